Context: an optimization exercise on an open-source flow, tuned for a short achievable clock period and few clock cycles. The choices shown serve that exercise and are no tape-out recipe.
Where RTL was checked, it was by simulation tests only, not by an equivalence proof against the original.
The runs stand in the order in which they began. Some may have run side by side, so a run need not build on the results above it, and the first need not be the original design.
The series may have gaps, and a smaller design here may also do less where the tests do not look.
The RTL of runs 2, 3, 6 and 7 was laid out without a check of its function.
No activity file was given, so power comes from the tool's default toggle rates.

$ cat flow/run.sh
#!/bin/bash
# synth_recipe.tcl (not shown) runs the flow's synth.tcl, then flattens the netlist and writes it again
# the make line also repeats each setting of config.mk as NAME=value (left out here)
make -C /OpenROAD-flow-scripts/flow DESIGN_CONFIG=/design/flow/config.mk WORK_HOME=/design/flow/orfs CLKGATE_MAP_FILE= SYNTH_SCRIPT=/design/flow/synth_recipe.tcl finish
$ cat flow/config.mk
export PLATFORM = sky130hd
export DESIGN_NAME = manta_style
export DESIGN_NICKNAME = manta_style
export VERILOG_FILES = /design/flow/design.v
export SDC_FILE = /design/flow/constraint.sdc
export NUM_CORES = 4
export LEC_CHECK = 0
export CAP_MARGIN = 20
export CORE_MARGIN = 2
export CORE_UTILIZATION = 40
export PLACE_DENSITY = 0.6
export SLEW_MARGIN = 20
$ cat flow/constraint.sdc
create_clock -name core_clock -period 8.5 [get_ports {clk}]
set_input_delay 1.7000 -clock core_clock [delete_from_list [all_inputs] [get_ports {clk}]]
set_output_delay 1.7000 -clock core_clock [all_outputs]
set_load 0.01 [all_outputs]
$ cat flow/design.v
module multiplier3 (
    input           clk,
    input           rst,
    input [15:0]    instr,
    input [15:0]    A,
    input [15:0]    B,
    output [15:0]   product,
    output [1:0]    mul_status,
    output [15:0]   ex_instr_out
);
    reg [15:0]      m2_instr;
    reg [20:0]      m2_pp [3:0];
    reg [15:0]      ex_instr;
    reg [31:0]      ex_sum;
    assign mul_status[1] = (m2_instr != 16'd0);
    assign mul_status[0] = (ex_instr != 16'd0);
    assign ex_instr_out = ex_instr;
    assign product = (ex_sum > 16'hffff ? 16'hffff : ex_sum[15:0]);
    always @(posedge clk) begin
        if (rst == 1'b1) begin
            m2_instr <= 16'd0;
            ex_instr <= 16'd0;
        end else begin
            m2_instr <= instr;
            ex_instr <= m2_instr;
        end
        m2_pp[3] <= (((A & {16{B[15]}}) << 3) 
                    + ((A & {16{B[14]}}) << 2)
                    + ((A & {16{B[13]}}) << 1)
                    + ((A & {16{B[12]}})));
        m2_pp[2] <= (((A & {16{B[11]}}) << 3) 
                    + ((A & {16{B[10]}}) << 2)
                    + ((A & {16{B[9]}}) << 1)
                    + ((A & {16{B[8]}})));
        m2_pp[1] <= (((A & {16{B[7]}}) << 3) 
                    + ((A & {16{B[6]}}) << 2)
                    + ((A & {16{B[5]}}) << 1)
                    + ((A & {16{B[4]}})));
        m2_pp[0] <= (((A & {16{B[3]}}) << 3) 
                    + ((A & {16{B[2]}}) << 2)
                    + ((A & {16{B[1]}}) << 1)
                    + ((A & {16{B[0]}})));
        ex_sum <= (m2_pp[3] << 12) + (m2_pp[2] << 8)
                   + (m2_pp[1] << 4) + m2_pp[0];
    end
endmodule
module alu (
    input           clk,
    input           rst,
    input [15:0]    rs1_data,
    input [15:0]    rs2_data,
    input [15:0]    instr,
    input [15:0]    pc,
    output reg [15:0]   out,
    output [1:0]    alu_status,
    output [15:0]   ex_instr_out,
    output reg      br_taken,
    output reg [15:0]   br_target
);
    reg [15:0] alu_instr;
    wire [15:0] mul_instr;
    reg [15:0] A;
    reg [15:0] B;
    reg [3:0] opcode;
    reg sel;
    wire [15:0] mul_out;
    wire [1:0] mul_status;
    multiplier3 mul(
        .clk (clk),
        .rst (rst),
        .instr (mul_instr),
        .A (rs1_data),
        .B (rs2_data),
        .product (mul_out),
        .mul_status (mul_status),
        .ex_instr_out (ex_instr_out)
    );
    assign alu_status = mul_status;
    assign mul_instr = (instr[15:12] == 4'h5 ? instr : 4'd0);
    always @(*) begin
        sel = (alu_status != 2'b00 || instr[15:12] == 4'h5);
        alu_instr = instr;
        A = rs1_data;
        B = rs2_data;
        if (sel == 1'b1)  begin
            alu_instr = ex_instr_out;
        end
        opcode = alu_instr[15:12];
        if (opcode > 4'h5) begin
            B = alu_instr[7:4];
        end
        br_taken = 1'b0;
        br_target = 16'd0;
        out = 16'd0;
        if (opcode == 4'h0 || opcode == 4'h6 || opcode == 4'hb || opcode == 4'hc) begin
            out = A + B;
        end else if (opcode == 4'h1) begin
            out = A - B;
        end else if (opcode == 4'h2 || opcode == 4'h7) begin
            out = A & B;
        end else if (opcode == 4'h3 || opcode == 4'h8) begin
            out = A | B;
        end else if (opcode == 4'h4) begin
            out = A ^ B;
        end else if (opcode == 4'h9) begin
            out = A << B;
        end else if (opcode == 4'ha) begin
            out = A >> B;
        end else if (opcode == 4'h5) begin
            out = mul_out;
        end else if (opcode == 4'hd) begin
            out = 16'd0;
            if (rs1_data != rs2_data)
                br_taken = 1'b1;
            br_target = pc + {{12{instr[7]}}, instr[7:4]};
        end else if (opcode == 4'he) begin
            out = pc + 16'd1;
            br_taken = 1'b1;
            br_target = pc + {{8{instr[11]}}, instr[11:4]};
        end else if (opcode == 4'hf) begin
            out = pc + 16'd1;
            br_taken = 1'b1;
            br_target = A + {{12{instr[7]}}, instr[7:4]};
        end
    end
endmodule
module register_file(
    input clk,
    input rst,
    input [3:0]    rd_1,
    input [3:0]    rd_2,
    input [3:0]    wr,
    input [15:0]    wr_data,
    input           wr_en,
    output reg [15:0] rd_1_data,
    output reg [15:0] rd_2_data
);
    reg [15:0] gpr [15:0];
    integer i;
    always @(posedge clk) begin
        if (rst == 1'b1) begin
            rd_1_data <= 16'd0;
            rd_2_data <= 16'd0;
            for (i = 0; i < 16; i = i + 1) begin
                gpr[i] <= 16'd0;
            end
        end else begin
            rd_1_data <= gpr[rd_1];
            rd_2_data <= gpr[rd_2];
            if (wr_en == 1'b1 && wr != 4'd0) begin
                gpr[wr] <= wr_data;
            end
            gpr[4'd0] <= 16'd0;
        end
    end
endmodule
module hazard_control(
    input [15:0]   id_instr,
    input [3:0]    ex_rd,
    input [3:0]    mem_rd,
    input [3:0]    wb_rd,
    input [1:0]    alu_status,
    input [3:0]    m1_opcode,    
    input          fwd_r1_en,
    input          fwd_r2_en,
    output reg if_id_stall,
    output reg id_ex_stall
);
    wire [3:0] id_rs1;
    wire [3:0] id_rs2;
    assign id_rs1 = (id_instr[15:12] != 4'he ? id_instr[11:8] : 4'd0);
    assign id_rs2 = (id_instr[15:12] < 4'h6 ? id_instr[7:4] : (id_instr[15:13] == 3'b110 ? id_instr[3:0] : 4'd0));
    assign rs1_hazard = (id_rs1 != 4'd0 && (id_rs1 == ex_rd || id_rs1 == mem_rd || id_rs1 == wb_rd));
    assign rs2_hazard = (id_rs2 != 4'd0 && (id_rs2 == ex_rd || id_rs2 == mem_rd || id_rs2 == wb_rd));
    always @(*) begin
        if_id_stall = 1'b0;
        id_ex_stall = 1'b0;
        if (alu_status > 2'b01 || m1_opcode == 4'h5) begin
            if_id_stall = 1'b1;
            id_ex_stall = 1'b1;
        end else if ((rs1_hazard && fwd_r1_en == 1'b0) || (rs2_hazard && fwd_r2_en == 1'b0)) begin
            if_id_stall = 1'b1;
            id_ex_stall = 1'b1;
        end
        if (id_instr[15:12] == 4'hd || id_instr[15:12] == 4'he ||id_instr[15:12] == 4'hf) begin
            if_id_stall = 1'b1;
        end
    end
endmodule
module forward_control(
    input [15:0]   id_instr,
    input [15:0]   ex_instr,
    input [15:0]   mem_instr,
    input [3:0]   wb_dest,
    input          wb_en,
    input [15:0]   ex_data,
    input [15:0]   mem_data,
    input [15:0]   wb_data,
    output reg [15:0]   fwd_r1_data,
    output reg          fwd_r1_en,
    output reg [15:0]   fwd_r2_data,
    output reg          fwd_r2_en
);
    wire [3:0] id_rs1;
    wire [3:0] id_rs2;
    assign id_rs1 = (id_instr[15:12] != 4'he ? id_instr[11:8] : 4'd0);
    assign id_rs2 = (id_instr[15:12] < 4'h6 ? id_instr[7:4] : (id_instr[15:13] == 3'b110 ? id_instr[3:0] : 4'd0));
    wire [3:0] ex_dest;
    wire       ex_rdy;
    wire [3:0] mem_dest;
    wire       mem_rdy;
    assign ex_dest = (ex_instr[15:13] != 3'b110 ? ex_instr[3:0] : 4'd0);
    assign ex_rdy = (ex_instr[15:12] != 4'hb);
    assign mem_dest = (mem_instr[15:13] != 3'b110 ? mem_instr[3:0] : 4'd0);
    assign mem_rdy = (mem_instr[15:12] != 4'hb);
    always @(*) begin
        fwd_r1_en = 1'b0;
        fwd_r1_data = 4'd0;
        if (id_rs1 != 4'd0) begin
            if (id_rs1 == wb_dest && wb_en == 1'b1 && id_rs1 != mem_dest && id_rs1 != ex_dest) begin
                fwd_r1_data = wb_data;
                fwd_r1_en = 1'b1;
            end else if (id_rs1 == mem_dest && mem_rdy == 1'b1 && id_rs1 != ex_dest) begin
                fwd_r1_data = mem_data;
                fwd_r1_en = 1'b1;
            end else if (id_rs1 == ex_dest && ex_rdy == 1'b1) begin
                fwd_r1_data = ex_data;
                fwd_r1_en = 1'b1;
            end
        end
        fwd_r2_en = 1'b0;
        fwd_r2_data = 4'd0;
        if (id_rs2 != 4'd0) begin
            if (id_rs2 == wb_dest && wb_en == 1'b1 && id_rs2 != mem_dest && id_rs2 != ex_dest) begin
                fwd_r2_data = wb_data;
                fwd_r2_en = 1'b1;
            end else if (id_rs2 == mem_dest && mem_rdy == 1'b1 && id_rs2 != ex_dest) begin
                fwd_r2_data = mem_data;
                fwd_r2_en = 1'b1;
            end else if (id_rs2 == ex_dest && ex_rdy == 1'b1) begin
                fwd_r2_data = ex_data;
                fwd_r2_en = 1'b1;
            end
        end
    end
endmodule
module i_cache (
    input clk,
    input rst,
    input [15:0] rd_dest,
    input rd_en,
    input nop,
    input [15:0] imem_rdata,
    output reg [15:0] rd_out,
    output reg [15:0] pc_out
);
    always @(posedge clk) begin
        if (rst == 1'b1) begin
            rd_out <= 16'd0;
            pc_out <= 16'hffff;
        end else begin
            if (rd_en == 1'b1) begin
                rd_out <= imem_rdata;
                pc_out <= rd_dest;
            end
            if (nop == 1'b1) begin
                rd_out <= 16'd0;
            end
        end
    end
endmodule
module d_cache (
    input clk,
    input rst,
    input           rd_en,
    input [15:0]    dmem_rdata,
    output reg [15:0] rd_out
);
    always @(posedge clk) begin
        if (rst == 1'b1) begin
            rd_out <= 16'd0;
        end else if (rd_en == 1'b1) begin
            rd_out <= dmem_rdata;
        end
    end
endmodule
module manta_style (
    input clk,
    input rst,
    output [15:0] imem_addr,
    input  [15:0] imem_rdata,
    output [15:0] dmem_addr,
    output        dmem_we,
    output [15:0] dmem_wdata,
    input  [15:0] dmem_rdata
);
    reg [15:0] pc;
    reg [15:0] id_instr;
    reg [15:0] id_pc;
    reg [3:0] id_rs1;
    reg [3:0] id_rs2;
    reg [3:0] id_wr;
    reg [15:0] id_wr_data;
    reg        id_wr_en;
    reg [15:0] ex_instr;
    reg [15:0] ex_pc;
    reg [15:0] ex_fwd_r1_data;
    reg        ex_fwd_r1_en;
    reg [15:0] ex_fwd_r2_data;
    reg        ex_fwd_r2_en;
    reg [15:0] ex_rs1_data;
    reg [15:0] ex_rs2_data;
    reg [15:0] ex_alu_out;
    reg [1:0]  alu_status;
    reg [15:0] alu_ex_instr;
    reg        br_taken;
    reg [15:0] br_target;
    reg [15:0] mem_instr;
    reg [15:0] mem_pc;
    reg [15:0] mem_rd_dest;
    reg        mem_rd_en;
    reg [15:0] mem_wr_dest;
    reg [15:0] mem_wr_data;
    reg        mem_wr_en;
    reg  [15:0] mem_alu_out;
    reg [15:0] mem_r2_data;
    reg [15:0] wb_instr;
    reg [15:0] wb_pc;
    reg [15:0] wb_mem_out;
    reg [15:0] wb_alu_out;
    reg [3:0]    hc_ex_rd;
    reg [3:0]    hc_mem_rd;
    reg [3:0]    hc_wb_rd;
    reg [3:0]    hc_m1_opcode;
    reg        if_id_stall;
    reg        id_ex_stall;
    wire        if_id_stall_wire;
    wire        id_ex_stall_wire;
    wire [15:0] id_instr_wire;
    wire [15:0] id_pc_wire;
    wire [15:0] ex_rs1_data_wire;
    wire [15:0] ex_rs2_data_wire;
    wire [15:0] ex_alu_out_wire;
    wire [1:0] alu_status_wire;
    wire [15:0] alu_ex_instr_wire;
    wire        br_taken_wire;
    wire [15:0] br_target_wire;
    wire [15:0] wb_mem_out_wire;
    wire [15:0] fwd_r1_data_wire;
    wire        fwd_r1_en_wire;
    wire [15:0] fwd_r2_data_wire;
    wire        fwd_r2_en_wire;
    hazard_control hc(
        .id_instr (id_instr),
        .ex_rd (hc_ex_rd),
        .mem_rd (hc_mem_rd),
        .wb_rd (hc_wb_rd),
        .alu_status (alu_status),
        .m1_opcode (ex_instr[15:12]),        
        .fwd_r1_en (fwd_r1_en_wire),
        .fwd_r2_en (fwd_r2_en_wire),
        .if_id_stall (if_id_stall_wire),
        .id_ex_stall (id_ex_stall_wire)
    );
    forward_control fc(
        .id_instr (id_instr),
        .ex_instr ((alu_status == 2'b00 && ex_instr[15:12] != 4'h5) ? ex_instr : alu_ex_instr),
        .mem_instr (mem_instr),
        .wb_dest (id_wr),
        .wb_en (id_wr_en),
        .ex_data (ex_alu_out_wire),
        .mem_data (mem_alu_out),
        .wb_data (id_wr_data),
        .fwd_r1_data (fwd_r1_data_wire),
        .fwd_r1_en (fwd_r1_en_wire),
        .fwd_r2_data (fwd_r2_data_wire),
        .fwd_r2_en (fwd_r2_en_wire)
    );
    i_cache icache(
        .clk (clk),
        .rst (rst),
        .rd_dest (pc),
        .rd_en (~if_id_stall),
        .nop (if_id_stall == 1'b1 && id_ex_stall == 1'b0),
        .imem_rdata (imem_rdata),
        .rd_out (id_instr_wire),
        .pc_out (id_pc_wire)
    );
    register_file rf(
        .clk (clk),
        .rst (rst),
        .rd_1 (id_rs1),
        .rd_2 (id_rs2),
        .wr (id_wr),
        .wr_data (id_wr_data),
        .wr_en (id_wr_en),
        .rd_1_data (ex_rs1_data_wire),
        .rd_2_data (ex_rs2_data_wire)
    );
    alu alu(
        .clk (clk),
        .rst (rst),
        .rs1_data (ex_rs1_data),
        .rs2_data (ex_rs2_data),
        .instr (ex_instr),
        .pc (ex_pc),
        .out (ex_alu_out_wire),
        .alu_status (alu_status_wire),
        .ex_instr_out (alu_ex_instr_wire),
        .br_taken (br_taken_wire),
        .br_target (br_target_wire)
    );
    d_cache dcache(
        .clk (clk),
        .rst (rst),
        .rd_en (mem_rd_en),
        .dmem_rdata (dmem_rdata),
        .rd_out (wb_mem_out_wire)
    );
    assign imem_addr = pc;
    assign dmem_addr = mem_rd_dest;
    assign dmem_we = mem_wr_en;
    assign dmem_wdata = mem_wr_data;
    always @(*) begin
        if_id_stall = if_id_stall_wire;
        id_ex_stall = id_ex_stall_wire;
        id_instr = id_instr_wire;
        id_pc = id_pc_wire;
        ex_rs1_data = ex_rs1_data_wire;
        ex_rs2_data = ex_rs2_data_wire;
        ex_alu_out = ex_alu_out_wire;
        alu_status = alu_status_wire;
        alu_ex_instr = alu_ex_instr_wire;
        br_taken = br_taken_wire;
        br_target = br_target_wire;
        if (if_id_stall != 1'b1) begin
            pc = id_pc + 1;
            if (br_taken == 1'b1) begin
                pc = br_target;
            end
        end else begin
            pc = id_pc;
        end
        id_rs1 = id_instr[11:8];
        id_rs2 = (id_instr[15:12] < 4'h6 ? id_instr[7:4] : (id_instr[15:13] == 3'b110 ? id_instr[3:0] : 4'd0));
        id_wr = wb_instr[3:0];
        id_wr_data = (wb_instr[15:12] != 4'hb ? wb_alu_out : wb_mem_out_wire);
        id_wr_en = (wb_instr[15:12] != 4'hc && wb_instr[15:12] != 4'hd ? 1'b1 : 1'b0);
        if (ex_fwd_r1_en == 1'b1) begin
            ex_rs1_data = ex_fwd_r1_data;
        end
        if (ex_fwd_r2_en == 1'b1) begin
            ex_rs2_data = ex_fwd_r2_data;
        end
        mem_rd_dest = mem_alu_out;
        mem_wr_dest = mem_alu_out;
        mem_wr_data = mem_r2_data;
        mem_rd_en = 1'b0;
        mem_wr_en = 1'b0;
        if (mem_instr[15:12] == 4'hb) begin
            mem_rd_en = 1'b1;
        end else if (mem_instr[15:12] == 4'hc) begin
            mem_wr_en = 1'b1;
        end
        hc_mem_rd = (mem_instr[15:13] != 3'b110 ? mem_instr[3:0] : 4'd0);
        hc_wb_rd = (wb_instr[15:13] != 3'b110 ? wb_instr[3:0] : 4'd0);
        hc_ex_rd = (alu_ex_instr[15:13] != 3'b110 ? alu_ex_instr[3:0] : 4'd0);
        if (alu_status == 2'b00 && ex_instr[15:12] != 4'h5) begin
            hc_ex_rd = (ex_instr[15:13] != 3'b110 ? ex_instr[3:0] : 4'd0);
        end
    end
    always @(posedge clk) begin
        if (rst == 1'b1) begin
            ex_pc <= 16'd0;
            ex_instr <= 16'd0;
            ex_fwd_r1_data <= 16'd0;
            ex_fwd_r1_en <= 1'b0;
            ex_fwd_r2_data <= 16'd0;
            ex_fwd_r2_en <= 1'b0;
            mem_instr <= 16'd0;
            mem_alu_out <= 16'd0;
            mem_r2_data <= 16'd0;
            wb_instr <= 16'd0;
            wb_alu_out <= 16'd0;
        end else begin
            ex_pc <= id_pc_wire;
            if (id_ex_stall != 1'b1) begin
                ex_instr <= id_instr;
            end else begin
                ex_instr <= 4'h0;
            end
            ex_fwd_r1_data <= fwd_r1_data_wire;
            ex_fwd_r1_en <= fwd_r1_en_wire;
            ex_fwd_r2_data <= fwd_r2_data_wire;
            ex_fwd_r2_en <= fwd_r2_en_wire;
            if (alu_status == 2'b00 && ex_instr[15:12] != 4'h5) begin
                mem_instr <= ex_instr;
            end else begin
                mem_instr <= alu_ex_instr;
            end
            mem_alu_out <= ex_alu_out;
            mem_r2_data <= ex_rs2_data;
            wb_instr <= mem_instr;
            wb_alu_out <= mem_alu_out;
        end
    end
endmodule
==> run notes, run 1 <==
status no timing/DRC/antenna violations; CTS Buf Count 70; Synth cell types 94; Post-Syn Area per Cell approximately 9 um^2; biggest regs rf.gpr (256), alu.mul.m2_pp (83), alu.mul.ex_sum (32); Crit. End Element output port; Max IR drop VDD about 160 uV; flop2flop setup slack approximately 2 ns; site row count around 120; n_diodes 0; async set-reset flop share out of synthesis 0; Tcrit/Tclk final 0.912; Synth Flop Type dfxtp_1; Commonest cells post-synth nand2_1, nor2_1, dfxtp_1; Final Routed Wirelength 142 mm; Worst-Skew Late Latency around 0.68 ns; pwr dens 199 nW/um^2; Die ar. approximately 100,000 um^2; setup ws final 0.745 ns; maxcap violations 0; Fmax 129 MHz; Synth area leader dfxtp_1; CTS tree yes; initial antenna violation count 4; CTS root buffer clkbuf_16; # nets final about 4,900; Storage cell area approximately 15,000 um^2; pin count of the biggest net entering global routing 80; Vias/cell between 5 and 6; Final setup viols 0; GRT Util Overall 0.274; first-iteration detailed-routing DRC count approximately 3,900; Post-Layout Cell Count just under 6,000; Slowest-stage cell, CP and4_1; Reg clk slew, reported paths 0.06 ns; unrepaired setup endpoints after global routing no; pins over their slew limit 0; DPL Wire Length roughly 100 mm; share of cells above drive strength 1 0.0854; Arrival @ worst endpoint 6.06 ns; HP Class reg -> reg; DRC viols 0; Routability Congestion a little under 1; aggregate negative setup slack 0 ns; Syn Std Cell Area roughly 40,000 um^2; final hold vios 0; Leak Pwr around 18 nW; post-cts sizing count 0; Final Cell Area between 40,000 and 50,000 um^2; worst-path maximum fanout 27; Post-DP Area around 42,000 um^2; first-pass GRT wire length approximately 210 mm; Die H roughly 320 um; Starting Density 0.405; hold_buf cts 0; Chip Width approximately 320 um; sequential-to-total area share from yosys stat 0.367; gr ovfl total 0; minimum hold slack between 0.3 and 0.4 ns; H-tree Lvls 3; Post-synth EDFFs 240; CTS max path bufs 3; average wire per standard cell roughly 24 um; antenna viol nets, final 0; number of fill cells between 9,000 and 10,000; Placed Cells between 5,000 and 6,000; Slew @ Worst Pin ~1.2 ns; Vias approximately 35,000; startpoint types flip-flop; most frequent cell after synthesis nand2_1; setup bufs post-CTS 0; Pre-antenna DRT Iters 6; area of the multi-input gates between 20,000 and 25,000 um^2; Layout area overhead 12.3%; top-area cell type share of the netlist area 0.187; largest cells by area after synthesis dfxtp_1, edfxtp_1, ha_1; Synth Register Bits approximately 600; Port-buffer cells slightly above 80; Clock Skew 0.0568 ns; vias in the first global route about 34,000; clock sink count around 610; Ports between 80 and 90; Post-Synthesis Cells between 4,000 and 5,000; post-route minimum period around 7.8 ns; Slew headroom 0.205; Core ar. ~100,000 um^2; worst setup path class reg -> out; Worst EP required around 6.8 ns; max reg flops about 260; pre-CTS WS between 1.5 and 2 ns; Slowest Stage Delay on Critical Path a little over 0.7 ns; Most flops, register rf.gpr; synth warn 11; crit-path cells nor4_1 -> and4_1 -> a41o_1 -> nand3_1 -> o31ai_1 -> mux2_2 -> o21ai_0 -> nand4_2 -> a2111oi_0 -> or2_2 -> clkdlybuf4s50_1
## stage by stage
| step | util | total power (W) |
|---|---|---|
| after floorplan | - | 0.00493 |
| after detailed placement | 0.430 | 0.00577 |
| final | 0.455 | 0.00894 |
| after global placement | 0.430 | 0.00576 |
| after global routing | 0.455 | 0.00935 |
| after CTS | 0.455 | 0.00897 |
## final timing paths
check,start,endpoint,cells after the start
setup / recovery,alu.mul.ex_instr[1],imem_addr[13],11
hold / removal,alu.mul.m2_pp[0][0],alu.mul.ex_sum[0],0
setup reg to reg,ex_fwd_r2_en,alu.mul.m2_pp[1][19],21
hold reg to reg,alu.mul.m2_pp[0][0],alu.mul.ex_sum[0],0
## layer usage
metal	up-vias	GRT usage	part of all wire
met3	374	0.0488	0.084
met4	4	0.121	0.046
met5	-	0	0.00016
li1	15800	-	-
met1	16900	0.362	0.42
met2	1586	0.438	0.45
## where the power goes
group          total, W  switching [W]  internal [W]
sequential      0.00348       0.000179       0.00330
clock           0.00320        0.00133       0.00187
combinational   0.00227        0.00143      0.000832
total           0.00894        0.00294       0.00600
## cells in the final DEF (no fill, tap or decap), types with 82 or more instances in the layout
master    instances
fa_1            147
edfxtp_1        240
o21ai_0         146
xnor2_1         104
nor3_1           82
nand3_1         175
a21oi_1         213
nand2_1         651
inv_1           244
dfxtp_1         370
nor2_1          584
buf_4           124
ha_1            243
## worst max-delay path: cells and delay by family, from the launching register on
family,cells,cell delay [ns]
DFF,1,0.33
muxes,1,0.40
AOI/OAI and AO/OA,4,1.77
buffers and inverters,1,0.53
and+or+nand+nor,5,2.34
## cell type report
type                    instances  share of cell area
clock inverters                33             0.00897
multi-input cells            3341               0.523
repair buffers                206              0.0390
clock buffers                  95              0.0451
well taps                    1287              0.0359
flip-flops and latches        613               0.327
inverters                     253              0.0212
## kinds of logic after synthesis
logic type / count (synthesis) / synth area share
simple gates: 1823 / 0.203
compound gates: 838 / 0.141
flops: 613 / 0.367
buf+inv: 514 / 0.0496
fa+ha+maj: 390 / 0.150
xor+xnor: 137 / 0.0300
mux: 135 / 0.0589
other cells: 1 / 0.0000938
Testbench counts, summed over its fixed seeds: cycles 699,543.
==> run 2: changes to the inputs <==
==> flow/design.v (replaced) <==
module multiplier3 (
    input             clk,
    input      [15:0] A,
    input      [15:0] B,
    output     [15:0] product
);
    reg [19:0] p0, p1, p2, p3;
    always @(posedge clk) begin
        p0 <= A * B[3:0];
        p1 <= A * B[7:4];
        p2 <= A * B[11:8];
        p3 <= A * B[15:12];
    end
    wire [31:0] full = {12'd0, p0} + {8'd0, p1, 4'd0} + {4'd0, p2, 8'd0} + {p3, 12'd0};
    assign product = (|full[31:16]) ? 16'hffff : full[15:0];
endmodule
module alu (
    input      [15:0] A,
    input      [15:0] B,
    input      [3:0]  shamt,
    input      [15:0] pc1,
    input             op_add,     
    input             op_sub,
    input             op_and,
    input             op_or,
    input             op_xor,
    input             op_shl,
    input             op_shr,
    input             op_link,
    output     [15:0] sum,
    output     [15:0] out
);
    assign sum = A + (op_sub ? ~B : B) + {15'd0, op_sub};
    wire [15:0] shl = A << shamt;
    wire [15:0] shr = A >> shamt;
    assign out = ({16{op_add | op_sub}} & sum)
               | ({16{op_and}}  & (A & B))
               | ({16{op_or}}   & (A | B))
               | ({16{op_xor}}  & (A ^ B))
               | ({16{op_shl}}  & shl)
               | ({16{op_shr}}  & shr)
               | ({16{op_link}} & pc1);
endmodule
module register_file (
    input             clk,
    input             rst,
    input      [3:0]  rd_1,
    input      [3:0]  rd_2,
    input      [3:0]  wr,
    input      [15:0] wr_data,
    input             wr_en,
    output     [15:0] rd_1_data,
    output     [15:0] rd_2_data
);
    reg [15:0] gpr [1:15];
    integer i;
    always @(posedge clk) begin
        if (rst) begin
            for (i = 1; i < 16; i = i + 1) gpr[i] <= 16'd0;
        end else if (wr_en && wr != 4'd0) begin
            gpr[wr] <= wr_data;
        end
    end
    assign rd_1_data = (rd_1 == 4'd0) ? 16'd0 : gpr[rd_1];
    assign rd_2_data = (rd_2 == 4'd0) ? 16'd0 : gpr[rd_2];
endmodule
module manta_style (
    input clk,
    input rst,
    output [15:0] imem_addr,
    input  [15:0] imem_rdata,
    output [15:0] dmem_addr,
    output        dmem_we,
    output [15:0] dmem_wdata,
    input  [15:0] dmem_rdata
);
    reg [15:0] fa;               
    reg        lr_v;             
    reg [3:0]  lr_rd;            
    reg [15:0] lr_q;
    assign imem_addr = fa;
    wire [3:0]  f_op     = imem_rdata[15:12];
    wire        f_bne_t  = (f_op == 4'hd) && (imem_rdata[11:8] != imem_rdata[3:0]);
    wire        f_jalr_p = (f_op == 4'hf) && lr_v && (imem_rdata[11:8] == lr_rd);
    wire        f_jmp    = f_bne_t || (f_op == 4'he) || f_jalr_p;
    wire [15:0] f_off4   = {{12{imem_rdata[7]}}, imem_rdata[7:4]};
    wire [15:0] f_off    = f_op[1] ? {{8{imem_rdata[11]}}, imem_rdata[11:4]} : f_off4;
    wire [15:0] f_seq    = fa + 16'd1;
    wire [15:0] f_tgt    = f_jalr_p ? lr_q + f_off4 : fa + f_off;
    reg        d_valid;
    reg [15:0] d_ir;
    reg [15:0] d_pc1;
    reg        d_jp;             
    reg [15:0] d_pbase;
    wire [3:0] d_op = d_ir[15:12];
    wire [3:0] d_ra = d_ir[11:8];
    wire [3:0] d_rb = d_ir[7:4];
    wire [3:0] d_rc = d_ir[3:0];
    wire       d_uses_a = (d_op != 4'he);
    wire       d_rr     = (d_op < 4'h6);                     
    wire       d_cd     = (d_op == 4'hc) || (d_op == 4'hd);   
    wire [3:0] d_r1 = d_uses_a ? d_ra : 4'd0;
    wire [3:0] d_r2 = d_rr ? d_rb : (d_cd ? d_rc : 4'd0);
    wire       d_wr = !d_cd && (d_rc != 4'd0);
    wire       d_imm = !d_rr;                                
    wire [15:0] d_immv = (d_op == 4'hf) ? {{12{d_ir[7]}}, d_ir[7:4]} : {12'd0, d_ir[7:4]};
    reg        e_valid;
    reg        e_wr;
    reg [3:0]  e_rd;
    reg        e_late;           
    reg        e_load, e_store, e_mul, e_bne, e_jalr;
    reg        e_add, e_sub, e_and, e_or, e_xor, e_shl, e_shr, e_link;
    reg [15:0] e_a, e_b, e_s, e_pc1;
    reg        e_fam, e_faw, e_fbm, e_fbw, e_fsm, e_fsw;
    reg        e_bt;             
    reg        e_jp;             
    reg [15:0] e_pbase;
    reg        m_wr;
    reg [3:0]  m_rd;
    reg        m_load, m_mul;
    reg        m_we;
    reg [15:0] m_res;
    reg [15:0] m_s;
    reg        w_wr;
    reg [3:0]  w_rd;
    reg [15:0] w_res;
    wire [15:0] rf1, rf2;
    register_file rf (
        .clk(clk), .rst(rst),
        .rd_1(d_r1), .rd_2(d_r2),
        .wr(w_rd), .wr_data(w_res), .wr_en(w_wr),
        .rd_1_data(rf1), .rd_2_data(rf2)
    );
    wire [15:0] d_v1 = (w_wr && w_rd == d_r1) ? w_res : rf1;
    wire [15:0] d_v2 = (w_wr && w_rd == d_r2) ? w_res : rf2;
    wire d_he1 = e_wr && (e_rd == d_r1) && (d_r1 != 4'd0);
    wire d_he2 = e_wr && (e_rd == d_r2) && (d_r2 != 4'd0);
    wire d_hm1 = m_wr && (m_rd == d_r1) && (d_r1 != 4'd0);
    wire d_hm2 = m_wr && (m_rd == d_r2) && (d_r2 != 4'd0);
    wire d_stall = d_valid && e_late && (d_he1 || d_he2);
    wire [15:0] x_a = e_fam ? m_res : (e_faw ? w_res : e_a);
    wire [15:0] x_b = e_fbm ? m_res : (e_fbw ? w_res : e_b);
    wire [15:0] x_s = e_fsm ? m_res : (e_fsw ? w_res : e_s);
    wire [15:0] x_sum, x_out;
    alu alu (
        .A(x_a), .B(x_b), .shamt(e_b[3:0]), .pc1(e_pc1),
        .op_add(e_add), .op_sub(e_sub), .op_and(e_and), .op_or(e_or),
        .op_xor(e_xor), .op_shl(e_shl), .op_shr(e_shr), .op_link(e_link),
        .sum(x_sum), .out(x_out)
    );
    wire [15:0] mul_out;
    multiplier3 mul (.clk(clk), .A(x_a), .B(x_b), .product(mul_out));
    wire x_redir = e_valid && ((e_bne && e_bt && (x_a == x_s)) ||
                               (e_jalr && !(e_jp && (x_a == e_pbase))));
    wire [15:0] x_tgt = e_bne ? e_pc1 : x_sum;
    assign dmem_addr  = m_res;
    assign dmem_we    = m_we;
    assign dmem_wdata = m_s;
    always @(posedge clk) begin
        if (rst) begin
            fa <= 16'd0;
        end else if (x_redir) begin
            fa <= x_tgt;
        end else if (!d_stall) begin
            fa <= f_jmp ? f_tgt : f_seq;
        end
        if (rst) begin
            lr_v <= 1'b0;
        end else if (f_op == 4'he && imem_rdata[3:0] != 4'd0) begin
            lr_v  <= 1'b1;
            lr_rd <= imem_rdata[3:0];
            lr_q  <= f_seq;
        end
        if (rst || x_redir) begin
            d_valid <= 1'b0;
        end else if (!d_stall) begin
            d_valid <= 1'b1;
            d_ir    <= imem_rdata;
            d_pc1   <= f_seq;
            d_jp    <= f_jalr_p;
            d_pbase <= lr_q;
        end
        e_rd   <= d_rc;
        e_late <= (d_op == 4'hb) || (d_op == 4'h5);
        e_load <= (d_op == 4'hb);
        e_store <= (d_op == 4'hc);
        e_mul  <= (d_op == 4'h5);
        e_bne  <= (d_op == 4'hd);
        e_jalr <= (d_op == 4'hf);
        e_add  <= (d_op == 4'h0) || (d_op == 4'h6) || (d_op == 4'hb) || (d_op == 4'hc);
        e_sub  <= (d_op == 4'h1);
        e_and  <= (d_op == 4'h2) || (d_op == 4'h7);
        e_or   <= (d_op == 4'h3) || (d_op == 4'h8);
        e_xor  <= (d_op == 4'h4);
        e_shl  <= (d_op == 4'h9);
        e_shr  <= (d_op == 4'ha);
        e_link <= (d_op == 4'he) || (d_op == 4'hf);
        e_a    <= d_v1;
        e_b    <= d_imm ? d_immv : d_v2;
        e_s    <= d_v2;
        e_pc1  <= d_pc1;
        e_fam  <= d_he1;
        e_faw  <= d_hm1;
        e_fbm  <= d_he2 && !d_imm;
        e_fbw  <= d_hm2 && !d_imm;
        e_fsm  <= d_he2;
        e_fsw  <= d_hm2;
        e_bt   <= (d_ra != d_rc);
        e_jp   <= d_jp;
        e_pbase <= d_pbase;
        if (rst || x_redir || d_stall || !d_valid) begin
            e_valid <= 1'b0;
            e_wr    <= 1'b0;
        end else begin
            e_valid <= 1'b1;
            e_wr    <= d_wr;
        end
        m_rd    <= e_rd;
        m_load  <= e_load;
        m_mul   <= e_mul;
        m_res   <= x_out;
        m_s     <= x_s;
        if (rst) begin
            m_wr <= 1'b0;
            m_we <= 1'b0;
        end else begin
            m_wr <= e_wr;
            m_we <= e_valid && e_store;
        end
        w_rd  <= m_rd;
        w_res <= m_load ? dmem_rdata : (m_mul ? mul_out : m_res);
        if (rst) begin
            w_wr <= 1'b0;
        end else begin
            w_wr <= m_wr;
        end
    end
endmodule
--- a/flow/config.mk
+++ b/flow/config.mk
@@ -6,7 +6,9 @@
 export NUM_CORES = 4
 export LEC_CHECK = 0
+export ABC_CLOCK_PERIOD_IN_PS = 3000
 export CAP_MARGIN = 20
 export CORE_MARGIN = 2
 export CORE_UTILIZATION = 40
 export PLACE_DENSITY = 0.6
+export SETUP_SLACK_MARGIN = 5
 export SLEW_MARGIN = 20
==> run notes, run 2 <==
HP Class reg -> reg; Tcrit/Tclk final 0.667 (-0.245); Final Cell Area 48,000 um^2 (+6.9%); Slew @ Worst Pin 1.10 ns (-0.0857 ns); Arrival @ worst endpoint 6.18 ns (+0.12 ns); maxcap violations 0 (unchanged); largest family of logic cells by synthesized area simple AND/OR/NAND/NOR gates; CTS max path bufs 3 (unchanged); Slowest-stage cell, CP fa_2; pre-CTS WS 2.33 ns (+0.816 ns); vias in the first global route 32,500 (-3.2%); H-tree Lvls 3 (unchanged); Chip Width 316 um (-1.3%); mux contribution to synthesized area 0.0385 (-0.0205); Clock Skew 0.0456 ns (-0.0112 ns); DPL Wire Length 90.4 mm (-9.3%); CTS Buf Count 70 (unchanged); minimum hold slack 0.328 ns (-0.000563 ns); worst setup path class reg -> reg; Routability Congestion 0.958 (-3.1%); Post-Synthesis Cells 4,292 (-3.6%); share of cells above drive strength 1 0.186 (+0.101); Port-buffer cells 82 (unchanged); Slew headroom 0.261 (+0.0555); Synth Area in Adders 0.136 (-0.0135); most frequent cells in the layout nand2_1, edfxtp_1, nor2_1, and2_1, dfxtp_1; Vias/cell 5.79 (-2.4%); startpoint types flip-flop; top-area cell type share of the netlist area 0.251 (+0.0638); number of fill cells 8,721 (-8.8%); Die ar. 99,900 um^2 (-2.5%); gr ovfl total 0 (unchanged); Synth Flop Type edfxtp_1; pins over their slew limit 0 (unchanged); Starting Density 0.403 (-0.00169); # nets final 4,871 (-0.77%); CTS root buffer clkbuf_16; area of the multi-input gates 23,800 um^2 (+1.4%); Synth area leader edfxtp_1; Core ar. 96,600 um^2 (-2.2%); xor/xnor share of the synthesized area 0.0490 (+0.0190); clock sink count 592 (-3.4%); Crit. End Element flip-flop; Post-Syn Area per Cell 9.07 um^2 (+1.0%); Leak Pwr 19.7 nW (+7.8%); CTS tree yes; Layout area overhead 23.2%; post-layout util 0.497 (+0.0420); synth warn 3 (-8); simple-gate share of the synthesized area 0.189 (-0.0141); first-pass GRT wire length 202 mm (-5.2%); aggregate negative setup slack 0 ns (unchanged); Synth Area in Compound Gates 0.146 (+0.00493); antenna viol nets, final 0 (unchanged); Synth cell types 78 (-17%); Synth Register Bits 592 (-3.4%); Slowest Stage Delay on Critical Path 0.45 ns (-0.26 ns); initial antenna violation count 3 (-1); max reg flops 256 (unchanged); CP most frequent cell buf_6; Commonest cells post-synth nand2_1, edfxtp_1, nor2_1; Die H 316 um (-1.3%); post-route minimum period 5.67 ns (-2.08 ns); pwr dens 243 nW/um^2 (+22%); status no timing/DRC/antenna violations; Worst EP required 9.01 ns (+2.21 ns); average wire per standard cell 23.8 um (-2.2%); Fmax 176 MHz (+37%); commonest non-fill, non-tap cell in the layout nand2_1; reg-to-reg startpoint mul.p0[5]; Post-synth EDFFs 325 (+35%); unrepaired setup endpoints after global routing yes; final hold vios 0 (unchanged); HP Start e_load; Max IR drop VDD 190 uV (+22%); worst-path maximum fanout 8 (-70%); Final Routed Wirelength 139 mm (-2.2%); GRT Util Overall 0.268 (-0.00564); most frequent cell after synthesis nand2_1; Storage cell area 15,200 um^2 (+3.5%); Most flops, register rf.gpr; Syn Std Cell Area 38,900 um^2 (-2.6%); Post-DP Area 41,600 um^2 (-2.1%); setup ws final 2.83 ns (+2.08 ns); Ports 83 (unchanged); Pre-antenna DRT Iters 5 (-1); Final setup viols 0 (unchanged); sequential-to-total area share from yosys stat 0.388 (+0.0208); pin count of the biggest net entering global routing 73 (-8.8%); first-iteration detailed-routing DRC count 3,439 (-11%); Worst-Skew Late Latency 0.66 ns (-0.02 ns); Worst Setup SP mul.p0[5]; largest cells by area after synthesis edfxtp_1, dfxtp_1, ha_1; Vias 33,700 (-2.5%); DRC viols 0 (unchanged); Reg clk slew, reported paths 0.06 ns (about the same); site row count 114 (-0.87%); async set-reset flop share out of synthesis 0 (unchanged)
==> run 2: changes by cell type after synthesis, moves of 58 or more <==
cell,delta
dfxtp_1,-106
mux4_2,-77
nor2_1,-281
xnor2_1,+58
nand3_1,-62
and2_1,+219
edfxtp_1,+85
==> run 2: metrics by stage <==
stage	cells	power, W
after global placement	5468	0.00770
after global routing	5823	0.0123
final	5824	0.0117
after CTS	5715	0.0112
after detailed placement	5468	0.00771
after floorplan	4307	0.00640
==> run 2: path summary, 6_finish.rpt <==
| kind | endpoint | slack [ns] | cells past startpoint |
|---|---|---|---|
| worst max-delay path | w_res[3] | 2.83 | 33 |
| worst min-delay path | m_load | 0.33 | 0 |
| worst max register to register | w_res[3] | 2.83 | 33 |
| worst min register to register | m_load | 0.33 | 0 |
==> run 2: cell type report <==
type / count / area share
diodes: 1 / 0.0000522
clock buffers: 84 / 0.0391
clock inverters: 44 / 0.0103
inverters: 266 / 0.0240
multi-input cells: 3173 / 0.496
flip-flops and latches: 592 / 0.317
well taps: 1276 / 0.0333
repair buffers: 386 / 0.0802
repair inverters: 2 / 0.000235
==> run 2: logic make-up after synthesis <==
logic type,Yosys count
adder cells (fa/ha/maj),346
AO/OA/AOI/OAI,843
buffers and inverters,544
XOR/XNOR,218
other,1
multiplexers,142
AND/OR/NAND/NOR,1606
flip-flops,592
==> run 2: critical path: cells and delay by family, from the launching register on <==
family	cells	cell delay, ns
buffers and inverters	12	1.22
DFF	1	0.34
AOI/OAI and AO/OA	12	2.29
and+or+nand+nor	5	0.66
adders and majority gates	3	0.88
xor gates and xnor gates	1	0.17
==> run 2: repair_timing <==
| item | 4_1_cts | 5_1_grt |
|---|---|---|
| setup endpoints to repair | 425 | 269 |
| hold buffers | 0 | 0 |
| pin swaps | 76 | 114 |
| gates resized for setup | 296 | 224 |
| setup buffers | 112 | 97 |
| gates cloned | 7 | 11 |
==> run 2: per-layer routing <==
layer  vias to the layer above  share of wire  wire length, um  GRT usage
li1                      15300              -                -          -
met1                     16500           0.42            58100      0.373
met2                      1678           0.44            61100      0.412
met3                       288           0.10            14200     0.0566
met4                         2          0.037             5080     0.0953
met5                         -       0.000094               13          0
==> run 2: report_power, final <==
group	total [W]	internal, W	switching [W]	leakage [nW]
clock	0.00310	0.00178	0.00132	1.13
combinational	0.00487	0.00201	0.00286	13.0
sequential	0.00371	0.00336	0.000352	5.54
total	0.0117	0.00715	0.00453	19.7
==> run 3: changes to the inputs <==
--- a/flow/design.v
+++ b/flow/design.v
@@ -5,13 +5,487 @@
     output     [15:0] product
 );
-    reg [19:0] p0, p1, p2, p3;
+    wire pp_0_0 = A[0] & B[0];
+    wire pp_1_0 = A[1] & B[0];
+    wire pp_2_0 = A[2] & B[0];
+    wire pp_3_0 = A[3] & B[0];
+    wire pp_4_0 = A[4] & B[0];
+    wire pp_5_0 = A[5] & B[0];
+    wire pp_6_0 = A[6] & B[0];
+    wire pp_7_0 = A[7] & B[0];
+    wire pp_8_0 = A[8] & B[0];
+    wire pp_9_0 = A[9] & B[0];
+    wire pp_10_0 = A[10] & B[0];
+    wire pp_11_0 = A[11] & B[0];
+    wire pp_12_0 = A[12] & B[0];
+    wire pp_13_0 = A[13] & B[0];
+    wire pp_14_0 = A[14] & B[0];
+    wire pp_15_0 = A[15] & B[0];
+    wire pp_0_1 = A[0] & B[1];
+    wire pp_1_1 = A[1] & B[1];
+    wire pp_2_1 = A[2] & B[1];
+    wire pp_3_1 = A[3] & B[1];
+    wire pp_4_1 = A[4] & B[1];
+    wire pp_5_1 = A[5] & B[1];
+    wire pp_6_1 = A[6] & B[1];
+    wire pp_7_1 = A[7] & B[1];
+    wire pp_8_1 = A[8] & B[1];
+    wire pp_9_1 = A[9] & B[1];
+    wire pp_10_1 = A[10] & B[1];
+    wire pp_11_1 = A[11] & B[1];
+    wire pp_12_1 = A[12] & B[1];
+    wire pp_13_1 = A[13] & B[1];
+    wire pp_14_1 = A[14] & B[1];
+    wire pp_0_2 = A[0] & B[2];
+    wire pp_1_2 = A[1] & B[2];
+    wire pp_2_2 = A[2] & B[2];
+    wire pp_3_2 = A[3] & B[2];
+    wire pp_4_2 = A[4] & B[2];
+    wire pp_5_2 = A[5] & B[2];
+    wire pp_6_2 = A[6] & B[2];
+    wire pp_7_2 = A[7] & B[2];
+    wire pp_8_2 = A[8] & B[2];
+    wire pp_9_2 = A[9] & B[2];
+    wire pp_10_2 = A[10] & B[2];
+    wire pp_11_2 = A[11] & B[2];
+    wire pp_12_2 = A[12] & B[2];
+    wire pp_13_2 = A[13] & B[2];
+    wire pp_0_3 = A[0] & B[3];
+    wire pp_1_3 = A[1] & B[3];
+    wire pp_2_3 = A[2] & B[3];
+    wire pp_3_3 = A[3] & B[3];
+    wire pp_4_3 = A[4] & B[3];
+    wire pp_5_3 = A[5] & B[3];
+    wire pp_6_3 = A[6] & B[3];
+    wire pp_7_3 = A[7] & B[3];
+    wire pp_8_3 = A[8] & B[3];
+    wire pp_9_3 = A[9] & B[3];
+    wire pp_10_3 = A[10] & B[3];
+    wire pp_11_3 = A[11] & B[3];
+    wire pp_12_3 = A[12] & B[3];
+    wire pp_0_4 = A[0] & B[4];
+    wire pp_1_4 = A[1] & B[4];
+    wire pp_2_4 = A[2] & B[4];
+    wire pp_3_4 = A[3] & B[4];
+    wire pp_4_4 = A[4] & B[4];
+    wire pp_5_4 = A[5] & B[4];
+    wire pp_6_4 = A[6] & B[4];
+    wire pp_7_4 = A[7] & B[4];
+    wire pp_8_4 = A[8] & B[4];
+    wire pp_9_4 = A[9] & B[4];
+    wire pp_10_4 = A[10] & B[4];
+    wire pp_11_4 = A[11] & B[4];
+    wire pp_0_5 = A[0] & B[5];
+    wire pp_1_5 = A[1] & B[5];
+    wire pp_2_5 = A[2] & B[5];
+    wire pp_3_5 = A[3] & B[5];
+    wire pp_4_5 = A[4] & B[5];
+    wire pp_5_5 = A[5] & B[5];
+    wire pp_6_5 = A[6] & B[5];
+    wire pp_7_5 = A[7] & B[5];
+    wire pp_8_5 = A[8] & B[5];
+    wire pp_9_5 = A[9] & B[5];
+    wire pp_10_5 = A[10] & B[5];
+    wire pp_0_6 = A[0] & B[6];
+    wire pp_1_6 = A[1] & B[6];
+    wire pp_2_6 = A[2] & B[6];
+    wire pp_3_6 = A[3] & B[6];
+    wire pp_4_6 = A[4] & B[6];
+    wire pp_5_6 = A[5] & B[6];
+    wire pp_6_6 = A[6] & B[6];
+    wire pp_7_6 = A[7] & B[6];
+    wire pp_8_6 = A[8] & B[6];
+    wire pp_9_6 = A[9] & B[6];
+    wire pp_0_7 = A[0] & B[7];
+    wire pp_1_7 = A[1] & B[7];
+    wire pp_2_7 = A[2] & B[7];
+    wire pp_3_7 = A[3] & B[7];
+    wire pp_4_7 = A[4] & B[7];
+    wire pp_5_7 = A[5] & B[7];
+    wire pp_6_7 = A[6] & B[7];
+    wire pp_7_7 = A[7] & B[7];
+    wire pp_8_7 = A[8] & B[7];
+    wire pp_0_8 = A[0] & B[8];
+    wire pp_1_8 = A[1] & B[8];
+    wire pp_2_8 = A[2] & B[8];
+    wire pp_3_8 = A[3] & B[8];
+    wire pp_4_8 = A[4] & B[8];
+    wire pp_5_8 = A[5] & B[8];
+    wire pp_6_8 = A[6] & B[8];
+    wire pp_7_8 = A[7] & B[8];
+    wire pp_0_9 = A[0] & B[9];
+    wire pp_1_9 = A[1] & B[9];
+    wire pp_2_9 = A[2] & B[9];
+    wire pp_3_9 = A[3] & B[9];
+    wire pp_4_9 = A[4] & B[9];
+    wire pp_5_9 = A[5] & B[9];
+    wire pp_6_9 = A[6] & B[9];
+    wire pp_0_10 = A[0] & B[10];
+    wire pp_1_10 = A[1] & B[10];
+    wire pp_2_10 = A[2] & B[10];
+    wire pp_3_10 = A[3] & B[10];
+    wire pp_4_10 = A[4] & B[10];
+    wire pp_5_10 = A[5] & B[10];
+    wire pp_0_11 = A[0] & B[11];
+    wire pp_1_11 = A[1] & B[11];
+    wire pp_2_11 = A[2] & B[11];
+    wire pp_3_11 = A[3] & B[11];
+    wire pp_4_11 = A[4] & B[11];
+    wire pp_0_12 = A[0] & B[12];
+    wire pp_1_12 = A[1] & B[12];
+    wire pp_2_12 = A[2] & B[12];
+    wire pp_3_12 = A[3] & B[12];
+    wire pp_0_13 = A[0] & B[13];
+    wire pp_1_13 = A[1] & B[13];
+    wire pp_2_13 = A[2] & B[13];
+    wire pp_0_14 = A[0] & B[14];
+    wire pp_1_14 = A[1] & B[14];
+    wire pp_0_15 = A[0] & B[15];
+    wire [15:0] aor;
+    assign aor[15] = A[15];
+    genvar g;
+    generate for (g = 0; g < 15; g = g + 1) begin : aor_g
+        assign aor[g] = aor[g + 1] | A[g];
+    end endgenerate
+    wire hi_any = (B[1] & aor[15]) | (B[2] & aor[14]) | (B[3] & aor[13]) | (B[4] & aor[12]) | (B[5] & aor[11]) | (B[6] & aor[10]) | (B[7] & aor[9]) | (B[8] & aor[8]) | (B[9] & aor[7]) | (B[10] & aor[6]) | (B[11] & aor[5]) | (B[12] & aor[4]) | (B[13] & aor[3]) | (B[14] & aor[2]) | (B[15] & aor[1]);
+    wire s1 = pp_13_0 ^ pp_12_1;
+    wire c2 = pp_13_0 & pp_12_1;
+    wire s3 = pp_14_0 ^ pp_13_1 ^ pp_12_2;
+    wire c4 = (pp_14_0 & pp_13_1) | (pp_14_0 & pp_12_2) | (pp_13_1 & pp_12_2);
+    wire s5 = pp_11_3 ^ pp_10_4;
+    wire c6 = pp_11_3 & pp_10_4;
+    wire s7 = pp_15_0 ^ pp_14_1 ^ pp_13_2;
+    wire c8 = (pp_15_0 & pp_14_1) | (pp_15_0 & pp_13_2) | (pp_14_1 & pp_13_2);
+    wire s9 = pp_12_3 ^ pp_11_4 ^ pp_10_5;
+    wire c10 = (pp_12_3 & pp_11_4) | (pp_12_3 & pp_10_5) | (pp_11_4 & pp_10_5);
+    wire s11 = pp_9_6 ^ pp_8_7;
+    wire c12 = pp_9_6 & pp_8_7;
+    wire s13 = pp_9_0 ^ pp_8_1;
+    wire c14 = pp_9_0 & pp_8_1;
+    wire s15 = pp_10_0 ^ pp_9_1 ^ pp_8_2;
+    wire c16 = (pp_10_0 & pp_9_1) | (pp_10_0 & pp_8_2) | (pp_9_1 & pp_8_2);
+    wire s17 = pp_7_3 ^ pp_6_4;
+    wire c18 = pp_7_3 & pp_6_4;
+    wire s19 = pp_11_0 ^ pp_10_1 ^ pp_9_2;
+    wire c20 = (pp_11_0 & pp_10_1) | (pp_11_0 & pp_9_2) | (pp_10_1 & pp_9_2);
+    wire s21 = pp_8_3 ^ pp_7_4 ^ pp_6_5;
+    wire c22 = (pp_8_3 & pp_7_4) | (pp_8_3 & pp_6_5) | (pp_7_4 & pp_6_5);
+    wire s23 = pp_5_6 ^ pp_4_7;
+    wire c24 = pp_5_6 & pp_4_7;
+    wire s25 = pp_12_0 ^ pp_11_1 ^ pp_10_2;
+    wire c26 = (pp_12_0 & pp_11_1) | (pp_12_0 & pp_10_2) | (pp_11_1 & pp_10_2);
+    wire s27 = pp_9_3 ^ pp_8_4 ^ pp_7_5;
+    wire c28 = (pp_9_3 & pp_8_4) | (pp_9_3 & pp_7_5) | (pp_8_4 & pp_7_5);
+    wire s29 = pp_6_6 ^ pp_5_7 ^ pp_4_8;
+    wire c30 = (pp_6_6 & pp_5_7) | (pp_6_6 & pp_4_8) | (pp_5_7 & pp_4_8);
+    wire s31 = pp_3_9 ^ pp_2_10;
+    wire c32 = pp_3_9 & pp_2_10;
+    wire s33 = s1 ^ pp_11_2 ^ pp_10_3;
+    wire c34 = (s1 & pp_11_2) | (s1 & pp_10_3) | (pp_11_2 & pp_10_3);
+    wire s35 = pp_9_4 ^ pp_8_5 ^ pp_7_6;
+    wire c36 = (pp_9_4 & pp_8_5) | (pp_9_4 & pp_7_6) | (pp_8_5 & pp_7_6);
+    wire s37 = pp_6_7 ^ pp_5_8 ^ pp_4_9;
+    wire c38 = (pp_6_7 & pp_5_8) | (pp_6_7 & pp_4_9) | (pp_5_8 & pp_4_9);
+    wire s39 = pp_3_10 ^ pp_2_11 ^ pp_1_12;
+    wire c40 = (pp_3_10 & pp_2_11) | (pp_3_10 & pp_1_12) | (pp_2_11 & pp_1_12);
+    wire s41 = s3 ^ s5 ^ pp_9_5;
+    wire c42 = (s3 & s5) | (s3 & pp_9_5) | (s5 & pp_9_5);
+    wire s43 = pp_8_6 ^ pp_7_7 ^ pp_6_8;
+    wire c44 = (pp_8_6 & pp_7_7) | (pp_8_6 & pp_6_8) | (pp_7_7 & pp_6_8);
+    wire s45 = pp_5_9 ^ pp_4_10 ^ pp_3_11;
+    wire c46 = (pp_5_9 & pp_4_10) | (pp_5_9 & pp_3_11) | (pp_4_10 & pp_3_11);
+    wire s47 = pp_2_12 ^ pp_1_13 ^ pp_0_14;
+    wire c48 = (pp_2_12 & pp_1_13) | (pp_2_12 & pp_0_14) | (pp_1_13 & pp_0_14);
+    wire s49 = s7 ^ s9 ^ s11;
+    wire c50 = (s7 & s9) | (s7 & s11) | (s9 & s11);
+    wire s51 = pp_7_8 ^ pp_6_9 ^ pp_5_10;
+    wire c52 = (pp_7_8 & pp_6_9) | (pp_7_8 & pp_5_10) | (pp_6_9 & pp_5_10);
+    wire s53 = pp_4_11 ^ pp_3_12 ^ pp_2_13;
+    wire c54 = (pp_4_11 & pp_3_12) | (pp_4_11 & pp_2_13) | (pp_3_12 & pp_2_13);
+    wire s55 = pp_1_14 ^ pp_0_15 ^ c4;
+    wire c56 = (pp_1_14 & pp_0_15) | (pp_1_14 & c4) | (pp_0_15 & c4);
+    wire s57 = pp_6_0 ^ pp_5_1;
+    wire c58 = pp_6_0 & pp_5_1;
+    wire s59 = pp_7_0 ^ pp_6_1 ^ pp_5_2;
+    wire c60 = (pp_7_0 & pp_6_1) | (pp_7_0 & pp_5_2) | (pp_6_1 & pp_5_2);
+    wire s61 = pp_4_3 ^ pp_3_4;
+    wire c62 = pp_4_3 & pp_3_4;
+    wire s63 = pp_8_0 ^ pp_7_1 ^ pp_6_2;
+    wire c64 = (pp_8_0 & pp_7_1) | (pp_8_0 & pp_6_2) | (pp_7_1 & pp_6_2);
+    wire s65 = pp_5_3 ^ pp_4_4 ^ pp_3_5;
+    wire c66 = (pp_5_3 & pp_4_4) | (pp_5_3 & pp_3_5) | (pp_4_4 & pp_3_5);
+    wire s67 = pp_2_6 ^ pp_1_7;
+    wire c68 = pp_2_6 & pp_1_7;
+    wire s69 = s13 ^ pp_7_2 ^ pp_6_3;
+    wire c70 = (s13 & pp_7_2) | (s13 & pp_6_3) | (pp_7_2 & pp_6_3);
+    wire s71 = pp_5_4 ^ pp_4_5 ^ pp_3_6;
+    wire c72 = (pp_5_4 & pp_4_5) | (pp_5_4 & pp_3_6) | (pp_4_5 & pp_3_6);
+    wire s73 = pp_2_7 ^ pp_1_8 ^ pp_0_9;
+    wire c74 = (pp_2_7 & pp_1_8) | (pp_2_7 & pp_0_9) | (pp_1_8 & pp_0_9);
+    wire s75 = s15 ^ s17 ^ pp_5_5;
+    wire c76 = (s15 & s17) | (s15 & pp_5_5) | (s17 & pp_5_5);
+    wire s77 = pp_4_6 ^ pp_3_7 ^ pp_2_8;
+    wire c78 = (pp_4_6 & pp_3_7) | (pp_4_6 & pp_2_8) | (pp_3_7 & pp_2_8);
+    wire s79 = pp_1_9 ^ pp_0_10 ^ c14;
+    wire c80 = (pp_1_9 & pp_0_10) | (pp_1_9 & c14) | (pp_0_10 & c14);
+    wire s81 = s19 ^ s21 ^ s23;
+    wire c82 = (s19 & s21) | (s19 & s23) | (s21 & s23);
+    wire s83 = pp_3_8 ^ pp_2_9 ^ pp_1_10;
+    wire c84 = (pp_3_8 & pp_2_9) | (pp_3_8 & pp_1_10) | (pp_2_9 & pp_1_10);
+    wire s85 = pp_0_11 ^ c16 ^ c18;
+    wire c86 = (pp_0_11 & c16) | (pp_0_11 & c18) | (c16 & c18);
+    wire s87 = s25 ^ s27 ^ s29;
+    wire c88 = (s25 & s27) | (s25 & s29) | (s27 & s29);
+    wire s89 = s31 ^ pp_1_11 ^ pp_0_12;
+    wire c90 = (s31 & pp_1_11) | (s31 & pp_0_12) | (pp_1_11 & pp_0_12);
+    wire s91 = c20 ^ c22 ^ c24;
+    wire c92 = (c20 & c22) | (c20 & c24) | (c22 & c24);
+    wire s93 = s33 ^ s35 ^ s37;
+    wire c94 = (s33 & s35) | (s33 & s37) | (s35 & s37);
+    wire s95 = s39 ^ pp_0_13 ^ c26;
+    wire c96 = (s39 & pp_0_13) | (s39 & c26) | (pp_0_13 & c26);
+    wire s97 = c28 ^ c30 ^ c32;
+    wire c98 = (c28 & c30) | (c28 & c32) | (c30 & c32);
+    wire s99 = s41 ^ s43 ^ s45;
+    wire c100 = (s41 & s43) | (s41 & s45) | (s43 & s45);
+    wire s101 = s47 ^ c2 ^ c34;
+    wire c102 = (s47 & c2) | (s47 & c34) | (c2 & c34);
+    wire s103 = c36 ^ c38 ^ c40;
+    wire c104 = (c36 & c38) | (c36 & c40) | (c38 & c40);
+    wire s105 = s49 ^ s51 ^ s53;
+    wire c106 = (s49 & s51) | (s49 & s53) | (s51 & s53);
+    wire s107 = s55 ^ c6 ^ c42;
+    wire c108 = (s55 & c6) | (s55 & c42) | (c6 & c42);
+    wire s109 = c44 ^ c46 ^ c48;
+    wire c110 = (c44 & c46) | (c44 & c48) | (c46 & c48);
+    wire s111 = pp_4_0 ^ pp_3_1;
+    wire c112 = pp_4_0 & pp_3_1;
+    wire s113 = pp_5_0 ^ pp_4_1 ^ pp_3_2;
+    wire c114 = (pp_5_0 & pp_4_1) | (pp_5_0 & pp_3_2) | (pp_4_1 & pp_3_2);
+    wire s115 = pp_2_3 ^ pp_1_4;
+    wire c116 = pp_2_3 & pp_1_4;
+    wire s117 = s57 ^ pp_4_2 ^ pp_3_3;
+    wire c118 = (s57 & pp_4_2) | (s57 & pp_3_3) | (pp_4_2 & pp_3_3);
+    wire s119 = pp_2_4 ^ pp_1_5 ^ pp_0_6;
+    wire c120 = (pp_2_4 & pp_1_5) | (pp_2_4 & pp_0_6) | (pp_1_5 & pp_0_6);
+    wire s121 = s59 ^ s61 ^ pp_2_5;
+    wire c122 = (s59 & s61) | (s59 & pp_2_5) | (s61 & pp_2_5);
+    wire s123 = pp_1_6 ^ pp_0_7 ^ c58;
+    wire c124 = (pp_1_6 & pp_0_7) | (pp_1_6 & c58) | (pp_0_7 & c58);
+    wire s125 = s63 ^ s65 ^ s67;
+    wire c126 = (s63 & s65) | (s63 & s67) | (s65 & s67);
+    wire s127 = pp_0_8 ^ c60 ^ c62;
+    wire c128 = (pp_0_8 & c60) | (pp_0_8 & c62) | (c60 & c62);
+    wire s129 = s69 ^ s71 ^ s73;
+    wire c130 = (s69 & s71) | (s69 & s73) | (s71 & s73);
+    wire s131 = c64 ^ c66 ^ c68;
+    wire c132 = (c64 & c66) | (c64 & c68) | (c66 & c68);
+    wire s133 = s75 ^ s77 ^ s79;
+    wire c134 = (s75 & s77) | (s75 & s79) | (s77 & s79);
+    wire s135 = c70 ^ c72 ^ c74;
+    wire c136 = (c70 & c72) | (c70 & c74) | (c72 & c74);
+    wire s137 = s81 ^ s83 ^ s85;
+    wire c138 = (s81 & s83) | (s81 & s85) | (s83 & s85);
+    wire s139 = c76 ^ c78 ^ c80;
+    wire c140 = (c76 & c78) | (c76 & c80) | (c78 & c80);
+    wire s141 = s87 ^ s89 ^ s91;
+    wire c142 = (s87 & s89) | (s87 & s91) | (s89 & s91);
+    wire s143 = c82 ^ c84 ^ c86;
+    wire c144 = (c82 & c84) | (c82 & c86) | (c84 & c86);
+    wire s145 = s93 ^ s95 ^ s97;
+    wire c146 = (s93 & s95) | (s93 & s97) | (s95 & s97);
+    wire s147 = c88 ^ c90 ^ c92;
+    wire c148 = (c88 & c90) | (c88 & c92) | (c90 & c92);
+    wire s149 = s99 ^ s101 ^ s103;
+    wire c150 = (s99 & s101) | (s99 & s103) | (s101 & s103);
+    wire s151 = c94 ^ c96 ^ c98;
+    wire c152 = (c94 & c96) | (c94 & c98) | (c96 & c98);
+    wire s153 = s105 ^ s107 ^ s109;
+    wire c154 = (s105 & s107) | (s105 & s109) | (s107 & s109);
+    wire s155 = c100 ^ c102 ^ c104;
+    wire c156 = (c100 & c102) | (c100 & c104) | (c102 & c104);
+    wire ovf1 = hi_any | c8 | c10 | c12 | c50 | c52 | c54 | c56 | c106 | c108 | c110;
+    reg ovf1_q;
+    reg c154_q;
+    reg c156_q;
+    reg q0_0;
+    reg q0_1;
+    reg q1_1;
+    reg q0_2;
+    reg q1_2;
+    reg q2_2;
+    reg q0_3;
+    reg q1_3;
+    reg q2_3;
+    reg q3_3;
+    reg q0_4;
+    reg q1_4;
+    reg q2_4;
+    reg q3_4;
+    reg q0_5;
+    reg q1_5;
+    reg q2_5;
+    reg q3_5;
+    reg q0_6;
+    reg q1_6;
+    reg q2_6;
+    reg q3_6;
+    reg q0_7;
+    reg q1_7;
+    reg q2_7;
+    reg q3_7;
+    reg q0_8;
+    reg q1_8;
+    reg q2_8;
+    reg q3_8;
+    reg q0_9;
+    reg q1_9;
+    reg q2_9;
+    reg q3_9;
+    reg q0_10;
+    reg q1_10;
+    reg q2_10;
+    reg q3_10;
+    reg q0_11;
+    reg q1_11;
+    reg q2_11;
+    reg q3_11;
+    reg q0_12;
+    reg q1_12;
+    reg q2_12;
+    reg q3_12;
+    reg q0_13;
+    reg q1_13;
+    reg q2_13;
+    reg q3_13;
+    reg q0_14;
+    reg q1_14;
+    reg q2_14;
+    reg q3_14;
+    reg q0_15;
+    reg q1_15;
+    reg q2_15;
+    reg q3_15;
     always @(posedge clk) begin
-        p0 <= A * B[3:0];
-        p1 <= A * B[7:4];
-        p2 <= A * B[11:8];
-        p3 <= A * B[15:12];
+        ovf1_q <= ovf1;
+        q0_0 <= pp_0_0;
+        q0_1 <= pp_1_0;
+        q1_1 <= pp_0_1;
+        q0_2 <= pp_2_0;
+        q1_2 <= pp_1_1;
+        q2_2 <= pp_0_2;
+        q0_3 <= pp_3_0;
+        q1_3 <= pp_2_1;
+        q2_3 <= pp_1_2;
+        q3_3 <= pp_0_3;
+        q0_4 <= s111;
+        q1_4 <= pp_2_2;
+        q2_4 <= pp_1_3;
+        q3_4 <= pp_0_4;
+        q0_5 <= s113;
+        q1_5 <= s115;
+        q2_5 <= pp_0_5;
+        q3_5 <= c112;
+        q0_6 <= s117;
+        q1_6 <= s119;
+        q2_6 <= c114;
+        q3_6 <= c116;
+        q0_7 <= s121;
+        q1_7 <= s123;
+        q2_7 <= c118;
+        q3_7 <= c120;
+        q0_8 <= s125;
+        q1_8 <= s127;
+        q2_8 <= c122;
+        q3_8 <= c124;
+        q0_9 <= s129;
+        q1_9 <= s131;
+        q2_9 <= c126;
+        q3_9 <= c128;
+        q0_10 <= s133;
+        q1_10 <= s135;
+        q2_10 <= c130;
+        q3_10 <= c132;
+        q0_11 <= s137;
+        q1_11 <= s139;
+        q2_11 <= c134;
+        q3_11 <= c136;
+        q0_12 <= s141;
+        q1_12 <= s143;
+        q2_12 <= c138;
+        q3_12 <= c140;
+        q0_13 <= s145;
+        q1_13 <= s147;
+        q2_13 <= c142;
+        q3_13 <= c144;
+        q0_14 <= s149;
+        q1_14 <= s151;
+        q2_14 <= c146;
+        q3_14 <= c148;
+        q0_15 <= s153;
+        q1_15 <= s155;
+        q2_15 <= c150;
+        q3_15 <= c152;
+        c154_q <= c154;
+        c156_q <= c156;
     end
-    wire [31:0] full = {12'd0, p0} + {8'd0, p1, 4'd0} + {4'd0, p2, 8'd0} + {p3, 12'd0};
-    assign product = (|full[31:16]) ? 16'hffff : full[15:0];
+    wire s157 = q0_3 ^ q1_3;
+    wire c158 = q0_3 & q1_3;
+    wire s159 = q0_4 ^ q1_4 ^ q2_4;
+    wire c160 = (q0_4 & q1_4) | (q0_4 & q2_4) | (q1_4 & q2_4);
+    wire s161 = q0_5 ^ q1_5 ^ q2_5;
+    wire c162 = (q0_5 & q1_5) | (q0_5 & q2_5) | (q1_5 & q2_5);
+    wire s163 = q0_6 ^ q1_6 ^ q2_6;
+    wire c164 = (q0_6 & q1_6) | (q0_6 & q2_6) | (q1_6 & q2_6);
+    wire s165 = q0_7 ^ q1_7 ^ q2_7;
+    wire c166 = (q0_7 & q1_7) | (q0_7 & q2_7) | (q1_7 & q2_7);
+    wire s167 = q0_8 ^ q1_8 ^ q2_8;
+    wire c168 = (q0_8 & q1_8) | (q0_8 & q2_8) | (q1_8 & q2_8);
+    wire s169 = q0_9 ^ q1_9 ^ q2_9;
+    wire c170 = (q0_9 & q1_9) | (q0_9 & q2_9) | (q1_9 & q2_9);
+    wire s171 = q0_10 ^ q1_10 ^ q2_10;
+    wire c172 = (q0_10 & q1_10) | (q0_10 & q2_10) | (q1_10 & q2_10);
+    wire s173 = q0_11 ^ q1_11 ^ q2_11;
+    wire c174 = (q0_11 & q1_11) | (q0_11 & q2_11) | (q1_11 & q2_11);
+    wire s175 = q0_12 ^ q1_12 ^ q2_12;
+    wire c176 = (q0_12 & q1_12) | (q0_12 & q2_12) | (q1_12 & q2_12);
+    wire s177 = q0_13 ^ q1_13 ^ q2_13;
+    wire c178 = (q0_13 & q1_13) | (q0_13 & q2_13) | (q1_13 & q2_13);
+    wire s179 = q0_14 ^ q1_14 ^ q2_14;
+    wire c180 = (q0_14 & q1_14) | (q0_14 & q2_14) | (q1_14 & q2_14);
+    wire s181 = q0_15 ^ q1_15 ^ q2_15;
+    wire c182 = (q0_15 & q1_15) | (q0_15 & q2_15) | (q1_15 & q2_15);
+    wire s183 = q0_2 ^ q1_2;
+    wire c184 = q0_2 & q1_2;
+    wire s185 = s157 ^ q2_3 ^ q3_3;
+    wire c186 = (s157 & q2_3) | (s157 & q3_3) | (q2_3 & q3_3);
+    wire s187 = s159 ^ q3_4 ^ c158;
+    wire c188 = (s159 & q3_4) | (s159 & c158) | (q3_4 & c158);
+    wire s189 = s161 ^ q3_5 ^ c160;
+    wire c190 = (s161 & q3_5) | (s161 & c160) | (q3_5 & c160);
+    wire s191 = s163 ^ q3_6 ^ c162;
+    wire c192 = (s163 & q3_6) | (s163 & c162) | (q3_6 & c162);
+    wire s193 = s165 ^ q3_7 ^ c164;
+    wire c194 = (s165 & q3_7) | (s165 & c164) | (q3_7 & c164);
+    wire s195 = s167 ^ q3_8 ^ c166;
+    wire c196 = (s167 & q3_8) | (s167 & c166) | (q3_8 & c166);
+    wire s197 = s169 ^ q3_9 ^ c168;
+    wire c198 = (s169 & q3_9) | (s169 & c168) | (q3_9 & c168);
+    wire s199 = s171 ^ q3_10 ^ c170;
+    wire c200 = (s171 & q3_10) | (s171 & c170) | (q3_10 & c170);
+    wire s201 = s173 ^ q3_11 ^ c172;
+    wire c202 = (s173 & q3_11) | (s173 & c172) | (q3_11 & c172);
+    wire s203 = s175 ^ q3_12 ^ c174;
+    wire c204 = (s175 & q3_12) | (s175 & c174) | (q3_12 & c174);
+    wire s205 = s177 ^ q3_13 ^ c176;
+    wire c206 = (s177 & q3_13) | (s177 & c176) | (q3_13 & c176);
+    wire s207 = s179 ^ q3_14 ^ c178;
+    wire c208 = (s179 & q3_14) | (s179 & c178) | (q3_14 & c178);
+    wire s209 = s181 ^ q3_15 ^ c180;
+    wire c210 = (s181 & q3_15) | (s181 & c180) | (q3_15 & c180);
+    wire [15:0] ra = {s209, s207, s205, s203, s201, s199, s197, s195, s193, s191, s189, s187, s185, s183, q0_1, q0_0};
+    wire [15:0] rb = {c208, c206, c204, c202, c200, c198, c196, c194, c192, c190, c188, c186, c184, q2_2, q1_1, 1'b0};
+    wire [16:0] sum = {1'b0, ra} + {1'b0, rb};
+    wire ovf = ovf1_q | sum[16] | c182 | c210 | c154_q | c156_q;
+    assign product = ovf ? 16'hffff : sum[15:0];
 endmodule
 module alu (
@@ -113,4 +587,5 @@
     reg [15:0] e_a, e_b, e_s, e_pc1;
     reg        e_fam, e_faw, e_fbm, e_fbw, e_fsm, e_fsw;
+    reg        e_mfam, e_mfaw, e_mfbm, e_mfbw;
     reg        e_bt;             
     reg        e_jp;             
@@ -150,5 +625,7 @@
     );
     wire [15:0] mul_out;
-    multiplier3 mul (.clk(clk), .A(x_a), .B(x_b), .product(mul_out));
+    wire [15:0] x_ma = e_mfam ? m_res : (e_mfaw ? w_res : e_a);
+    wire [15:0] x_mb = e_mfbm ? m_res : (e_mfbw ? w_res : e_b);
+    multiplier3 mul (.clk(clk), .A(x_ma), .B(x_mb), .product(mul_out));
     wire x_redir = e_valid && ((e_bne && e_bt && (x_a == x_s)) ||
                                (e_jalr && !(e_jp && (x_a == e_pbase))));
@@ -176,4 +653,6 @@
         end else if (!d_stall) begin
             d_valid <= 1'b1;
+        end
+        if (!d_stall) begin
             d_ir    <= imem_rdata;
             d_pc1   <= f_seq;
@@ -206,4 +685,8 @@
         e_fsm  <= d_he2;
         e_fsw  <= d_hm2;
+        e_mfam <= d_he1 && (d_op == 4'h5);
+        e_mfaw <= d_hm1 && (d_op == 4'h5);
+        e_mfbm <= d_he2 && (d_op == 4'h5);
+        e_mfbw <= d_hm2 && (d_op == 4'h5);
         e_bt   <= (d_ra != d_rc);
         e_jp   <= d_jp;
--- a/flow/config.mk
+++ b/flow/config.mk
@@ -7,8 +7,8 @@
 export LEC_CHECK = 0
 export ABC_CLOCK_PERIOD_IN_PS = 3000
-export CAP_MARGIN = 20
+export CAP_MARGIN = 40
 export CORE_MARGIN = 2
 export CORE_UTILIZATION = 40
 export PLACE_DENSITY = 0.6
 export SETUP_SLACK_MARGIN = 5
-export SLEW_MARGIN = 20
+export SLEW_MARGIN = 40
==> run notes, run 3 <==
Synth area leader edfxtp_1; Die H 295 um (-6.5%); share of cells above drive strength 1 0.143 (-0.0438); Post-Syn Area per Cell 9.37 um^2 (+3.2%); Ports 83 (unchanged); Die ar. 87,300 um^2 (-13%); Synth Register Bits 577 (-2.5%); top-area cell type share of the netlist area 0.287 (+0.0368); Slowest Stage Delay on Critical Path 0.50 ns (+0.05 ns); hold_buf cts 0 (unchanged); antenna viol nets, final 0 (unchanged); worst setup path class reg -> reg; CTS tree yes; max reg flops 256 (unchanged); CTS Buf Count 67 (-4.3%); sequential-to-total area share from yosys stat 0.436 (+0.0481); CTS root buffer clkbuf_16; Routability Congestion 0.927 (-3.3%); met2 WL 51.9 mm (-15%); Placed Cells 4,679 (-14%); Slew @ Worst Pin 0.918 ns (-0.179 ns); Slowest-stage cell, CP fa_1; HP Class reg -> reg; Final Power 0.00879 W (-25%); Core ar. 83,800 um^2 (-13%); Port-buffer cells 82 (unchanged); H-tree Lvls 3 (unchanged); Layout area overhead 18.2%; first-iteration detailed-routing DRC count 3,263 (-5.1%); Post-Synthesis Cells 3,626 (-16%); pins over their slew limit 0 (unchanged); average wire per standard cell 23.9 um (+0.61%); crit-path leading delay family adder cells; synth warn 3 (unchanged); Leak Pwr 15.6 nW (-21%); CTS max path bufs 3 (unchanged); largest cells by area after synthesis edfxtp_1, dfxtp_1, nand2_1; clock sink count 577 (-2.5%); first-pass GRT wire length 171 mm (-15%); Crit. End Element flip-flop; Pre-antenna DRT Iters 9 (+4); Syn Std Cell Area 34,000 um^2 (-13%); Post-synth EDFFs 325 (unchanged); final hold vios 0 (unchanged); highest metal used met4; Reg clk slew, reported paths 0.06 ns (about the same); Clock Skew 0.0252 ns (-0.0203 ns); Worst EP required 8.98 ns (-0.03 ns); most frequent cell after synthesis nand2_1; Vias 28,500 (-16%); unrepaired setup endpoints after global routing yes; async set-reset flop share out of synthesis 0 (unchanged); pwr dens 219 nW/um^2 (-10%); startpoint types flip-flop; post-route minimum period 3.61 ns (-2.06 ns); crit-path cells buf_6 -> buf_4 -> mux2i_1 -> o21ai_2 -> nand2b_1 -> fa_1 -> inv_2 -> fa_1 -> fa_2 -> nor4_2 -> nand3b_1 -> nor3_2 -> o21ai_1 -> a2111oi_2 -> o2111ai_1; site row count 106 (-7.0%); aggregate negative setup slack 0 ns (unchanged); maxcap violations 0 (unchanged); Synth cell types 88 (+13%); M1 WL 49.9 mm (-14%); n_diodes 0 (-1); Buf/Inv on CP 3 (-9); Chip Width 295 um (-6.5%); gr ovfl total 0 (unchanged); Arrival @ worst endpoint 4.08 ns (-2.10 ns); Final Routed Wirelength 117 mm (-15%); Post-Layout Cell Count 4,898 (-16%); DRC viols 0 (unchanged); GRT Util Overall 0.259 (-0.00912); Max IR drop VDD 154 uV (-19%); DPL Wire Length 74.0 mm (-18%); most frequent cells in the layout nand2_1, edfxtp_1, nor2_1, and2_1, dfxtp_1; Final setup viols 0 (unchanged); Tcrit/Tclk final 0.424 (-0.243); # nets final 3,950 (-19%); Vias/cell 5.81 (+0.37%); Worst-Skew Late Latency 0.63 ns (-0.03 ns); vias in the first global route 26,700 (-18%); met3 wire length 9.93 mm (-30%); pin count of the biggest net entering global routing 71 (-2.7%); initial antenna violation count 1 (-2); Slew headroom 0.381 (+0.121); Synth Flop Type edfxtp_1; worst-path maximum fanout 6 (-2); Fmax 277 MHz (+57%); Commonest cells post-synth nand2_1, edfxtp_1, nor2_1; CP most frequent cell fa_1; commonest non-fill, non-tap cell in the layout nand2_1; Most flops, register rf.gpr; status no timing/DRC/antenna violations; Starting Density 0.405 (+0.00187)
-- run 3: cell types whose count changed in the layout (fill, tap and decap cells not counted), sizes merged, moves of 33 or more --
cell   before  now
fa        130   95
nor2      303  270
xnor2     162  109
inv       252  122
ha        216  106
nand2     701  607
buf       296  170
o21ai     194  116
-- run 3: logic make-up (layout without fill, tap and decap cells) --
group                    Yosys count  after routing  share of synthesized area
AO/OA/AOI/OAI                    706            709                      0.142
multiplexers                     120            120                     0.0390
XOR/XNOR                         143            143                     0.0369
adder cells (fa/ha/maj)          201            201                     0.0950
buffers and inverters            381            500                     0.0440
flip-flops                       577            577                      0.436
other                              1             16                   0.000110
AND/OR/NAND/NOR                 1497           1498                      0.207
-- run 3: power by group --
part	switching (W)	internal [W]
logic	0.00156	0.000989
registers	0.000267	0.00320
clock network	0.00121	0.00156
-- run 3: worst paths after layout --
path,from,end,slack (ns),depth (start not counted)
worst max-delay path,e_mfaw,mul.ovf1_q,4.89,15
worst min-delay path,e_mul,m_mul,0.33,0
worst max register to register,e_mfaw,mul.ovf1_q,4.89,15
worst min register to register,e_mul,m_mul,0.33,0
-- run 3: routing by layer --
layer	GRT usage	vias to the layer above
met2	0.399	1442
met1	0.364	13900
met4	0.106	0
met5	0	-
li1	-	12900
met3	0.0377	281
-- run 3: what timing repair did --
action	4_1_cts	5_1_grt
gates resized for setup	148	125
pin swaps	15	42
endpoints found under the setup margin	301	201
gates cloned	5	8
setup buffers	34	54
-- run 3: final cells by class --
type / count / area [um^2]
timing repair buffer: 259 / 2610
clock inverter: 23 / 224
inverter: 123 / 475
sequential: 577 / 14900
multi-input combinational: 2687 / 18700
tap: 1134 / 1420
fill: 7908 / 43700
clock buffer: 95 / 1850
-- run 3: through the flow --
step                      setup slack, ns  instance area, um^2  hold slack, ns  utilization
after floorplan                      4.62                34300           0.310            -
after global placement               3.50                36100           0.312        0.431
after detailed placement             3.50                36200           0.313        0.432
after CTS                            4.83                39100           0.326        0.467
after global routing                 4.71                40100           0.338        0.479
final                                4.89                40100           0.327        0.479
==> run 4: changes to the inputs <==
--- a/flow/design.v
+++ b/flow/design.v
@@ -304,8 +304,6 @@
     wire s155 = c100 ^ c102 ^ c104;
     wire c156 = (c100 & c102) | (c100 & c104) | (c102 & c104);
-    wire ovf1 = hi_any | c8 | c10 | c12 | c50 | c52 | c54 | c56 | c106 | c108 | c110;
+    wire ovf1 = hi_any | c8 | c10 | c12 | c50 | c52 | c54 | c56 | c106 | c108 | c110 | c154 | c156;
     reg ovf1_q;
-    reg c154_q;
-    reg c156_q;
     reg q0_0;
     reg q0_1;
@@ -426,6 +424,4 @@
         q2_15 <= c150;
         q3_15 <= c152;
-        c154_q <= c154;
-        c156_q <= c156;
     end
     wire s157 = q0_3 ^ q1_3;
@@ -486,5 +482,5 @@
     wire [15:0] rb = {c208, c206, c204, c202, c200, c198, c196, c194, c192, c190, c188, c186, c184, q2_2, q1_1, 1'b0};
     wire [16:0] sum = {1'b0, ra} + {1'b0, rb};
-    wire ovf = ovf1_q | sum[16] | c182 | c210 | c154_q | c156_q;
+    wire ovf = ovf1_q | sum[16] | c182 | c210;
     assign product = ovf ? 16'hffff : sum[15:0];
 endmodule
@@ -587,5 +583,4 @@
     reg [15:0] e_a, e_b, e_s, e_pc1;
     reg        e_fam, e_faw, e_fbm, e_fbw, e_fsm, e_fsw;
-    reg        e_mfam, e_mfaw, e_mfbm, e_mfbw;
     reg        e_bt;             
     reg        e_jp;             
@@ -625,7 +620,5 @@
     );
     wire [15:0] mul_out;
-    wire [15:0] x_ma = e_mfam ? m_res : (e_mfaw ? w_res : e_a);
-    wire [15:0] x_mb = e_mfbm ? m_res : (e_mfbw ? w_res : e_b);
-    multiplier3 mul (.clk(clk), .A(x_ma), .B(x_mb), .product(mul_out));
+    multiplier3 mul (.clk(clk), .A(x_a), .B(x_b), .product(mul_out));
     wire x_redir = e_valid && ((e_bne && e_bt && (x_a == x_s)) ||
                                (e_jalr && !(e_jp && (x_a == e_pbase))));
@@ -685,8 +678,4 @@
         e_fsm  <= d_he2;
         e_fsw  <= d_hm2;
-        e_mfam <= d_he1 && (d_op == 4'h5);
-        e_mfaw <= d_hm1 && (d_op == 4'h5);
-        e_mfbm <= d_he2 && (d_op == 4'h5);
-        e_mfbw <= d_hm2 && (d_op == 4'h5);
         e_bt   <= (d_ra != d_rc);
         e_jp   <= d_jp;
==> run notes, run 4 <==
Tcrit/Tclk final 0.517 (+0.0922); number of fill cells 7,686 (-2.8%); Final Routed Wirelength 124 mm (+5.7%); max reg flops 256 (unchanged); Slew headroom 0.374 (-0.00767); DRC viols 0 (unchanged); Clock Power Share 0.327 (+0.011); Synth Register Bits 571 (-1.0%); Clock Skew 0.0236 ns (-0.00158 ns); vias in the first global route 27,200 (+1.5%); CTS max path bufs 3 (unchanged); startpoint types flip-flop; commonest non-fill, non-tap cell in the layout nand2_1; Layout area overhead 19.3%; post-layout util 0.481 (+0.00269); CTS root buffer clkbuf_16; Reg clk slew, reported paths 0.06 ns (about the same); sw frac 0.344 (-0.00108); Slowest Stage Delay on Critical Path 0.49 ns (about the same); Most flops, register rf.gpr; Synth area leader edfxtp_1; site row count 106 (unchanged); most frequent cell after synthesis nand2_1; Buf/Inv on CP 4 (+1); top-area cell type share of the netlist area 0.289 (+0.00149); Max IR drop VDD 135 uV (-12%); gr ovfl total 0 (unchanged); synth warn 3 (unchanged); largest cells by area after synthesis edfxtp_1, dfxtp_1, fa_1; Pre-antenna DRT Iters 9 (unchanged); async set-reset flop share out of synthesis 0 (unchanged); worst-path maximum fanout 15 (+9); CTS Buf Count 68 (+1.5%); Synth cell types 89 (+1.1%); Routability Congestion 0.961 (+3.7%); Chip Width 295 um (-0.25%); Fmax 228 MHz (-18%); Core ar. 83,700 um^2 (-0.16%); crit-path cells buf_12 -> mux2i_1 -> nor2_1 -> a21oi_1 -> buf_6 -> inv_1 -> nand2_1 -> fa_1 -> inv_1 -> fa_1 -> fa_1 -> fa_2 -> nand4b_1 -> nor4_2 -> nand2_1 -> or4_1 -> nor4_1 -> nand3_1; Int Pwr 0.00592 W (+2.8%); H-tree Lvls 3 (unchanged); Commonest cells post-synth nand2_1, edfxtp_1, nor2_1; share of cells above drive strength 1 0.163 (+0.0198); GRT Util Overall 0.282 (+0.0231); Post-Syn Area per Cell 9.76 um^2 (+4.2%); pins over their slew limit 0 (unchanged); initial antenna violation count 3 (+2); clock sink count 571 (-1.0%); Worst-Skew Late Latency 0.62 ns (about the same); first-iteration detailed-routing DRC count 3,071 (-5.9%); sequential-to-total area share from yosys stat 0.435 (-0.00130); post-route minimum period 4.39 ns (+0.783 ns); Leak Pwr 15.8 nW (+0.91%); Slew @ Worst Pin 0.939 ns (+0.0202 ns); DPL Wire Length 80.2 mm (+8.4%); Final setup viols 0 (unchanged); Vias 28,000 (-1.6%); HP Class reg -> reg; most frequent cells in the layout nand2_1, edfxtp_1, nor2_1, and2_1, dfxtp_1; Ports 83 (unchanged); # nets final 3,785 (-4.2%); Post-synth EDFFs 325 (unchanged); Vias/cell 5.92 (+1.8%); switching power 0.00311 W (+2.4%); pin count of the biggest net entering global routing 119 (+68%); crit-path leading delay family adder cells; unrepaired setup endpoints after global routing yes; Storage cell area 14,800 um^2 (-0.79%); average wire per standard cell 26.2 um (+9.4%); CP most frequent cell fa_1; Comb pwr share 0.286 (-0.004); CTS tree yes; antenna viol nets, final 0 (unchanged); Crit. End Element flip-flop; Arrival @ worst endpoint 4.88 ns (+0.80 ns); final hold vios 0 (unchanged); Synth Flop Type edfxtp_1; hold_buf cts 0 (unchanged); status no timing/DRC/antenna violations; Starting Density 0.404 (-0.00145); aggregate negative setup slack 0 ns (unchanged); sequential power share 0.387 (-0.008); Die H 295 um (-0.25%); Port-buffer cells 82 (unchanged); Slowest-stage cell, CP fa_1; Die ar. 86,800 um^2 (-0.51%); area of the multi-input gates 18,500 um^2 (-0.66%); pwr dens 224 nW/um^2 (+2.3%); Post-Synthesis Cells 3,462 (-4.5%); worst setup path class reg -> reg; first-pass GRT wire length 181 mm (+6.0%); Syn Std Cell Area 33,800 um^2 (-0.52%); n_diodes 0 (unchanged); maxcap violations 0 (unchanged); Worst EP required 8.99 ns (about the same)
[run 4: cells by family (layout without fill, tap and decap cells)]
family	Yosys count	in the layout	synth area share
compound gates	730	731	0.153
xor+xnor	141	141	0.0370
fa+ha+maj	201	201	0.0955
buf+inv	435	557	0.0510
flops	571	571	0.435
mux	180	180	0.0600
other cells	1	16	0.000111
simple gates	1203	1203	0.169
[run 4: worst paths after layout]
path,start,to,slack [ns],cells past startpoint
min,e_mul,m_mul,0.33,0
max reg2reg,e_fbw,mul.ovf1_q,4.11,18
max,e_fbw,mul.ovf1_q,4.11,18
min reg2reg,e_mul,m_mul,0.33,0
[run 4: power groups by stage]
stage / Sequential, W / Clock (W) / Combinational [W]
finish: 0.00349 / 0.00295 / 0.00258
global route: 0.00352 / 0.00310 / 0.00277
CTS: 0.00348 / 0.00299 / 0.00239
detailed placement: 0.00354 / 0 / 0.00218
global placement: 0.00353 / 0 / 0.00217
floorplan: 0.00334 / 0 / 0.00148
[run 4: per-layer routing]
metal | share of wire | GRT usage
met1 | 0.42 | 0.394
met2 | 0.44 | 0.424
met3 | 0.096 | 0.0541
met4 | 0.047 | 0.124
met5 | 0.000089 | 0
[run 4: timing repair]
| action | CTS | global route |
|---|---|---|
| setup endpoints to repair | 382 | 102 |
| gates cloned | 4 | 1 |
| buffers inserted | 57 | 42 |
| pin swaps | 28 | 37 |
| resized for setup | 215 | 111 |
[run 4: worst register-to-register path, cell delays in order, from the launching register on]
cell,delay (ns)
dfxtp_4,0.43
buf_12,0.15
mux2i_1,0.19
nor2_1,0.05
a21oi_1,0.15
buf_6,0.23
inv_1,0.09
nand2_1,0.09
fa_1,0.41
inv_1,0.08
fa_1,0.43
fa_1,0.49
fa_2,0.34
nand4b_1,0.20
nor4_2,0.15
nand2_1,0.06
or4_1,0.43
nor4_1,0.19
nand3_1,0.11
[run 4: final cells by class]
cell class | count | area share
clock buffer | 93 | 0.0476
sequential | 571 | 0.367
inverter | 169 | 0.0172
clock inverter | 27 | 0.00761
timing repair buffer | 268 | 0.0656
tap | 1134 | 0.0352
multi-input combinational | 2472 | 0.460
[run 4: through the flow]
stage	hold slack (ns)	cells	area, um^2	power (W)	setup WS, ns
after floorplan	0.310	3477	34200	0.00482	4.42
after global routing	0.336	4734	40300	0.00938	3.96
final	0.327	4734	40300	0.00903	4.11
after detailed placement	0.313	4510	36000	0.00572	3.28
after CTS	0.326	4691	39400	0.00885	4.06
after global placement	0.315	4509	35900	0.00570	3.36
Testbench counts for the RTL of run 4, summed over its fixed seeds: cycles 541,542.
==> run 5: changes to the inputs <==
--- a/flow/design.v
+++ b/flow/design.v
@@ -143,8 +143,19 @@
     wire [15:0] aor;
     assign aor[15] = A[15];
-    genvar g;
-    generate for (g = 0; g < 15; g = g + 1) begin : aor_g
-        assign aor[g] = aor[g + 1] | A[g];
-    end endgenerate
+    assign aor[0] = |A[15:0];
+    assign aor[1] = |A[15:1];
+    assign aor[2] = |A[15:2];
+    assign aor[3] = |A[15:3];
+    assign aor[4] = |A[15:4];
+    assign aor[5] = |A[15:5];
+    assign aor[6] = |A[15:6];
+    assign aor[7] = |A[15:7];
+    assign aor[8] = |A[15:8];
+    assign aor[9] = |A[15:9];
+    assign aor[10] = |A[15:10];
+    assign aor[11] = |A[15:11];
+    assign aor[12] = |A[15:12];
+    assign aor[13] = |A[15:13];
+    assign aor[14] = |A[15:14];
     wire hi_any = (B[1] & aor[15]) | (B[2] & aor[14]) | (B[3] & aor[13]) | (B[4] & aor[12]) | (B[5] & aor[11]) | (B[6] & aor[10]) | (B[7] & aor[9]) | (B[8] & aor[8]) | (B[9] & aor[7]) | (B[10] & aor[6]) | (B[11] & aor[5]) | (B[12] & aor[4]) | (B[13] & aor[3]) | (B[14] & aor[2]) | (B[15] & aor[1]);
     wire s1 = pp_13_0 ^ pp_12_1;
@@ -304,6 +315,18 @@
     wire s155 = c100 ^ c102 ^ c104;
     wire c156 = (c100 & c102) | (c100 & c104) | (c102 & c104);
-    wire ovf1 = hi_any | c8 | c10 | c12 | c50 | c52 | c54 | c56 | c106 | c108 | c110 | c154 | c156;
+    wire ovf1 = hi_any;
     reg ovf1_q;
+    reg c8_q;
+    reg c10_q;
+    reg c12_q;
+    reg c50_q;
+    reg c52_q;
+    reg c54_q;
+    reg c56_q;
+    reg c106_q;
+    reg c108_q;
+    reg c110_q;
+    reg c154_q;
+    reg c156_q;
     reg q0_0;
     reg q0_1;
@@ -424,4 +447,16 @@
         q2_15 <= c150;
         q3_15 <= c152;
+        c8_q <= c8;
+        c10_q <= c10;
+        c12_q <= c12;
+        c50_q <= c50;
+        c52_q <= c52;
+        c54_q <= c54;
+        c56_q <= c56;
+        c106_q <= c106;
+        c108_q <= c108;
+        c110_q <= c110;
+        c154_q <= c154;
+        c156_q <= c156;
     end
     wire s157 = q0_3 ^ q1_3;
@@ -482,5 +517,5 @@
     wire [15:0] rb = {c208, c206, c204, c202, c200, c198, c196, c194, c192, c190, c188, c186, c184, q2_2, q1_1, 1'b0};
     wire [16:0] sum = {1'b0, ra} + {1'b0, rb};
-    wire ovf = ovf1_q | sum[16] | c182 | c210;
+    wire ovf = ovf1_q | sum[16] | c182 | c210 | c8_q | c10_q | c12_q | c50_q | c52_q | c54_q | c56_q | c106_q | c108_q | c110_q | c154_q | c156_q;
     assign product = ovf ? 16'hffff : sum[15:0];
 endmodule
@@ -583,4 +618,5 @@
     reg [15:0] e_a, e_b, e_s, e_pc1;
     reg        e_fam, e_faw, e_fbm, e_fbw, e_fsm, e_fsw;
+    reg        e_mfam, e_mfaw, e_mfbm, e_mfbw;
     reg        e_bt;             
     reg        e_jp;             
@@ -592,4 +628,6 @@
     reg [15:0] m_res;
     reg [15:0] m_s;
+    reg        m_jmiss;          
+    reg [15:0] m_jt;
     reg        w_wr;
     reg [3:0]  w_rd;
@@ -620,8 +658,10 @@
     );
     wire [15:0] mul_out;
-    multiplier3 mul (.clk(clk), .A(x_a), .B(x_b), .product(mul_out));
-    wire x_redir = e_valid && ((e_bne && e_bt && (x_a == x_s)) ||
-                               (e_jalr && !(e_jp && (x_a == e_pbase))));
-    wire [15:0] x_tgt = e_bne ? e_pc1 : x_sum;
+    wire [15:0] x_ma = e_mfam ? m_res : (e_mfaw ? w_res : e_a);
+    wire [15:0] x_mb = e_mfbm ? m_res : (e_mfbw ? w_res : e_b);
+    multiplier3 mul (.clk(clk), .A(x_ma), .B(x_mb), .product(mul_out));
+    wire x_bmiss = e_valid && e_bne && e_bt && (x_a == x_s);
+    wire x_jmiss = e_valid && e_jalr && !(e_jp && (x_a == e_pbase));
+    wire x_redir = x_bmiss || x_jmiss || m_jmiss;
     assign dmem_addr  = m_res;
     assign dmem_we    = m_we;
@@ -630,6 +670,8 @@
         if (rst) begin
             fa <= 16'd0;
-        end else if (x_redir) begin
-            fa <= x_tgt;
+        end else if (m_jmiss) begin
+            fa <= m_jt;
+        end else if (x_bmiss) begin
+            fa <= e_pc1;
         end else if (!d_stall) begin
             fa <= f_jmp ? f_tgt : f_seq;
@@ -678,4 +720,8 @@
         e_fsm  <= d_he2;
         e_fsw  <= d_hm2;
+        e_mfam <= d_he1 && (d_op == 4'h5);
+        e_mfaw <= d_hm1 && (d_op == 4'h5);
+        e_mfbm <= d_he2 && (d_op == 4'h5);
+        e_mfbw <= d_hm2 && (d_op == 4'h5);
         e_bt   <= (d_ra != d_rc);
         e_jp   <= d_jp;
@@ -693,8 +739,11 @@
         m_res   <= x_out;
         m_s     <= x_s;
+        m_jt    <= x_sum;
         if (rst) begin
             m_wr <= 1'b0;
             m_we <= 1'b0;
+            m_jmiss <= 1'b0;
         end else begin
+            m_jmiss <= x_jmiss;
             m_wr <= e_wr;
             m_we <= e_valid && e_store;
==> run notes, run 5 <==
Post-Synthesis Cells 3,686 (+6.5%); CTS Buf Count 70 (+2.9%); Vias 29,500 (+5.4%); Slew @ Worst Pin 0.896 ns (-0.0431 ns); Final Routed Wirelength 127 mm (+2.5%); largest cells by area after synthesis edfxtp_1, dfxtp_1, fa_1; maxcap violations 0 (unchanged); worst-path maximum fanout 7 (-8); unrepaired setup endpoints after global routing yes; Die ar. 91,800 um^2 (+5.8%); clock sink count 604 (+5.8%); Synth Area in Adders 0.0902 (-0.00531); Worst-Skew Late Latency 0.63 ns (about the same); Fmax 285 MHz (+25%); Max IR drop VDD 174 uV (+29%); DRC viols 0 (unchanged); Syn Std Cell Area 35,800 um^2 (+5.9%); Slew headroom 0.403 (+0.0294); hold_buf cts 0 (unchanged); Reg clk slew, reported paths 0.06 ns (about the same); Synth Register Bits 604 (+5.8%); pin count of the biggest net entering global routing 75 (-37%); H-tree Lvls 3 (unchanged); average wire per standard cell 25.5 um (-2.5%); most frequent cells in the layout nand2_1, nor2_1, edfxtp_1, and2_1, dfxtp_1; Buf/Inv on CP 1 (-3); Slowest-stage cell, CP clkdlybuf4s50_1; initial antenna violation count 2 (-1); Clock Skew 0.0254 ns (+0.00174 ns); Core ar. 88,500 um^2 (+5.8%); Post-synth EDFFs 325 (unchanged); xor/xnor share of the synthesized area 0.0338 (-0.00317); Synth cell types 92 (+3.4%); DPL Wire Length 82.3 mm (+2.6%); final hold vios 0 (unchanged); crit-path cells clkdlybuf4s50_1; crit-path leading delay family buffers and inverters; CTS max path bufs 3 (unchanged); Leak Pwr 16.6 nW (+5.2%); aggregate negative setup slack 0 ns (unchanged); most frequent cell after synthesis nand2_1; Slowest Stage Delay on Critical Path 0.65 ns (+0.16 ns); Arrival @ worst endpoint 1.81 ns (-3.07 ns); mux contribution to synthesized area 0.0775 (+0.0175); Port-buffer cells 82 (unchanged); # nets final 3,987 (+5.3%); Starting Density 0.404 (+0.000446); Commonest cells post-synth nand2_1, nor2_1, edfxtp_1; Crit. End Element output port; startpoint types flip-flop; gr ovfl total 0 (unchanged); Most flops, register rf.gpr; Die H 303 um (+2.9%); number of fill cells 8,072 (+5.0%); top-area cell type share of the netlist area 0.273 (-0.0160); minimum hold slack 0.327 ns (-0.000175 ns); simple-gate share of the synthesized area 0.185 (+0.0158); antenna viol nets, final 0 (unchanged); max reg flops 256 (unchanged); worst setup path class reg -> out; CTS root buffer clkbuf_16; commonest non-fill, non-tap cell in the layout nand2_1; Routability Congestion 0.954 (-0.75%); GRT Util Overall 0.270 (-0.0120); sequential-to-total area share from yosys stat 0.429 (-0.00567); Final setup viols 0 (unchanged); Post-Syn Area per Cell 9.71 um^2 (-0.55%); Synth Area in Compound Gates 0.136 (-0.0168); pins over their slew limit 0 (unchanged); Layout area overhead 17.3%; Chip Width 303 um (+2.9%); synth warn 3 (unchanged); first-pass GRT wire length 184 mm (+1.7%); Final Power 0.00996 W (+10%); CTS tree yes; Synth area leader edfxtp_1; pwr dens 237 nW/um^2 (+5.9%); largest family of logic cells by synthesized area simple AND/OR/NAND/NOR gates; Vias/cell 5.94 (+0.34%); Tcrit/Tclk final 0.413 (-0.104); Synth Flop Type edfxtp_1; Worst EP required 6.80 ns (-2.19 ns); first-iteration detailed-routing DRC count 3,541 (+15%); Ports 83 (unchanged); post-route minimum period 3.51 ns (-0.885 ns); Pre-antenna DRT Iters 6 (-3); status no timing/DRC/antenna violations; share of cells above drive strength 1 0.153 (-0.00940); site row count 109 (+2.8%); async set-reset flop share out of synthesis 0 (unchanged); vias in the first global route 28,000 (+3.0%); HP Class reg -> reg
==> run 5: worst paths after layout <==
check,from,to,slack [ns],cells past startpoint
worst min-delay path,e_load,m_load,0.33,0
worst max register to register,d_ir[15],e_b[1],5.05,11
worst min register to register,e_load,m_load,0.33,0
worst max-delay path,m_res[0],dmem_addr[0],4.99,1
==> run 5: logic make-up after synthesis <==
kind of cell / after synthesis
muxes: 241
other: 1
DFF: 604
AOI/OAI and AO/OA: 687
xor gates and xnor gates: 138
and+or+nand+nor: 1378
adders and majority gates: 201
buffers and inverters: 436
==> run 5: repair_timing <==
action,CTS,global route
cloned,5,5
pin swaps,18,29
gates resized for setup,151,119
endpoints found under the setup margin,243,69
buffers inserted,22,42
==> run 5: area by class of cell <==
type / instances / area [um^2] / share of cell area
clock buffers: 92 / 2000 / 0.0476
well taps: 1165 / 1460 / 0.0347
diodes: 1 / 2.50 / 0.0000596
multi-input cells: 2665 / 19600 / 0.467
flip-flops and latches: 604 / 15400 / 0.367
clock inverters: 36 / 417 / 0.00993
repair buffers: 247 / 2420 / 0.0576
inverters: 164 / 638 / 0.0152
==> run 5: where the power goes <==
| part | internal, W | switching (W) | leakage [nW] | total [W] |
|---|---|---|---|---|
| Sequential | 0.00339 | 0.000311 | 5.69 | 0.00370 |
| Combinational | 0.00120 | 0.00190 | 9.71 | 0.00310 |
| Clock | 0.00191 | 0.00125 | 1.18 | 0.00316 |
==> run 5: layer usage <==
layer	up-vias	GRT usage	share of wire
met2	1603	0.414	0.44
met1	14400	0.377	0.42
met4	0	0.115	0.046
met5	-	0	0
li1	13200	-	-
met3	309	0.0443	0.092
==> run 5: worst reg2reg max path, stage by stage (launching register included) <==
cell and delay (ns):
edfxtp_1 0.46, buf_4 0.18, and4b_2 0.29, a21oi_4 0.15, buf_6 0.29, buf_16 0.34, xnor2_1 0.15, nor4_4 0.29
buf_4 0.31, a41oi_2 0.18, a32o_1 0.42, mux2_2 0.28
==> run 5: metrics by stage <==
stage	worst slack [ns]	cells	cell area (um^2)	utilization
floorplan	4.61	3701	36100	-
global placement	3.30	4771	38000	0.429
detailed placement	3.77	4771	38000	0.430
CTS	4.99	4926	41100	0.465
global route	4.91	4973	42000	0.474
finish	4.99	4974	42000	0.474
Testbench counts for the RTL of run 5, summed over its fixed seeds: cycles 541,542.
==> run 6: changes to the inputs <==
--- a/flow/design.v
+++ b/flow/design.v
@@ -3,5 +3,6 @@
     input      [15:0] A,
     input      [15:0] B,
-    output     [15:0] product
+    output     [15:0] product,      
+    output            ovf           
 );
     wire pp_0_0 = A[0] & B[0];
@@ -517,6 +518,6 @@
     wire [15:0] rb = {c208, c206, c204, c202, c200, c198, c196, c194, c192, c190, c188, c186, c184, q2_2, q1_1, 1'b0};
     wire [16:0] sum = {1'b0, ra} + {1'b0, rb};
-    wire ovf = ovf1_q | sum[16] | c182 | c210 | c8_q | c10_q | c12_q | c50_q | c52_q | c54_q | c56_q | c106_q | c108_q | c110_q | c154_q | c156_q;
-    assign product = ovf ? 16'hffff : sum[15:0];
+    assign ovf = ovf1_q | sum[16] | c182 | c210 | c8_q | c10_q | c12_q | c50_q | c52_q | c54_q | c56_q | c106_q | c108_q | c110_q | c154_q | c156_q;
+    assign product = sum[15:0];
 endmodule
 module alu (
@@ -633,13 +634,15 @@
     reg [3:0]  w_rd;
     reg [15:0] w_res;
+    reg        w_ovf;            
+    wire [15:0] w_val = w_res | {16{w_ovf}};
     wire [15:0] rf1, rf2;
     register_file rf (
         .clk(clk), .rst(rst),
         .rd_1(d_r1), .rd_2(d_r2),
-        .wr(w_rd), .wr_data(w_res), .wr_en(w_wr),
+        .wr(w_rd), .wr_data(w_val), .wr_en(w_wr),
         .rd_1_data(rf1), .rd_2_data(rf2)
     );
-    wire [15:0] d_v1 = (w_wr && w_rd == d_r1) ? w_res : rf1;
-    wire [15:0] d_v2 = (w_wr && w_rd == d_r2) ? w_res : rf2;
+    wire [15:0] d_v1 = (w_wr && w_rd == d_r1) ? w_val : rf1;
+    wire [15:0] d_v2 = (w_wr && w_rd == d_r2) ? w_val : rf2;
     wire d_he1 = e_wr && (e_rd == d_r1) && (d_r1 != 4'd0);
     wire d_he2 = e_wr && (e_rd == d_r2) && (d_r2 != 4'd0);
@@ -647,7 +650,7 @@
     wire d_hm2 = m_wr && (m_rd == d_r2) && (d_r2 != 4'd0);
     wire d_stall = d_valid && e_late && (d_he1 || d_he2);
-    wire [15:0] x_a = e_fam ? m_res : (e_faw ? w_res : e_a);
-    wire [15:0] x_b = e_fbm ? m_res : (e_fbw ? w_res : e_b);
-    wire [15:0] x_s = e_fsm ? m_res : (e_fsw ? w_res : e_s);
+    wire [15:0] x_a = e_fam ? m_res : (e_faw ? w_val : e_a);
+    wire [15:0] x_b = e_fbm ? m_res : (e_fbw ? w_val : e_b);
+    wire [15:0] x_s = e_fsm ? m_res : (e_fsw ? w_val : e_s);
     wire [15:0] x_sum, x_out;
     alu alu (
@@ -658,7 +661,8 @@
     );
     wire [15:0] mul_out;
-    wire [15:0] x_ma = e_mfam ? m_res : (e_mfaw ? w_res : e_a);
-    wire [15:0] x_mb = e_mfbm ? m_res : (e_mfbw ? w_res : e_b);
-    multiplier3 mul (.clk(clk), .A(x_ma), .B(x_mb), .product(mul_out));
+    wire [15:0] x_ma = e_mfam ? m_res : (e_mfaw ? w_val : e_a);
+    wire [15:0] x_mb = e_mfbm ? m_res : (e_mfbw ? w_val : e_b);
+    wire        mul_ovf;
+    multiplier3 mul (.clk(clk), .A(x_ma), .B(x_mb), .product(mul_out), .ovf(mul_ovf));
     wire x_bmiss = e_valid && e_bne && e_bt && (x_a == x_s);
     wire x_jmiss = e_valid && e_jalr && !(e_jp && (x_a == e_pbase));
@@ -751,4 +755,5 @@
         w_rd  <= m_rd;
         w_res <= m_load ? dmem_rdata : (m_mul ? mul_out : m_res);
+        w_ovf <= m_mul && mul_ovf;
         if (rst) begin
             w_wr <= 1'b0;
==> flow/flow/run.sh (new file) <==
#!/bin/bash
set -euo pipefail
bash standard.sh SETUP_SLACK_MARGIN=5.7 finish > standard.log 2>&1
==> flow/standard.sh (new file) <==
#!/bin/bash
# synth_recipe.tcl (not shown) runs the flow's synth.tcl, then flattens the netlist and writes it again
# the make line also repeats each setting of config.mk as NAME=value (left out here)
make -C /OpenROAD-flow-scripts/flow DESIGN_CONFIG=/design/flow/config.mk WORK_HOME=/design/flow/orfs CLKGATE_MAP_FILE= SYNTH_SCRIPT=/design/flow/synth_recipe.tcl "${@:-finish}"
--- a/flow/config.mk
+++ b/flow/config.mk
@@ -6,5 +6,4 @@
 export NUM_CORES = 4
 export LEC_CHECK = 0
-export ABC_CLOCK_PERIOD_IN_PS = 3000
 export CAP_MARGIN = 40
 export CORE_MARGIN = 2
removed: flow/run.sh
==> run notes, run 6 <==
status no timing/DRC/antenna violations; Chip Width 302 um (-0.41%); Synth Flop Type edfxtp_1; # nets final 4,497 (+13%); Worst-Skew Late Latency 0.64 ns (about the same); Reg2Reg Capture Point m_res[13]; crit-path leading delay family compound AO/OA/AOI/OAI gates; share of cells above drive strength 1 0.327 (+0.174); max reg flops 256 (unchanged); Most flops, register rf.gpr; Vias/cell 6.16 (+3.8%); Final Power 0.0109 W (+9.9%); most frequent cell after synthesis nor2_1; top-area cell type share of the netlist area 0.275 (+0.00228); CTS Buf Count 69 (-1.4%); most frequent cells in the layout nor2_1, nand2_1, edfxtp_1, buf_4, dfxtp_1; minimum hold slack 0.327 ns (+0.000112 ns); maxcap violations 0 (unchanged); Routability Congestion 0.944 (-1.1%); HP Class reg -> reg; largest cells by area after synthesis edfxtp_1, dfxtp_1, nor2_1; CP most frequent cell buf_12; worst setup path class in -> reg; average wire per standard cell 27.7 um (+8.6%); final hold vios 0 (unchanged); H-tree Lvls 3 (unchanged); hold_buf cts 0 (unchanged); Synth area leader edfxtp_1; Final Routed Wirelength 152 mm (+20%); async set-reset flop share out of synthesis 0 (unchanged); flop2flop setup slack 4.87 ns (-0.18 ns); Core ar. 88,100 um^2 (-0.46%); Tcrit/Tclk final 0.427 (+0.0149); first-pass GRT wire length 210 mm (+14%); Syn Std Cell Area 35,500 um^2 (-0.83%); Layout area overhead 40.1%; Buf/Inv on CP 3 (+2); Crit. End Element flip-flop; Slowest Stage Delay on Critical Path 0.40 ns (-0.25 ns); unrepaired setup endpoints after global routing yes; simple-gate share of the synthesized area 0.180 (-0.00445); Leak Pwr 19.5 nW (+17%); Die H 302 um (-0.41%); vias in the first global route 31,500 (+12%); Commonest cells post-synth nor2_1, nand2_1, edfxtp_1; Reg clk slew, reported paths 0.06 ns (about the same); pins over their slew limit 0 (unchanged); Worst Setup SP imem_rdata[7]; reg-to-reg startpoint w_ovf; gr ovfl total 0 (unchanged); Starting Density 0.403 (-0.00149); startpoint types input port; worst-path maximum fanout 7 (unchanged); Slew @ Worst Pin 0.966 ns (+0.0706 ns); site row count 109 (unchanged); crit-path cells buf_6 -> buf_12 -> nand2b_4 -> buf_12 -> nand2_8 -> ha_4 -> o21ai_4 -> nor2_2 -> o221a_2 -> or2_1 -> a31o_2 -> a2111o_1 -> o41a_1 -> o2bb2ai_1; Port-buffer cells 82 (unchanged); Min-Delay Endpoint m_mul; Post-synth EDFFs 325 (unchanged); DRC viols 0 (unchanged); commonest non-fill, non-tap cell in the layout nor2_1; xor/xnor share of the synthesized area 0.0333 (-0.000458); Worst EP required 9.05 ns (+2.25 ns); Post-Syn Area per Cell 9.26 um^2 (-4.6%); mux contribution to synthesized area 0.0383 (-0.0392); Synth Area in Compound Gates 0.168 (+0.0323); Ports 83 (unchanged); Arrival @ worst endpoint 4.18 ns (+2.37 ns); Final Cell Area 49,700 um^2 (+18%); CTS tree yes; Synth Area in Adders 0.0910 (+0.000754); Synth Register Bits 605 (+0.17%); post-route minimum period 3.63 ns (+0.126 ns); Post-Synthesis Cells 3,832 (+4.0%); pin count of the biggest net entering global routing 79 (+5.3%); first-iteration detailed-routing DRC count 4,831 (+36%); Max IR drop VDD 212 uV (+22%); Post-DP Area 38,200 um^2 (+0.46%); clock sink count 605 (+0.17%); sequential-to-total area share from yosys stat 0.433 (+0.00415); Post-Layout Cell Count 5,482 (+10%); pwr dens 220 nW/um^2 (-7.2%); synth warn 3 (unchanged); CTS max path bufs 3 (unchanged); antenna viol nets, final 0 (unchanged); Slew headroom 0.355 (-0.0477); Hold Path Cell Cnt 0 (unchanged); number of fill cells 7,317 (-9.4%); Clock Skew 0.0346 ns (+0.00924 ns); Final setup viols 0 (unchanged); Vias 33,800 (+14%); DPL Wire Length 83.3 mm (+1.2%); Placed Cells 4,882 (+2.3%); aggregate negative setup slack 0 ns (unchanged); Die ar. 91,100 um^2 (-0.82%); initial antenna violation count 7 (+5); largest family of logic cells by synthesized area simple AND/OR/NAND/NOR gates; Slowest-stage cell, CP a2111o_1; GRT Util Overall 0.311 (+0.0411); CTS root buffer clkbuf_16; HP Start e_mul; Pre-antenna DRT Iters 8 (+2); R2R cell count 16 (+5); Synth cell types 96 (+4.3%); Fmax 275 MHz (-3.5%)
run 6: changes by cell type in the layout (fill, tap and decap cells not counted), sizes merged, moves of 52 or more:
| cell | previous run | this run |
|---|---|---|
| a211oi | 55 | 108 |
| and2 | 249 | 17 |
| buf | 164 | 542 |
| inv | 163 | 215 |
| mux2i | 187 | 75 |
| nand2 | 405 | 490 |
| nor2 | 342 | 574 |
| o21ai | 95 | 166 |
run 6: what timing repair did:
action / 4_1_cts / 5_1_grt
gates cloned: 50 / 19
gates resized for setup: 777 / 444
setup endpoints to repair: 764 / 475
setup buffers: 233 / 172
pin swaps: 148 / 226
run 6: worst max path at each step:
| stage | depth (start not counted) | endpoint |
|---|---|---|
| after floorplan | 11 | fa[14] |
| after global placement | 12 | fa[15] |
| after detailed placement | 12 | fa[15] |
| after CTS | 13 | fa[14] |
| after global routing | 14 | fa[14] |
| final | 14 | fa[14] |
run 6: routing by layer:
layer / GRT usage / share of wire
met5: 0 / 0.00016
met4: 0.162 / 0.068
met3: 0.0646 / 0.12
met2: 0.474 / 0.43
met1: 0.418 / 0.38
run 6: area by class of cell:
type	count	area, um^2	share of cell area
clock inverter	30	349	0.00703
timing repair buffer	604	6860	0.138
clock buffer	94	1890	0.0381
antenna	2	5.00	0.000101
tap	1165	1460	0.0293
inverter	214	831	0.0167
multi-input combinational	2768	22800	0.459
sequential	605	15500	0.312
run 6: cell families (layout without fill, tap and decap cells):
| family | Yosys count | after routing |
|---|---|---|
| AOI/OAI and AO/OA | 836 | 842 |
| xor gates and xnor gates | 135 | 135 |
| adders and majority gates | 201 | 201 |
| buffers and inverters | 500 | 942 |
| DFF | 605 | 605 |
| muxes | 110 | 110 |
| other | 1 | 18 |
| and+or+nand+nor | 1444 | 1464 |
run 6: power breakdown:
| group | internal [W] | leakage [nW] | switching, W |
|---|---|---|---|
| logic | 0.00174 | 12.7 | 0.00248 |
| registers | 0.00340 | 5.71 | 0.000307 |
| clock network | 0.00173 | 1.08 | 0.00128 |
run 6: per-stage QoR:
stage,setup WS (ns),util
3_3_place_gp,3.63,0.433
3_5_place_dp,3.56,0.434
2_1_floorplan,4.59,-
4_1_cts,4.74,0.519
5_1_grt,4.80,0.564
6_report,4.87,0.564
==> run 7: changes to the inputs <==
--- a/flow/design.v
+++ b/flow/design.v
@@ -537,9 +537,8 @@
     output     [15:0] out
 );
-    assign sum = A + (op_sub ? ~B : B) + {15'd0, op_sub};
+    ks_add #(.W(16)) add (.a(A), .b(op_sub ? ~B : B), .cin(op_sub), .sum(sum), .cout());
     wire [15:0] shl = A << shamt;
     wire [15:0] shr = A >> shamt;
-    assign out = ({16{op_add | op_sub}} & sum)
-               | ({16{op_and}}  & (A & B))
+    wire [15:0] other = ({16{op_and}}  & (A & B))
                | ({16{op_or}}   & (A | B))
                | ({16{op_xor}}  & (A ^ B))
@@ -547,4 +546,36 @@
                | ({16{op_shr}}  & shr)
                | ({16{op_link}} & pc1);
+    assign out = (op_add | op_sub) ? sum : other;
+endmodule
+module ks_add #(
+    parameter W = 16
+) (
+    input  [W-1:0] a,
+    input  [W-1:0] b,
+    input          cin,
+    output [W-1:0] sum,
+    output         cout
+);
+    localparam L = $clog2(W);
+    wire [W-1:0] g [0:L];
+    wire [W-1:0] p [0:L];
+    assign p[0] = a ^ b;
+    assign g[0] = (a & b) | {{(W-1){1'b0}}, (a[0] ^ b[0]) & cin};
+    genvar i, j;
+    generate
+        for (i = 0; i < L; i = i + 1) begin : lvl
+            for (j = 0; j < W; j = j + 1) begin : bit_
+                if (j >= (1 << i)) begin : comb
+                    assign g[i+1][j] = g[i][j] | (p[i][j] & g[i][j - (1 << i)]);
+                    assign p[i+1][j] = p[i][j] & p[i][j - (1 << i)];
+                end else begin : pass
+                    assign g[i+1][j] = g[i][j];
+                    assign p[i+1][j] = p[i][j];
+                end
+            end
+        end
+    endgenerate
+    assign sum  = p[0] ^ {g[L][W-2:0], cin};
+    assign cout = g[L][W-1];
 endmodule
 module register_file (
@@ -597,4 +628,5 @@
     reg [15:0] d_ir;
     reg [15:0] d_pc1;
+    reg [3:0]  d_r1, d_r2;       
     reg        d_jp;             
     reg [15:0] d_pbase;
@@ -606,6 +638,4 @@
     wire       d_rr     = (d_op < 4'h6);                     
     wire       d_cd     = (d_op == 4'hc) || (d_op == 4'hd);   
-    wire [3:0] d_r1 = d_uses_a ? d_ra : 4'd0;
-    wire [3:0] d_r2 = d_rr ? d_rb : (d_cd ? d_rc : 4'd0);
     wire       d_wr = !d_cd && (d_rc != 4'd0);
     wire       d_imm = !d_rr;                                
@@ -616,4 +646,5 @@
     reg        e_late;           
     reg        e_load, e_store, e_mul, e_bne, e_jalr;
+    reg        e_zcmp;           
     reg        e_add, e_sub, e_and, e_or, e_xor, e_shl, e_shr, e_link;
     reg [15:0] e_a, e_b, e_s, e_pc1;
@@ -634,15 +665,13 @@
     reg [3:0]  w_rd;
     reg [15:0] w_res;
-    reg        w_ovf;            
-    wire [15:0] w_val = w_res | {16{w_ovf}};
     wire [15:0] rf1, rf2;
     register_file rf (
         .clk(clk), .rst(rst),
         .rd_1(d_r1), .rd_2(d_r2),
-        .wr(w_rd), .wr_data(w_val), .wr_en(w_wr),
+        .wr(w_rd), .wr_data(w_res), .wr_en(w_wr),
         .rd_1_data(rf1), .rd_2_data(rf2)
     );
-    wire [15:0] d_v1 = (w_wr && w_rd == d_r1) ? w_val : rf1;
-    wire [15:0] d_v2 = (w_wr && w_rd == d_r2) ? w_val : rf2;
+    wire [15:0] d_v1 = (w_wr && w_rd == d_r1) ? w_res : rf1;
+    wire [15:0] d_v2 = (w_wr && w_rd == d_r2) ? w_res : rf2;
     wire d_he1 = e_wr && (e_rd == d_r1) && (d_r1 != 4'd0);
     wire d_he2 = e_wr && (e_rd == d_r2) && (d_r2 != 4'd0);
@@ -650,7 +679,7 @@
     wire d_hm2 = m_wr && (m_rd == d_r2) && (d_r2 != 4'd0);
     wire d_stall = d_valid && e_late && (d_he1 || d_he2);
-    wire [15:0] x_a = e_fam ? m_res : (e_faw ? w_val : e_a);
-    wire [15:0] x_b = e_fbm ? m_res : (e_fbw ? w_val : e_b);
-    wire [15:0] x_s = e_fsm ? m_res : (e_fsw ? w_val : e_s);
+    wire [15:0] x_a = e_fam ? m_res : (e_faw ? w_res : e_a);
+    wire [15:0] x_b = e_fbm ? m_res : (e_fbw ? w_res : e_b);
+    wire [15:0] x_s = e_fsm ? m_res : (e_fsw ? w_res : e_s);
     wire [15:0] x_sum, x_out;
     alu alu (
@@ -661,6 +690,6 @@
     );
     wire [15:0] mul_out;
-    wire [15:0] x_ma = e_mfam ? m_res : (e_mfaw ? w_val : e_a);
-    wire [15:0] x_mb = e_mfbm ? m_res : (e_mfbw ? w_val : e_b);
+    wire [15:0] x_ma = e_mfam ? m_res : (e_mfaw ? w_res : e_a);
+    wire [15:0] x_mb = e_mfbm ? m_res : (e_mfbw ? w_res : e_b);
     wire        mul_ovf;
     multiplier3 mul (.clk(clk), .A(x_ma), .B(x_mb), .product(mul_out), .ovf(mul_ovf));
@@ -668,4 +697,7 @@
     wire x_jmiss = e_valid && e_jalr && !(e_jp && (x_a == e_pbase));
     wire x_redir = x_bmiss || x_jmiss || m_jmiss;
+    wire d_fuse = d_valid && (d_op == 4'hd) && e_valid && e_zcmp && e_wr &&
+                  (((d_ra == e_rd) && (d_rc == 4'd0)) || ((d_rc == e_rd) && (d_ra == 4'd0)));
+    wire d_early = d_fuse && (x_a == x_b);
     assign dmem_addr  = m_res;
     assign dmem_we    = m_we;
@@ -678,4 +710,6 @@
         end else if (x_bmiss) begin
             fa <= e_pc1;
+        end else if (d_early) begin
+            fa <= d_pc1;
         end else if (!d_stall) begin
             fa <= f_jmp ? f_tgt : f_seq;
@@ -688,5 +722,5 @@
             lr_q  <= f_seq;
         end
-        if (rst || x_redir) begin
+        if (rst || x_redir || d_early) begin
             d_valid <= 1'b0;
         end else if (!d_stall) begin
@@ -695,4 +729,7 @@
         if (!d_stall) begin
             d_ir    <= imem_rdata;
+            d_r1    <= (f_op != 4'he) ? imem_rdata[11:8] : 4'd0;
+            d_r2    <= (f_op < 4'h6) ? imem_rdata[7:4] :
+                       ((f_op == 4'hc) || (f_op == 4'hd)) ? imem_rdata[3:0] : 4'd0;
             d_pc1   <= f_seq;
             d_jp    <= f_jalr_p;
@@ -708,4 +745,5 @@
         e_add  <= (d_op == 4'h0) || (d_op == 4'h6) || (d_op == 4'hb) || (d_op == 4'hc);
         e_sub  <= (d_op == 4'h1);
+        e_zcmp <= (d_op == 4'h1) || (d_op == 4'h4);
         e_and  <= (d_op == 4'h2) || (d_op == 4'h7);
         e_or   <= (d_op == 4'h3) || (d_op == 4'h8);
@@ -728,5 +766,5 @@
         e_mfbm <= d_he2 && (d_op == 4'h5);
         e_mfbw <= d_hm2 && (d_op == 4'h5);
-        e_bt   <= (d_ra != d_rc);
+        e_bt   <= (d_ra != d_rc) && !d_early;
         e_jp   <= d_jp;
         e_pbase <= d_pbase;
@@ -754,6 +792,5 @@
         end
         w_rd  <= m_rd;
-        w_res <= m_load ? dmem_rdata : (m_mul ? mul_out : m_res);
-        w_ovf <= m_mul && mul_ovf;
+        w_res <= m_load ? dmem_rdata : (m_mul ? (mul_out | {16{mul_ovf}}) : m_res);
         if (rst) begin
             w_wr <= 1'b0;
==> flow/flow/run.sh (replaced) <==
#!/bin/bash
set -euo pipefail
bash standard.sh SETUP_SLACK_MARGIN=5.7 "BUFFER_PORTS_ARGS=-buffer_cell sky130_fd_sc_hd__buf_4" finish > standard.log 2>&1
==> run notes, run 7 <==
Worst EP required 9.01 ns (-0.04 ns); most frequent cells in the layout edfxtp_1, and2_1, buf_4, nor2_1, nand2_1; DRC viols 0 (unchanged); Placed Cells 4,293 (-12%); CTS tree yes; crit-path cells buf_12 -> ha_4 -> inv_2 -> fa_2 -> and2b_1 -> o31a_1 -> o31ai_4 -> a2111oi_4 -> o21ai_2 -> a31oi_1 -> xnor2_1 -> a221o_1 -> a311oi_1; Slew @ Worst Pin 0.854 ns (-0.112 ns); H-tree Lvls 3 (unchanged); Post-synth EDFFs 333 (+2.5%); CTS Buf Count 72 (+4.3%); largest cells by area after synthesis edfxtp_1, dfxtp_1, mux4_2; Critical Path Sink fa[14]; hold_buf cts 0 (unchanged); Worst Setup SP imem_rdata[4]; Final setup viols 0 (unchanged); average wire per standard cell 26.4 um (-4.8%); flop2flop setup slack 5.04 ns (+0.17 ns); aggregate negative setup slack 0 ns (unchanged); Most flops, register rf.gpr; sequential-to-total area share from yosys stat 0.449 (+0.0157); Pre-antenna DRT Iters 7 (-1); DPL Wire Length 77.9 mm (-6.5%); Ports 83 (unchanged); reg-to-reg startpoint mul.q0_5; crit-path leading delay family compound AO/OA/AOI/OAI gates; Synth Area in Adders 0.0919 (+0.000911); CTS max path bufs 3 (unchanged); Chip Width 300 um (-0.49%); final hold vios 0 (unchanged); clock sink count 621 (+2.6%); Die H 300 um (-0.49%); Port-buffer cells 82 (unchanged); Leak Pwr 17.8 nW (-8.6%); Synth area leader edfxtp_1; worst setup path class in -> reg; # nets final 3,738 (-17%); antenna viol nets, final 0 (unchanged); synth warn 4 (+1); HP Class reg -> reg; Slowest-stage cell, CP o31a_1; Synth Area in Compound Gates 0.0962 (-0.0719); Post-Layout Cell Count 4,712 (-14%); worst-path maximum fanout 5 (-2); pins over their slew limit 0 (unchanged); Syn Std Cell Area 35,100 um^2 (-0.99%); Final Cell Area 45,700 um^2 (-8.1%); Commonest cells post-synth edfxtp_1, dfxtp_1, nor2_1; Starting Density 0.404 (+0.00158); Post-DP Area 37,800 um^2 (-1.1%); site row count 108 (-0.92%); initial antenna violation count 4 (-3); commonest non-fill, non-tap cell in the layout edfxtp_1; xor/xnor share of the synthesized area 0.0364 (+0.00308); Vias 27,600 (-18%); post-route minimum period 3.58 ns (-0.0574 ns); first-pass GRT wire length 182 mm (-13%); share of cells above drive strength 1 0.338 (+0.0109); async set-reset flop share out of synthesis 0 (unchanged); Layout area overhead 30.0%; Post-Syn Area per Cell 11.0 um^2 (+19%); Slew headroom 0.430 (+0.0743); Core ar. 86,900 um^2 (-1.4%); simple-gate share of the synthesized area 0.142 (-0.0387); first-iteration detailed-routing DRC count 3,340 (-31%); Clock Skew 0.0327 ns (-0.00193 ns); Fmax 280 MHz (+1.6%); most frequent cell after synthesis edfxtp_1; Slowest Stage Delay on Critical Path 0.29 ns (-0.11 ns); R2R cell count 15 (-1); top-area cell type share of the netlist area 0.285 (+0.00959); Tcrit/Tclk final 0.421 (-0.00675); gr ovfl total 0 (unchanged); n_diodes 0 (-2); Arrival @ worst endpoint 4.08 ns (-0.10 ns); Buf/Inv on CP 2 (-1); Routability Congestion 0.938 (-0.66%); Synth Flop Type edfxtp_1; CTS root buffer clkbuf_16; Synth Register Bits 621 (+2.6%); pin count of the biggest net entering global routing 79 (unchanged); CP Depth 13 (-1); vias in the first global route 27,600 (-12%); largest family of logic cells by synthesized area simple AND/OR/NAND/NOR gates; Vias/cell 5.85 (-5.0%); Final Routed Wirelength 124 mm (-18%); pwr dens 220 nW/um^2 (about the same); Max IR drop VDD 176 uV (-17%); max reg flops 256 (unchanged); status no timing/DRC/antenna violations; mux contribution to synthesized area 0.140 (+0.102); maxcap violations 0 (unchanged); Crit. End Element flip-flop; Post-Synthesis Cells 3,190 (-17%); Die ar. 90,200 um^2 (-0.98%); Worst-Skew Late Latency 0.62 ns (-0.02 ns); GRT Util Overall 0.274 (-0.0373); startpoint types input port; Synth cell types 90 (-6.3%); unrepaired setup endpoints after global routing yes; Reg2Reg Capture Point w_res[3]; Reg clk slew, reported paths 0.06 ns (about the same)
-- run 7: cell types whose count changed after synthesis, sizes merged, moves of 57 or more --
cell,previous run,this run
a211oi,108,21
nand3,125,27
a311oi,59,2
and2,16,260
nor2,569,281
mux4,19,168
nand2,476,246
-- run 7: cell type report --
class	count	area [um^2]
tap	1155	1450
inverter	194	763
timing repair buffer	431	4660
multi-input combinational	2182	20400
timing repair inverter	1	11.3
fill	7269	41200
sequential	621	16000
clock buffer	99	2020
clock inverter	29	333
-- run 7: cell families after synthesis --
group	count (synthesis)
AND/OR/NAND/NOR	1009
AO/OA/AOI/OAI	533
adder cells (fa/ha/maj)	201
multiplexers	277
flip-flops	621
XOR/XNOR	146
other	1
buffers and inverters	402
-- run 7: timing repair --
item                                    4_1_cts  5_1_grt
resized for setup                           453      162
buffers inserted                            235       45
pin swaps                                   133       89
endpoints found under the setup margin      622      364
cloned                                        9        2
-- run 7: routing by layer --
| layer | wire length (um) | global-route usage |
|---|---|---|
| met1 | 51400 | 0.386 |
| met2 | 55000 | 0.412 |
| met3 | 12700 | 0.0538 |
| met4 | 5400 | 0.115 |
| met5 | 0 | 0 |
-- run 7: how the worst min path moves through the flow --
stage / slack [ns] / end / depth (start not counted) / start
2_1_floorplan: 0.31 / m_load / 0 / e_load
5_1_grt: 0.34 / m_mul / 0 / e_mul
3_5_place_dp: 0.31 / m_mul / 0 / e_mul
3_3_place_gp: 0.31 / m_mul / 0 / e_mul
4_1_cts: 0.33 / m_mul / 0 / e_mul
6_report: 0.33 / m_mul / 0 / e_mul
-- run 7: through the flow --
stage / util / worst slack [ns] / power [W] / hold slack, ns
2_1_floorplan: - / 4.44 / 0.00522 / 0.310
3_3_place_gp: 0.432 / 4.01 / 0.00609 / 0.310
3_5_place_dp: 0.435 / 4.04 / 0.00610 / 0.312
4_1_cts: 0.511 / 4.99 / 0.00977 / 0.330
5_1_grt: 0.525 / 4.82 / 0.0104 / 0.342
6_report: 0.525 / 4.92 / 0.0101 / 0.329
-- run 7: power breakdown --
part | switching, W | leakage (nW) | internal [W] | total [W]
Combinational | 0.00171 | 10.8 | 0.00140 | 0.00311
Sequential | 0.000352 | 5.86 | 0.00346 | 0.00381
Clock | 0.00128 | 1.15 | 0.00185 | 0.00314
==> run 8: changes to the inputs <==
--- a/flow/design.v
+++ b/flow/design.v
@@ -537,5 +537,5 @@
     output     [15:0] out
 );
-    ks_add #(.W(16)) add (.a(A), .b(op_sub ? ~B : B), .cin(op_sub), .sum(sum), .cout());
+    ks_add #(.W(16), .L(4)) add (.a(A), .b(op_sub ? ~B : B), .cin(op_sub), .sum(sum), .cout());
     wire [15:0] shl = A << shamt;
     wire [15:0] shr = A >> shamt;
@@ -549,5 +549,6 @@
 endmodule
 module ks_add #(
-    parameter W = 16
+    parameter W = 16,
+    parameter L = 4              
 ) (
     input  [W-1:0] a,
@@ -557,5 +558,4 @@
     output         cout
 );
-    localparam L = $clog2(W);
     wire [W-1:0] g [0:L];
     wire [W-1:0] p [0:L];
@@ -645,4 +645,8 @@
     reg [3:0]  e_rd;
     reg        e_late;           
+    reg [15:0] e_addr;           
+    reg        e_we;             
+    reg [15:0] e_sd;             
+    reg        e_fdm;
     reg        e_load, e_store, e_mul, e_bne, e_jalr;
     reg        e_zcmp;           
@@ -656,8 +660,6 @@
     reg        m_wr;
     reg [3:0]  m_rd;
-    reg        m_load, m_mul;
-    reg        m_we;
+    reg        m_mul;
     reg [15:0] m_res;
-    reg [15:0] m_s;
     reg        m_jmiss;          
     reg [15:0] m_jt;
@@ -678,5 +680,11 @@
     wire d_hm1 = m_wr && (m_rd == d_r1) && (d_r1 != 4'd0);
     wire d_hm2 = m_wr && (m_rd == d_r2) && (d_r2 != 4'd0);
-    wire d_stall = d_valid && e_late && (d_he1 || d_he2);
+    wire d_ls = (d_op == 4'hb) || (d_op == 4'hc);
+    wire d_stall = d_valid && ((e_late && (d_he1 || d_he2)) ||
+                               (d_ls && (d_he1 || (d_hm1 && m_mul))) ||
+                               ((d_op == 4'hc) && d_hm2 && m_mul));
+    wire [15:0] d_sd = d_hm2 ? m_res : d_v2;
+    wire [15:0] d_base = d_hm1 ? m_res : d_v1;
+    wire [15:0] d_addr = d_base + {12'd0, d_ir[7:4]};
     wire [15:0] x_a = e_fam ? m_res : (e_faw ? w_res : e_a);
     wire [15:0] x_b = e_fbm ? m_res : (e_fbw ? w_res : e_b);
@@ -700,7 +708,7 @@
                   (((d_ra == e_rd) && (d_rc == 4'd0)) || ((d_rc == e_rd) && (d_ra == 4'd0)));
     wire d_early = d_fuse && (x_a == x_b);
-    assign dmem_addr  = m_res;
-    assign dmem_we    = m_we;
-    assign dmem_wdata = m_s;
+    assign dmem_addr  = e_addr;
+    assign dmem_we    = e_we;
+    assign dmem_wdata = e_fdm ? m_res : e_sd;
     always @(posedge clk) begin
         if (rst) begin
@@ -737,5 +745,8 @@
         end
         e_rd   <= d_rc;
-        e_late <= (d_op == 4'hb) || (d_op == 4'h5);
+        e_late <= (d_op == 4'h5);
+        e_addr <= d_addr;
+        e_sd   <= d_sd;
+        e_fdm  <= d_he2 && (d_op == 4'hc);
         e_load <= (d_op == 4'hb);
         e_store <= (d_op == 4'hc);
@@ -743,5 +754,5 @@
         e_bne  <= (d_op == 4'hd);
         e_jalr <= (d_op == 4'hf);
-        e_add  <= (d_op == 4'h0) || (d_op == 4'h6) || (d_op == 4'hb) || (d_op == 4'hc);
+        e_add  <= (d_op == 4'h0) || (d_op == 4'h6);
         e_sub  <= (d_op == 4'h1);
         e_zcmp <= (d_op == 4'h1) || (d_op == 4'h4);
@@ -772,25 +783,23 @@
             e_valid <= 1'b0;
             e_wr    <= 1'b0;
+            e_we    <= 1'b0;
         end else begin
             e_valid <= 1'b1;
             e_wr    <= d_wr;
+            e_we    <= (d_op == 4'hc);
         end
         m_rd    <= e_rd;
-        m_load  <= e_load;
         m_mul   <= e_mul;
-        m_res   <= x_out;
-        m_s     <= x_s;
+        m_res   <= e_load ? dmem_rdata : x_out;
         m_jt    <= x_sum;
         if (rst) begin
             m_wr <= 1'b0;
-            m_we <= 1'b0;
             m_jmiss <= 1'b0;
         end else begin
             m_jmiss <= x_jmiss;
             m_wr <= e_wr;
-            m_we <= e_valid && e_store;
         end
         w_rd  <= m_rd;
-        w_res <= m_load ? dmem_rdata : (m_mul ? (mul_out | {16{mul_ovf}}) : m_res);
+        w_res <= m_mul ? (mul_out | {16{mul_ovf}}) : m_res;
         if (rst) begin
             w_wr <= 1'b0;
==> run notes, run 8 <==
status no timing/DRC/antenna violations; Final Routed Wirelength 128 mm (+2.7%); Commonest cells post-synth edfxtp_1, nor2_1, dfxtp_1; Port-buffer cells 82 (unchanged); Reg clk slew, reported paths 0.06 ns (about the same); Routability Congestion 0.917 (-2.2%); Starting Density 0.405 (+0.000409); Slew headroom 0.390 (-0.0391); Post-Synthesis Cells 3,277 (+2.7%); Worst EP required 9.03 ns (+0.02 ns); Leak Pwr 18.6 nW (+4.7%); vias in the first global route 28,400 (+3.1%); Most flops, register rf.gpr; clock sink count 635 (+2.3%); pwr dens 205 nW/um^2 (-6.9%); Layout area overhead 30.0% (about the same); Fmax 281 MHz (+0.61%); pin count of the biggest net entering global routing 42 (-47%); DPL Wire Length 79.5 mm (+2.1%); max reg flops 256 (unchanged); Die H 306 um (+1.9%); async set-reset flop share out of synthesis 0 (unchanged); Post-synth EDFFs 333 (unchanged); top-area cell type share of the netlist area 0.274 (-0.0106); most frequent cell after synthesis edfxtp_1; Arrival @ worst endpoint 4.09 ns (about the same); CTS max path bufs 3 (unchanged); startpoint types flip-flop; Vias 28,500 (+3.3%); hold_buf cts 0 (unchanged); site row count 110 (+1.9%); Vias/cell 5.87 (+0.19%); maxcap violations 0 (unchanged); Crit. End Element flip-flop; Tcrit/Tclk final 0.418 (-0.00254); GRT Util Overall 0.267 (-0.00645); Reg2Reg Capture Point e_addr[9]; Worst-Skew Late Latency 0.63 ns (about the same); DRC viols 0 (unchanged); Chip Width 306 um (+1.9%); R2R cell count 14 (-1); aggregate negative setup slack 0 ns (unchanged); Pre-antenna DRT Iters 9 (+2); Ports 83 (unchanged); CTS tree yes; HP Class reg -> reg; antenna viol nets, final 0 (unchanged); # nets final 3,867 (+3.5%); Max IR drop VDD 140 uV (-20%); Final Power 0.00973 W (-3.3%); largest cells by area after synthesis edfxtp_1, dfxtp_1, mux4_2; Clock Skew 0.0324 ns (-0.000343 ns); first-pass GRT wire length 186 mm (+2.4%); Critical Path Sink e_addr[9]; CTS root buffer clkbuf_16; n_diodes 0 (unchanged); worst setup path class reg -> reg; sequential-to-total area share from yosys stat 0.440 (-0.00899); H-tree Lvls 3 (unchanged); gr ovfl total 0 (unchanged); Synth Register Bits 635 (+2.3%); post-route minimum period 3.55 ns (-0.0216 ns); Slew @ Worst Pin 0.914 ns (+0.0598 ns); worst-path maximum fanout 7 (+2); commonest non-fill, non-tap cell in the layout edfxtp_1; synth warn 4 (unchanged); average wire per standard cell 26.3 um (-0.34%); first-iteration detailed-routing DRC count 3,412 (+2.2%); final hold vios 0 (unchanged); CTS Buf Count 73 (+1.4%); share of cells above drive strength 1 0.354 (+0.0162); flop2flop setup slack 4.95 ns (-0.09 ns); pins over their slew limit 0 (unchanged); Syn Std Cell Area 36,500 um^2 (+3.9%); Core ar. 90,100 um^2 (+3.8%); Die ar. 93,600 um^2 (+3.8%); Post-Syn Area per Cell 11.1 um^2 (+1.1%); unrepaired setup endpoints after global routing yes; Synth Flop Type edfxtp_1; most frequent cells in the layout edfxtp_1, buf_4, nor2_1, and2_1, dfxtp_1; initial antenna violation count 2 (-2); Final setup viols 0 (unchanged); Synth area leader edfxtp_1; Synth cell types 93 (+3.3%)
## run 8: changes by cell type after synthesis, moves of 11 or more
cell and delta:
dfxtp_1 +14, nand2_1 -35, a31oi_1 -13, xor2_1 +23, o22a_1 +12, nor2_1 +24, inv_1 -23, clkbuf_1 +11
mux2_2 +45
## run 8: stage by stage
step                hold slack [ns]  utilization  worst slack (ns)  instance area [um^2]  std cells
detailed placement            0.327        0.433              4.10                 39000       4372
finish                        0.332        0.526              4.95                 47400       4858
global placement              0.325        0.430              3.91                 38700       4361
CTS                           0.335        0.510              4.96                 46000       4775
floorplan                     0.323            -              4.50                 37700       3292
global route                  0.335        0.526              4.85                 47400       4858
## run 8: final cells by class
cell class,count,area (um^2)
well taps,1176,1470
repair inverters,1,11.3
multi-input cells,2259,21300
clock inverters,30,258
flip-flops and latches,635,16300
repair buffers,488,5320
fillers,7508,42700
inverters,169,682
clock buffers,100,2090
## run 8: repair_timing
action	4_1_cts	5_1_grt
pin swaps	167	109
endpoints found under the setup margin	563	294
gates cloned	13	3
resized for setup	520	157
setup buffers	260	79
## run 8: cells by family (layout without fill, tap and decap cells)
| logic type | Yosys count | in the layout | share of synthesized area |
|---|---|---|---|
| XOR/XNOR | 171 | 171 | 0.0411 |
| flip-flops | 635 | 635 | 0.440 |
| other | 1 | 16 | 0.000103 |
| buffers and inverters | 400 | 788 | 0.0445 |
| AND/OR/NAND/NOR | 1009 | 1011 | 0.137 |
| multiplexers | 338 | 338 | 0.155 |
| adder cells (fa/ha/maj) | 206 | 206 | 0.0904 |
| AO/OA/AOI/OAI | 517 | 517 | 0.0916 |
## run 8: how the worst min path moves through the flow
stage | from | end | depth (start not counted)
floorplan | d_jp | e_jp | 0
global placement | d_pbase[9] | e_pbase[9] | 0
detailed placement | d_pbase[12] | e_pbase[12] | 0
CTS | d_pbase[12] | e_pbase[12] | 0
global route | d_pbase[12] | e_pbase[12] | 0
finish | d_pbase[12] | e_pbase[12] | 0
## run 8: metal layers
metal | part of all wire | up-vias | GRT usage | wire [um]
li1 | - | 12400 | - | -
met4 | 0.042 | 0 | 0.113 | 5390
met2 | 0.46 | 1559 | 0.420 | 58600
met5 | 0 | - | 0 | 0
met1 | 0.41 | 14200 | 0.360 | 52400
met3 | 0.090 | 335 | 0.0549 | 11500
## run 8: where the power goes
group	switching, W	internal (W)
logic	0.00146	0.00128
registers	0.000331	0.00351
clock network	0.00133	0.00182
## run 8: worst max-delay path: stages, from the launching register on
cell and delay (ns):
dfxtp_4 0.44, buf_16 0.16, buf_12 0.11, mux4_2 0.53
mux4_2 0.48, a22o_1 0.20, mux2_2 0.27, ha_1 0.33
a21oi_2 0.20, inv_2 0.06, a21oi_4 0.20, buf_6 0.15
nor4_4 0.04, nand2_1 0.11, xor2_1 0.18
Testbench counts for the RTL of run 8, summed over its fixed seeds: cycles 528,626.
==> run 9: changes to the inputs <==
==> flow/run.sh (new file) <==
#!/bin/bash
# synth_recipe.tcl (not shown) runs the flow's synth.tcl, then flattens the netlist and writes it again
# the make line also repeats each setting of config.mk as NAME=value (left out here)
make -C /OpenROAD-flow-scripts/flow DESIGN_CONFIG=/design/flow/config.mk WORK_HOME=/design/flow/orfs CLKGATE_MAP_FILE= SYNTH_SCRIPT=/design/flow/synth_recipe.tcl finish
removed: flow/flow/run.sh
removed: flow/standard.sh
==> run notes, run 9 <==
status no timing/DRC/antenna violations; Final Cell Area 43,700 um^2 (-7.9%); gr ovfl total 0 (unchanged); Ports 83 (unchanged); HP Start d_pbase[5]; Synth Flop Type edfxtp_1; CTS max path bufs 3 (unchanged); Die ar. 93,600 um^2 (unchanged); vias in the first global route 26,500 (-6.8%); Fmax 278 MHz (-1.2%); Layout area overhead 19.8%; Syn Std Cell Area 36,500 um^2 (unchanged); startpoint types flip-flop; pwr dens 213 nW/um^2 (+4.0%); Final Routed Wirelength 118 mm (-8.0%); Post-Syn Area per Cell 11.1 um^2 (unchanged); worst setup path class reg -> reg; Synth Register Bits 635 (unchanged); post-route minimum period 3.60 ns (+0.0434 ns); Final Power 0.00933 W (-4.2%); Die H 306 um (unchanged); number of fill cells 7,934 (+5.7%); worst-path maximum fanout 10 (+3); hold_buf cts 0 (unchanged); share of cells above drive strength 1 0.238 (-0.117); Pre-antenna DRT Iters 5 (-4); maxcap violations 0 (unchanged); first-pass GRT wire length 174 mm (-6.8%); commonest non-fill, non-tap cell in the layout edfxtp_1; clock sink count 635 (unchanged); DRC viols 0 (unchanged); GRT Util Overall 0.247 (-0.0198); synth warn 4 (unchanged); aggregate negative setup slack 0 ns (unchanged); Crit. End Element flip-flop; H-tree Lvls 3 (unchanged); crit-path leading delay family multiplexers; Tcrit/Tclk final 0.423 (+0.00511); Commonest cells post-synth edfxtp_1, nor2_1, dfxtp_1; site row count 110 (unchanged); CP most frequent cell mux4_2; average wire per standard cell 25.3 um (-3.7%); Chip Width 306 um (unchanged); max reg flops 256 (unchanged); Post-synth EDFFs 333 (unchanged); Worst-Skew Late Latency 0.64 ns (about the same); Buf/Inv on CP 1 (-3); initial antenna violation count 2 (unchanged); CTS root buffer clkbuf_16; largest cells by area after synthesis edfxtp_1, dfxtp_1, mux4_2; Starting Density 0.405 (unchanged); Synth cell types 93 (unchanged); Worst EP required 9.05 ns (+0.02 ns); Clock Skew 0.0331 ns (+0.000780 ns); CTS Buf Count 73 (unchanged); Reg clk slew, reported paths 0.07 ns (about the same); final hold vios 0 (unchanged); Slowest Stage Delay on Critical Path 0.54 ns (about the same); Hold Path Cell Cnt 0 (unchanged); Slew headroom 0.432 (+0.0419); Routability Congestion 0.920 (+0.32%); Post-DP Area 38,800 um^2 (-0.53%); # nets final 3,645 (-5.7%); Slowest-stage cell, CP mux4_2; CP Depth 12 (-2); Port-buffer cells 82 (unchanged); Vias/cell 5.79 (-1.3%); Vias 26,900 (-5.7%); R2R cell count 12 (-2); Arrival @ worst endpoint 4.15 ns (+0.06 ns); Most flops, register rf.gpr; unrepaired setup endpoints after global routing yes; DPL Wire Length 78.6 mm (-1.1%); crit-path cells buf_12 -> mux4_2 -> mux4_2 -> a22o_1 -> mux2_4 -> ha_4 -> fa_2 -> a21o_1 -> a21oi_4 -> nand4bb_4 -> nor3_1 -> xnor2_1; Slew @ Worst Pin 0.851 ns (-0.0628 ns); Final setup viols 0 (unchanged); first-iteration detailed-routing DRC count 2,924 (-14%); async set-reset flop share out of synthesis 0 (unchanged); most frequent cell after synthesis edfxtp_1; sequential-to-total area share from yosys stat 0.440 (unchanged); Max IR drop VDD 139 uV (-0.83%); most frequent cells in the layout edfxtp_1, nor2_1, and2_1, dfxtp_1, nand2_1; antenna viol nets, final 0 (unchanged); pin count of the biggest net entering global routing 65 (+55%); Post-Synthesis Cells 3,277 (unchanged); Leak Pwr 17.0 nW (-9.0%); pins over their slew limit 0 (unchanged); HP Class reg -> reg; Synth area leader edfxtp_1; top-area cell type share of the netlist area 0.274 (unchanged); Core ar. 90,100 um^2 (unchanged); CTS tree yes
==> run 9: cell counts after synthesis <==
Identical to the previous run, type by type.
==> run 9: final timing paths <==
| path | end | slack (ns) |
|---|---|---|
| max | e_addr[12] | 4.90 |
| min | e_pbase[5] | 0.32 |
| max reg2reg | e_addr[12] | 4.90 |
| min reg2reg | e_pbase[5] | 0.32 |
==> run 9: cell type report <==
cell class,instances,area (um^2),area share
Multi-Input combinational cell,2257,20100,0.461
Clock inverter,32,320,0.00733
Tap cell,1176,1470,0.0337
Clock buffer,101,2140,0.0490
Inverter,169,657,0.0150
Sequential cell,635,16200,0.370
Antenna cell,3,7.51,0.000172
Timing Repair Buffer,269,2780,0.0635
==> run 9: metrics by stage <==
step / hold WS (ns) / setup WS [ns] / utilization / cells
global placement: 0.325 / 3.49 / 0.428 / 4379
floorplan: 0.323 / 4.43 / - / 3292
global route: 0.342 / 4.73 / 0.485 / 4639
CTS: 0.324 / 4.91 / 0.474 / 4585
finish: 0.320 / 4.90 / 0.485 / 4642
detailed placement: 0.327 / 3.43 / 0.430 / 4382
==> run 9: where the power goes <==
| part | internal (W) | total, W | switching (W) |
|---|---|---|---|
| clock network | 0.00190 | 0.00324 | 0.00134 |
| registers | 0.00351 | 0.00384 | 0.000335 |
| logic | 0.00100 | 0.00224 | 0.00124 |
==> run 9: timing repair <==
action / 4_1_cts / 5_1_grt
endpoints found under the setup margin: 496 / 227
pin swaps: 48 / 56
buffers inserted: 65 / 54
gates cloned: 5 / 0
endpoints found under the hold margin: 0 / 0
resized for setup: 246 / 126
==> run 9: layer usage <==
metal  vias to the layer above  global-route usage  share of wire
met5                         -                   0              0
met4                         0              0.0790          0.034
met3                       248              0.0393          0.085
met2                      1318               0.392           0.46
met1                     13400               0.348           0.43
li1                      11900                   -              -
==> run 9: logic make-up (layout without fill, tap and decap cells) <==
logic type	after synthesis	after routing	share of synthesized area
other cells	1	19	0.000103
flops	635	635	0.440
compound gates	517	517	0.0916
fa+ha+maj	206	206	0.0904
xor+xnor	171	171	0.0411
simple gates	1009	1009	0.137
buf+inv	400	571	0.0445
mux	338	338	0.155
==> run 10: changes to the inputs <==
--- a/flow/design.v
+++ b/flow/design.v
@@ -517,5 +517,6 @@
     wire [15:0] ra = {s209, s207, s205, s203, s201, s199, s197, s195, s193, s191, s189, s187, s185, s183, q0_1, q0_0};
     wire [15:0] rb = {c208, c206, c204, c202, c200, c198, c196, c194, c192, c190, c188, c186, c184, q2_2, q1_1, 1'b0};
-    wire [16:0] sum = {1'b0, ra} + {1'b0, rb};
+    wire [16:0] sum;
+    ks_add #(.W(16), .L(4)) cpa (.a(ra), .b(rb), .cin(1'b0), .sum(sum[15:0]), .cout(sum[16]));
     assign ovf = ovf1_q | sum[16] | c182 | c210 | c8_q | c10_q | c12_q | c50_q | c52_q | c54_q | c56_q | c106_q | c108_q | c110_q | c154_q | c156_q;
     assign product = sum[15:0];
@@ -584,9 +585,11 @@
     input      [3:0]  rd_1,
     input      [3:0]  rd_2,
+    input      [3:0]  rd_3,
     input      [3:0]  wr,
     input      [15:0] wr_data,
     input             wr_en,
     output     [15:0] rd_1_data,
-    output     [15:0] rd_2_data
+    output     [15:0] rd_2_data,
+    output     [15:0] rd_3_data
 );
     reg [15:0] gpr [1:15];
@@ -601,4 +604,5 @@
     assign rd_1_data = (rd_1 == 4'd0) ? 16'd0 : gpr[rd_1];
     assign rd_2_data = (rd_2 == 4'd0) ? 16'd0 : gpr[rd_2];
+    assign rd_3_data = (rd_3 == 4'd0) ? 16'd0 : gpr[rd_3];
 endmodule
 module manta_style (
@@ -624,9 +628,14 @@
     wire [15:0] f_off    = f_op[1] ? {{8{imem_rdata[11]}}, imem_rdata[11:4]} : f_off4;
     wire [15:0] f_seq    = fa + 16'd1;
-    wire [15:0] f_tgt    = f_jalr_p ? lr_q + f_off4 : fa + f_off;
+    wire [15:0] f_tgt_j, f_tgt_r;
+    ks_add #(.W(16), .L(4)) f_add (.a(fa), .b(f_off), .cin(1'b0), .sum(f_tgt_j), .cout());
+    ks_add #(.W(16), .L(4)) r_add (.a(lr_q), .b(f_off4), .cin(1'b0), .sum(f_tgt_r), .cout());
+    wire [15:0] f_tgt    = f_jalr_p ? f_tgt_r : f_tgt_j;
     reg        d_valid;
     reg [15:0] d_ir;
     reg [15:0] d_pc1;
     reg [3:0]  d_r1, d_r2;       
+    reg [15:0] d_fb;             
+    reg        b_hm, b_hw, b_hz;  
     reg        d_jp;             
     reg [15:0] d_pbase;
@@ -667,8 +676,12 @@
     reg [3:0]  w_rd;
     reg [15:0] w_res;
-    wire [15:0] rf1, rf2;
+    reg        z_wr;             
+    reg [3:0]  z_rd;
+    reg [15:0] z_res;
+    wire [15:0] rf1, rf2, rf3;
+    wire [3:0]  f_r1 = (f_op != 4'he) ? imem_rdata[11:8] : 4'd0;
     register_file rf (
         .clk(clk), .rst(rst),
-        .rd_1(d_r1), .rd_2(d_r2),
+        .rd_1(d_r1), .rd_2(d_r2), .rd_3(f_r1), .rd_3_data(rf3),
         .wr(w_rd), .wr_data(w_res), .wr_en(w_wr),
         .rd_1_data(rf1), .rd_2_data(rf2)
@@ -685,6 +698,8 @@
                                ((d_op == 4'hc) && d_hm2 && m_mul));
     wire [15:0] d_sd = d_hm2 ? m_res : d_v2;
-    wire [15:0] d_base = d_hm1 ? m_res : d_v1;
-    wire [15:0] d_addr = d_base + {12'd0, d_ir[7:4]};
+    wire [15:0] d_base = b_hm ? m_res : (b_hw ? w_res : (b_hz ? z_res : d_fb));
+    wire [3:0]  b_r1n = d_stall ? d_r1 : f_r1;      
+    wire [15:0] d_addr;
+    ks_add #(.W(16), .L(4)) agu (.a(d_base), .b({12'd0, d_ir[7:4]}), .cin(1'b0), .sum(d_addr), .cout());
     wire [15:0] x_a = e_fam ? m_res : (e_faw ? w_res : e_a);
     wire [15:0] x_b = e_fbm ? m_res : (e_fbw ? w_res : e_b);
@@ -735,7 +750,11 @@
             d_valid <= 1'b1;
         end
+        d_fb <= d_stall ? d_base : rf3;
+        b_hm <= e_wr && (e_rd == b_r1n) && (b_r1n != 4'd0);
+        b_hw <= m_wr && (m_rd == b_r1n) && (b_r1n != 4'd0);
+        b_hz <= w_wr && (w_rd == b_r1n) && (b_r1n != 4'd0);
         if (!d_stall) begin
             d_ir    <= imem_rdata;
-            d_r1    <= (f_op != 4'he) ? imem_rdata[11:8] : 4'd0;
+            d_r1    <= f_r1;
             d_r2    <= (f_op < 4'h6) ? imem_rdata[7:4] :
                        ((f_op == 4'hc) || (f_op == 4'hd)) ? imem_rdata[3:0] : 4'd0;
@@ -801,9 +820,13 @@
         end
         w_rd  <= m_rd;
+        z_rd  <= w_rd;
+        z_res <= w_res;
         w_res <= m_mul ? (mul_out | {16{mul_ovf}}) : m_res;
         if (rst) begin
             w_wr <= 1'b0;
+            z_wr <= 1'b0;
         end else begin
             w_wr <= m_wr;
+            z_wr <= w_wr;
         end
     end
==> flow/flow/run.sh (new file) <==
#!/bin/bash
set -euo pipefail
bash standard.sh SETUP_SLACK_MARGIN=5.7 "BUFFER_PORTS_ARGS=-buffer_cell sky130_fd_sc_hd__buf_4" finish > standard.log 2>&1
==> flow/standard.sh (new file) <==
#!/bin/bash
# synth_recipe.tcl (not shown) runs the flow's synth.tcl, then flattens the netlist and writes it again
# the make line also repeats each setting of config.mk as NAME=value (left out here)
make -C /OpenROAD-flow-scripts/flow DESIGN_CONFIG=/design/flow/config.mk WORK_HOME=/design/flow/orfs CLKGATE_MAP_FILE= SYNTH_SCRIPT=/design/flow/synth_recipe.tcl "${@:-finish}"
removed: flow/run.sh
==> run notes, run 10 <==
Vias/cell 6.17 (+6.6%); site row count 116 (+5.5%); met1 usage 0.397 (+0.0495); Worst-Skew Late Latency 0.68 ns (+0.04 ns); crit-path cells buf_12 -> mux2_4 -> buf_6; async set-reset flop share out of synthesis 0 (unchanged); Fmax 294 MHz (+5.7%); startpoint types flip-flop; Arrival @ worst endpoint 1.70 ns (-2.45 ns); R2R cell count 11 (-1); CTS Buf Count 76 (+4.1%); GRT Util Overall 0.289 (+0.0415); Critical Path Sink dmem_wdata[15]; first-pass GRT wire length 220 mm (+27%); post-layout util 0.530 (+0.0448); Tcrit/Tclk final 0.400 (-0.0230); Ports 83 (unchanged); synth warn 4 (unchanged); Worst EP required 6.80 ns (-2.25 ns); Max IR drop VDD 146 uV (+5.0%); Die H 321 um (+4.7%); Crit. End Element output port; first-iteration detailed-routing DRC count 4,573 (+56%); global route hottest layer met2; initial antenna violation count 2 (unchanged); Reg clk slew, reported paths 0.06 ns (about the same); Comb pwr share 0.312 (+0.072); Synth Register Bits 666 (+4.9%); final hold vios 0 (unchanged); Reg2Reg Capture Point mul.q0_14; aggregate negative setup slack 0 ns (unchanged); setup ws final 5.10 ns (+0.195 ns); worst setup path class reg -> out; Slew @ Worst Pin 1.06 ns (+0.213 ns); average wire per standard cell 28.2 um (+11%); largest cells by area after synthesis edfxtp_1, dfxtp_1, mux4_2; Routability Congestion 0.928 (+0.90%); DPL Wire Length 92.8 mm (+18%); Layout area overhead 31.8%; Starting Density 0.402 (-0.00283); pre-CTS WS 3.92 ns (+0.490 ns); share of cells above drive strength 1 0.355 (+0.118); HP Class reg -> reg; pin count of the biggest net entering global routing 58 (-11%); CTS tree yes; n_diodes 0 (-3); most frequent cells in the layout edfxtp_1, buf_4, nand2_1, and2_1, dfxtp_1; Slowest Stage Delay on Critical Path 0.37 ns (-0.17 ns); CTS root buffer clkbuf_16; Synth area leader edfxtp_1; Commonest cells post-synth dfxtp_1, edfxtp_1, nand2_1; Slew headroom 0.290 (-0.142); Pre-antenna DRT Iters 6 (+1); Leak Pwr 20.4 nW (+20%); Synth cell types 96 (+3.2%); most frequent cell after synthesis dfxtp_1; met2 usage 0.428 (+0.0354); maxcap violations 0 (unchanged); Most flops, register rf.gpr; sequential power share 0.360 (-0.052); H-tree Lvls 3 (unchanged); switching power 0.00370 W (+27%); Final setup viols 0 (unchanged); reg-to-reg startpoint e_mfbw; Post-Synthesis Cells 3,734 (+14%); Final Routed Wirelength 155 mm (+31%); clock sink count 666 (+4.9%); commonest non-fill, non-tap cell in the layout edfxtp_1; Post-synth EDFFs 329 (-1.2%); flop2flop setup slack 5.12 ns (+0.22 ns); Int Pwr 0.00743 W (+16%); Die ar. 103,000 um^2 (+9.7%); antenna viol nets, final 0 (unchanged); Port-buffer cells 82 (unchanged); DRC viols 0 (unchanged); post-route minimum period 3.40 ns (-0.195 ns); top-area cell type share of the netlist area 0.247 (-0.0275); vias in the first global route 32,600 (+23%); CTS max path bufs 3 (unchanged); status no timing/DRC/antenna violations; Clock Skew 0.0336 ns (+0.000478 ns); pins over their slew limit 0 (unchanged); Vias 33,800 (+26%); Chip Width 321 um (+4.7%); Worst Setup SP e_fdm; Post-Syn Area per Cell 10.7 um^2 (-3.6%); Syn Std Cell Area 40,100 um^2 (+9.8%); sw frac 0.332 (+0.0195); Slowest-stage cell, CP dfxtp_4; unrepaired setup endpoints after global routing yes; Final Power 0.0111 W (+19%); Core ar. 99,700 um^2 (+11%); gr ovfl total 0 (unchanged); # nets final 4,360 (+20%); met3 usage 0.0606 (+0.0212); worst-path maximum fanout 8 (-2); pwr dens 211 nW/um^2 (-1.2%); Synth Flop Type dfxtp_1; max reg flops 256 (unchanged); sequential-to-total area share from yosys stat 0.415 (-0.0249); Clock Power Share 0.328 (-0.020)
## run 10: cell type report
class	count	area [um^2]
fill	8179	46900
multi-input combinational	2641	24400
sequential	666	16800
timing repair buffer	575	6570
clock buffer	94	2160
tap	1298	1620
inverter	159	633
clock inverter	47	609
timing repair inverter	1	8.76
## run 10: power groups by stage
stage	sequential (W)	clock [W]	combinational, W
6_report	0.00401	0.00365	0.00347
5_1_grt	0.00403	0.00380	0.00366
4_1_cts	0.00399	0.00367	0.00314
3_5_place_dp	0.00408	0	0.00246
3_3_place_gp	0.00408	0	0.00243
2_1_floorplan	0.00388	0	0.00177
## run 10: cells by family after synthesis
group	Yosys count	share of synthesized area
AND/OR/NAND/NOR	1150	0.144
AO/OA/AOI/OAI	671	0.110
flip-flops	666	0.415
buffers and inverters	451	0.0457
multiplexers	424	0.168
adder cells (fa/ha/maj)	206	0.0823
XOR/XNOR	165	0.0361
other	1	0.0000936
## run 10: critical path: cells and delay by family (launching register included)
kind                   cells  cell delay [ns]
muxes                      1             0.37
DFF                        1             0.37
buffers and inverters      2             0.29
## run 10: how the worst min path moves through the flow
stage	from	end	slack [ns]	depth (start not counted)
2_1_floorplan	d_jp	e_jp	0.32	0
3_3_place_gp	d_pbase[13]	e_pbase[13]	0.32	0
3_5_place_dp	d_pbase[8]	e_pbase[8]	0.33	0
4_1_cts	d_pbase[3]	e_pbase[3]	0.33	0
5_1_grt	d_pbase[3]	e_pbase[3]	0.34	0
6_report	d_pbase[3]	e_pbase[3]	0.33	0
## run 10: stage by stage
step / cell area, um^2 / instances / hold WS (ns)
3_3_place_gp: 42400 / 4898 / 0.324
5_1_grt: 52800 / 5481 / 0.341
6_report: 52800 / 5481 / 0.326
3_5_place_dp: 42800 / 4916 / 0.327
2_1_floorplan: 41400 / 3749 / 0.323
4_1_cts: 50900 / 5370 / 0.326
## run 10: routing by layer
metal	routed length (um)	up-vias
li1	-	14300
met1	61100	16700
met2	65900	2309
met3	17900	562
met4	9770	0
met5	0	-
## run 10: what timing repair did
item	in CTS	in global routing
hold buffers	0	0
gates resized for setup	543	203
hold endpoints to repair	0	0
gates cloned	23	12
buffers inserted	290	98
pin swaps	169	148
setup endpoints to repair	621	288
Testbench counts for the RTL of run 10, summed over its fixed seeds: cycles 528,626.
==> run 11: changes to the inputs <==
--- a/flow/config.mk
+++ b/flow/config.mk
@@ -8,6 +8,6 @@
 export CAP_MARGIN = 40
 export CORE_MARGIN = 2
-export CORE_UTILIZATION = 40
-export PLACE_DENSITY = 0.6
+export CORE_UTILIZATION = 50
+export PLACE_DENSITY = 0.7
 export SETUP_SLACK_MARGIN = 5
 export SLEW_MARGIN = 40
==> run notes, run 11 <==
CTS max path bufs 3 (unchanged); # nets final 4,288 (-1.7%); Commonest cells post-synth dfxtp_1, edfxtp_1, nand2_1; setup ws final 5.08 ns (-0.0148 ns); Syn Std Cell Area 40,100 um^2 (unchanged); top-area cell type share of the netlist area 0.247 (unchanged); Worst EP required 9.01 ns (+2.21 ns); Post-Syn Area per Cell 10.7 um^2 (unchanged); Leak Pwr 19.8 nW (-3.0%); Core ar. 79,100 um^2 (-21%); Slew @ Worst Pin 1.04 ns (-0.0223 ns); Hold Path Cell Cnt 0 (unchanged); Worst-Skew Late Latency 0.65 ns (-0.03 ns); Crit. End Element flip-flop; Post-synth EDFFs 329 (unchanged); Vias 34,300 (+1.3%); HP Class reg -> reg; vias in the first global route 32,500 (-0.33%); Synth cell types 96 (unchanged); Reg2Reg Capture Point m_res[15]; Slowest Stage Delay on Critical Path 0.42 ns (+0.05 ns); Routability Congestion 0.929 (about the same); DPL Wire Length 87.1 mm (-6.1%); n_diodes 0 (unchanged); post-route minimum period 3.42 ns (+0.0148 ns); HP Start d_pbase[5]; Port-buffer cells 82 (unchanged); pre-CTS WS 4.04 ns (+0.117 ns); Int Pwr 0.00714 W (-3.9%); CTS root buffer clkbuf_16; GRT Util Overall 0.341 (+0.0518); Final Cell Area 51,200 um^2 (-3.1%); DRC viols 0 (unchanged); pin count of the biggest net entering global routing 65 (+12%); commonest non-fill, non-tap cell in the layout edfxtp_1; Slowest-stage cell, CP ha_1; Min-Delay Endpoint e_pbase[5]; Clock Power Share 0.313 (-0.015); Post-Synthesis Cells 3,734 (unchanged); Starting Density 0.506 (+0.105); flop2flop setup slack 5.08 ns (-0.04 ns); Vias/cell 6.65 (+7.7%); post-layout util 0.647 (+0.117); first-pass GRT wire length 209 mm (-5.2%); most frequent cell after synthesis dfxtp_1; Synth area leader edfxtp_1; Final Routed Wirelength 150 mm (-2.8%); average wire per standard cell 29.2 um (+3.4%); Synth Register Bits 666 (unchanged); site row count 103 (-11%); final hold vios 0 (unchanged); sequential-to-total area share from yosys stat 0.415 (unchanged); Pre-antenna DRT Iters 6 (unchanged); sw frac 0.331 (-0.00176); share of cells above drive strength 1 0.335 (-0.0205); Synth Flop Type dfxtp_1; initial antenna violation count 6 (+4); crit-path leading delay family compound AO/OA/AOI/OAI gates; Die ar. 82,400 um^2 (-20%); status no timing/DRC/antenna violations; antenna viol nets, final 0 (unchanged); Comb pwr share 0.310 (-0.002); aggregate negative setup slack 0 ns (unchanged); CTS Buf Count 74 (-2.6%); Reg clk slew, reported paths 0.07 ns (about the same); CP most frequent cell mux2i_1; Final setup viols 0 (unchanged); pwr dens 208 nW/um^2 (-1.2%); maxcap violations 0 (unchanged); crit-path cells buf_6 -> buf_16 -> mux2i_1 -> nor2_1 -> a21oi_2 -> xnor2_1 -> ha_1 -> o21a_1 -> o21ai_1 -> a211oi_2 -> o31ai_2 -> mux2i_1 -> nand4_1 -> o31a_1; Max IR drop VDD 152 uV (+4.3%); Chip Width 287 um (-10%); gr ovfl total 0 (unchanged); async set-reset flop share out of synthesis 0 (unchanged); Buf/Inv on CP 2 (unchanged); Die H 287 um (-10%); CTS tree yes; Post-DP Area 42,300 um^2 (-1.1%); Arrival @ worst endpoint 3.93 ns (+2.23 ns); first-iteration detailed-routing DRC count 5,006 (+9.5%); reg-to-reg startpoint e_fbw; startpoint types flip-flop; R2R cell count 14 (+3); Tcrit/Tclk final 0.402 (+0.00174); worst-path maximum fanout 5 (-3); worst setup path class reg -> reg; Most flops, register rf.gpr; max reg flops 256 (unchanged); Slew headroom 0.305 (+0.0148); Ports 83 (unchanged); most frequent cells in the layout edfxtp_1, buf_4, nand2_1, dfxtp_1, and2_1; H-tree Lvls 3 (unchanged); Layout area overhead 27.8%; Clock Skew 0.0424 ns (+0.00877 ns); Fmax 293 MHz (-0.43%); sequential power share 0.377 (+0.017); pins over their slew limit 0 (unchanged); minimum hold slack 0.336 ns (+0.00983 ns); largest cells by area after synthesis edfxtp_1, dfxtp_1, mux4_2; clock sink count 666 (unchanged); unrepaired setup endpoints after global routing yes; switching power 0.00353 W (-4.7%); synth warn 4 (unchanged)
run 11: changes by cell type in the layout (fill, tap and decap cells not counted), sizes merged:
cell | before | now
inv | 166 | 155
bufbuf | 11 | 9
clkbuf | 100 | 109
and2 | 264 | 270
buf | 558 | 481
nand2 | 300 | 299
clkinv | 20 | 22
clkinvlp | 10 | 8
bufinv | 11 | 7
o21a | 27 | 28
run 11: through the flow:
stage / total power (W) / cells
final: 0.0107 / 5154
after global placement: 0.00645 / 4639
after global routing: 0.0110 / 5154
after floorplan: 0.00565 / 3749
after CTS: 0.0103 / 5030
after detailed placement: 0.00649 / 4653
run 11: layout make-up:
| cell class | count | area, um^2 |
|---|---|---|
| fillers | 5655 | 27900 |
| multi-input cells | 2647 | 24400 |
| flip-flops and latches | 666 | 16800 |
| repair buffers | 499 | 5540 |
| clock buffers | 100 | 2150 |
| well taps | 1050 | 1310 |
| inverters | 159 | 634 |
| clock inverters | 32 | 345 |
| repair inverters | 1 | 8.76 |
run 11: how the worst max path moves through the flow:
stage / start / end / slack, ns / depth (start not counted)
after floorplan: imem_rdata[8] / fa[15] / 4.72 / 14
final: e_fbw / m_res[15] / 5.08 / 14
after CTS: imem_rdata[4] / fa[10] / 5.12 / 14
after detailed placement: imem_rdata[8] / fa[6] / 4.04 / 9
after global routing: e_fbw / m_res[14] / 4.98 / 15
after global placement: imem_rdata[8] / d_fb[12] / 4.10 / 7
run 11: worst register-to-register path: cells and delay by family (launching register included):
family                   cells  cell delay [ns]
flip-flops                   1             0.39
adder cells (fa/ha/maj)      1             0.43
AND/OR/NAND/NOR              2             0.21
multiplexers                 2             0.43
AO/OA/AOI/OAI                6             1.50
XOR/XNOR                     1             0.12
buffers and inverters        2             0.25
run 11: cell families (layout without fill, tap and decap cells):
group / after synthesis / in the layout / share of synthesized area
XOR/XNOR: 165 / 165 / 0.0361
AND/OR/NAND/NOR: 1150 / 1163 / 0.144
other: 1 / 16 / 0.0000936
AO/OA/AOI/OAI: 671 / 673 / 0.110
multiplexers: 424 / 424 / 0.168
flip-flops: 666 / 666 / 0.415
adder cells (fa/ha/maj): 206 / 206 / 0.0823
buffers and inverters: 451 / 791 / 0.0457
run 11: power by group through the flow:
stage	Clock, W	Combinational (W)	Sequential, W
6_report	0.00334	0.00330	0.00402
5_1_grt	0.00346	0.00348	0.00404
4_1_cts	0.00332	0.00294	0.00400
3_5_place_dp	0	0.00241	0.00409
3_3_place_gp	0	0.00236	0.00409
2_1_floorplan	0	0.00177	0.00388
run 11: routing by layer:
metal | up-vias | global-route usage | share of wire
met3 | 706 | 0.0922 | 0.14
met4 | 14 | 0.196 | 0.074
met2 | 2858 | 0.498 | 0.42
met5 | - | 0 | 0.0011
li1 | 14100 | - | -
met1 | 16600 | 0.456 | 0.36
run 11: repair_timing:
| action | 4_1_cts | 5_1_grt |
|---|---|---|
| gates resized for setup | 388 | 230 |
| hold buffers | 0 | 0 |
| buffers inserted | 222 | 108 |
| pin swaps | 142 | 145 |
| cloned | 23 | 15 |
| setup endpoints to repair | 641 | 351 |
==> run 12: changes to the inputs <==
--- a/flow/design.v
+++ b/flow/design.v
@@ -535,4 +535,6 @@
     input             op_shr,
     input             op_link,
+    input             ld,         
+    input      [15:0] ld_data,
     output     [15:0] sum,
     output     [15:0] out
@@ -546,5 +548,6 @@
                | ({16{op_shl}}  & shl)
                | ({16{op_shr}}  & shr)
-               | ({16{op_link}} & pc1);
+               | ({16{op_link}} & pc1)
+               | ({16{ld}}      & ld_data);
     assign out = (op_add | op_sub) ? sum : other;
 endmodule
@@ -672,5 +675,6 @@
     reg [15:0] m_res;
     reg        m_jmiss;          
-    reg [15:0] m_jt;
+    reg [15:0] m_jb, m_joff;     
+    wire [15:0] m_jt = m_jb + m_joff;
     reg        w_wr;
     reg [3:0]  w_rd;
@@ -710,4 +714,5 @@
         .op_add(e_add), .op_sub(e_sub), .op_and(e_and), .op_or(e_or),
         .op_xor(e_xor), .op_shl(e_shl), .op_shr(e_shr), .op_link(e_link),
+        .ld(e_load), .ld_data(dmem_rdata),
         .sum(x_sum), .out(x_out)
     );
@@ -810,6 +815,7 @@
         m_rd    <= e_rd;
         m_mul   <= e_mul;
-        m_res   <= e_load ? dmem_rdata : x_out;
-        m_jt    <= x_sum;
+        m_res   <= x_out;
+        m_jb    <= x_a;
+        m_joff  <= e_b;
         if (rst) begin
             m_wr <= 1'b0;
--- a/flow/config.mk
+++ b/flow/config.mk
@@ -8,6 +8,6 @@
 export CAP_MARGIN = 40
 export CORE_MARGIN = 2
-export CORE_UTILIZATION = 50
-export PLACE_DENSITY = 0.7
+export CORE_UTILIZATION = 40
+export PLACE_DENSITY = 0.6
 export SETUP_SLACK_MARGIN = 5
 export SLEW_MARGIN = 40
==> run notes, run 12 <==
Post-synth EDFFs 329 (unchanged); most frequent cell after synthesis dfxtp_1; Die ar. 105,000 um^2 (+28%); crit-path cells buf_12 -> nand2b_4 -> nand2_4 -> ha_4 -> a2111oi_4 -> o21ai_2 -> a41oi_2 -> buf_6 -> o21ai_1 -> and3b_1 -> o311ai_2 -> o2111ai_1 -> o2111a_1; Leak Pwr 20.7 nW (+4.4%); Slowest Stage Delay on Critical Path 0.43 ns (about the same); HP Class reg -> reg; Post-Layout Cell Count 5,642 (+9.5%); final hold vios 0 (unchanged); maxcap violations 0 (unchanged); Synth Register Bits 682 (+2.4%); async set-reset flop share out of synthesis 0 (unchanged); gr ovfl total 0 (unchanged); Most flops, register rf.gpr; Max IR drop VDD 160 uV (+5.1%); Post-Syn Area per Cell 10.6 um^2 (-0.80%); Ports 83 (unchanged); antenna viol nets, final 0 (unchanged); status no timing/DRC/antenna violations; Post-Synthesis Cells 3,858 (+3.3%); Commonest cells post-synth dfxtp_1, edfxtp_1, nand2_1; Fmax 281 MHz (-4.1%); GRT Util Overall 0.300 (-0.0404); Vias/cell 6.14 (-7.6%); post-route minimum period 3.56 ns (+0.147 ns); R2R cell count 14 (unchanged); worst-path maximum fanout 7 (+2); initial antenna violation count 13 (+7); first-iteration detailed-routing DRC count 4,784 (-4.4%); sequential-to-total area share from yosys stat 0.413 (-0.00229); Port-buffer cells 82 (unchanged); Crit. End Element flip-flop; DRC viols 0 (unchanged); average wire per standard cell 29.1 um (about the same); site row count 117 (+14%); Die H 324 um (+13%); max reg flops 256 (unchanged); Arrival @ worst endpoint 4.08 ns (+0.15 ns); worst setup path class in -> reg; pwr dens 213 nW/um^2 (+2.4%); Clock Skew 0.0289 ns (-0.0135 ns); Vias 34,700 (+1.1%); Final setup viols 0 (unchanged); startpoint types input port; Placed Cells 5,095 (+9.5%); Final Routed Wirelength 164 mm (+9.4%); setup ws final 4.94 ns (-0.147 ns); hold_buf cts 0 (unchanged); aggregate negative setup slack 0 ns (unchanged); Slew @ Worst Pin 0.949 ns (-0.0935 ns); synth warn 4 (unchanged); flop2flop setup slack 5.12 ns (+0.04 ns); commonest non-fill, non-tap cell in the layout edfxtp_1; pin count of the biggest net entering global routing 77 (+18%); largest cells by area after synthesis edfxtp_1, dfxtp_1, mux4_2; unrepaired setup endpoints after global routing yes; CTS tree yes; first-pass GRT wire length 234 mm (+12%); Slew headroom 0.367 (+0.0624); Final Power 0.0115 W (+7.4%); CTS Buf Count 80 (+8.1%); Synth area leader edfxtp_1; pre-CTS WS 3.67 ns (-0.368 ns); Core ar. 102,000 um^2 (+29%); top-area cell type share of the netlist area 0.241 (-0.00599); # nets final 4,460 (+4.0%); Worst-Skew Late Latency 0.65 ns (about the same); Synth cell types 97 (+1.0%); DPL Wire Length 102 mm (+17%); Tcrit/Tclk final 0.419 (+0.0173); Routability Congestion 0.942 (+1.4%); most frequent cells in the layout edfxtp_1, buf_4, nand2_1, dfxtp_1, nor2_1; Layout area overhead 30.7%; Syn Std Cell Area 41,100 um^2 (+2.5%); number of fill cells 8,623 (+52%); clock sink count 682 (+2.4%); pins over their slew limit 0 (unchanged); H-tree Lvls 3 (unchanged); Pre-antenna DRT Iters 6 (unchanged); Reg clk slew, reported paths 0.05 ns (-0.02 ns); post-layout util 0.528 (-0.119); vias in the first global route 33,100 (+2.0%); area of the multi-input gates 25,400 um^2 (+4.3%); Chip Width 324 um (+13%); Storage cell area 17,200 um^2 (+2.0%); Slowest-stage cell, CP a2111oi_4; CTS max path bufs 3 (unchanged); Hold Path Cell Cnt 0 (unchanged); CTS root buffer clkbuf_16; Worst EP required 9.02 ns (about the same); Starting Density 0.404 (-0.103); Synth Flop Type dfxtp_1; share of cells above drive strength 1 0.340 (+0.00564)
-- run 12: cell count changes in the layout (fill, tap and decap cells not counted), sizes merged, moves of 14 or more --
cell / before / now
ha: 110 / 125
buf: 481 / 517
o22ai: 40 / 24
inv: 155 / 169
xnor2: 114 / 129
nor2: 271 / 285
dfxtp: 337 / 353
-- run 12: stage by stage --
| stage | hold WS (ns) | area, um^2 |
|---|---|---|
| global route | 0.345 | 53700 |
| CTS | 0.341 | 51800 |
| detailed placement | 0.327 | 43600 |
| finish | 0.340 | 53700 |
| floorplan | 0.323 | 42300 |
| global placement | 0.324 | 43400 |
-- run 12: layer usage --
layer	up-vias	track usage	wire length (um)
met5	-	0	63
met4	10	0.142	9500
met3	576	0.0918	20200
met2	2321	0.451	71600
met1	17100	0.395	63000
li1	14700	-	-
-- run 12: cells by family after synthesis --
family / count (synthesis) / share of synthesized area
AND/OR/NAND/NOR: 1195 / 0.146
other: 1 / 0.0000913
multiplexers: 416 / 0.158
adder cells (fa/ha/maj): 222 / 0.0854
AO/OA/AOI/OAI: 705 / 0.115
XOR/XNOR: 180 / 0.0384
flip-flops: 682 / 0.413
buffers and inverters: 457 / 0.0442
-- run 12: power by group --
group	total (W)	switching, W	internal, W	leakage, nW
clock	0.00366	0.00148	0.00219	1.36
combinational	0.00365	0.00203	0.00162	12.9
sequential	0.00414	0.000374	0.00377	6.37
total	0.0115	0.00388	0.00757	20.7
-- run 12: what timing repair did --
item / 4_1_cts / 5_1_grt
pin swaps: 156 / 143
endpoints found under the setup margin: 643 / 326
setup buffers: 273 / 90
gates cloned: 30 / 2
gates resized for setup: 586 / 208
-- run 12: final timing paths --
path	startpoint	endpoint
setup / recovery	imem_rdata[13]	fa[13]
setup reg to reg	e_faw	m_res[15]
hold reg to reg	d_pbase[10]	e_pbase[10]
hold / removal	d_pbase[10]	e_pbase[10]
-- run 12: area by class of cell --
| type | instances | area share |
|---|---|---|
| Multi-Input combinational cell | 2742 | 0.474 |
| Sequential cell | 682 | 0.320 |
| Timing Repair Buffer | 528 | 0.109 |
| Clock buffer | 111 | 0.0429 |
| Tap cell | 1368 | 0.0319 |
| Inverter | 169 | 0.0128 |
| Clock inverter | 38 | 0.00921 |
| Timing Repair inverter | 1 | 0.000163 |
| Antenna cell | 3 | 0.000140 |
-- run 12: worst max-delay path: cells and delay by family --
family | cells | cell delay, ns
AO/OA/AOI/OAI | 7 | 1.46
AND/OR/NAND/NOR | 3 | 0.43
buffers and inverters | 2 | 0.27
adder cells (fa/ha/maj) | 1 | 0.20
Testbench counts for the RTL of run 12, summed over its fixed seeds: cycles 528,626.
==> run 13: changes to the inputs <==
--- a/flow/design.v
+++ b/flow/design.v
@@ -589,4 +589,5 @@
     input      [3:0]  rd_2,
     input      [3:0]  rd_3,
+    input      [3:0]  rd_4,
     input      [3:0]  wr,
     input      [15:0] wr_data,
@@ -594,5 +595,6 @@
     output     [15:0] rd_1_data,
     output     [15:0] rd_2_data,
-    output     [15:0] rd_3_data
+    output     [15:0] rd_3_data,
+    output     [15:0] rd_4_data
 );
     reg [15:0] gpr [1:15];
@@ -608,4 +610,5 @@
     assign rd_2_data = (rd_2 == 4'd0) ? 16'd0 : gpr[rd_2];
     assign rd_3_data = (rd_3 == 4'd0) ? 16'd0 : gpr[rd_3];
+    assign rd_4_data = (rd_4 == 4'd0) ? 16'd0 : gpr[rd_4];
 endmodule
 module manta_style (
@@ -625,5 +628,6 @@
     assign imem_addr = fa;
     wire [3:0]  f_op     = imem_rdata[15:12];
-    wire        f_bne_t  = (f_op == 4'hd) && (imem_rdata[11:8] != imem_rdata[3:0]);
+    wire        f_pnt;            
+    wire        f_bne_t  = (f_op == 4'hd) && (imem_rdata[11:8] != imem_rdata[3:0]) && !f_pnt;
     wire        f_jalr_p = (f_op == 4'hf) && lr_v && (imem_rdata[11:8] == lr_rd);
     wire        f_jmp    = f_bne_t || (f_op == 4'he) || f_jalr_p;
@@ -641,4 +645,8 @@
     reg [15:0] d_fb;             
     reg        b_hm, b_hw, b_hz;  
+    reg        c_hm, c_hw, c_hz;  
+    reg        d_pnt;            
+    reg [15:0] d_fb2;            
+    reg        d_pok;            
     reg        d_jp;             
     reg [15:0] d_pbase;
@@ -683,9 +691,10 @@
     reg [3:0]  z_rd;
     reg [15:0] z_res;
-    wire [15:0] rf1, rf2, rf3;
+    wire [15:0] rf1, rf2, rf3, rf4;
     wire [3:0]  f_r1 = (f_op != 4'he) ? imem_rdata[11:8] : 4'd0;
     register_file rf (
         .clk(clk), .rst(rst),
         .rd_1(d_r1), .rd_2(d_r2), .rd_3(f_r1), .rd_3_data(rf3),
+        .rd_4(imem_rdata[7:4]), .rd_4_data(rf4),
         .wr(w_rd), .wr_data(w_res), .wr_en(w_wr),
         .rd_1_data(rf1), .rd_2_data(rf2)
@@ -704,4 +713,12 @@
     wire [15:0] d_base = b_hm ? m_res : (b_hw ? w_res : (b_hz ? z_res : d_fb));
     wire [3:0]  b_r1n = d_stall ? d_r1 : f_r1;      
+    wire [3:0]  c_r2n = d_stall ? d_rb : imem_rdata[7:4];
+    wire d_zc = d_valid && ((d_op == 4'h1) || (d_op == 4'h4)) && (d_rc != 4'd0) &&
+                !(e_wr && (((e_rd == d_ra) && (d_ra != 4'd0)) || ((e_rd == d_rb) && (d_rb != 4'd0)))) &&
+                !(m_mul && (b_hm || c_hm));
+    wire d_zeq = d_zc && d_pok && (d_fb == d_fb2) && !(b_hm || b_hw || b_hz || c_hm || c_hw || c_hz);
+    assign f_pnt = d_zeq && (f_op == 4'hd) &&
+                   (((imem_rdata[11:8] == d_rc) && (imem_rdata[3:0] == 4'd0)) ||
+                    ((imem_rdata[3:0] == d_rc) && (imem_rdata[11:8] == 4'd0)));
     wire [15:0] d_addr;
     ks_add #(.W(16), .L(4)) agu (.a(d_base), .b({12'd0, d_ir[7:4]}), .cin(1'b0), .sum(d_addr), .cout());
@@ -727,5 +744,5 @@
     wire d_fuse = d_valid && (d_op == 4'hd) && e_valid && e_zcmp && e_wr &&
                   (((d_ra == e_rd) && (d_rc == 4'd0)) || ((d_rc == e_rd) && (d_ra == 4'd0)));
-    wire d_early = d_fuse && (x_a == x_b);
+    wire d_early = d_fuse && !d_pnt && (x_a == x_b);
     assign dmem_addr  = e_addr;
     assign dmem_we    = e_we;
@@ -756,4 +773,9 @@
         end
         d_fb <= d_stall ? d_base : rf3;
+        d_fb2 <= rf4;
+        d_pok <= !d_stall;
+        c_hm <= e_wr && (e_rd == c_r2n) && (c_r2n != 4'd0);
+        c_hw <= m_wr && (m_rd == c_r2n) && (c_r2n != 4'd0);
+        c_hz <= w_wr && (w_rd == c_r2n) && (c_r2n != 4'd0);
         b_hm <= e_wr && (e_rd == b_r1n) && (b_r1n != 4'd0);
         b_hw <= m_wr && (m_rd == b_r1n) && (b_r1n != 4'd0);
@@ -766,4 +788,5 @@
             d_pc1   <= f_seq;
             d_jp    <= f_jalr_p;
+            d_pnt   <= f_pnt;
             d_pbase <= lr_q;
         end
@@ -801,5 +824,5 @@
         e_mfbm <= d_he2 && (d_op == 4'h5);
         e_mfbw <= d_hm2 && (d_op == 4'h5);
-        e_bt   <= (d_ra != d_rc) && !d_early;
+        e_bt   <= (d_ra != d_rc) && !d_early && !d_pnt;
         e_jp   <= d_jp;
         e_pbase <= d_pbase;
==> run notes, run 13 <==
Max IR drop VDD 137 uV (-14%); Post-Syn Area per Cell 10.8 um^2 (+1.5%); worst-path maximum fanout 10 (+3); Min-Delay Endpoint e_pbase[6]; pwr dens 202 nW/um^2 (-5.4%); Slew headroom 0.206 (-0.161); aggregate negative setup slack 0 ns (unchanged); Crit. End Element flip-flop; Core ar. 109,000 um^2 (+6.8%); maxcap violations 0 (unchanged); average wire per standard cell 30.8 um (+5.7%); Worst EP required 9.06 ns (+0.04 ns); Starting Density 0.402 (-0.00126); pins over their slew limit 0 (unchanged); vias in the first global route 35,600 (+7.5%); Reg2Reg Capture Point fa[5]; Fmax 281 MHz (+0.19%); Synth area leader edfxtp_1; Die H 335 um (+3.2%); CTS root buffer clkbuf_16; Routability Congestion 0.973 (+3.4%); Leak Pwr 22.5 nW (+8.7%); commonest non-fill, non-tap cell in the layout nor2_1; Worst-Skew Late Latency 0.67 ns (+0.02 ns); post-layout util 0.531 (+0.00344); most frequent cells in the layout nor2_1, edfxtp_1, buf_4, dfxtp_1, and2_1; Synth cell types 94 (-3.1%); Layout area overhead 31.9%; Clock Skew 0.0297 ns (+0.000762 ns); Final Power 0.0116 W (+1.7%); Most flops, register rf.gpr; pin count of the biggest net entering global routing 68 (-12%); HP Start d_pbase[6]; CTS Buf Count 81 (+1.3%); Reg clk slew, reported paths 0.06 ns (about the same); CP most frequent cell nor4_1; Placed Cells 5,348 (+5.0%); sequential-to-total area share from yosys stat 0.397 (-0.0154); GRT Util Overall 0.312 (+0.0118); Slowest Stage Delay on Critical Path 0.43 ns (about the same); Syn Std Cell Area 43,700 um^2 (+6.5%); clock sink count 703 (+3.1%); first-pass GRT wire length 254 mm (+8.6%); flop2flop setup slack 5.04 ns (-0.08 ns); Synth Flop Type dfxtp_1; hold_buf cts 0 (unchanged); Vias 37,300 (+7.7%); initial antenna violation count 11 (-2); Chip Width 335 um (+3.2%); unrepaired setup endpoints after global routing yes; largest cells by area after synthesis edfxtp_1, dfxtp_1, mux4_2; Slew @ Worst Pin 1.16 ns (+0.209 ns); Hold Path Cell Cnt 0 (unchanged); H-tree Lvls 3 (unchanged); Post-synth EDFFs 330 (+0.30%); CTS max path bufs 3 (unchanged); most frequent cell after synthesis nor2_1; Post-Synthesis Cells 4,049 (+5.0%); R2R cell count 13 (-1); worst setup path class in -> reg; Slowest-stage cell, CP a311o_1; share of cells above drive strength 1 0.349 (+0.00820); Port-buffer cells 82 (unchanged); reg-to-reg startpoint e_faw; Synth Register Bits 703 (+3.1%); Final Routed Wirelength 182 mm (+11%); top-area cell type share of the netlist area 0.227 (-0.0140); crit-path cells buf_16 -> ha_4 -> and2_4 -> a31oi_4 -> nand3_2 -> a311o_1 -> a2111oi_4 -> nor4_1 -> nor4_1 -> a32oi_1 -> a211oi_1; Tcrit/Tclk final 0.418 (-0.000792); Final setup viols 0 (unchanged); post-route minimum period 3.56 ns (-0.00673 ns); gr ovfl total 0 (unchanged); Die ar. 112,000 um^2 (+6.4%); status no timing/DRC/antenna violations; HP Class reg -> reg; synth warn 4 (unchanged); final hold vios 0 (unchanged); Pre-antenna DRT Iters 6 (unchanged); startpoint types input port; Vias/cell 6.32 (+2.9%); async set-reset flop share out of synthesis 0 (unchanged); antenna viol nets, final 0 (unchanged); Commonest cells post-synth nor2_1, dfxtp_1, edfxtp_1; DPL Wire Length 109 mm (+6.4%); site row count 121 (+3.4%); # nets final 4,673 (+4.8%); Buf/Inv on CP 1 (-1); CTS tree yes; Arrival @ worst endpoint 4.12 ns (+0.04 ns); first-iteration detailed-routing DRC count 5,232 (+9.4%); Post-Layout Cell Count 5,905 (+4.7%); crit-path leading delay family compound AO/OA/AOI/OAI gates; max reg flops 256 (unchanged); DRC viols 0 (unchanged); Ports 83 (unchanged)
run 13: cell types whose count changed after synthesis, moves of 26 or more:
| cell | delta |
|---|---|
| xor2_1 | +26 |
| mux4_2 | +73 |
| a31oi_1 | -28 |
| nand2_1 | -71 |
| nor2b_1 | -27 |
| nor2_1 | +97 |
| mux2i_1 | +42 |
run 13: through the flow:
stage	hold WS, ns	worst slack, ns	area, um^2
CTS	0.342	4.98	55400
floorplan	0.323	4.44	45100
finish	0.340	4.94	57700
global route	0.354	4.86	57700
detailed placement	0.327	3.50	46800
global placement	0.326	3.48	46300
run 13: layer usage:
layer	GRT usage	part of all wire	vias up
li1	-	-	15500
met1	0.398	0.37	18300
met2	0.481	0.44	2802
met3	0.0829	0.12	748
met4	0.175	0.073	4
met5	0	0.00015	-
run 13: how the worst max path moves through the flow:
| stage | startpoint | to | cells past startpoint |
|---|---|---|---|
| after floorplan | imem_rdata[9] | fa[10] | 16 |
| after global placement | imem_rdata[7] | fa[15] | 11 |
| after detailed placement | imem_rdata[7] | fa[15] | 11 |
| after CTS | imem_rdata[10] | fa[1] | 10 |
| after global routing | imem_rdata[7] | fa[15] | 11 |
| final | imem_rdata[7] | fa[15] | 11 |
run 13: cells by family (layout without fill, tap and decap cells):
logic type	Yosys count	after routing	share of synthesized area
and+or+nand+nor	1212	1215	0.138
DFF	703	703	0.397
AOI/OAI and AO/OA	693	695	0.105
muxes	515	515	0.191
buffers and inverters	483	900	0.0442
adders and majority gates	222	222	0.0802
xor gates and xnor gates	220	220	0.0441
other	1	21	0.0000857
run 13: final cells by class:
class                      count  area (um^2)
clock inverter                47          607
antenna                        5         12.5
multi-input combinational   2883        27500
clock buffer                 105         2200
timing repair buffer         581         7360
sequential                   703        17600
inverter                     167          681
fill                        9067        51000
tap                         1414         1770
run 13: what timing repair did:
| item | CTS | global route |
|---|---|---|
| pin swaps | 136 | 158 |
| setup endpoints to repair | 642 | 216 |
| buffers inserted | 254 | 101 |
| gates resized for setup | 605 | 291 |
| gates cloned | 37 | 8 |
run 13: report_power, final:
group | internal, W | switching (W)
sequential | 0.00386 | 0.000333
combinational | 0.00166 | 0.00205
clock | 0.00221 | 0.00153
total | 0.00773 | 0.00391
Testbench counts for the RTL of run 13, summed over its fixed seeds: cycles 525,453.
==> run 14: changes to the inputs <==
--- a/flow/design.v
+++ b/flow/design.v
@@ -633,10 +633,13 @@
     wire        f_jmp    = f_bne_t || (f_op == 4'he) || f_jalr_p;
     wire [15:0] f_off4   = {{12{imem_rdata[7]}}, imem_rdata[7:4]};
-    wire [15:0] f_off    = f_op[1] ? {{8{imem_rdata[11]}}, imem_rdata[11:4]} : f_off4;
+    wire [15:0] f_off8   = {{8{imem_rdata[11]}}, imem_rdata[11:4]};
     wire [15:0] f_seq    = fa + 16'd1;
-    wire [15:0] f_tgt_j, f_tgt_r;
-    ks_add #(.W(16), .L(4)) f_add (.a(fa), .b(f_off), .cin(1'b0), .sum(f_tgt_j), .cout());
+    wire [15:0] f_tgt_8, f_tgt_4, f_tgt_r;
+    ks_add #(.W(16), .L(4)) j_add (.a(fa), .b(f_off8), .cin(1'b0), .sum(f_tgt_8), .cout());
+    ks_add #(.W(16), .L(4)) b_add (.a(fa), .b(f_off4), .cin(1'b0), .sum(f_tgt_4), .cout());
     ks_add #(.W(16), .L(4)) r_add (.a(lr_q), .b(f_off4), .cin(1'b0), .sum(f_tgt_r), .cout());
-    wire [15:0] f_tgt    = f_jalr_p ? f_tgt_r : f_tgt_j;
+    wire        f_s8 = !f_jalr_p && f_op[1];
+    wire        f_s4 = !f_jalr_p && !f_op[1];
+    wire [15:0] f_tgt = ({16{f_jalr_p}} & f_tgt_r) | ({16{f_s8}} & f_tgt_8) | ({16{f_s4}} & f_tgt_4);
     reg        d_valid;
     reg [15:0] d_ir;
@@ -739,10 +742,27 @@
     wire        mul_ovf;
     multiplier3 mul (.clk(clk), .A(x_ma), .B(x_mb), .product(mul_out), .ovf(mul_ovf));
-    wire x_bmiss = e_valid && e_bne && e_bt && (x_a == x_s);
-    wire x_jmiss = e_valid && e_jalr && !(e_jp && (x_a == e_pbase));
+    wire a_m = e_fam, a_w = !e_fam && e_faw, a_e = !e_fam && !e_faw;
+    wire b_m = e_fbm, b_w = !e_fbm && e_fbw, b_e = !e_fbm && !e_fbw;
+    wire s_m = e_fsm, s_w = !e_fsm && e_fsw, s_e = !e_fsm && !e_fsw;
+    wire eq_mw = (m_res == w_res);
+    wire eq_am = (e_a == m_res), eq_aw = (e_a == w_res);
+    wire eq_sm = (e_s == m_res), eq_sw = (e_s == w_res), eq_as = (e_a == e_s);
+    wire eq_bm = (e_b == m_res), eq_bw = (e_b == w_res), eq_ab = (e_a == e_b);
+    wire eq_pm = (e_pbase == m_res), eq_pw = (e_pbase == w_res), eq_pa = (e_pbase == e_a);
+    wire x_eq_as = (a_m && s_m) || (a_w && s_w) ||
+                   (a_m && s_w && eq_mw) || (a_w && s_m && eq_mw) ||
+                   (a_m && s_e && eq_sm) || (a_w && s_e && eq_sw) ||
+                   (a_e && s_m && eq_am) || (a_e && s_w && eq_aw) || (a_e && s_e && eq_as);
+    wire x_eq_ab = (a_m && b_m) || (a_w && b_w) ||
+                   (a_m && b_w && eq_mw) || (a_w && b_m && eq_mw) ||
+                   (a_m && b_e && eq_bm) || (a_w && b_e && eq_bw) ||
+                   (a_e && b_m && eq_am) || (a_e && b_w && eq_aw) || (a_e && b_e && eq_ab);
+    wire x_eq_ap = (a_m && eq_pm) || (a_w && eq_pw) || (a_e && eq_pa);
+    wire x_bmiss = e_valid && e_bne && e_bt && x_eq_as;
+    wire x_jmiss = e_valid && e_jalr && !(e_jp && x_eq_ap);
     wire x_redir = x_bmiss || x_jmiss || m_jmiss;
     wire d_fuse = d_valid && (d_op == 4'hd) && e_valid && e_zcmp && e_wr &&
                   (((d_ra == e_rd) && (d_rc == 4'd0)) || ((d_rc == e_rd) && (d_ra == 4'd0)));
-    wire d_early = d_fuse && !d_pnt && (x_a == x_b);
+    wire d_early = d_fuse && !d_pnt && x_eq_ab;
     assign dmem_addr  = e_addr;
     assign dmem_we    = e_we;
==> run notes, run 14 <==
status no timing/DRC/antenna violations; Syn Std Cell Area 45,900 um^2 (+4.9%); Slew @ Worst Pin 1.01 ns (-0.150 ns); max reg flops 256 (unchanged); Die ar. 117,000 um^2 (+4.8%); hold_buf cts 0 (unchanged); share of cells above drive strength 1 0.333 (-0.0152); Reg2Reg Capture Point m_res[13]; R2R cell count 16 (+3); Crit. End Element flip-flop; startpoint types input port; GRT Util Overall 0.318 (+0.00545); Tcrit/Tclk final 0.429 (+0.0105); Max IR drop VDD 158 uV (+15%); setup ws final 4.85 ns (-0.0894 ns); Ports 83 (unchanged); sequential-to-total area share from yosys stat 0.379 (-0.0185); flop2flop setup slack 4.88 ns (-0.16 ns); CTS tree yes; sw frac 0.352 (+0.0160); HP Class reg -> reg; CTS max path bufs 3 (unchanged); antenna viol nets, final 0 (unchanged); pwr dens 201 nW/um^2 (-0.28%); Leak Pwr 23.7 nW (+5.3%); Int Pwr 0.00779 W (+0.74%); Layout area overhead 30.2%; Core ar. 114,000 um^2 (+4.9%); DRC viols 0 (unchanged); first-iteration detailed-routing DRC count 6,349 (+21%); Routability Congestion 0.967 (-0.63%); Reg clk slew, reported paths 0.06 ns (about the same); Post-Syn Area per Cell 10.6 um^2 (-2.0%); Final setup viols 0 (unchanged); Synth Register Bits 703 (unchanged); Arrival @ worst endpoint 4.22 ns (+0.10 ns); Clock Skew 0.0598 ns (+0.0301 ns); Worst-Skew Late Latency 0.70 ns (+0.03 ns); Starting Density 0.402 (about the same); Commonest cells post-synth nor2_1, dfxtp_1, edfxtp_1; Synth Flop Type dfxtp_1; number of fill cells 9,573 (+5.6%); post-route minimum period 3.65 ns (+0.0894 ns); switching power 0.00423 W (+8.2%); most frequent cell after synthesis nor2_1; CTS root buffer clkbuf_16; Hold Path Cell Cnt 0 (unchanged); Min-Delay Endpoint e_pbase[5]; Comb pwr share 0.338 (+0.019); unrepaired setup endpoints after global routing yes; reg-to-reg startpoint e_faw; gr ovfl total 0 (unchanged); site row count 124 (+2.5%); Pre-antenna DRT Iters 6 (unchanged); Final Routed Wirelength 194 mm (+6.7%); Chip Width 343 um (+2.4%); Slew headroom 0.309 (+0.103); initial antenna violation count 14 (+3); top-area cell type share of the netlist area 0.216 (-0.0105); Vias/cell 6.38 (+0.91%); Post-Synthesis Cells 4,335 (+7.1%); Storage cell area 17,600 um^2 (about the same); area of the multi-input gates 29,400 um^2 (+6.9%); average wire per standard cell 30.9 um (+0.36%); Synth area leader edfxtp_1; pin count of the biggest net entering global routing 66 (-2.9%); final hold vios 0 (unchanged); aggregate negative setup slack 0 ns (unchanged); Port-buffer cells 82 (unchanged); synth warn 4 (unchanged); CTS Buf Count 82 (+1.2%); commonest non-fill, non-tap cell in the layout nor2_1; H-tree Lvls 3 (unchanged); DPL Wire Length 114 mm (+4.8%); most frequent cells in the layout nor2_1, edfxtp_1, buf_4, dfxtp_1, mux4_2; pins over their slew limit 0 (unchanged); pre-CTS WS 3.77 ns (+0.270 ns); Worst EP required 9.07 ns (about the same); largest cells by area after synthesis edfxtp_1, dfxtp_1, mux4_2; Fmax 274 MHz (-2.5%); Synth cell types 92 (-2.1%); HP Start d_pbase[5]; Clock Power Share 0.309 (-0.012); maxcap violations 0 (unchanged); clock sink count 703 (unchanged); Post-synth EDFFs 330 (unchanged); async set-reset flop share out of synthesis 0 (unchanged); Die H 343 um (+2.4%); Vias 40,100 (+7.3%); vias in the first global route 38,500 (+8.0%); # nets final 4,961 (+6.2%); worst setup path class in -> reg; Most flops, register rf.gpr; first-pass GRT wire length 271 mm (+6.7%); sequential power share 0.352 (-0.008); worst-path maximum fanout 3 (-7)
-- run 14: cell count changes after synthesis, moves of 13 or more --
cell	before	now
and3_1	8	31
xnor2_1	143	195
o311ai_0	17	4
mux2i_1	223	187
o21ai_0	167	145
and2_1	272	257
xor2_1	77	200
nor4_1	27	55
nor2_1	381	400
buf_2	30	71
a21o_1	28	41
nand4_1	25	39
-- run 14: layout make-up --
class,instances,share of cell area
Multi-Input combinational cell,3137,0.492
Sequential cell,703,0.295
Timing Repair Buffer,598,0.122
Clock buffer,106,0.0388
Tap cell,1512,0.0317
Inverter,167,0.0112
Clock inverter,47,0.00823
Timing Repair inverter,5,0.000796
Antenna cell,3,0.000126
-- run 14: kinds of logic (layout without fill, tap and decap cells) --
group | after synthesis | after routing | synth area share
buffers and inverters | 515 | 923 | 0.0452
multiplexers | 481 | 481 | 0.176
other | 1 | 19 | 0.0000817
XOR/XNOR | 395 | 395 | 0.0754
adder cells (fa/ha/maj) | 233 | 233 | 0.0794
AND/OR/NAND/NOR | 1281 | 1286 | 0.139
AO/OA/AOI/OAI | 726 | 726 | 0.105
flip-flops | 703 | 703 | 0.379
-- run 14: layer usage --
metal  track usage  part of all wire
met1         0.424              0.38
met2         0.450              0.41
met3         0.109              0.15
met4         0.172             0.064
met5             0           0.00028
-- run 14: power groups by stage --
stage / logic [W] / clock network, W / registers (W)
floorplan: 0.00212 / 0 / 0.00408
global placement: 0.00298 / 0 / 0.00427
detailed placement: 0.00303 / 0 / 0.00427
CTS: 0.00372 / 0.00372 / 0.00421
global route: 0.00426 / 0.00386 / 0.00425
finish: 0.00407 / 0.00372 / 0.00424
-- run 14: stage by stage --
| stage | instances | hold WS [ns] | power (W) | instance area, um^2 | utilization |
|---|---|---|---|---|---|
| CTS | 6165 | 0.339 | 0.0117 | 57500 | 0.504 |
| global placement | 5699 | 0.326 | 0.00725 | 48500 | 0.425 |
| global route | 6276 | 0.345 | 0.0124 | 59700 | 0.524 |
| floorplan | 4350 | 0.323 | 0.00620 | 47200 | - |
| finish | 6278 | 0.339 | 0.0120 | 59700 | 0.524 |
| detailed placement | 5721 | 0.327 | 0.00730 | 48900 | 0.429 |
-- run 14: worst max path at each step --
stage	from	end	slack, ns	cells past startpoint
final	imem_rdata[4]	fa[14]	4.85	13
after global routing	imem_rdata[4]	fa[14]	4.76	13
after CTS	imem_rdata[4]	fa[10]	4.96	12
after detailed placement	imem_rdata[7]	fa[14]	3.77	12
after global placement	imem_rdata[7]	fa[14]	3.54	12
after floorplan	imem_rdata[4]	fa[10]	4.50	11
-- run 14: critical path, cell delays in order --
cell and delay (ns):
buf_16 0.11, ha_4 0.15, fa_2 0.37, a211oi_4 0.32, buf_4 0.18, o21ai_4 0.07, a2111oi_4 0.37, nor3_2 0.10
a31oi_1 0.21, xor2_1 0.13, o221ai_2 0.20, o22ai_1 0.11, o31ai_1 0.20
-- run 14: what timing repair did --
action,CTS,global route
cloned,41,12
setup endpoints to repair,576,276
pin swaps,149,173
gates resized for setup,609,252
hold endpoints to repair,0,0
setup buffers,250,98
Testbench counts for the RTL of run 14, summed over its fixed seeds: cycles 525,453.
==> run 15: changes to the inputs <==
--- a/flow/design.v
+++ b/flow/design.v
@@ -686,6 +686,5 @@
     reg [15:0] m_res;
     reg        m_jmiss;          
-    reg [15:0] m_jb, m_joff;     
-    wire [15:0] m_jt = m_jb + m_joff;
+    reg [15:0] m_jt;
     reg        w_wr;
     reg [3:0]  w_rd;
@@ -769,7 +768,5 @@
     assign dmem_wdata = e_fdm ? m_res : e_sd;
     always @(posedge clk) begin
-        if (rst) begin
-            fa <= 16'd0;
-        end else if (m_jmiss) begin
+        if (m_jmiss) begin
             fa <= m_jt;
         end else if (x_bmiss) begin
@@ -859,9 +856,8 @@
         m_mul   <= e_mul;
         m_res   <= x_out;
-        m_jb    <= x_a;
-        m_joff  <= e_b;
+        m_jt    <= rst ? 16'd0 : x_sum;
         if (rst) begin
             m_wr <= 1'b0;
-            m_jmiss <= 1'b0;
+            m_jmiss <= 1'b1;             
         end else begin
             m_jmiss <= x_jmiss;
==> run notes, run 15 <==
Max IR drop VDD 176 uV (+12%); Arrival @ worst endpoint 3.95 ns (-0.27 ns); Vias 39,300 (-2.0%); Fmax 280 MHz (+2.0%); Worst EP required 8.87 ns (-0.20 ns); Most flops, register rf.gpr; first-iteration detailed-routing DRC count 5,678 (-11%); Clock Power Share 0.292 (-0.017); Synth Area in Compound Gates 0.102 (-0.00311); simple-gate share of the synthesized area 0.137 (-0.00247); Commonest cells post-synth nor2_1, edfxtp_1, dfxtp_1; pins over their slew limit 0 (unchanged); startpoint types input port; largest family of logic cells by synthesized area multiplexers; sequential-to-total area share from yosys stat 0.385 (+0.00605); CTS root buffer clkbuf_16; Layout area overhead 33.9%; initial antenna violation count 10 (-4); commonest non-fill, non-tap cell in the layout buf_4; antenna viol nets, final 0 (unchanged); aggregate negative setup slack 0 ns (unchanged); DPL Wire Length 106 mm (-6.4%); global route hottest layer met2; HP Class reg -> reg; Int Pwr 0.00804 W (+3.2%); share of cells above drive strength 1 0.356 (+0.0228); Post-Syn Area per Cell 10.7 um^2 (+0.73%); crit-path cells buf_16 -> ha_4 -> fa_2 -> a211oi_2 -> o21bai_2 -> a31oi_2 -> o21ai_2 -> o31ai_4 -> o21ai_2 -> xor2_1 -> a211oi_2 -> o31ai_1; Placed Cells 5,552 (-3.0%); most frequent cell after synthesis nor2_1; xor/xnor share of the synthesized area 0.0760 (+0.000547); minimum hold slack 0.333 ns (-0.00570 ns); Synth Flop Type edfxtp_1; Tcrit/Tclk final 0.421 (-0.00827); Synth cell types 104 (+13%); CTS max path bufs 3 (unchanged); H-tree Lvls 3 (unchanged); Core ar. 111,000 um^2 (-2.8%); Final setup viols 0 (unchanged); Crit. End Element flip-flop; gr ovfl total 0 (unchanged); status no timing/DRC/antenna violations; GRT Util Overall 0.315 (-0.00221); top-area cell type share of the netlist area 0.232 (+0.0162); Leak Pwr 23.6 nW (-0.14%); async set-reset flop share out of synthesis 0 (unchanged); pin count of the biggest net entering global routing 65 (-1.5%); DRC viols 0 (unchanged); Worst-Skew Late Latency 0.67 ns (-0.03 ns); Storage cell area 17,400 um^2 (-1.2%); first-pass GRT wire length 265 mm (-2.3%); hold_buf cts 0 (unchanged); CTS Buf Count 81 (-1.2%); switching power 0.00433 W (+2.3%); Synth area leader edfxtp_1; Reg clk slew, reported paths 0.06 ns (about the same); Synth Area in Adders 0.0768 (-0.00262); Routability Congestion 0.922 (-4.6%); maxcap violations 0 (unchanged); Die ar. 115,000 um^2 (-2.5%); Slew headroom 0.322 (+0.0136); worst-path maximum fanout 3 (unchanged); # nets final 4,890 (-1.4%); Die H 338 um (-1.2%); final hold vios 0 (unchanged); Slowest Stage Delay on Critical Path 0.41 ns (+0.04 ns); met2 usage 0.461 (+0.0105); pwr dens 206 nW/um^2 (+2.6%); Synth Register Bits 687 (-2.3%); synth warn 4 (unchanged); Chip Width 338 um (-1.2%); max reg flops 256 (unchanged); Vias/cell 6.33 (-0.77%); Pre-antenna DRT Iters 6 (unchanged); Port-buffer cells 82 (unchanged); Final Routed Wirelength 191 mm (-1.6%); Starting Density 0.404 (+0.00140); sw frac 0.350 (-0.00188); pre-CTS WS 3.51 ns (-0.257 ns); Comb pwr share 0.365 (+0.027); average wire per standard cell 30.8 um (-0.34%); Slowest-stage cell, CP fa_2; clock sink count 687 (-2.3%); vias in the first global route 37,500 (-2.6%); Clock Skew 0.0462 ns (-0.0136 ns); unrepaired setup endpoints after global routing yes; Post-Synthesis Cells 4,197 (-3.2%); setup ws final 4.92 ns (+0.0703 ns); post-route minimum period 3.58 ns (-0.0703 ns); most frequent cells in the layout buf_4, nor2_1, edfxtp_1, and2_1, dfxtp_1; area of the multi-input gates 28,800 um^2 (-1.9%); number of fill cells 9,186 (-4.0%); Post-Layout Cell Count 6,201 (-1.2%); sequential power share 0.343 (-0.009); largest cells by area after synthesis edfxtp_1, dfxtp_1, mux4_2; met3 usage 0.0858 (-0.0235); mux contribution to synthesized area 0.178 (+0.00194); met1 usage 0.423 (-0.00147); Post-synth EDFFs 346 (+4.8%); CTS tree yes; Slew @ Worst Pin 1.01 ns (-0.000856 ns); worst setup path class in -> reg; Syn Std Cell Area 44,700 um^2 (-2.5%); site row count 122 (-1.6%); Ports 83 (unchanged)
-- run 15: changes by cell type after synthesis, sizes merged, moves of 21 or more --
cell	delta
xor2	-46
nor3	-23
buf	-25
dfxtp	-32
xnor2	+39
mux2i	+21
-- run 15: path summary, 6_finish.rpt --
kind,start,endpoint,slack (ns),cells after the start
setup / recovery,imem_rdata[4],fa[14],4.92,12
hold / removal,d_pbase[4],e_pbase[4],0.33,0
setup reg to reg,d_fb[11],fa[1],5.13,11
hold reg to reg,d_pbase[4],e_pbase[4],0.33,0
-- run 15: what timing repair did --
item | 4_1_cts | 5_1_grt
cloned | 47 | 12
setup buffers | 310 | 123
gates resized for setup | 626 | 260
endpoints found under the setup margin | 619 | 260
pin swaps | 169 | 152
-- run 15: worst max-delay path: cells and delay by family --
kind | cells | cell delay, ns
xor gates and xnor gates | 1 | 0.15
AOI/OAI and AO/OA | 8 | 1.40
buffers and inverters | 1 | 0.12
adders and majority gates | 2 | 0.57
-- run 15: layout make-up --
cell class                 instances  share of cell area
clock inverter                    40             0.00714
multi-input combinational       3021               0.481
antenna                            8            0.000334
sequential                       687               0.290
inverter                         170              0.0111
timing repair buffer             678               0.140
tap                             1488              0.0311
clock buffer                     109              0.0380
-- run 15: logic make-up (layout without fill, tap and decap cells) --
group           after synthesis  in the layout
other cells                   1             24
mux                         490            490
simple gates               1215           1220
xor+xnor                    388            388
flops                       687            687
buf+inv                     512            997
fa+ha+maj                   217            217
compound gates              687            690
-- run 15: layer usage --
layer / up-vias / routed length [um]
met5: - / 62
met4: 10 / 12900
met3: 718 / 24900
met2: 2987 / 81000
met1: 19400 / 72100
li1: 16100 / -
-- run 15: per-stage QoR --
step                total power, W  instance area, um^2  utilization
floorplan                  0.00638                46100            -
global placement           0.00747                47500        0.429
detailed placement         0.00751                47900        0.432
CTS                         0.0120                57500        0.519
global route                0.0127                59900        0.540
finish                      0.0124                59900        0.541
-- run 15: power by group through the flow --
stage,sequential [W],combinational [W],clock [W]
after global placement,0.00429,0.00318,0
after detailed placement,0.00429,0.00322,0
after CTS,0.00422,0.00415,0.00363
after floorplan,0.00411,0.00227,0
final,0.00424,0.00452,0.00361
after global routing,0.00426,0.00473,0.00376
Testbench counts for the RTL of run 15, summed over its fixed seeds: cycles 525,965.
==> run 16: changes to the inputs <==
--- a/flow/design.v
+++ b/flow/design.v
@@ -535,6 +535,4 @@
     input             op_shr,
     input             op_link,
-    input             ld,         
-    input      [15:0] ld_data,
     output     [15:0] sum,
     output     [15:0] out
@@ -548,6 +546,5 @@
                | ({16{op_shl}}  & shl)
                | ({16{op_shr}}  & shr)
-               | ({16{op_link}} & pc1)
-               | ({16{ld}}      & ld_data);
+               | ({16{op_link}} & pc1);
     assign out = (op_add | op_sub) ? sum : other;
 endmodule
@@ -589,5 +586,4 @@
     input      [3:0]  rd_2,
     input      [3:0]  rd_3,
-    input      [3:0]  rd_4,
     input      [3:0]  wr,
     input      [15:0] wr_data,
@@ -595,6 +591,5 @@
     output     [15:0] rd_1_data,
     output     [15:0] rd_2_data,
-    output     [15:0] rd_3_data,
-    output     [15:0] rd_4_data
+    output     [15:0] rd_3_data
 );
     reg [15:0] gpr [1:15];
@@ -610,5 +605,4 @@
     assign rd_2_data = (rd_2 == 4'd0) ? 16'd0 : gpr[rd_2];
     assign rd_3_data = (rd_3 == 4'd0) ? 16'd0 : gpr[rd_3];
-    assign rd_4_data = (rd_4 == 4'd0) ? 16'd0 : gpr[rd_4];
 endmodule
 module manta_style (
@@ -628,18 +622,14 @@
     assign imem_addr = fa;
     wire [3:0]  f_op     = imem_rdata[15:12];
-    wire        f_pnt;            
-    wire        f_bne_t  = (f_op == 4'hd) && (imem_rdata[11:8] != imem_rdata[3:0]) && !f_pnt;
+    wire        f_bne_t  = (f_op == 4'hd) && (imem_rdata[11:8] != imem_rdata[3:0]);
     wire        f_jalr_p = (f_op == 4'hf) && lr_v && (imem_rdata[11:8] == lr_rd);
     wire        f_jmp    = f_bne_t || (f_op == 4'he) || f_jalr_p;
     wire [15:0] f_off4   = {{12{imem_rdata[7]}}, imem_rdata[7:4]};
-    wire [15:0] f_off8   = {{8{imem_rdata[11]}}, imem_rdata[11:4]};
+    wire [15:0] f_off    = f_op[1] ? {{8{imem_rdata[11]}}, imem_rdata[11:4]} : f_off4;
     wire [15:0] f_seq    = fa + 16'd1;
-    wire [15:0] f_tgt_8, f_tgt_4, f_tgt_r;
-    ks_add #(.W(16), .L(4)) j_add (.a(fa), .b(f_off8), .cin(1'b0), .sum(f_tgt_8), .cout());
-    ks_add #(.W(16), .L(4)) b_add (.a(fa), .b(f_off4), .cin(1'b0), .sum(f_tgt_4), .cout());
+    wire [15:0] f_tgt_j, f_tgt_r;
+    ks_add #(.W(16), .L(4)) f_add (.a(fa), .b(f_off), .cin(1'b0), .sum(f_tgt_j), .cout());
     ks_add #(.W(16), .L(4)) r_add (.a(lr_q), .b(f_off4), .cin(1'b0), .sum(f_tgt_r), .cout());
-    wire        f_s8 = !f_jalr_p && f_op[1];
-    wire        f_s4 = !f_jalr_p && !f_op[1];
-    wire [15:0] f_tgt = ({16{f_jalr_p}} & f_tgt_r) | ({16{f_s8}} & f_tgt_8) | ({16{f_s4}} & f_tgt_4);
+    wire [15:0] f_tgt    = f_jalr_p ? f_tgt_r : f_tgt_j;
     reg        d_valid;
     reg [15:0] d_ir;
@@ -648,8 +638,4 @@
     reg [15:0] d_fb;             
     reg        b_hm, b_hw, b_hz;  
-    reg        c_hm, c_hw, c_hz;  
-    reg        d_pnt;            
-    reg [15:0] d_fb2;            
-    reg        d_pok;            
     reg        d_jp;             
     reg [15:0] d_pbase;
@@ -693,10 +679,9 @@
     reg [3:0]  z_rd;
     reg [15:0] z_res;
-    wire [15:0] rf1, rf2, rf3, rf4;
+    wire [15:0] rf1, rf2, rf3;
     wire [3:0]  f_r1 = (f_op != 4'he) ? imem_rdata[11:8] : 4'd0;
     register_file rf (
         .clk(clk), .rst(rst),
         .rd_1(d_r1), .rd_2(d_r2), .rd_3(f_r1), .rd_3_data(rf3),
-        .rd_4(imem_rdata[7:4]), .rd_4_data(rf4),
         .wr(w_rd), .wr_data(w_res), .wr_en(w_wr),
         .rd_1_data(rf1), .rd_2_data(rf2)
@@ -715,12 +700,4 @@
     wire [15:0] d_base = b_hm ? m_res : (b_hw ? w_res : (b_hz ? z_res : d_fb));
     wire [3:0]  b_r1n = d_stall ? d_r1 : f_r1;      
-    wire [3:0]  c_r2n = d_stall ? d_rb : imem_rdata[7:4];
-    wire d_zc = d_valid && ((d_op == 4'h1) || (d_op == 4'h4)) && (d_rc != 4'd0) &&
-                !(e_wr && (((e_rd == d_ra) && (d_ra != 4'd0)) || ((e_rd == d_rb) && (d_rb != 4'd0)))) &&
-                !(m_mul && (b_hm || c_hm));
-    wire d_zeq = d_zc && d_pok && (d_fb == d_fb2) && !(b_hm || b_hw || b_hz || c_hm || c_hw || c_hz);
-    assign f_pnt = d_zeq && (f_op == 4'hd) &&
-                   (((imem_rdata[11:8] == d_rc) && (imem_rdata[3:0] == 4'd0)) ||
-                    ((imem_rdata[3:0] == d_rc) && (imem_rdata[11:8] == 4'd0)));
     wire [15:0] d_addr;
     ks_add #(.W(16), .L(4)) agu (.a(d_base), .b({12'd0, d_ir[7:4]}), .cin(1'b0), .sum(d_addr), .cout());
@@ -733,5 +710,4 @@
         .op_add(e_add), .op_sub(e_sub), .op_and(e_and), .op_or(e_or),
         .op_xor(e_xor), .op_shl(e_shl), .op_shr(e_shr), .op_link(e_link),
-        .ld(e_load), .ld_data(dmem_rdata),
         .sum(x_sum), .out(x_out)
     );
@@ -763,5 +739,5 @@
     wire d_fuse = d_valid && (d_op == 4'hd) && e_valid && e_zcmp && e_wr &&
                   (((d_ra == e_rd) && (d_rc == 4'd0)) || ((d_rc == e_rd) && (d_ra == 4'd0)));
-    wire d_early = d_fuse && !d_pnt && x_eq_ab;
+    wire d_early = d_fuse && x_eq_ab;
     assign dmem_addr  = e_addr;
     assign dmem_we    = e_we;
@@ -790,9 +766,4 @@
         end
         d_fb <= d_stall ? d_base : rf3;
-        d_fb2 <= rf4;
-        d_pok <= !d_stall;
-        c_hm <= e_wr && (e_rd == c_r2n) && (c_r2n != 4'd0);
-        c_hw <= m_wr && (m_rd == c_r2n) && (c_r2n != 4'd0);
-        c_hz <= w_wr && (w_rd == c_r2n) && (c_r2n != 4'd0);
         b_hm <= e_wr && (e_rd == b_r1n) && (b_r1n != 4'd0);
         b_hw <= m_wr && (m_rd == b_r1n) && (b_r1n != 4'd0);
@@ -805,5 +776,4 @@
             d_pc1   <= f_seq;
             d_jp    <= f_jalr_p;
-            d_pnt   <= f_pnt;
             d_pbase <= lr_q;
         end
@@ -841,5 +811,5 @@
         e_mfbm <= d_he2 && (d_op == 4'h5);
         e_mfbw <= d_hm2 && (d_op == 4'h5);
-        e_bt   <= (d_ra != d_rc) && !d_early && !d_pnt;
+        e_bt   <= (d_ra != d_rc) && !d_early;
         e_jp   <= d_jp;
         e_pbase <= d_pbase;
@@ -855,5 +825,5 @@
         m_rd    <= e_rd;
         m_mul   <= e_mul;
-        m_res   <= x_out;
+        m_res   <= e_load ? dmem_rdata : x_out;
         m_jt    <= rst ? 16'd0 : x_sum;
         if (rst) begin
==> run notes, run 16 <==
status no timing/DRC/antenna violations; unrepaired setup endpoints after global routing yes; pre-CTS WS 3.72 ns (+0.213 ns); maxcap violations 0 (unchanged); Leak Pwr 21.2 nW (-10%); CTS root buffer clkbuf_16; Final setup viols 0 (unchanged); Final Routed Wirelength 163 mm (-15%); Slew @ Worst Pin 0.910 ns (-0.0971 ns); xor/xnor share of the synthesized area 0.0694 (-0.00660); Commonest cells post-synth edfxtp_1, nor2_1, dfxtp_1; max reg flops 256 (unchanged); site row count 118 (-3.3%); most frequent cell after synthesis edfxtp_1; async set-reset flop share out of synthesis 0 (unchanged); # nets final 4,524 (-7.5%); Slowest-stage cell, CP o41ai_4; DPL Wire Length 94.9 mm (-11%); synth warn 4 (unchanged); Chip Width 328 um (-3.2%); Vias 35,000 (-11%); final hold vios 0 (unchanged); Most flops, register rf.gpr; Pre-antenna DRT Iters 6 (unchanged); Synth Area in Compound Gates 0.103 (+0.000285); Synth Area in Adders 0.0787 (+0.00190); Port-buffer cells 82 (unchanged); Post-Syn Area per Cell 10.6 um^2 (-1.0%); Crit. End Element flip-flop; Routability Congestion 0.935 (+1.4%); Slowest Stage Delay on Critical Path 0.36 ns (-0.05 ns); setup ws final 4.88 ns (-0.0411 ns); CTS tree yes; Reg clk slew, reported paths 0.06 ns (about the same); DRC viols 0 (unchanged); Synth area leader edfxtp_1; Arrival @ worst endpoint 4.12 ns (+0.17 ns); Ports 83 (unchanged); Die ar. 107,000 um^2 (-6.3%); largest cells by area after synthesis edfxtp_1, dfxtp_1, mux4_2; crit-path cells buf_8 -> ha_4 -> inv_2 -> fa_2 -> nand2b_4 -> a21oi_4 -> buf_6 -> buf_6 -> o21a_4 -> o41ai_4 -> xnor2_1 -> mux2i_1 -> o21a_1 -> a211o_1 -> a2bb2oi_1; Worst-Skew Late Latency 0.66 ns (about the same); commonest non-fill, non-tap cell in the layout edfxtp_1; HP Class reg -> reg; most frequent cells in the layout edfxtp_1, nor2_1, nand2_1, buf_4, and2_1; CTS Buf Count 78 (-3.7%); Buf/Inv on CP 4 (+3); Core ar. 104,000 um^2 (-6.5%); vias in the first global route 33,600 (-10%); average wire per standard cell 28.5 um (-7.6%); CP most frequent cell buf_6; simple-gate share of the synthesized area 0.150 (+0.0132); pwr dens 214 nW/um^2 (+3.7%); Synth Register Bits 666 (-3.1%); H-tree Lvls 3 (unchanged); Slew headroom 0.376 (+0.0535); Placed Cells 5,239 (-5.6%); Synth cell types 103 (-0.96%); startpoint types input port; worst setup path class in -> reg; gr ovfl total 0 (unchanged); top-area cell type share of the netlist area 0.247 (+0.0150); Syn Std Cell Area 41,900 um^2 (-6.3%); Vias/cell 6.10 (-3.6%); first-pass GRT wire length 232 mm (-13%); clock sink count 666 (-3.1%); first-iteration detailed-routing DRC count 4,910 (-14%); post-route minimum period 3.62 ns (+0.0411 ns); Worst EP required 9.00 ns (+0.13 ns); Post-synth EDFFs 345 (-0.29%); Clock Skew 0.0236 ns (-0.0226 ns); Starting Density 0.404 (+0.000645); Tcrit/Tclk final 0.425 (+0.00483); share of cells above drive strength 1 0.324 (-0.0320); pin count of the biggest net entering global routing 92 (+42%); Post-Synthesis Cells 3,971 (-5.4%); pins over their slew limit 0 (unchanged); sequential-to-total area share from yosys stat 0.401 (+0.0157); Post-Layout Cell Count 5,733 (-7.5%); Max IR drop VDD 171 uV (-3.2%); Layout area overhead 28.8%; crit-path leading delay family compound AO/OA/AOI/OAI gates; Die H 328 um (-3.2%); initial antenna violation count 7 (-3); Fmax 277 MHz (-1.1%); Synth Flop Type edfxtp_1; hold_buf cts 0 (unchanged); worst-path maximum fanout 3 (unchanged); antenna viol nets, final 0 (unchanged); mux contribution to synthesized area 0.150 (-0.0284); CTS max path bufs 3 (unchanged); aggregate negative setup slack 0 ns (unchanged); largest family of logic cells by synthesized area simple AND/OR/NAND/NOR gates; GRT Util Overall 0.293 (-0.0223)
-- run 16: cell type report --
class	instances	area (um^2)
diodes	4	10.0
repair buffers	522	6390
clock buffers	117	2310
fillers	8836	49700
inverters	163	628
multi-input cells	2853	25700
flip-flops and latches	666	16900
clock inverters	28	230
well taps	1380	1730
-- run 16: per-stage QoR --
step                total power, W  hold WS [ns]  instance area (um^2)   util
finish                      0.0116         0.339                 54000  0.521
global route                0.0120         0.348                 54000  0.521
CTS                         0.0112         0.339                 52100  0.503
detailed placement         0.00719         0.327                 44600  0.430
global placement           0.00715         0.326                 44400  0.428
floorplan                  0.00618         0.323                 43200      -
-- run 16: final timing paths --
kind | start | endpoint | slack, ns | cells after the start
max | imem_rdata[4] | fa[8] | 4.88 | 15
min | d_pbase[8] | e_pbase[8] | 0.34 | 0
max reg2reg | e_mfbw | mul.q0_15 | 5.17 | 10
min reg2reg | d_pbase[8] | e_pbase[8] | 0.34 | 0
-- run 16: cells by family after synthesis --
group | Yosys count
fa+ha+maj | 206
buf+inv | 472
xor+xnor | 331
flops | 666
other cells | 1
compound gates | 643
simple gates | 1261
mux | 391
-- run 16: layer usage --
layer / part of all wire / global-route usage / routed length, um / vias to the layer above
li1: - / - / - / 14800
met2: 0.43 / 0.432 / 70200 / 2398
met1: 0.39 / 0.397 / 64400 / 17300
met5: 0.00089 / 0 / 145 / -
met3: 0.12 / 0.0785 / 19500 / 508
met4: 0.056 / 0.148 / 9090 / 9
-- run 16: power breakdown --
| group | internal, W | leakage (nW) | switching, W |
|---|---|---|---|
| combinational | 0.00183 | 13.7 | 0.00221 |
| sequential | 0.00375 | 6.26 | 0.000353 |
| clock | 0.00195 | 1.25 | 0.00145 |
-- run 16: timing repair --
item,CTS,global route
setup endpoints to repair,491,297
pin swaps,151,147
buffers inserted,223,87
hold endpoints to repair,0,0
cloned,28,6
gates resized for setup,551,210
Testbench counts for the RTL of run 16, summed over its fixed seeds: cycles 529,138.
==> run 17: changes to the inputs <==
==> flow/design.v: back to that of run 10 <==
--- a/flow/config.mk
+++ b/flow/config.mk
@@ -8,6 +8,6 @@
 export CAP_MARGIN = 40
 export CORE_MARGIN = 2
-export CORE_UTILIZATION = 40
-export PLACE_DENSITY = 0.6
+export CORE_UTILIZATION = 55
+export PLACE_DENSITY = 0.65
 export SETUP_SLACK_MARGIN = 5
 export SLEW_MARGIN = 40
==> run notes, run 17 <==
status no timing/DRC/antenna violations; Post-synth EDFFs 329 (-4.6%); CTS Buf Count 75 (-3.8%); DPL Wire Length 94.1 mm (-0.82%); Final setup viols 0 (unchanged); Chip Width 274 um (-16%); Slew @ Worst Pin 0.913 ns (+0.00245 ns); aggregate negative setup slack 0 ns (unchanged); Layout area overhead 31.3%; top-area cell type share of the netlist area 0.247 (-0.000666); first-pass GRT wire length 226 mm (-2.5%); Routability Congestion 0.940 (+0.50%); DRC viols 0 (unchanged); Clock Skew 0.0435 ns (+0.0199 ns); post-layout util 0.732 (+0.211); worst-path maximum fanout 9 (+6); Leak Pwr 20.3 nW (-3.8%); Synth Flop Type dfxtp_1; Vias 34,700 (-0.79%); HP Start d_pbase[3]; Commonest cells post-synth dfxtp_1, edfxtp_1, nand2_1; Final Routed Wirelength 158 mm (-3.1%); Slowest Stage Delay on Critical Path 0.46 ns (+0.10 ns); average wire per standard cell 30.9 um (+8.5%); most frequent cells in the layout edfxtp_1, buf_4, nand2_1, dfxtp_1, and2_1; first-iteration detailed-routing DRC count 4,895 (-0.31%); max reg flops 256 (unchanged); Port-buffer cells 82 (unchanged); Worst-Skew Late Latency 0.65 ns (about the same); Synth area leader edfxtp_1; unrepaired setup endpoints after global routing yes; final hold vios 0 (unchanged); area of the multi-input gates 25,000 um^2 (-3.1%); share of cells above drive strength 1 0.367 (+0.0430); largest cells by area after synthesis edfxtp_1, dfxtp_1, mux4_2; Reg clk slew, reported paths 0.06 ns (about the same); antenna viol nets, final 0 (unchanged); Worst Setup SP e_faw; initial antenna violation count 7 (unchanged); Post-Syn Area per Cell 10.7 um^2 (+1.7%); Vias/cell 6.78 (+11%); number of fill cells 4,689 (-47%); Slew headroom 0.392 (+0.0157); CP most frequent cell mux2i_1; Storage cell area 16,800 um^2 (-0.73%); Die ar. 75,000 um^2 (-30%); CTS tree yes; synth warn 4 (unchanged); Worst EP required 9.02 ns (+0.02 ns); H-tree Lvls 3 (unchanged); Slowest-stage cell, CP ha_1; Core ar. 71,900 um^2 (-31%); pin count of the biggest net entering global routing 69 (-25%); Fmax 294 MHz (+6.2%); gr ovfl total 0 (unchanged); sequential-to-total area share from yosys stat 0.415 (+0.0144); # nets final 4,346 (-3.9%); startpoint types flip-flop; worst setup path class reg -> reg; GRT Util Overall 0.412 (+0.119); Synth Register Bits 666 (unchanged); Post-Layout Cell Count 5,120 (-11%); Arrival @ worst endpoint 3.92 ns (-0.20 ns); site row count 98 (-17%); minimum hold slack 0.343 ns (+0.00357 ns); HP Class reg -> reg; clock sink count 666 (unchanged); Die H 274 um (-16%); CTS max path bufs 3 (unchanged); maxcap violations 0 (unchanged); crit-path cells buf_12 -> mux2i_1 -> o21a_2 -> clkinvlp_4 -> ha_1 -> o21a_1 -> o21ai_1 -> a211oi_2 -> o31ai_4 -> mux2i_1 -> nand4_1 -> o31a_1; Post-Synthesis Cells 3,734 (-6.0%); Synth cell types 96 (-6.8%); reg-to-reg startpoint e_faw; commonest non-fill, non-tap cell in the layout edfxtp_1; Syn Std Cell Area 40,100 um^2 (-4.4%); Most flops, register rf.gpr; CTS root buffer clkbuf_16; Tcrit/Tclk final 0.401 (-0.0249); pwr dens 210 nW/um^2 (-2.1%); post-route minimum period 3.40 ns (-0.212 ns); most frequent cell after synthesis dfxtp_1; Crit. End Element flip-flop; pins over their slew limit 0 (unchanged); Starting Density 0.558 (+0.153); Ports 83 (unchanged); async set-reset flop share out of synthesis 0 (unchanged); hold_buf cts 0 (unchanged); vias in the first global route 33,700 (+0.42%); Final Power 0.0110 W (-4.6%); Pre-antenna DRT Iters 8 (+2); Max IR drop VDD 231 uV (+35%); Placed Cells 4,558 (-13%)
[run 17: cell count changes in the layout (fill, tap and decap cells not counted), sizes merged, moves of 10 or more]
cell | previous run | this run
xor2 | 158 | 51
nor3 | 78 | 60
nor2 | 341 | 271
nor4 | 44 | 19
inv | 168 | 158
nand4 | 35 | 20
edfxtp | 345 | 329
xnor2 | 173 | 114
o22ai | 29 | 40
clkbuf | 122 | 106
mux2 | 39 | 64
o21ai | 135 | 165
buf | 500 | 546
dfxtp | 321 | 337
[run 17: report_power, final]
| group | switching (W) | leakage, nW | internal [W] |
|---|---|---|---|
| combinational | 0.00200 | 12.9 | 0.00163 |
| clock | 0.00141 | 1.25 | 0.00197 |
| sequential | 0.000323 | 6.24 | 0.00369 |
| total | 0.00374 | 20.3 | 0.00729 |
[run 17: worst paths after layout]
path	to	slack (ns)	cells after the start
max	m_res[15]	5.10	12
max reg2reg	m_res[15]	5.10	12
min	e_pbase[3]	0.34	0
min reg2reg	e_pbase[3]	0.34	0
[run 17: critical path, delay by kind of cell, from the launching register on]
kind / cells / cell delay [ns]
AOI/OAI and AO/OA: 6 / 1.51
adders and majority gates: 1 / 0.46
buffers and inverters: 2 / 0.33
DFF: 1 / 0.40
muxes: 2 / 0.41
and+or+nand+nor: 1 / 0.17
[run 17: what timing repair did]
| action | in CTS | in global routing |
|---|---|---|
| resized for setup | 591 | 249 |
| gates cloned | 32 | 5 |
| buffers inserted | 304 | 79 |
| endpoints found under the setup margin | 646 | 247 |
| pin swaps | 199 | 172 |
[run 17: final cells by class]
type,count,area share
antenna,1,0.0000476
clock buffer,104,0.0415
clock inverter,36,0.00694
inverter,159,0.0122
multi-input combinational,2640,0.474
sequential,666,0.320
tap,950,0.0226
timing repair buffer,563,0.123
timing repair inverter,1,0.000166
[run 17: per-layer routing]
layer | vias to the layer above | global-route usage | routed length, um
li1 | 14300 | - | -
met1 | 17000 | 0.550 | 59100
met2 | 2760 | 0.610 | 67700
met3 | 662 | 0.125 | 21100
met4 | 0 | 0.205 | 10300
met5 | - | 0 | 0
[run 17: kinds of logic (layout without fill, tap and decap cells)]
family	Yosys count	in the layout	share of synthesized area
AOI/OAI and AO/OA	671	673	0.110
DFF	666	666	0.415
and+or+nand+nor	1150	1156	0.144
buffers and inverters	451	863	0.0457
adders and majority gates	206	206	0.0823
other	1	17	0.0000936
xor gates and xnor gates	165	165	0.0361
muxes	424	424	0.168
[run 17: per-stage QoR]
step           setup slack [ns]  cell area (um^2)
6_report                   5.10             52600
5_1_grt                    5.03             52600
4_1_cts                    5.16             50700
3_5_place_dp               4.12             42200
3_3_place_gp               4.02             41900
2_1_floorplan              4.72             41400
Testbench counts for the RTL of run 17, summed over its fixed seeds: cycles 528,626.
==> run 18: changes to the inputs <==
==> flow/flow/run.sh (replaced) <==
#!/bin/bash
set -euo pipefail
bash standard.sh SETUP_SLACK_MARGIN=6.0 "BUFFER_PORTS_ARGS=-buffer_cell sky130_fd_sc_hd__buf_4" finish > standard.log 2>&1
--- a/flow/config.mk
+++ b/flow/config.mk
@@ -8,5 +8,5 @@
 export CAP_MARGIN = 40
 export CORE_MARGIN = 2
-export CORE_UTILIZATION = 55
+export CORE_UTILIZATION = 45
 export PLACE_DENSITY = 0.65
 export SETUP_SLACK_MARGIN = 5
==> run notes, run 18 <==
status no timing/DRC/antenna violations; startpoint types flip-flop; DPL Wire Length 89.4 mm (-5.0%); aggregate negative setup slack 0 ns (unchanged); maxcap violations 0 (unchanged); average wire per standard cell 29.5 um (-4.7%); Storage cell area 16,800 um^2 (+0.19%); CTS max path bufs 3 (unchanged); Pre-antenna DRT Iters 8 (unchanged); Die ar. 91,400 um^2 (+22%); Syn Std Cell Area 40,100 um^2 (unchanged); CTS tree yes; Ports 83 (unchanged); Commonest cells post-synth dfxtp_1, edfxtp_1, nand2_1; sequential-to-total area share from yosys stat 0.415 (unchanged); first-pass GRT wire length 221 mm (-2.1%); Crit. End Element output port; Chip Width 302 um (+10%); Worst EP required 6.80 ns (-2.22 ns); pwr dens 205 nW/um^2 (-2.2%); initial antenna violation count 7 (unchanged); most frequent cell after synthesis dfxtp_1; Synth cell types 96 (unchanged); Post-synth EDFFs 329 (unchanged); largest cells by area after synthesis edfxtp_1, dfxtp_1, mux4_2; Slowest-stage cell, CP dfxtp_4; Post-Syn Area per Cell 10.7 um^2 (unchanged); Slowest Stage Delay on Critical Path 0.36 ns (-0.10 ns); Final Power 0.0111 W (+0.38%); share of cells above drive strength 1 0.381 (+0.0137); Tcrit/Tclk final 0.401 (about the same); Placed Cells 4,766 (+4.6%); GRT Util Overall 0.328 (-0.0834); Fmax 294 MHz (about the same); Arrival @ worst endpoint 1.71 ns (-2.21 ns); Synth area leader edfxtp_1; Die H 302 um (+10%); CTS Buf Count 75 (unchanged); antenna viol nets, final 0 (unchanged); top-area cell type share of the netlist area 0.247 (unchanged); crit-path leading delay family buffers and inverters; hold_buf cts 0 (unchanged); Layout area overhead 34.8%; Routability Congestion 0.934 (-0.64%); site row count 109 (+11%); gr ovfl total 0 (unchanged); Port-buffer cells 82 (unchanged); final hold vios 0 (unchanged); Final Routed Wirelength 158 mm (about the same); Synth Register Bits 666 (unchanged); Final Cell Area 54,000 um^2 (+2.6%); Starting Density 0.453 (-0.104); pre-CTS WS 4.03 ns (-0.0987 ns); Leak Pwr 20.8 nW (+2.4%); Synth Flop Type dfxtp_1; worst-path maximum fanout 7 (-2); # nets final 4,392 (+1.1%); clock sink count 666 (unchanged); Post-Synthesis Cells 3,734 (unchanged); Max IR drop VDD 150 uV (-35%); vias in the first global route 33,300 (-1.1%); Slew headroom 0.425 (+0.0330); Post-DP Area 42,700 um^2 (+1.1%); Core ar. 88,400 um^2 (+23%); n_diodes 0 (-1); H-tree Lvls 3 (unchanged); DRC viols 0 (unchanged); Post-Layout Cell Count 5,376 (+5.0%); worst setup path class reg -> out; Reg clk slew, reported paths 0.06 ns (about the same); Final setup viols 0 (unchanged); number of fill cells 6,584 (+40%); synth warn 4 (unchanged); pins over their slew limit 0 (unchanged); Vias 34,600 (-0.29%); CTS root buffer clkbuf_16; CP most frequent cell buf_12; area of the multi-input gates 25,000 um^2 (about the same); commonest non-fill, non-tap cell in the layout edfxtp_1; first-iteration detailed-routing DRC count 5,036 (+2.9%); Most flops, register rf.gpr; setup ws final 5.09 ns (-0.00124 ns); max reg flops 256 (unchanged); async set-reset flop share out of synthesis 0 (unchanged); Vias/cell 6.44 (-5.0%); Slew @ Worst Pin 0.862 ns (-0.0507 ns); crit-path cells buf_12 -> buf_12 -> mux2_4 -> buf_6; post-route minimum period 3.41 ns (+0.00124 ns); most frequent cells in the layout edfxtp_1, nand2_1, buf_4, and2_1, dfxtp_1; unrepaired setup endpoints after global routing yes; Clock Skew 0.0218 ns (-0.0217 ns); HP Class reg -> reg; Buf/Inv on CP 3 (+1); pin count of the biggest net entering global routing 65 (-5.8%); Worst-Skew Late Latency 0.63 ns (-0.02 ns)
## run 18: cell counts after synthesis
Identical to the previous run, type by type.
## run 18: path summary, 6_finish.rpt
kind / start / depth (start not counted) / slack [ns] / endpoint
max: e_fdm / 4 / 5.09 / dmem_wdata[6]
min: d_pbase[5] / 0 / 0.32 / e_pbase[5]
max reg2reg: d_ir[14] / 9 / 5.11 / fa[10]
min reg2reg: d_pbase[5] / 0 / 0.32 / e_pbase[5]
## run 18: timing repair
action / CTS / global route
endpoints found under the setup margin: 795 / 602
cloned: 31 / 16
resized for setup: 575 / 304
hold endpoints to repair: 0 / 0
pin swaps: 197 / 179
buffers inserted: 328 / 99
## run 18: kinds of logic after synthesis
family          Yosys count  share of synthesized area
other cells               1                  0.0000936
buf+inv                 451                     0.0457
fa+ha+maj               206                     0.0823
flops                   666                      0.415
compound gates          671                      0.110
xor+xnor                165                     0.0361
mux                     424                      0.168
simple gates           1150                      0.144
## run 18: area by class of cell
class                      instances  share of cell area
clock buffer                     108              0.0420
clock inverter                    28             0.00640
inverter                         159              0.0117
multi-input combinational       2641               0.462
sequential                       666               0.312
tap                             1165              0.0270
timing repair buffer             608               0.138
timing repair inverter             1            0.000162
## run 18: power breakdown
part           leakage (nW)  switching [W]  internal [W]
clock network          1.29        0.00143       0.00205
registers              6.25       0.000343       0.00369
logic                  13.3        0.00193       0.00162
## run 18: stage by stage
step | utilization | hold WS [ns]
5_1_grt | 0.611 | 0.334
2_1_floorplan | - | 0.323
3_3_place_gp | 0.480 | 0.326
3_5_place_dp | 0.483 | 0.327
6_report | 0.611 | 0.324
4_1_cts | 0.583 | 0.327
## run 18: layer usage
metal | up-vias | wire length (um) | GRT usage
li1 | 14300 | - | -
met1 | 17000 | 58600 | 0.442
met2 | 2633 | 68400 | 0.490
met3 | 637 | 20400 | 0.0812
met4 | 2 | 10900 | 0.173
met5 | - | 13 | 0.00414
==> run 19: changes to the inputs <==
--- a/flow/design.v
+++ b/flow/design.v
@@ -586,4 +586,5 @@
     input      [3:0]  rd_2,
     input      [3:0]  rd_3,
+    input      [3:0]  rd_4,
     input      [3:0]  wr,
     input      [15:0] wr_data,
@@ -591,5 +592,6 @@
     output     [15:0] rd_1_data,
     output     [15:0] rd_2_data,
-    output     [15:0] rd_3_data
+    output     [15:0] rd_3_data,
+    output     [15:0] rd_4_data
 );
     reg [15:0] gpr [1:15];
@@ -605,4 +607,5 @@
     assign rd_2_data = (rd_2 == 4'd0) ? 16'd0 : gpr[rd_2];
     assign rd_3_data = (rd_3 == 4'd0) ? 16'd0 : gpr[rd_3];
+    assign rd_4_data = (rd_4 == 4'd0) ? 16'd0 : gpr[rd_4];
 endmodule
 module manta_style (
@@ -622,5 +625,6 @@
     assign imem_addr = fa;
     wire [3:0]  f_op     = imem_rdata[15:12];
-    wire        f_bne_t  = (f_op == 4'hd) && (imem_rdata[11:8] != imem_rdata[3:0]);
+    wire        f_pnt;            
+    wire        f_bne_t  = (f_op == 4'hd) && (imem_rdata[11:8] != imem_rdata[3:0]) && !f_pnt;
     wire        f_jalr_p = (f_op == 4'hf) && lr_v && (imem_rdata[11:8] == lr_rd);
     wire        f_jmp    = f_bne_t || (f_op == 4'he) || f_jalr_p;
@@ -638,4 +642,8 @@
     reg [15:0] d_fb;             
     reg        b_hm, b_hw, b_hz;  
+    reg [15:0] d_fb2;            
+    reg        d_pok;            
+    reg        c_hm, c_hw, c_hz;  
+    reg        d_pnt;            
     reg        d_jp;             
     reg [15:0] d_pbase;
@@ -679,9 +687,10 @@
     reg [3:0]  z_rd;
     reg [15:0] z_res;
-    wire [15:0] rf1, rf2, rf3;
+    wire [15:0] rf1, rf2, rf3, rf4;
     wire [3:0]  f_r1 = (f_op != 4'he) ? imem_rdata[11:8] : 4'd0;
     register_file rf (
         .clk(clk), .rst(rst),
         .rd_1(d_r1), .rd_2(d_r2), .rd_3(f_r1), .rd_3_data(rf3),
+        .rd_4(imem_rdata[7:4]), .rd_4_data(rf4),
         .wr(w_rd), .wr_data(w_res), .wr_en(w_wr),
         .rd_1_data(rf1), .rd_2_data(rf2)
@@ -700,4 +709,11 @@
     wire [15:0] d_base = b_hm ? m_res : (b_hw ? w_res : (b_hz ? z_res : d_fb));
     wire [3:0]  b_r1n = d_stall ? d_r1 : f_r1;      
+    wire [3:0]  c_r2n = d_stall ? d_rb : imem_rdata[7:4];
+    wire d_zc = d_valid && ((d_op == 4'h1) || (d_op == 4'h4)) && (d_rc != 4'd0) &&
+                !(e_wr && (((e_rd == d_ra) && (d_ra != 4'd0)) || ((e_rd == d_rb) && (d_rb != 4'd0))));
+    wire d_zeq = d_zc && d_pok && (d_fb == d_fb2) && !(b_hm || b_hw || b_hz || c_hm || c_hw || c_hz);
+    assign f_pnt = d_zeq && (f_op == 4'hd) &&
+                   (((imem_rdata[11:8] == d_rc) && (imem_rdata[3:0] == 4'd0)) ||
+                    ((imem_rdata[3:0] == d_rc) && (imem_rdata[11:8] == 4'd0)));
     wire [15:0] d_addr;
     ks_add #(.W(16), .L(4)) agu (.a(d_base), .b({12'd0, d_ir[7:4]}), .cin(1'b0), .sum(d_addr), .cout());
@@ -722,5 +738,5 @@
     wire d_fuse = d_valid && (d_op == 4'hd) && e_valid && e_zcmp && e_wr &&
                   (((d_ra == e_rd) && (d_rc == 4'd0)) || ((d_rc == e_rd) && (d_ra == 4'd0)));
-    wire d_early = d_fuse && (x_a == x_b);
+    wire d_early = d_fuse && !d_pnt && (x_a == x_b);
     assign dmem_addr  = e_addr;
     assign dmem_we    = e_we;
@@ -751,4 +767,9 @@
         end
         d_fb <= d_stall ? d_base : rf3;
+        d_fb2 <= rf4;
+        d_pok <= !d_stall;
+        c_hm <= e_wr && (e_rd == c_r2n) && (c_r2n != 4'd0);
+        c_hw <= m_wr && (m_rd == c_r2n) && (c_r2n != 4'd0);
+        c_hz <= w_wr && (w_rd == c_r2n) && (c_r2n != 4'd0);
         b_hm <= e_wr && (e_rd == b_r1n) && (b_r1n != 4'd0);
         b_hw <= m_wr && (m_rd == b_r1n) && (b_r1n != 4'd0);
@@ -761,4 +782,5 @@
             d_pc1   <= f_seq;
             d_jp    <= f_jalr_p;
+            d_pnt   <= f_pnt;
             d_pbase <= lr_q;
         end
@@ -796,5 +818,5 @@
         e_mfbm <= d_he2 && (d_op == 4'h5);
         e_mfbw <= d_hm2 && (d_op == 4'h5);
-        e_bt   <= (d_ra != d_rc) && !d_early;
+        e_bt   <= (d_ra != d_rc) && !d_early && !d_pnt;
         e_jp   <= d_jp;
         e_pbase <= d_pbase;
==> flow/flow/run.sh (replaced) <==
#!/bin/bash
set -euo pipefail
bash standard.sh SETUP_SLACK_MARGIN=5.7 "BUFFER_PORTS_ARGS=-buffer_cell sky130_fd_sc_hd__buf_4" finish > standard.log 2>&1
--- a/flow/config.mk
+++ b/flow/config.mk
@@ -8,6 +8,6 @@
 export CAP_MARGIN = 40
 export CORE_MARGIN = 2
-export CORE_UTILIZATION = 45
-export PLACE_DENSITY = 0.65
+export CORE_UTILIZATION = 40
+export PLACE_DENSITY = 0.6
 export SETUP_SLACK_MARGIN = 5
 export SLEW_MARGIN = 40
==> run notes, run 19 <==
startpoint types flip-flop; DPL Wire Length 104 mm (+16%); Final Routed Wirelength 174 mm (+9.6%); commonest non-fill, non-tap cell in the layout nor2_1; Most flops, register rf.gpr; most frequent cell after synthesis nor2_1; max reg flops 256 (unchanged); sequential power share 0.364 (about the same); Worst EP required 6.80 ns (about the same); final hold vios 0 (unchanged); xor/xnor share of the synthesized area 0.0446 (+0.00855); Commonest cells post-synth nor2_1, dfxtp_1, edfxtp_1; pins over their slew limit 0 (unchanged); Slew @ Worst Pin 0.920 ns (+0.0579 ns); CTS max path bufs 3 (unchanged); Clock Power Share 0.320 (+0.005); Layout area overhead 32.3%; Synth area leader edfxtp_1; Comb pwr share 0.315 (-0.006); pin count of the biggest net entering global routing 65 (unchanged); average wire per standard cell 30.1 um (+2.0%); top-area cell type share of the netlist area 0.232 (-0.0148); worst-path maximum fanout 8 (+1); CTS tree yes; Synth Flop Type dfxtp_1; Slowest Stage Delay on Critical Path 0.44 ns (+0.08 ns); first-pass GRT wire length 247 mm (+11%); Final Cell Area 56,600 um^2 (+4.8%); vias in the first global route 34,500 (+3.6%); most frequent cells in the layout nor2_1, edfxtp_1, buf_4, mux4_2, dfxtp_1; Post-Synthesis Cells 3,933 (+5.3%); Max IR drop VDD 162 uV (+8.0%); sw frac 0.334 (about the same); Syn Std Cell Area 42,800 um^2 (+6.7%); Ports 83 (unchanged); Vias/cell 6.24 (-3.0%); Synth Register Bits 687 (+3.2%); Pre-antenna DRT Iters 10 (+2); Clock Skew 0.0346 ns (+0.0128 ns); Die H 331 um (+9.4%); worst setup path class reg -> out; Final Power 0.0115 W (+3.8%); largest cells by area after synthesis edfxtp_1, dfxtp_1, mux4_2; switching power 0.00384 W (+3.7%); aggregate negative setup slack 0 ns (unchanged); pwr dens 203 nW/um^2 (-0.90%); # nets final 4,558 (+3.8%); DRC viols 0 (unchanged); largest family of logic cells by synthesized area multiplexers; Routability Congestion 1.02 (+9.0%); HP Class reg -> reg; site row count 119 (+9.2%); Synth cell types 89 (-7.3%); Core ar. 106,000 um^2 (+20%); crit-path cells buf_16 -> mux2_4 -> buf_6; CTS root buffer clkbuf_16; mux contribution to synthesized area 0.205 (+0.0372); async set-reset flop share out of synthesis 0 (unchanged); gr ovfl total 0 (unchanged); GRT Util Overall 0.311 (-0.0177); antenna viol nets, final 0 (unchanged); Post-Syn Area per Cell 10.9 um^2 (+1.3%); maxcap violations 0 (unchanged); Reg clk slew, reported paths 0.06 ns (about the same); synth warn 4 (unchanged); post-route minimum period 3.51 ns (+0.103 ns); Post-DP Area 45,500 um^2 (+6.5%); post-layout util 0.535 (-0.0758); Starting Density 0.405 (-0.0489); simple-gate share of the synthesized area 0.133 (-0.0105); status no timing/DRC/antenna violations; sequential-to-total area share from yosys stat 0.399 (-0.0161); clock sink count 687 (+3.2%); Tcrit/Tclk final 0.413 (+0.0121); Chip Width 331 um (+9.4%); CTS Buf Count 79 (+5.3%); unrepaired setup endpoints after global routing yes; Slowest-stage cell, CP dfxtp_4; Final setup viols 0 (unchanged); share of cells above drive strength 1 0.377 (-0.00391); Int Pwr 0.00765 W (+3.9%); Arrival @ worst endpoint 1.81 ns (+0.10 ns); H-tree Lvls 3 (unchanged); Die ar. 110,000 um^2 (+20%); Slew headroom 0.387 (-0.0378); Synth Area in Compound Gates 0.0980 (-0.0117); Vias 36,100 (+4.2%); minimum hold slack 0.338 ns (+0.0140 ns); Fmax 285 MHz (-2.9%); Port-buffer cells 82 (unchanged); Crit. End Element output port; Leak Pwr 22.0 nW (+5.4%); Post-synth EDFFs 330 (+0.30%); Synth Area in Adders 0.0771 (-0.00519); hold_buf cts 0 (unchanged); initial antenna violation count 7 (unchanged); first-iteration detailed-routing DRC count 4,965 (-1.4%); Worst-Skew Late Latency 0.68 ns (+0.05 ns)
-- run 19: changes by cell type after synthesis, moves of 17 or more --
cell      previous run  this run
buf_2               31        14
a21oi_1            149       184
a31oi_1             46        13
mux4_2             180       261
nor2_1             270       380
xor2_1              51        87
dfxtp_1            337       357
buf_1               28        50
nand2_1            295       209
mux2i_1            171       199
clkbuf_1           218       242
-- run 19: final timing paths --
check	startpoint	end	slack, ns	cells after the start
max	e_fdm	dmem_wdata[0]	4.99	3
min	d_pbase[2]	e_pbase[2]	0.34	0
max reg2reg	w_res[2]	e_wr	5.08	14
min reg2reg	d_pbase[2]	e_pbase[2]	0.34	0
-- run 19: cells by family (layout without fill, tap and decap cells) --
kind of cell | count (synthesis) | in the layout
xor gates and xnor gates | 217 | 217
and+or+nand+nor | 1157 | 1161
buffers and inverters | 474 | 903
other | 1 | 19
muxes | 529 | 530
adders and majority gates | 206 | 206
DFF | 687 | 687
AOI/OAI and AO/OA | 662 | 662
-- run 19: layer usage --
layer / track usage / share of wire / routed length [um] / vias up
met3: 0.0869 / 0.12 / 20900 / 629
met4: 0.160 / 0.062 / 10800 / 2
met2: 0.477 / 0.45 / 77700 / 2517
met5: 0 / 0.000075 / 13 / -
met1: 0.401 / 0.37 / 64300 / 17800
li1: - / - / - / 15100
-- run 19: area by class of cell --
| class | instances | area (um^2) |
|---|---|---|
| fill | 8846 | 49100 |
| multi-input combinational | 2792 | 27000 |
| sequential | 687 | 17300 |
| timing repair buffer | 597 | 7090 |
| clock buffer | 110 | 2320 |
| tap | 1391 | 1740 |
| inverter | 160 | 658 |
| clock inverter | 35 | 447 |
| timing repair inverter | 1 | 8.76 |
| antenna | 3 | 7.51 |
-- run 19: worst max-delay path: cells and delay by family, from the launching register on --
family	cells	cell delay [ns]
flops	1	0.44
mux	1	0.36
buf+inv	2	0.33
-- run 19: what timing repair did --
item | CTS | global route
buffers inserted | 280 | 112
pin swaps | 160 | 174
gates cloned | 38 | 4
gates resized for setup | 671 | 257
endpoints found under the setup margin | 642 | 290
-- run 19: power by group through the flow --
stage / combinational (W) / sequential [W] / clock, W
after floorplan: 0.00183 / 0.00400 / 0
after global placement: 0.00252 / 0.00424 / 0
after detailed placement: 0.00254 / 0.00424 / 0
after CTS: 0.00328 / 0.00415 / 0.00370
after global routing: 0.00381 / 0.00420 / 0.00385
final: 0.00363 / 0.00418 / 0.00368
-- run 19: per-stage QoR --
stage,std cells,setup slack (ns)
2_1_floorplan,3948,4.45
3_3_place_gp,5182,3.69
6_report,5776,4.99
3_5_place_dp,5194,3.72
4_1_cts,5657,5.01
5_1_grt,5774,4.99
Testbench counts for the RTL of run 19, summed over its fixed seeds: cycles 525,453.
==> run 20: changes to the inputs <==
--- a/flow/config.mk
+++ b/flow/config.mk
@@ -8,6 +8,6 @@
 export CAP_MARGIN = 40
 export CORE_MARGIN = 2
-export CORE_UTILIZATION = 40
-export PLACE_DENSITY = 0.6
+export CORE_UTILIZATION = 55
+export PLACE_DENSITY = 0.65
 export SETUP_SLACK_MARGIN = 5
 export SLEW_MARGIN = 40
==> run notes, run 20 <==
DRC viols 0 (unchanged); aggregate negative setup slack 0 ns (unchanged); pin count of the biggest net entering global routing 65 (unchanged); share of cells above drive strength 1 0.364 (-0.0133); Post-Syn Area per Cell 10.9 um^2 (unchanged); worst-path maximum fanout 6 (-2); max reg flops 256 (unchanged); Vias/cell 6.86 (+9.8%); CTS Buf Count 78 (-1.3%); sw frac 0.338 (+0.00370); most frequent cells in the layout nor2_1, buf_4, edfxtp_1, dfxtp_1, mux4_2; clock sink count 687 (unchanged); pins over their slew limit 0 (unchanged); GRT Util Overall 0.418 (+0.107); most frequent cell after synthesis nor2_1; simple-gate share of the synthesized area 0.133 (unchanged); initial antenna violation count 8 (+1); gr ovfl total 0 (unchanged); Slew @ Worst Pin 0.872 ns (-0.0478 ns); Post-Layout Cell Count 5,428 (-6.0%); top-area cell type share of the netlist area 0.232 (unchanged); Syn Std Cell Area 42,800 um^2 (unchanged); final hold vios 0 (unchanged); Die H 283 um (-15%); Chip Width 283 um (-15%); DPL Wire Length 100 mm (-3.4%); commonest non-fill, non-tap cell in the layout nor2_1; Synth area leader edfxtp_1; switching power 0.00377 W (-1.9%); average wire per standard cell 31.7 um (+5.5%); Slew headroom 0.419 (+0.0319); Reg2Reg Capture Point e_we; Final setup viols 0 (unchanged); HP Class reg -> reg; xor/xnor share of the synthesized area 0.0446 (unchanged); Die ar. 80,000 um^2 (-27%); Layout area overhead 30.0%; HP Start d_pbase[5]; flop2flop setup slack 5.01 ns (-0.07 ns); # nets final 4,559 (+0.022%); Core ar. 77,200 um^2 (-27%); antenna viol nets, final 0 (unchanged); Synth cell types 89 (unchanged); Worst EP required 9.00 ns (+2.20 ns); Ports 83 (unchanged); Vias 37,200 (+3.2%); worst setup path class reg -> reg; Max IR drop VDD 180 uV (+12%); vias in the first global route 34,800 (+0.91%); Commonest cells post-synth nor2_1, dfxtp_1, edfxtp_1; Tcrit/Tclk final 0.410 (-0.00262); post-route minimum period 3.49 ns (-0.0223 ns); Crit. End Element flip-flop; H-tree Lvls 3 (unchanged); Final Routed Wirelength 172 mm (-0.87%); Pre-antenna DRT Iters 7 (-3); unrepaired setup endpoints after global routing yes; Synth Area in Adders 0.0771 (unchanged); CTS max path bufs 3 (unchanged); Int Pwr 0.00738 W (-3.5%); sequential power share 0.374 (+0.010); Hold Path Cell Cnt 0 (unchanged); minimum hold slack 0.342 ns (+0.00390 ns); CTS tree yes; Synth Register Bits 687 (unchanged); Fmax 287 MHz (+0.64%); Comb pwr share 0.325 (+0.010); reg-to-reg startpoint e_faw; Min-Delay Endpoint e_pbase[5]; Clock Power Share 0.301 (-0.019); CTS root buffer clkbuf_16; mux contribution to synthesized area 0.205 (unchanged); Post-synth EDFFs 330 (unchanged); Post-Synthesis Cells 3,933 (unchanged); Synth Flop Type dfxtp_1; first-pass GRT wire length 240 mm (-2.5%); Port-buffer cells 82 (unchanged); sequential-to-total area share from yosys stat 0.399 (unchanged); pwr dens 201 nW/um^2 (-1.3%); status no timing/DRC/antenna violations; async set-reset flop share out of synthesis 0 (unchanged); Clock Skew 0.0521 ns (+0.0175 ns); Most flops, register rf.gpr; Placed Cells 4,847 (-6.7%); Arrival @ worst endpoint 3.98 ns (+2.17 ns); Leak Pwr 21.7 nW (-1.1%); Reg clk slew, reported paths 0.06 ns (about the same); startpoint types flip-flop; Worst Setup SP e_faw; synth warn 4 (unchanged); Worst-Skew Late Latency 0.64 ns (-0.04 ns); hold_buf cts 0 (unchanged); R2R cell count 11 (-3); largest family of logic cells by synthesized area multiplexers; first-iteration detailed-routing DRC count 6,306 (+27%); Synth Area in Compound Gates 0.0980 (unchanged); Starting Density 0.554 (+0.149); site row count 102 (-14%); maxcap violations 0 (unchanged); Routability Congestion 0.946 (-7.0%); largest cells by area after synthesis edfxtp_1, dfxtp_1, mux4_2
run 20: worst max-delay path by stage:
stage,slack (ns),to
after floorplan,4.45,fa[11]
after global placement,3.78,fa[14]
after detailed placement,3.82,fa[4]
after CTS,5.11,fa[15]
after global routing,4.92,fa[5]
final,5.01,e_we
run 20: cells by family (layout without fill, tap and decap cells):
logic type | count (synthesis) | in the layout
simple gates | 1157 | 1162
buf+inv | 474 | 900
xor+xnor | 217 | 217
mux | 529 | 529
compound gates | 662 | 663
fa+ha+maj | 206 | 206
flops | 687 | 687
other cells | 1 | 24
run 20: layout make-up:
class	instances	area, um^2
inverters	160	652
repair inverters	1	8.76
clock inverters	38	284
flip-flops and latches	687	17300
fillers	5167	21600
clock buffers	103	2200
multi-input cells	2793	26900
diodes	8	20.0
repair buffers	598	6960
well taps	1040	1300
run 20: layer usage:
layer  share of wire  global-route usage  up-vias
li1                -                   -    15100
met1            0.36               0.574    18000
met2            0.41               0.591     3322
met3            0.16               0.135      763
met4           0.068               0.215       10
met5         0.00099                   0        -
run 20: worst max-delay path, stage by stage, from the launching register on:
cell     delay, ns
dfxtp_4       0.44
buf_16        0.15
mux2i_1       0.22
o21a_2        0.28
inv_2         0.18
xnor2_1       0.17
nand4_1       0.17
nor4_4        0.33
a31oi_2       0.17
or4b_4        0.53
or4_4         0.48
nor4_4        0.24
run 20: through the flow:
| step | total power [W] | utilization | worst slack [ns] | instance area (um^2) |
|---|---|---|---|---|
| CTS | 0.0107 | 0.691 | 5.11 | 53300 |
| global placement | 0.00672 | 0.580 | 3.78 | 44800 |
| finish | 0.0112 | 0.720 | 5.01 | 55600 |
| global route | 0.0114 | 0.720 | 4.92 | 55600 |
| floorplan | 0.00583 | - | 4.45 | 44300 |
| detailed placement | 0.00674 | 0.585 | 3.82 | 45200 |
run 20: timing repair:
action | in CTS | in global routing
gates cloned | 33 | 6
pin swaps | 170 | 153
setup endpoints to repair | 565 | 325
gates resized for setup | 589 | 227
buffers inserted | 264 | 129
run 20: power by group through the flow:
stage	logic [W]	registers (W)	clock network [W]
2_1_floorplan	0.00183	0.00400	0
3_3_place_gp	0.00250	0.00422	0
3_5_place_dp	0.00252	0.00422	0
4_1_cts	0.00321	0.00415	0.00334
5_1_grt	0.00377	0.00419	0.00349
6_report	0.00362	0.00418	0.00336
==> run 21: changes to the inputs <==
==> flow/flow/run.sh (replaced) <==
#!/bin/bash
set -euo pipefail
bash standard.sh SETUP_SLACK_MARGIN=6.0 "BUFFER_PORTS_ARGS=-buffer_cell sky130_fd_sc_hd__buf_4" finish > standard.log 2>&1
--- a/flow/config.mk
+++ b/flow/config.mk
@@ -8,5 +8,5 @@
 export CAP_MARGIN = 40
 export CORE_MARGIN = 2
-export CORE_UTILIZATION = 55
+export CORE_UTILIZATION = 45
 export PLACE_DENSITY = 0.65
 export SETUP_SLACK_MARGIN = 5
==> run notes, run 21 <==
status no timing/DRC/antenna violations; Reg2Reg Capture Point fa[4]; Max IR drop VDD 144 uV (-20%); pre-CTS WS 3.82 ns (-0.00176 ns); Post-Syn Area per Cell 10.9 um^2 (unchanged); Slowest-stage cell, CP o31a_1; largest cells by area after synthesis edfxtp_1, dfxtp_1, mux4_2; HP Class reg -> reg; Vias 37,200 (+0.032%); Ports 83 (unchanged); initial antenna violation count 6 (-2); worst setup path class in -> reg; minimum hold slack 0.319 ns (-0.0232 ns); site row count 113 (+11%); unrepaired setup endpoints after global routing yes; Final setup viols 0 (unchanged); synth warn 4 (unchanged); commonest non-fill, non-tap cell in the layout nor2_1; sequential-to-total area share from yosys stat 0.399 (unchanged); reg-to-reg startpoint e_faw; Placed Cells 5,058 (+4.4%); Post-Layout Cell Count 5,686 (+4.8%); Synth area leader edfxtp_1; Routability Congestion 0.940 (-0.63%); async set-reset flop share out of synthesis 0 (unchanged); Tcrit/Tclk final 0.411 (+0.00116); Syn Std Cell Area 42,800 um^2 (unchanged); Layout area overhead 33.4%; DPL Wire Length 105 mm (+4.4%); worst-path maximum fanout 4 (-2); Synth cell types 89 (unchanged); most frequent cells in the layout nor2_1, edfxtp_1, buf_4, mux4_2, dfxtp_1; pins over their slew limit 0 (unchanged); Min-Delay Endpoint e_pbase[15]; average wire per standard cell 31.5 um (-0.79%); Most flops, register rf.gpr; Die ar. 97,500 um^2 (+22%); Port-buffer cells 82 (unchanged); vias in the first global route 35,300 (+1.4%); antenna viol nets, final 0 (unchanged); Hold Path Cell Cnt 0 (unchanged); Slowest Stage Delay on Critical Path 0.34 ns (-0.19 ns); Reg clk slew, reported paths 0.06 ns (about the same); Slew headroom 0.392 (-0.0263); Worst EP required 9.03 ns (+0.03 ns); HP Start d_pbase[15]; CTS max path bufs 3 (unchanged); H-tree Lvls 3 (unchanged); gr ovfl total 0 (unchanged); Die H 312 um (+10%); Synth Register Bits 687 (unchanged); Fmax 286 MHz (-0.28%); share of cells above drive strength 1 0.385 (+0.0214); pin count of the biggest net entering global routing 58 (-11%); first-iteration detailed-routing DRC count 5,619 (-11%); clock sink count 687 (unchanged); Pre-antenna DRT Iters 6 (-1); R2R cell count 13 (+2); max reg flops 256 (unchanged); Post-Synthesis Cells 3,933 (unchanged); most frequent cell after synthesis nor2_1; post-route minimum period 3.50 ns (+0.00984 ns); Worst-Skew Late Latency 0.66 ns (+0.02 ns); Final Routed Wirelength 179 mm (+3.9%); Core ar. 94,600 um^2 (+23%); maxcap violations 0 (unchanged); Commonest cells post-synth nor2_1, dfxtp_1, edfxtp_1; GRT Util Overall 0.352 (-0.0660); final hold vios 0 (unchanged); pwr dens 201 nW/um^2 (about the same); Post-synth EDFFs 330 (unchanged); Chip Width 312 um (+10%); CP most frequent cell buf_16; Arrival @ worst endpoint 4.03 ns (+0.05 ns); aggregate negative setup slack 0 ns (unchanged); top-area cell type share of the netlist area 0.232 (unchanged); Crit. End Element flip-flop; # nets final 4,587 (+0.61%); Synth Flop Type dfxtp_1; Starting Density 0.452 (-0.102); Slew @ Worst Pin 0.902 ns (+0.0299 ns); CTS Buf Count 78 (unchanged); DRC viols 0 (unchanged); Vias/cell 6.55 (-4.5%); CTS root buffer clkbuf_16; flop2flop setup slack 5.11 ns (+0.10 ns); first-pass GRT wire length 251 mm (+4.2%); Leak Pwr 22.1 nW (+2.0%); setup ws final 5.00 ns (-0.00984 ns); CTS tree yes; Clock Skew 0.0367 ns (-0.0154 ns); crit-path cells buf_16 -> buf_16 -> ha_4 -> buf_6 -> inv_2 -> fa_2 -> nor2b_2 -> o31a_1 -> o211a_1 -> o21ai_2 -> nor2b_4 -> xor2_1 -> o221ai_1 -> o21ai_1 -> a31oi_1; startpoint types input port; hold_buf cts 0 (unchanged)
==> run 21: changes by cell type in the layout (fill, tap and decap cells not counted), sizes merged, moves of 2 or more <==
cell,delta
buf,+22
clkinvlp,+4
clkbuf,+13
inv,+5
bufbuf,+2
clkinv,-13
==> run 21: cell families (layout without fill, tap and decap cells) <==
family                   Yosys count  count (layout)  share of synthesized area
AO/OA/AOI/OAI                    662             662                     0.0980
XOR/XNOR                         217             217                     0.0446
adder cells (fa/ha/maj)          206             206                     0.0771
buffers and inverters            474             934                     0.0433
flip-flops                       687             687                      0.399
multiplexers                     529             529                      0.205
other                              1              25                  0.0000877
AND/OR/NAND/NOR                 1157            1161                      0.133
==> run 21: final cells by class <==
cell class              count  area (um^2)
repair inverters            1         8.76
multi-input cells        2791        27100
repair buffers            628         7760
clock inverters            35          327
fillers                  7170        37500
inverters                 160          666
well taps                1265         1580
diodes                      9         22.5
flip-flops and latches    687        17300
clock buffers             110         2310
==> run 21: repair_timing <==
| action | CTS | global route |
|---|---|---|
| pin swaps | 178 | 173 |
| setup buffers | 326 | 107 |
| setup endpoints to repair | 808 | 525 |
| resized for setup | 680 | 265 |
| cloned | 33 | 8 |
==> run 21: critical path: cells and delay by family <==
family | cells | cell delay (ns)
adders and majority gates | 2 | 0.37
AOI/OAI and AO/OA | 6 | 1.17
buffers and inverters | 4 | 0.39
and+or+nand+nor | 2 | 0.24
xor gates and xnor gates | 1 | 0.16
==> run 21: per-layer routing <==
metal	wire (um)	part of all wire	track usage	vias to the layer above
li1	-	-	-	15100
met3	25600	0.14	0.119	748
met2	76600	0.43	0.515	3045
met5	18	0.00010	0	-
met1	63900	0.36	0.458	18300
met4	12700	0.071	0.194	2
==> run 21: worst max-delay path by stage <==
stage	from	endpoint	slack (ns)
3_3_place_gp	imem_rdata[4]	fa[14]	3.69
2_1_floorplan	imem_rdata[8]	fa[11]	4.45
5_1_grt	imem_rdata[4]	fa[12]	4.95
6_report	imem_rdata[4]	fa[12]	5.00
4_1_cts	imem_rdata[4]	fa[15]	5.03
3_5_place_dp	imem_rdata[8]	d_fb[14]	3.82
==> run 21: power breakdown <==
| group | total, W | internal [W] | switching (W) | leakage (nW) |
|---|---|---|---|---|
| registers | 0.00420 | 0.00380 | 0.000394 | 6.41 |
| logic | 0.00372 | 0.00171 | 0.00201 | 14.4 |
| clock network | 0.00352 | 0.00205 | 0.00147 | 1.29 |
==> run 21: through the flow <==
stage                     area (um^2)  utilization  total power [W]
final                           57100        0.603           0.0114
after global routing            57000        0.603           0.0118
after CTS                       54700        0.578           0.0110
after detailed placement        45500        0.481          0.00679
after global placement          45200        0.478          0.00675
after floorplan                 44700            -          0.00585

## what the ideal ports hide
No port has a modelled driver above. Below, the same layouts with a new extraction and two added sets of constraints. Step 1, drivers: a clkbuf_16 drives clk and a buf_2 each remaining input, both assumed. Step 2 also shifts input and output timing later by t, the mid clock arrival at the registers, as if the neighbouring blocks saw the same clock. Three values: ideal ports, drivers, drivers and shift; two values: the first two.
| run | t, ns | setup slack, ns | worst hold slack (ns) | pins driven straight from the clock port |
|---|---|---|---|---|
| run 1 | 0.720 | 0.745 / 0.674 / 1.394 | 0.328 / 0.328 / 0.328 | 1 |
| run 2 | 0.706 | 2.828 / 2.828 / 2.828 | 0.328 / 0.328 / 0.328 | 1 |
| run 3 | 0.683 | 4.892 / 4.892 / 4.407 | 0.327 / 0.327 / 0.327 | 1 |
| run 4 | 0.682 | 4.109 / 4.109 / 4.109 | 0.327 / 0.327 / 0.327 | 1 |
| run 5 | 0.684 | 4.994 / 4.923 / 4.433 | 0.327 / 0.327 / 0.327 | 1 |
| run 6 | 0.692 | 4.867 / 4.867 / 4.214 | 0.327 / 0.327 / 0.327 | 1 |
| run 7 | 0.672 | 4.925 / 4.945 / 4.272 | 0.329 / 0.329 / 0.329 | 1 |
| run 8 | 0.683 | 4.946 / 4.946 / 4.314 | 0.332 / 0.332 / 0.332 | 1 |
| run 9 | 0.692 | 4.903 / 4.903 / 4.257 | 0.320 / 0.320 / 0.320 | 1 |
| run 10 | 0.730 | 5.098 / 5.025 / 4.397 | 0.326 / 0.326 / 0.326 | 1 |
| run 11 | 0.690 | 5.083 / 5.083 / 4.458 | 0.336 / 0.336 / 0.336 | 1 |
| run 12 | 0.703 | 4.937 / 4.846 / 4.143 | 0.340 / 0.340 / 0.340 | 1 |
| run 13 | 0.724 | 4.944 / 4.758 / 4.034 | 0.340 / 0.340 / 0.340 | 1 |
| run 14 | 0.745 | 4.854 / 4.808 / 4.063 | 0.339 / 0.339 / 0.339 | 1 |
| run 15 | 0.719 | 4.924 / 4.816 / 4.097 | 0.333 / 0.333 / 0.333 | 1 |
| run 16 | 0.720 | 4.883 / 4.800 / 4.080 | 0.339 / 0.339 / 0.339 | 1 |
| run 17 | 0.692 | 5.095 / 5.089 / 4.436 | 0.343 / 0.343 / 0.343 | 1 |
| run 18 | 0.692 | 5.094 / 5.025 / 4.409 | 0.324 / 0.324 / 0.324 | 1 |
| run 19 | 0.748 | 4.991 / 4.904 / 4.156 | 0.338 / 0.338 / 0.338 | 1 |
| run 20 | 0.690 | 5.013 / 4.936 / 4.246 | 0.342 / 0.342 / 0.342 | 1 |
| run 21 | 0.716 | 5.004 / 4.877 / 4.162 | 0.319 / 0.319 / 0.319 | 1 |
After both steps setup and hold are still met in every run listed. The setup slack of run 13, which loses most, moves by -0.186 ns with the drivers and by -0.910 ns with both steps.
